Source: an optimization exercise on an open RTL-to-GDS flow (aim: small area). Production flows keep margins and buffers that such runs may drop. Where RTL was checked, it was by simulation tests only, not by an equivalence proof against the original. Runs are listed by start time; runs that overlapped did not see each other's results, and the first one shown may already differ from the original design. The series may have gaps, and a smaller design here may also do less where the tests do not look. The RTL of runs 7, 8, 12, 15 and 18 was laid out without a check of its function.

### flow/design.v
`timescale 1ns/10ps
module CannyEdge(dAddrRegRow, dAddrRegCol, bWE, bCE, InData, OutData,
	OPMode, bOPEnable, dReadReg, dWriteReg,	clk, rst_b);
input 	[2:0]			dAddrRegRow, dAddrRegCol;
input				bWE, bCE;
input 	[8-1:0] 	InData;
output 	[8-1:0] 	OutData;
reg     [8-1:0] 	OutData;
input 	[2:0]			OPMode;
input 				bOPEnable;
input 	[3:0]			dReadReg, dWriteReg;
input				clk, rst_b;
reg 	[8-1:0]	regX[0:24];	 
reg 	[8-1:0]	regY[0:24];	 
reg 	[8-1:0]	regZ[0:24];	 
wire 	[8-1:0]	gf[0:24];	 
reg signed [31:0] sobel_x [0:8];
reg signed [31:0] sobel_y [0:8];
reg 	[8-1:0]	Out_gf, Out_gradient, Out_direction, Out_bThres;
parameter 			dThresHigh = 15;
parameter			dThresLow = 10;
reg 		[31:0]		tpSum;
reg		[1:0]		IntSignal;
reg signed 	[31:0] 		Gx, Gy, fGx, fGy;
reg signed	[1:0]		dx, dy;
wire signed [31:0] abs_Gx;
wire signed [31:0] abs_Gy;
assign gf[0] =1;  assign gf[1] =3;  assign gf[2]=4;   assign gf[3]=3;   assign gf[4]=1;
assign gf[5] =3;  assign gf[6] =7;  assign gf[7]=10;  assign gf[8]=7;   assign gf[9]=3;
assign gf[10]=4;  assign gf[11]=10; assign gf[12]=16; assign gf[13]=10; assign gf[14]=4;
assign gf[15]=3;  assign gf[16]=7;  assign gf[17]=10; assign gf[18]=7;  assign gf[19]=3;
assign gf[20]=1;  assign gf[21]=3;  assign gf[22]=4;  assign gf[23]=3;  assign gf[24]=1;
assign 	abs_Gx = (Gx < 0) ? -Gx : Gx;
assign	abs_Gy = (Gy < 0) ? -Gy : Gy;
always @(posedge clk or negedge rst_b)
begin
	if(!rst_b) begin
		IntSignal <= 2'b00;
	end
	else if(bCE==1'b0 && bWE==1'b0) 
	begin
		if(dWriteReg == 0)
			regX[dAddrRegRow*5+dAddrRegCol] <= InData;
		else if (dWriteReg == 1)
            regY[dAddrRegRow*5 + dAddrRegCol] <= InData;
        else if (dWriteReg == 2)
            regZ[dAddrRegRow*5 + dAddrRegCol] <= InData;
	end
	else if(bCE==1'b0 && bWE==1'b1)
	begin
		if(dReadReg == 0)
			OutData <= Out_gf;
		else if (dReadReg == 1)
            OutData <= Out_gradient;
        else if (dReadReg == 2)
            OutData <= Out_direction;
        else if (dReadReg == 3)
            OutData <= regX[dAddrRegRow*5 + dAddrRegCol];
        else if (dReadReg == 4)
            OutData <= Out_bThres;
	end
	else
	begin
	if(bOPEnable==1'b0)
	begin
		if(OPMode == 0)
		begin
			if(IntSignal == 2'b00)	begin
				tpSum <= gf[0]*regX[0]+gf[1]*regX[1]+gf[2]*regX[2]+gf[3]*regX[3]+
						 gf[4]*regX[4]+gf[5]*regX[5]+gf[6]*regX[6]+gf[7]*regX[7]+
						 gf[8]*regX[8]+gf[9]*regX[9]+gf[10]*regX[10]+gf[11]*regX[11]+
						 gf[12]*regX[12]+gf[13]*regX[13]+gf[14]*regX[14]+gf[15]*regX[15]+
						 gf[16]*regX[16]+gf[17]*regX[17]+gf[18]*regX[18]+gf[19]*regX[19]+
						 gf[20]*regX[20]+gf[21]*regX[21]+gf[22]*regX[22]+gf[23]*regX[23]+
						 gf[24]*regX[24];
				IntSignal <= 2'b01;
			end
			else if(IntSignal == 2'b01) begin
				Out_gf <= tpSum >> 7;
				tpSum  <= tpSum;
				IntSignal <= IntSignal;
			end
			else begin
				Out_gf <= Out_gf;
				IntSignal <= IntSignal;
				tpSum <= 0;
			end
		end
		else if(OPMode == 1)
		begin
			if(IntSignal == 2'b00)	begin
				Gx <= regX[0]*-1 + regX[1]*0 + regX[2]*1 +
				      regX[5]*-2 + regX[6]*0 + regX[7]*2 +
				      regX[10]*-1 + regX[11]*0 + regX[12]*1;
				Gy <= regX[0]*1 + regX[1]*2 + regX[2]*1 +
				      regX[5]*0 + regX[6]*0 + regX[7]*0 +
				      regX[10]*-1 + regX[11]*-2 + regX[12]*-1;
				IntSignal <= 2'b01;
			end
			else if(IntSignal == 2'b01) begin
				Out_gradient <= (abs_Gx + abs_Gy) >> 3;
				IntSignal <= 2'b10;
			end	
			else if(IntSignal == 2'b10) begin
				if(Gy < 0)
				begin
					fGx <= -Gx;
					fGy <= -Gy;
				end
				else
				begin
					fGx <= Gx;
					fGy <= Gy;
				end
				IntSignal <= 2'b11;
			end
			else if(IntSignal == 2'b11) begin
				if(fGx >=0)
				begin
				Out_direction <= (fGy <= (fGx >> 1)) ? 0 : (fGy > ((5*fGx) >> 1)) ? 90 : 45;
				end
				else  
				begin
				Out_direction <= (fGy <= -(fGx >>> 1)) ? 0 : (fGy > -(5*fGx >>> 1)) ? 90 : 135;
				end
				IntSignal <= IntSignal;
			end
		end
		else if(OPMode == 2)
		begin
			if(IntSignal == 2'b00) begin
				if(regY[6] == 8'd0)begin
					dx <= 1; dy <= 0;
				end
				else if(regY[6] == 8'd45)begin
					dx <= 1; dy <= -1;
				end				
				else if(regY[6] == 8'd90)begin
					dx <= 0; dy <= 1;
				end				
				else if(regY[6] == 8'd135)begin
					dx <= -1; dy <= -1;
				end
				IntSignal <= 2'b01;
			end
			else if(IntSignal == 2'b01) begin
				if((regX[6] >= regX[6+dx+(5*dy)])&&(regX[6] >= regX[6-dx-(5*dy)]))
				begin
					regX[6+dx+(5*dy)] <= 0;
					regX[6-dx-(5*dy)] <= 0;	 
				end
				else
				begin
					regX[6] <= 0;
				end
				IntSignal <= IntSignal;
			end
		end
		else if(OPMode == 3)
		begin
			if(IntSignal == 2'b00) begin
				case (regY[6])
                        0: begin dx <= 1; dy <= 0; end
                        45: begin dx <= 1; dy <= -1; end
                        90: begin dx <= 0; dy <= 1; end
                        135: begin dx <= -1; dy <= -1; end
                endcase
				IntSignal <= 2'b01;
			end	
			else if(IntSignal == 2'b01) begin
				if(regX[6] >= dThresHigh)		 
					Out_bThres <= 1;
				else if(regX[6] <= dThresLow)		 
					Out_bThres <= 0;
				else					 
				begin
					if(regX[6-5*dy-dx] >= dThresHigh || regX[6+5*dy+dx] >= dThresHigh)
						Out_bThres <= 1;
					else if(regZ[6-5*dy-dx] == 1 || regZ[6+5*dy+dx] == 1)
						Out_bThres <= 1;
					else
						Out_bThres <= 0;
				end
				IntSignal <= IntSignal;
			end
		end
	end	
	else
		IntSignal <= 2'b00;
	end  
end
endmodule
### flow/config.mk
export PLATFORM = sky130hd
export DESIGN_NAME = CannyEdge
export DESIGN_NICKNAME = CannyEdge
export VERILOG_FILES = /design/flow/design.v
export SDC_FILE = /design/flow/constraint.sdc
export NUM_CORES = 4
export LEC_CHECK = 0
export CAP_MARGIN = 20
export CORE_MARGIN = 2
export CORE_UTILIZATION = 40
export SLEW_MARGIN = 20
### flow/constraint.sdc
create_clock -name core_clock -period 12.0 [get_ports {clk}]
set_input_delay 2.4000 -clock core_clock [delete_from_list [all_inputs] [get_ports {clk}]]
set_output_delay 2.4000 -clock core_clock [all_outputs]
set_load 0.01 [all_outputs]
### flow/run.sh
#!/bin/bash
# synth_recipe.tcl (not shown) runs the flow's synth.tcl, then flattens the netlist and writes it again
# the make line also repeats each setting of config.mk as NAME=value (left out here)
make -C /OpenROAD-flow-scripts/flow DESIGN_CONFIG=/design/flow/config.mk WORK_HOME=/design/flow/orfs CLKGATE_MAP_FILE= SYNTH_SCRIPT=/design/flow/synth_recipe.tcl finish
==> flow_summary.ini, run 1 <==
[critical_path]
critPathSlowestCell = fa_1
worst-setup-path-type = reg2reg
end_kind = flip-flop
path_delay_family = adder cells
cpMostUsedCell = fa_1
rrSetupSlack_ns = 1.65
worstPathMaxFanout = 8
slowest_delay_ns = 0.72
critPathArrivalTime_ns = 10.78
required_ns = 12.44
cp-start-kind = flip-flop
critical_path_buf_inv_count = 6

[floorplanning]
die_width_um = 387.2
dieArea_sq_mm = 0.1499
coreArea_sq_mm = 0.1457
num_rows = 140
initial_core_util = 0.4030
ioPinCount = 38
die_h_um = 387.2

[synth]
avgSynthCellArea_sq_um = 10.79
syn_inst = 5441
yosys_warnings = 4
synth_edf_count = 579
synth_area_leaders = edfxtp_1 30%, fa_1 25%, ha_1 12%
synth_top_area_cell = edfxtp_1
synth_cell_types = 91
synth-async-reset-ratio = 0.003442
syn-num-nets = 6749
ys_ff_latch = 581
yosysTopAreaCellShare = 0.2960
yosysSeqAreaShare = 0.2969
ys.flop_type = edfxtp_1
synthesis.area_sq_mm = 0.05873

[sta]
maxSlewHeadroom = 0.1016
final-hold-violation-count = 0
rsz0062_at_grt = false
slew_viol_final = 0
period_share = 0.8622
finalClockSkew_ns = 0.04744
fin_crit_ns = 10.35
tightest_slew_ns = 1.334
fin_setup_tns_ns = 0
clock.fmax_ghz = 0.09665
setup_viol = 0

[global_route]
grt_use_met3 = 0.07959
grt_usage = 0.3130
gr-total-overflow = 0
grt_pass1_wl_mm = 333.9
antenna_found_initial = 16
grtUsageMet1 = 0.3997
grt_busiest_layer = met2
grt_start_max_net_pins = 65
grt_use_met2 = 0.4779
grt_pass1_vias = 46080

[run_status]
status = timing/DRC/antenna clean

[finish]
drive_above_1_share = 0.06363
layout_common_cells = 1,048 x inv_1, 721 x fa_1, 579 x edfxtp_1
fillers = 13730
finalNetCount = 6881
syn_to_final_growth_pct = 10.29
final_common_cell = inv_1

[cts]
cts_buffer_depth = 3
path_clk_slew_ns = 0.06
cts_num_sinks = 581
cts_setup_buffers = 0
root_buffer = clkbuf_16
cts_buffers = 68
hold_buffers = 0
cts-resized-gates = 0
cts_tree = built
h-tree-depth = 3
clk-insertion-delay-late_ns = 0.71

[job]
cap_violations = 0

[placed_design]
place_hpwl_mm = 186.6
place_congestion = 1.054
port_buffers = 37

[detailed_routing]
viasPerCell = 5.975
routed_wl_mm = 235.4
wire_per_inst_um = 31.18
dr.pass1.iters = 9
route.detailed.drc = 0
via_count = 45110
drt_iter0_markers = 5350
ant_nets = 0

[worst_hold_path]
min_path_type = reg2reg
==> flip-flops by register name (all words and copies together) (netlist names), 2 cells and up <==
signal         cells
Out_gf             8
dx                 2
regX             200
dy                 2
IntSignal          2
Gx                32
regY               8
fGy               32
Out_gradient       8
fGx               32
regZ             200
OutData            8
Gy                32
tpSum              8
Out_direction      6
==> path summary, 6_finish.rpt <==
kind / start / to / depth (start not counted)
max in group asynchronous: rst_b / IntSignal[0]$_DFFE_PN0P_ / 1
worst min register to register: tpSum[12]$_SDFFCE_PN0P_ / Out_gf[5]$_DFFE_PP_ / 0
worst max-delay path: regX[5][2]$_DFFE_PP_ / Gx[29]$_DFFE_PP_ / 33
worst min-delay path: tpSum[12]$_SDFFCE_PN0P_ / Out_gf[5]$_DFFE_PP_ / 0
worst max register to register: regX[5][2]$_DFFE_PP_ / Gx[29]$_DFFE_PP_ / 33
min in group asynchronous: rst_b / IntSignal[1]$_DFFE_PN0P_ / 1
==> per-stage QoR <==
stage / utilization / hold WS [ns] / instances / setup slack [ns] / area (sq um)
3_5_place_dp: 0.4285 / 0.4144 / 7418 / 1.750 / 62450
3_3_place_gp: 0.4285 / 0.4105 / 7417 / 1.709 / 62450
4_1_cts: 0.4440 / 0.4243 / 7541 / 1.676 / 64710
5_1_grt: 0.4443 / 0.4405 / 7543 / 0.9419 / 64760
2_1_floorplan: - / 0.4003 / 5441 / 2.724 / 58730
6_report: 0.4445 / 0.4221 / 7550 / 1.653 / 64770
==> kinds of logic (layout without fill, tap and decap cells) <==
logic type | after synthesis | after routing | synth area share
muxes | 19 | 19 | 0.003515
DFF | 581 | 581 | 0.2969
xor gates and xnor gates | 273 | 273 | 0.04110
other | 0 | 7 | 0
adders and majority gates | 1278 | 1278 | 0.3646
buffers and inverters | 1173 | 1358 | 0.07544
and+or+nand+nor | 983 | 983 | 0.08520
AOI/OAI and AO/OA | 1134 | 1134 | 0.1333
==> cells in the mapped netlist (94+ instances only) <==
cell type / number
inv_1: 1049
nand2_1: 238
ha_1: 556
nand3_1: 94
clkbuf_1: 95
o21ai_0: 202
nor3_1: 101
fa_1: 722
a22oi_1: 124
a21oi_1: 201
a21o_1: 100
nor2_1: 194
edfxtp_1: 579
xnor2_1: 222
==> layer usage <==
metal | part of all wire | wire [um]
met1 | 0.40 | 93190
met2 | 0.44 | 102400
met3 | 0.095 | 22410
met4 | 0.073 | 17260
met5 | 0.00057 | 134
==> cell type report <==
type | count | area [sq um] | area share
sequential | 581 | 17440 | 0.2692
antenna | 7 | 17.52 | 0.0002704
timing repair buffer | 186 | 1490 | 0.02301
inverter | 1049 | 3938 | 0.06079
clock inverter | 46 | 524.3 | 0.008093
tap | 1917 | 2399 | 0.03703
multi-input combinational | 3687 | 37230 | 0.5748
clock buffer | 77 | 1735 | 0.02679
Power of run 1 is not shown: the default activity estimate is doubtful for this run.
==> run 2, diff against run 1 <==
==> flow/design.v (replaced) <==
module CannyEdge(dAddrRegRow, dAddrRegCol, bWE, bCE, InData, OutData,
	OPMode, bOPEnable, dReadReg, dWriteReg, clk, rst_b);
input  [2:0] dAddrRegRow, dAddrRegCol;
input        bWE, bCE;
input  [7:0] InData;
output [7:0] OutData;
reg    [7:0] OutData;
input  [2:0] OPMode;
input        bOPEnable;
input  [3:0] dReadReg, dWriteReg;
input        clk, rst_b;
reg [7:0] X [0:24];
reg [1:0] y6;             
reg [7:0] zf;             
reg [2:0] cnt;            
reg [14:0] acc;           
reg [10:0] gx, gy;
reg        flag;          
reg        thr;           
wire op   = bCE & ~bOPEnable;
wire act  = op & (cnt < 3'd5);
wire m_g  = (OPMode == 3'd0);
wire m_s  = (OPMode == 3'd1);
wire m_n  = (OPMode == 3'd2);
wire m_h  = (OPMode == 3'd3);
wire wr   = ~bCE & ~bWE;
wire rd   = ~bCE & bWE;
always @(posedge clk or negedge rst_b)
	if (!rst_b) cnt <= 3'd0;
	else if (op) cnt <= (cnt == 3'd5) ? cnt : cnt + 3'd1;
	else cnt <= 3'd0;
wire       d0 = (y6 == 2'd0);
reg  [2:0] rsel, csel;
always @* begin
	if (op & (m_n | m_h)) begin
		if (cnt[0] == 1'b0) begin
			rsel = d0 ? 3'd1 : 3'd0;
			csel = d0 ? 3'd0 : {1'b0, ~y6};
		end else begin
			rsel = d0 ? 3'd1 : 3'd2;
			csel = d0 ? 3'd2 : {1'b0, y6} - 3'd1;
		end
	end else if (op) begin
		rsel = cnt;
		csel = dAddrRegCol;
	end else begin
		rsel = dAddrRegRow;
		csel = dAddrRegCol;
	end
end
reg [7:0] rb0, rb1, rb2, rb3, rb4;
always @* begin
	case (rsel)
	3'd0: begin rb0 = X[0];  rb1 = X[1];  rb2 = X[2];  rb3 = X[3];  rb4 = X[4];  end
	3'd1: begin rb0 = X[5];  rb1 = X[6];  rb2 = X[7];  rb3 = X[8];  rb4 = X[9];  end
	3'd2: begin rb0 = X[10]; rb1 = X[11]; rb2 = X[12]; rb3 = X[13]; rb4 = X[14]; end
	3'd3: begin rb0 = X[15]; rb1 = X[16]; rb2 = X[17]; rb3 = X[18]; rb4 = X[19]; end
	default: begin rb0 = X[20]; rb1 = X[21]; rb2 = X[22]; rb3 = X[23]; rb4 = X[24]; end
	endcase
end
reg [7:0] xr;
always @* begin
	case (csel)
	3'd0: xr = rb0;
	3'd1: xr = rb1;
	3'd2: xr = rb2;
	3'd3: xr = rb3;
	default: xr = rb4;
	endcase
end
wire [11:0] srow = rb0 + rb4 + 3 * (rb1 + rb3) + 4 * rb2;
wire [9:0]  ring = (cnt == 3'd2) ? (rb1 + rb3) : (cnt[0] ? (rb1 + rb2 + rb3) : 10'd0);
wire [14:0] mrow = (cnt == 3'd2) ? {srow, 2'b00} : (cnt[0] ? 3 * srow : srow);
wire [14:0] accn = (cnt == 3'd0 ? 15'd0 : acc) + mrow - {ring, 1'b0};
always @(posedge clk)
	if (act & m_g) acc <= accn;
wire [10:0] dd = {3'b000, rb2} - {3'b000, rb0};
wire [10:0] ss = rb0 + 2 * rb1 + rb2;
always @(posedge clk)
	if (act & m_s & (cnt < 3'd3)) begin
		gx <= (cnt == 3'd0 ? 11'd0 : gx) + (cnt == 3'd1 ? {dd[9:0], 1'b0} : dd);
		if (cnt == 3'd0) gy <= ss;
		else if (cnt == 3'd2) gy <= gy - ss;
	end
wire [10:0] ax = gx[10] ? -gx : gx;
wire [10:0] ay = gy[10] ? -gy : gy;
wire        ng = gx[10] ^ gy[10];
wire [10:0] gsum = ax + ay;
wire [12:0] m5 = ax + 4 * ax;
wire        c0 = ({ay, 1'b0} <= ax + ng);
wire        c90 = ({ay, 1'b0} > m5 + ng);
wire [7:0]  dirv = c0 ? 8'd0 : c90 ? 8'd90 : ng ? 8'd135 : 8'd45;
wire [7:0] x6 = X[6];
wire       ge6 = (x6 >= xr);
reg        za, zb;
always @* begin
	case (y6)
	2'd0: begin za = zf[3]; zb = zf[4]; end
	2'd1: begin za = zf[2]; zb = zf[5]; end
	2'd2: begin za = zf[1]; zb = zf[6]; end
	default: begin za = zf[0]; zb = zf[7]; end
	endcase
end
wire       hi = (xr >= 8'd15);
wire       nmsw = act & m_n & (cnt == 3'd1);
wire       ok = flag & ge6;
always @(posedge clk)
	if (act & (m_n | m_h) & (cnt == 3'd0))
		flag <= m_n ? ge6 : (hi | za);
always @(posedge clk)
	if (act & m_h & (cnt == 3'd1))
		thr <= (x6 >= 8'd15) | ((x6 > 8'd10) & (flag | hi | zb));
wire [7:0] wd = bCE ? 8'd0 : InData;
wire [4:0] ra = dAddrRegRow * 5 + dAddrRegCol;
wire [4:0] na = d0 ? 5'd5 : (y6 == 2'd1) ? 5'd2 : (y6 == 2'd2) ? 5'd1 : 5'd0;
wire [4:0] nb = d0 ? 5'd7 : (y6 == 2'd1) ? 5'd10 : (y6 == 2'd2) ? 5'd11 : 5'd12;
integer i;
always @(posedge clk) begin
	for (i = 0; i < 25; i = i + 1)
		if ((wr & (dWriteReg == 4'd0) & (ra == i)) |
		    (nmsw & (ok ? (na == i || nb == i) : (i == 6))))
			X[i] <= wd;
end
always @(posedge clk)
	if (wr & (dWriteReg == 4'd1) & (ra == 5'd6)) y6 <= InData[1:0];
wire zone = (InData == 8'd1);
always @(posedge clk)
	if (wr & (dWriteReg == 4'd2)) begin
		if (ra == 5'd0)  zf[0] <= zone;
		if (ra == 5'd1)  zf[1] <= zone;
		if (ra == 5'd2)  zf[2] <= zone;
		if (ra == 5'd5)  zf[3] <= zone;
		if (ra == 5'd7)  zf[4] <= zone;
		if (ra == 5'd10) zf[5] <= zone;
		if (ra == 5'd11) zf[6] <= zone;
		if (ra == 5'd12) zf[7] <= zone;
	end
always @(posedge clk)
	if (rd)
		case (dReadReg)
		4'd0: OutData <= acc[14:7];
		4'd1: OutData <= gsum[10:3];
		4'd2: OutData <= dirv;
		4'd3: OutData <= xr;
		4'd4: OutData <= {7'd0, thr};
		default: ;
		endcase
endmodule
==> flow_summary.ini, run 2 <==
[run_status]
status = timing/DRC/antenna clean

[floorplanning]
die_h_um = 215.5
die_width_um = 215.5
dieArea_sq_mm = 0.04642
initial_core_util = 0.4044
num_rows = 77
ioPinCount = 38
coreArea_sq_mm = 0.04422

[cts]
cts_buffers = 27
root_buffer = clkbuf_16
cts_tree = built
clk-insertion-delay-late_ns = 0.56
path_clk_slew_ns = 0.06
cts_num_sinks = 260
hold_buffers = 0
h-tree-depth = 1
cts_buffer_depth = 3

[finish]
layout_common_cells = 257 x edfxtp_1, 172 x ha_1, 156 x inv_1
reg.largest.list = X: 200 flops, acc: 15 flops
syn_to_final_growth_pct = 13.66
finalNetCount = 1974
final_common_cell = edfxtp_1
largest_reg_flops = 200
drive_above_1_share = 0.09373
top_register = X

[detailed_routing]
ant_nets = 0
dr.pass1.iters = 6
via_count = 12960
route.detailed.drc = 0
routed_wl_mm = 47.95
drt_iter0_markers = 1193
viasPerCell = 5.555
wire_per_inst_um = 20.56

[sta]
final-hold-violation-count = 0
period_share = 0.9533
clock.fmax_ghz = 0.08742
fin_setup_tns_ns = 0
setup_viol = 0
tightest_slew_ns = 1.102
maxSlewHeadroom = 0.2629
finalClockSkew_ns = 0.009939
fin_crit_ns = 11.44
slew_viol_final = 0
hold_ws_ns = 0.6149

[synth]
synth-async-reset-ratio = 0.01154
synth_cell_types = 85
ys_ff_latch = 260
yosys-top-cells-count = 257 x edfxtp_1, 172 x ha_1, 156 x inv_1
yosysTopAreaCellShare = 0.4315
syn-num-nets = 1883
synth_top_area_cell = edfxtp_1
ys.flop_type = edfxtp_1
syn_inst = 1628
synthesis.area_sq_mm = 0.01788
synth_edf_count = 257
synth_area_leaders = edfxtp_1 43%, ha_1 12%, fa_1 5.9%
synthMostInstantiatedCell = edfxtp_1
yosysSeqAreaShare = 0.4357
yosys_warnings = 2
avgSynthCellArea_sq_um = 10.99

[critical_path]
slowest_delay_ns = 0.56
worst-setup-path-type = in2reg
critPathSlowestCell = clkdlybuf4s50_1
worstPathMaxFanout = 12
cp-start-kind = input pin
end_kind = flip-flop
required_ns = 12.36
critPathArrivalTime_ns = 11.80

[global_route]
grt_usage = 0.2066
grt_start_max_net_pins = 26
gr-total-overflow = 0
grt_pass1_wl_mm = 74.42
antenna_found_initial = 0
grt_pass1_vias = 13060

[placed_design]
place_congestion = 0.9328
port_buffers = 37
place_hpwl_mm = 36.95

[job]
cap_violations = 0

[worst_hold_path]
min_path_type = reg2reg
run 2: metal layers:
metal / wire [um] / track usage
met1: 21380 / 0.2791
met2: 23040 / 0.3524
met3: 2404 / 0.02537
met4: 1119 / 0.05356
met5: 0 / 0
run 2: timing repair:
item                                    4_1_cts  5_1_grt
buffers inserted                              0        6
resized for setup                             0       17
endpoints found under the setup margin        0        2
run 2: path summary, 6_finish.rpt:
check	startpoint	depth (start not counted)	slack, ns	to
setup reg to reg	cnt[0]$_DFFE_PN0P_	41	1.95	acc[14]$_DFFE_PP_
min in group asynchronous	rst_b	1	2.01	cnt[0]$_DFFE_PN0P_
max in group asynchronous	rst_b	1	9.84	cnt[2]$_DFFE_PN0P_
hold reg to reg	acc[8]$_DFFE_PP_	1	0.61	OutData[1]$_DFFE_PP_
setup / recovery	bOPEnable	41	0.56	acc[14]$_DFFE_PP_
hold / removal	acc[8]$_DFFE_PP_	1	0.61	OutData[1]$_DFFE_PP_
run 2: critical path: cells and delay by family:
| family | cells | cell delay, ns |
|---|---|---|
| xor+xnor | 3 | 0.58 |
| compound gates | 11 | 2.08 |
| mux | 3 | 0.50 |
| buf+inv | 10 | 1.78 |
| simple gates | 5 | 0.92 |
| fa+ha+maj | 9 | 3.51 |
run 2: cell families (layout without fill, tap and decap cells):
family	count (synthesis)	count (layout)	synth area share
and+or+nand+nor	410	410	0.1166
AOI/OAI and AO/OA	399	399	0.1573
DFF	260	260	0.4357
adders and majority gates	227	227	0.1808
buffers and inverters	201	312	0.04477
xor gates and xnor gates	120	120	0.05877
muxes	10	10	0.005807
other	1	2	0.0002097
run 2: per-stage QoR:
step	worst slack, ns	area (sq um)	util	std cells
finish	0.5607	20330	0.4597	2332
global route	-0.05447	20320	0.4596	2331
CTS	0.5078	20220	0.4571	2325
detailed placement	-0.02031	19300	0.4366	2276
global placement	0.1645	19300	0.4364	2276
floorplan	0.7241	17880	-	1628
run 2: layout make-up:
type / count / area [sq um]
Fill cell: 4123 / 23890
Multi-Input combinational cell: 1167 / 9393
Sequential cell: 260 / 7792
Timing Repair Buffer: 107 / 902.1
Tap cell: 592 / 740.7
Clock buffer: 29 / 683.2
Inverter: 156 / 585.6
Clock inverter: 20 / 227.7
Antenna cell: 1 / 2.502
Power of run 2 is not shown: default switching activity piles up to over one toggle a cycle in this logic, so the estimate is an artifact.
==> run 3, diff against run 2 <==
==> flow/design.v (replaced) <==
module CannyEdge(dAddrRegRow, dAddrRegCol, bWE, bCE, InData, OutData,
	OPMode, bOPEnable, dReadReg, dWriteReg, clk, rst_b);
input  [2:0] dAddrRegRow, dAddrRegCol;
input        bWE, bCE;
input  [7:0] InData;
output [7:0] OutData;
reg    [7:0] OutData;
input  [2:0] OPMode;
input        bOPEnable;
input  [3:0] dReadReg, dWriteReg;
input        clk, rst_b;
function [15:0] add;
	input [15:0] a, b;
	input ci;
	integer k;
	reg c;
	begin
		c = ci;
		for (k = 0; k < 16; k = k + 1) begin
			add[k] = a[k] ^ b[k] ^ c;
			c = (a[k] & b[k]) | (c & (a[k] ^ b[k]));
		end
	end
endfunction
function geq;
	input [13:0] a, b;
	integer k;
	reg c;
	begin
		c = 1'b1;
		for (k = 0; k < 14; k = k + 1)
			c = (a[k] & ~b[k]) | (c & (a[k] | ~b[k]));
		geq = c;
	end
endfunction
reg [7:0] X [0:24];
reg [1:0] y6;             
reg [7:0] zf;             
reg [2:0] cnt;            
reg [14:0] acc;           
reg [10:0] gx, gy;        
reg        flag;          
reg        thr;           
wire op   = bCE & ~bOPEnable;
wire act  = op & ~(cnt[2] & cnt[0]);
wire m_g  = (OPMode == 3'd0);
wire m_s  = (OPMode == 3'd1);
wire m_n  = (OPMode == 3'd2);
wire m_h  = (OPMode == 3'd3);
wire wr   = ~bCE & ~bWE;
wire rd   = ~bCE & bWE;
wire c_0  = (cnt == 3'd0);
wire c_1  = (cnt == 3'd1);
wire c_2  = (cnt == 3'd2);
always @(posedge clk or negedge rst_b)
	if (!rst_b) cnt <= 3'd0;
	else if (op) cnt <= (cnt == 3'd5) ? cnt : cnt + 3'd1;
	else cnt <= 3'd0;
wire       d0 = (y6 == 2'd0);
reg  [2:0] rsel, csel;
always @* begin
	if (op & (m_n | m_h)) begin
		if (cnt[0] == 1'b0) begin
			rsel = d0 ? 3'd1 : 3'd0;
			csel = d0 ? 3'd0 : {1'b0, ~y6};
		end else begin
			rsel = d0 ? 3'd1 : 3'd2;
			csel = d0 ? 3'd2 : {1'b0, y6} - 3'd1;
		end
	end else if (op) begin
		rsel = cnt;
		csel = dAddrRegCol;
	end else begin
		rsel = dAddrRegRow;
		csel = dAddrRegCol;
	end
end
reg [7:0] rb0, rb1, rb2, rb3, rb4;
always @* begin
	case (rsel)
	3'd0: begin rb0 = X[0];  rb1 = X[1];  rb2 = X[2];  rb3 = X[3];  rb4 = X[4];  end
	3'd1: begin rb0 = X[5];  rb1 = X[6];  rb2 = X[7];  rb3 = X[8];  rb4 = X[9];  end
	3'd2: begin rb0 = X[10]; rb1 = X[11]; rb2 = X[12]; rb3 = X[13]; rb4 = X[14]; end
	3'd3: begin rb0 = X[15]; rb1 = X[16]; rb2 = X[17]; rb3 = X[18]; rb4 = X[19]; end
	default: begin rb0 = X[20]; rb1 = X[21]; rb2 = X[22]; rb3 = X[23]; rb4 = X[24]; end
	endcase
end
reg [7:0] xr;
always @* begin
	case (csel)
	3'd0: xr = rb0;
	3'd1: xr = rb1;
	3'd2: xr = rb2;
	3'd3: xr = rb3;
	default: xr = rb4;
	endcase
end
wire [8:0]  gP  = add(rb0, rb4, 1'b0);
wire [8:0]  gQ  = add(rb1, rb3, 1'b0);
wire [9:0]  gPQ = add(gP, gQ, 1'b0);
wire [11:0] gS  = add(add(gPQ, {gQ, 1'b0}, 1'b0), {rb2, 2'b00}, 1'b0);
wire [10:0] gE1 = add(gPQ, {rb2, 1'b0}, 1'b0);
wire [14:0] gsh = c_2 ? {gS, 2'b00} : cnt[0] ? {gS, 1'b0} : {3'b000, gS};
wire [14:0] gE  = c_2 ? ~{5'd0, gQ, 1'b0} : cnt[0] ? {4'd0, gE1} : 15'd0;
wire [14:0] accn = add(add(c_0 ? 15'd0 : acc, gsh, 1'b0), gE, c_2);
always @(posedge clk)
	if (act & m_g) acc <= accn;
wire [10:0] dd = add({3'b000, rb2}, ~{3'b000, rb0}, 1'b1);
wire [10:0] ss = add(add(rb0, rb2, 1'b0), {rb1, 1'b0}, 1'b0);
wire [10:0] gxn = add(c_0 ? 11'd0 : gx, c_1 ? {dd[9:0], 1'b0} : dd, 1'b0);
wire [10:0] gyn = add(c_0 ? 11'd0 : gy, c_2 ? ~ss : ss, c_2);
always @(posedge clk)
	if (act & m_s & ~cnt[2] & ~(cnt[1] & cnt[0])) begin
		gx <= gxn;
		if (~cnt[0]) gy <= gyn;
	end
wire        sx = gx[10], sy = gy[10];
wire [10:0] ax = add(gx ^ {11{sx}}, 16'd0, sx);
wire [10:0] ay = add(gy ^ {11{sy}}, 16'd0, sy);
wire        ng = sx ^ sy;
wire [11:0] gsum = add(ax, ay, 1'b0);
wire [13:0] m5 = add(ax, {ax, 2'b00}, ng);
wire [13:0] m1 = add(ax, 16'd0, ng);
wire        c0  = geq(m1, {ay, 1'b0});
wire        c90 = ~geq(m5, {ay, 1'b0});
wire [7:0]  dirv = c0 ? 8'd0 : c90 ? 8'd90 : ng ? 8'd135 : 8'd45;
wire [7:0] x6 = X[6];
wire       ge6 = geq(x6, xr);
reg        za, zb;
always @* begin
	case (y6)
	2'd0: begin za = zf[3]; zb = zf[4]; end
	2'd1: begin za = zf[2]; zb = zf[5]; end
	2'd2: begin za = zf[1]; zb = zf[6]; end
	default: begin za = zf[0]; zb = zf[7]; end
	endcase
end
wire       hi = (xr[7:4] != 4'd0) | (xr[3:0] == 4'hf);
wire       nmsw = act & m_n & c_1;
wire       ok = flag & ge6;
always @(posedge clk)
	if (act & (m_n | m_h) & c_0)
		flag <= m_n ? ge6 : (hi | za);
always @(posedge clk)
	if (act & m_h & c_1)
		thr <= (x6 >= 8'd15) | ((x6 > 8'd10) & (flag | hi | zb));
wire [7:0] wd = bCE ? 8'd0 : InData;
reg  [4:0] rdec, cdec;
always @* begin
	rdec = 5'd0; cdec = 5'd0;
	case (dAddrRegRow)
	3'd0: rdec[0] = 1'b1;
	3'd1: rdec[1] = 1'b1;
	3'd2: rdec[2] = 1'b1;
	3'd3: rdec[3] = 1'b1;
	3'd4: rdec[4] = 1'b1;
	default: ;
	endcase
	case (dAddrRegCol)
	3'd0: cdec[0] = 1'b1;
	3'd1: cdec[1] = 1'b1;
	3'd2: cdec[2] = 1'b1;
	3'd3: cdec[3] = 1'b1;
	3'd4: cdec[4] = 1'b1;
	default: ;
	endcase
end
wire [4:0] na = d0 ? 5'd5 : (y6 == 2'd1) ? 5'd2 : (y6 == 2'd2) ? 5'd1 : 5'd0;
wire [4:0] nb = d0 ? 5'd7 : (y6 == 2'd1) ? 5'd10 : (y6 == 2'd2) ? 5'd11 : 5'd12;
wire       wx = wr & (dWriteReg == 4'd0);
integer i;
always @(posedge clk) begin
	for (i = 0; i < 25; i = i + 1)
		if ((wx & rdec[i / 5] & cdec[i % 5]) |
		    (nmsw & (ok ? (na == i || nb == i) : (i == 6))))
			X[i] <= wd;
end
always @(posedge clk)
	if (wr & (dWriteReg == 4'd1) & rdec[1] & cdec[1]) y6 <= InData[1:0];
wire zone = (InData == 8'd1);
wire wz   = wr & (dWriteReg == 4'd2);
always @(posedge clk) begin
	if (wz & rdec[0] & cdec[0]) zf[0] <= zone;
	if (wz & rdec[0] & cdec[1]) zf[1] <= zone;
	if (wz & rdec[0] & cdec[2]) zf[2] <= zone;
	if (wz & rdec[1] & cdec[0]) zf[3] <= zone;
	if (wz & rdec[1] & cdec[2]) zf[4] <= zone;
	if (wz & rdec[2] & cdec[0]) zf[5] <= zone;
	if (wz & rdec[2] & cdec[1]) zf[6] <= zone;
	if (wz & rdec[2] & cdec[2]) zf[7] <= zone;
end
always @(posedge clk)
	if (rd)
		case (dReadReg)
		4'd0: OutData <= acc[14:7];
		4'd1: OutData <= gsum[10:3];
		4'd2: OutData <= dirv;
		4'd3: OutData <= xr;
		4'd4: OutData <= {7'd0, thr};
		default: ;
		endcase
endmodule
==> flow_summary.ini, run 3 <==
[placed_design]
port_buffers = 37
place_congestion = 0.8826
place_ws_ns = -1.245
place_hpwl_mm = 33.02

[floorplanning]
ioPinCount = 38
coreArea_sq_mm = 0.03955
die_width_um = 203.9
initial_core_util = 0.4043
die_h_um = 203.9
dieArea_sq_mm = 0.04159
num_rows = 73

[finish]
drive_above_1_share = 0.2164
multiInputGateArea_sq_mm = 0.007807
finalNetCount = 1647
largest_reg_flops = 200
diodes = 0
syn_to_final_growth_pct = 20.36
fillers = 3466
seq_area_sq_mm = 0.007792
top_register = X
reg.largest.list = X: 200 flops, acc: 15 flops
layout_common_cells = 257 x edfxtp_1, 153 x buf_4, 113 x nand2_1
final_common_cell = edfxtp_1

[cts]
cts_num_sinks = 260
cts_buffer_depth = 3
hold_buffers = 0
cts_buffers = 28
h-tree-depth = 1
cts_tree = built
clk-insertion-delay-late_ns = 0.59
root_buffer = clkbuf_16
path_clk_slew_ns = 0.06

[detailed_routing]
dr.pass1.iters = 5
viasPerCell = 5.508
ant_nets = 0
route.detailed.drc = 0
wire_per_inst_um = 21.84
drt_iter0_markers = 1332
via_count = 10880
routed_wl_mm = 43.16

[global_route]
gr-total-overflow = 0
grt_start_max_net_pins = 38
antenna_found_initial = 0
grt_pass1_wl_mm = 66.28
grt_usage = 0.2122
grt_pass1_vias = 11020

[worst_hold_path]
min_from = acc[14]$_DFFE_PP_
min_path_type = reg2reg
min_to = OutData[7]$_DFFE_PP_
min_path_cells = 1

[synth]
yosysSeqAreaShare = 0.4874
yosys_warnings = 2
synth_cell_types = 90
yosys-top-cells-count = 257 x edfxtp_1, 127 x fa_1, 115 x nand2_1
synthesis.area_sq_mm = 0.01599
syn-num-nets = 1480
synthMostInstantiatedCell = edfxtp_1
avgSynthCellArea_sq_um = 12.65
syn_inst = 1264
yosysTopAreaCellShare = 0.4827
synth_edf_count = 257
ys.flop_type = edfxtp_1
ys_ff_latch = 260
synth_area_leaders = edfxtp_1 48%, fa_1 16%, ha_1 4.6%
synth-async-reset-ratio = 0.01154
synth_top_area_cell = edfxtp_1

[critical_path]
critPathArrivalTime_ns = 12.39
cpMostUsedCell = fa_2
critPathSlowestCell = fa_2
slowest_delay_ns = 0.60
worstPathMaxFanout = 4
required_ns = 12.31
rrSetupSlack_ns = 1.04
r2r_start = y6[0]$_DFFE_PP_
rr_endpoint = acc[14]$_DFFE_PP_
worst-setup-path-type = in2reg
cp-start-kind = input pin
end_kind = flip-flop
worst_r2r_path_depth = 36

[job]
cap_violations = 0

[sta]
final-hold-violation-count = 0
period_share = 1.006
maxSlewHeadroom = 0.2752
fin_ws_ns = -0.07777
setup_viol = 1
clock.fmax_ghz = 0.08280
slew_viol_final = 0
tightest_slew_ns = 1.087
fin_crit_ns = 12.08
rsz0062_at_grt = true
finalClockSkew_ns = 0.03793
fin_setup_tns_ns = -0.07777

[run_status]
violations = negative setup slack
status = finished with violations
run 3: cell count changes in the layout (fill, tap and decap cells not counted), sizes merged, moves of 22 or more:
cell    before  now
xnor2       90   22
ha         172   59
a21oi       96   41
o21ai       63   24
buf         70  165
inv        159  108
fa          53  127
a21o        34    4
o21bai      23    1
run 3: per-layer routing:
metal / global-route usage / share of wire / vias to the layer above
li1: - / - / 4976
met1: 0.2909 / 0.43 / 5415
met2: 0.3418 / 0.47 / 411
met3: 0.04177 / 0.076 / 81
met4: 0.06439 / 0.032 / 0
met5: 0 / 0 / -
run 3: cell families (layout without fill, tap and decap cells):
group	count (synthesis)	after routing	share of synthesized area
simple gates	334	334	0.1024
flops	260	260	0.4874
compound gates	247	247	0.1220
fa+ha+maj	188	188	0.2064
buf+inv	171	358	0.04414
xor+xnor	43	43	0.02356
mux	21	21	0.01409
run 3: timing repair:
item | in CTS | in global routing
pin swaps | 39 | 27
gates resized for setup | 59 | 14
buffers inserted | 16 | 6
endpoints found under the setup margin | 3 | 2
run 3: area by class of cell:
cell class,instances,share of cell area
clock buffer,33,0.03739
clock inverter,17,0.01073
inverter,109,0.02139
multi-input combinational,833,0.4057
sequential,260,0.4050
tap,525,0.03414
timing repair buffer,199,0.08564
run 3: critical path: cells and delay by family:
family | cells | cell delay, ns
AO/OA/AOI/OAI | 4 | 0.83
AND/OR/NAND/NOR | 4 | 0.73
buffers and inverters | 5 | 0.46
XOR/XNOR | 3 | 0.40
adder cells (fa/ha/maj) | 19 | 7.56
run 3: worst max-delay path by stage:
stage	end	from	depth (start not counted)
finish	acc[14]$_DFFE_PP_	OPMode[1]	35
global route	acc[14]$_DFFE_PP_	OPMode[1]	35
floorplan	acc[14]$_DFFE_PP_	OPMode[1]	34
CTS	acc[14]$_DFFE_PP_	OPMode[1]	35
detailed placement	acc[14]$_DFFE_PP_	OPMode[2]	35
global placement	acc[14]$_DFFE_PP_	OPMode[2]	34
run 3: through the flow:
step	utilization	cells	cell area [sq um]	hold WS (ns)
after floorplan	-	1264	16120	0.5327
after global placement	0.4545	1904	17970	0.5619
after detailed placement	0.4546	1904	17980	0.5650
after CTS	0.4842	1970	19150	0.5865
after global routing	0.4865	1976	19240	0.6104
final	0.4865	1976	19240	0.5857
Power of run 3 is not shown: the default activity estimate is doubtful for this run.
==> run 4, diff against run 3 <==
--- a/flow/design.v
+++ b/flow/design.v
@@ -52,29 +52,18 @@
 wire c_0  = (cnt == 3'd0);
 wire c_1  = (cnt == 3'd1);
 wire c_2  = (cnt == 3'd2);
+wire c_3  = (cnt == 3'd3);
 always @(posedge clk or negedge rst_b)
 	if (!rst_b) cnt <= 3'd0;
 	else if (op) cnt <= (cnt == 3'd5) ? cnt : cnt + 3'd1;
 	else cnt <= 3'd0;
+reg        mnh;
+always @(posedge clk) mnh <= (OPMode[2:1] == 2'b01);
 wire       d0 = (y6 == 2'd0);
-reg  [2:0] rsel, csel;
-always @* begin
-	if (op & (m_n | m_h)) begin
-		if (cnt[0] == 1'b0) begin
-			rsel = d0 ? 3'd1 : 3'd0;
-			csel = d0 ? 3'd0 : {1'b0, ~y6};
-		end else begin
-			rsel = d0 ? 3'd1 : 3'd2;
-			csel = d0 ? 3'd2 : {1'b0, y6} - 3'd1;
-		end
-	end else if (op) begin
-		rsel = cnt;
-		csel = dAddrRegCol;
-	end else begin
-		rsel = dAddrRegRow;
-		csel = dAddrRegCol;
-	end
-end
+wire [2:0] osel = (mnh & c_1 & ~d0) ? 3'd0 : (mnh & c_2 & d0) ? 3'd1 : cnt;
+wire [2:0] ncol = c_1 ? (d0 ? 3'd0 : {1'b0, ~y6}) : (d0 ? 3'd2 : {1'b0, y6} - 3'd1);
+wire [2:0] rsel = bCE ? osel : dAddrRegRow;
+wire [2:0] csel = bCE ? ncol : dAddrRegCol;
 reg [7:0] rb0, rb1, rb2, rb3, rb4;
 always @* begin
 	case (rsel)
@@ -105,19 +94,24 @@
 wire [14:0] accn = add(add(c_0 ? 15'd0 : acc, gsh, 1'b0), gE, c_2);
 always @(posedge clk)
 	if (act & m_g) acc <= accn;
+wire        sx = gx[10], sy = gy[10];
+wire        nx = c_3 & sx, ny = c_3 & sy;
 wire [10:0] dd = add({3'b000, rb2}, ~{3'b000, rb0}, 1'b1);
 wire [10:0] ss = add(add(rb0, rb2, 1'b0), {rb1, 1'b0}, 1'b0);
-wire [10:0] gxn = add(c_0 ? 11'd0 : gx, c_1 ? {dd[9:0], 1'b0} : dd, 1'b0);
-wire [10:0] gyn = add(c_0 ? 11'd0 : gy, c_2 ? ~ss : ss, c_2);
+wire [10:0] gxa = c_0 ? 11'd0 : (gx ^ {11{nx}});
+wire [10:0] gxb = c_3 ? 11'd0 : c_1 ? {dd[9:0], 1'b0} : dd;
+wire [10:0] gya = c_0 ? 11'd0 : (gy ^ {11{ny}});
+wire [10:0] gyb = c_3 ? 11'd0 : c_2 ? ~ss : ss;
+wire [10:0] gxn = add(gxa, gxb, nx);
+wire [10:0] gyn = add(gya, gyb, c_2 | ny);
 always @(posedge clk)
-	if (act & m_s & ~cnt[2] & ~(cnt[1] & cnt[0])) begin
-		gx <= gxn;
-		if (~cnt[0]) gy <= gyn;
+	if (act & m_s & ~cnt[2]) begin
+		gx <= {c_3 ? sx ^ sy : gxn[10], gxn[9:0]};
+		if (~cnt[0] | c_3) gy <= gyn;
 	end
-wire        sx = gx[10], sy = gy[10];
-wire [10:0] ax = add(gx ^ {11{sx}}, 16'd0, sx);
-wire [10:0] ay = add(gy ^ {11{sy}}, 16'd0, sy);
-wire        ng = sx ^ sy;
+wire [9:0]  ax = gx[9:0];
+wire [9:0]  ay = gy[9:0];
+wire        ng = gx[10];
 wire [11:0] gsum = add(ax, ay, 1'b0);
 wire [13:0] m5 = add(ax, {ax, 2'b00}, ng);
 wire [13:0] m1 = add(ax, 16'd0, ng);
@@ -136,13 +130,13 @@
 	endcase
 end
 wire       hi = (xr[7:4] != 4'd0) | (xr[3:0] == 4'hf);
-wire       nmsw = act & m_n & c_1;
+wire       nmsw = act & m_n & c_2;
 wire       ok = flag & ge6;
 always @(posedge clk)
-	if (act & (m_n | m_h) & c_0)
+	if (act & (m_n | m_h) & c_1)
 		flag <= m_n ? ge6 : (hi | za);
 always @(posedge clk)
-	if (act & m_h & c_1)
+	if (act & m_h & c_2)
 		thr <= (x6 >= 8'd15) | ((x6 > 8'd10) & (flag | hi | zb));
 wire [7:0] wd = bCE ? 8'd0 : InData;
 reg  [4:0] rdec, cdec;
==> flow_summary.ini, run 4 <==
[run_status]
status = timing/DRC/antenna clean

[floorplanning]
die_h_um = 203.0
ioPinCount = 38
initial_core_util = 0.4078
num_rows = 72
coreArea_sq_mm = 0.03883
die_width_um = 203.0
dieArea_sq_mm = 0.04119

[cts]
cts_buffers = 28
path_clk_slew_ns = 0.06
cts_buffer_depth = 3
cts_num_sinks = 261
cts_tree = built
clk-insertion-delay-late_ns = 0.60
root_buffer = clkbuf_16
h-tree-depth = 1

[worst_hold_path]
min_path_cells = 1
min_to = OutData[0]$_DFFE_PP_
min_from = acc[7]$_DFFE_PP_
min_path_type = reg2reg

[critical_path]
slowest_delay_ns = 0.60
cpMostUsedCell = fa_2
worstPathMaxFanout = 10
required_ns = 12.31
cp-start-kind = input pin
r2r_start = y6[0]$_DFFE_PP_
rrSetupSlack_ns = 0.73
path_delay_family = adder cells
worst_r2r_path_depth = 35
end_kind = flip-flop
rr_endpoint = acc[14]$_DFFE_PP_
worstSetupPathDepth = 33
cp-startpoint = bCE
worst-setup-path-type = in2reg
critical_path_buf_inv_count = 5
critPathArrivalTime_ns = 12.13
critPathSlowestCell = fa_2

[global_route]
grtUsageMet1 = 0.2859
grt_pass1_vias = 11140
grt_use_met3 = 0.04205
grt_use_met2 = 0.3551
antenna_found_initial = 0
grt_busiest_layer = met2
grt_usage = 0.2145
grt_pass1_wl_mm = 66.87
grt_start_max_net_pins = 39
gr-total-overflow = 0

[sta]
final-hold-violation-count = 0
period_share = 0.9850
tightest_slew_ns = 1.142
rsz0062_at_grt = true
clock.fmax_ghz = 0.08461
slew_viol_final = 0
finalClockSkew_ns = 0.04233
maxSlewHeadroom = 0.2385
fin_crit_ns = 11.82
setup_viol = 0

[synth]
synth_top_area_cell = edfxtp_1
syn-num-nets = 1450
ys.flop_type = edfxtp_1
synthesis.area_sq_mm = 0.01583
synth_edf_count = 257
yosys-top-cells-count = 257 x edfxtp_1, 126 x fa_1, 117 x nand2_1
synthMostInstantiatedCell = edfxtp_1
ys_ff_latch = 261
yosys_warnings = 2
yosysTopAreaCellShare = 0.4874
synth-async-reset-ratio = 0.01149
syn_inst = 1255
yosysSeqAreaShare = 0.4934
synth_area_leaders = edfxtp_1 49%, fa_1 16%, ha_1 3.1%
avgSynthCellArea_sq_um = 12.62
synth_cell_types = 91

[finish]
reg.largest.list = X: 200 flops, acc: 15 flops
top_register = X
finalNetCount = 1612
diodes = 0
largest_reg_flops = 200
drive_above_1_share = 0.2182
fillers = 3428
layout_common_cells = 257 x edfxtp_1, 147 x buf_4, 116 x nand2_1
final_common_cell = edfxtp_1
fin_cells = 1957
seq_area_sq_mm = 0.007812
multiInputGateArea_sq_mm = 0.007662
syn_to_final_growth_pct = 20.59

[detailed_routing]
routed_wl_mm = 43.36
dr.pass1.iters = 7
route.detailed.drc = 0
viasPerCell = 5.585
drt_iter0_markers = 1121
wire_per_inst_um = 22.16
via_count = 10930
ant_nets = 0

[placed_design]
dp_cells = 1885
port_buffers = 37
place_congestion = 0.9532
place_hpwl_mm = 32.91

[job]
cap_violations = 0
==> run 4: cell count changes in the layout (fill, tap and decap cells not counted), moves of 10 or more <==
cell / before / now
and2_1: 18 / 6
nor2b_1: 11 / 29
a31oi_1: 8 / 18
ha_1: 57 / 38
a22oi_1: 25 / 9
nand4_1: 2 / 12
xor2_1: 21 / 2
nand2b_1: 9 / 21
xnor2_1: 21 / 35
==> run 4: metrics by stage <==
stage                     worst slack, ns  hold slack, ns  setup TNS (ns)  area, sq um  utilization
after floorplan                   -0.4840          0.5426         -0.5992        16000            -
after global placement             -1.100          0.6059          -2.296        17770       0.4576
after detailed placement           -1.136          0.6006          -2.440        17780       0.4580
after CTS                        -0.02503          0.6146        -0.02503        18960       0.4884
after global routing              -0.1825          0.6390         -0.1825        19090       0.4918
final                              0.1805          0.6046               0        19090       0.4918
==> run 4: final cells by class <==
cell class,instances,area share
clock buffer,30,0.03709
clock inverter,22,0.01370
inverter,99,0.01959
multi-input combinational,832,0.4013
sequential,261,0.4091
tap,518,0.03394
timing repair buffer,195,0.08525
==> run 4: worst register-to-register path, delay by kind of cell (launching register included) <==
kind | cells | cell delay, ns
multiplexers | 1 | 0.13
AND/OR/NAND/NOR | 3 | 0.64
AO/OA/AOI/OAI | 4 | 0.65
flip-flops | 1 | 0.48
buffers and inverters | 5 | 0.74
XOR/XNOR | 3 | 0.42
adder cells (fa/ha/maj) | 19 | 7.94
==> run 4: cell families (layout without fill, tap and decap cells) <==
group | after synthesis | in the layout | share of synthesized area
and+or+nand+nor | 356 | 356 | 0.1123
DFF | 261 | 261 | 0.4934
AOI/OAI and AO/OA | 249 | 249 | 0.1246
adders and majority gates | 169 | 169 | 0.1927
buffers and inverters | 162 | 346 | 0.04291
xor gates and xnor gates | 38 | 38 | 0.02102
muxes | 20 | 20 | 0.01304
==> run 4: worst max-delay path by stage <==
stage / to
after floorplan: acc[14]$_DFFE_PP_
after global placement: acc[14]$_DFFE_PP_
after detailed placement: acc[14]$_DFFE_PP_
after CTS: acc[14]$_DFFE_PP_
after global routing: acc[14]$_DFFE_PP_
final: acc[14]$_DFFE_PP_
==> run 4: repair_timing <==
action                                  in CTS  in global routing
gates cloned                                 0                  1
buffers inserted                            13                  5
endpoints found under the setup margin       2                  2
gates resized for setup                     48                 18
hold buffers                                 0                  0
pin swaps                                   53                 46
==> run 4: per-layer routing <==
layer / wire length [um] / vias to the layer above
met5: 0 / -
met4: 1490 / 0
met3: 3093 / 99
met2: 20530 / 426
met1: 18250 / 5458
li1: - / 4946
Power of run 4 is not shown: the default activity estimate is doubtful for this run.
==> run 5, diff against run 4 <==
--- a/flow/config.mk
+++ b/flow/config.mk
@@ -7,5 +7,7 @@
 export LEC_CHECK = 0
 export CAP_MARGIN = 20
 export CORE_MARGIN = 2
-export CORE_UTILIZATION = 40
+export CORE_UTILIZATION = 60
+export CTS_BUF_LIST = sky130_fd_sc_hd__clkbuf_8
+export GPL_TIMING_DRIVEN = 0
 export SLEW_MARGIN = 20
==> flow_summary.ini, run 5 <==
[global_route]
grt_start_max_net_pins = 26
gr-total-overflow = 0
antenna_found_initial = 0
grt_pass1_vias = 11230
grt_pass1_wl_mm = 66.56
grt_usage = 0.3213

[sta]
clock.fmax_ghz = 0.08123
finalClockSkew_ns = 0.01917
slew_viol_final = 0
rsz0062_at_grt = true
period_share = 1.026
final-hold-violation-count = 0
setup_viol = 1
fin_ws_ns = -0.3110
maxSlewHeadroom = 0.1840
fin_crit_ns = 12.31
tightest_slew_ns = 1.208

[placed_design]
place_hpwl_mm = 33.15
dpl_cell_area_sq_mm = 0.01706
place_ws_ns = -2.084
dp_cells = 1642
port_buffers = 33
place_congestion = 0.9161

[critical_path]
worst-setup-path-type = in2reg
required_ns = 12.31
worstPathMaxFanout = 8
r2r_start = cnt[0]$_DFFE_PN0P_
slowest_delay_ns = 0.59
critPathArrivalTime_ns = 12.62
end_kind = flip-flop
cp-start-kind = input pin
critPathSlowestCell = fa_2
cp-startpoint = bCE
cpMostUsedCell = fa_2

[finish]
top_register = X
diodes = 0
reg.largest.list = X: 200 flops, acc: 15 flops
largest_reg_flops = 200
drive_above_1_share = 0.1986
utilization = 0.7124
finalNetCount = 1594
final_common_cell = edfxtp_1
fin_area_sq_mm = 0.01851
fin_cells = 1765
syn_to_final_growth_pct = 16.91
layout_common_cells = 257 x edfxtp_1, 115 x nand2_1, 108 x inv_1

[run_status]
status = finished with violations
violations = negative setup slack

[floorplanning]
num_rows = 59
die_h_um = 166.5
coreArea_sq_mm = 0.02598
die_width_um = 166.5
dieArea_sq_mm = 0.02771
initial_core_util = 0.6094
ioPinCount = 38

[synth]
synth_compound_area_frac = 0.1246
yosys_warnings = 2
avgSynthCellArea_sq_um = 12.62
synth_top_area_cell = edfxtp_1
synth-simple-area-share = 0.1123
synthMostInstantiatedCell = edfxtp_1
synth_edf_count = 257
synth_top_family_by_area = adder cells
ys.flop_type = edfxtp_1
yosysSeqAreaShare = 0.4934
syn-num-nets = 1450
ys_ff_latch = 261
synth_xor_xnor_area_share = 0.02102
yosysTopAreaCellShare = 0.4874
synthesis.area_sq_mm = 0.01583
synth-async-reset-ratio = 0.01149
yosys-top-cells-count = 257 x edfxtp_1, 126 x fa_1, 117 x nand2_1
synth.area.mux_share = 0.01304
syn_inst = 1255
synth_cell_types = 91
synth_area_leaders = edfxtp_1 49%, fa_1 16%, ha_1 3.1%
synth_adder_area_share = 0.1927

[detailed_routing]
via_count = 11150
drt_iter0_markers = 1251
wire_per_inst_um = 25.04
ant_nets = 0
viasPerCell = 6.318
route.detailed.drc = 0
routed_wl_mm = 44.19
dr.pass1.iters = 8

[cts]
path_clk_slew_ns = 0.06
cts_num_sinks = 261
cts_tree = built
h-tree-depth = 2
clk-insertion-delay-late_ns = 0.57
root_buffer = clkbuf_8
cts_buffer_depth = 3
cts_buffers = 42

[worst_hold_path]
min_path_type = reg2reg
min_from = acc[13]$_DFFE_PP_

[job]
cap_violations = 0
-- run 5: layout make-up --
class                           count  area (sq um)
Tap cell                          335         419.2
Inverter                           99         379.1
Fill cell                        1835          7473
Timing Repair Buffer              102         914.6
Sequential cell                   261          7812
Clock inverter                     33         192.7
Buffer                             61         446.7
Multi-Input combinational cell    832          7769
Clock buffer                       42         578.1
-- run 5: through the flow --
step	TNS (ns)	hold WS, ns
after CTS	-0.3000	0.6215
after global placement	-6.290	0.6073
after floorplan	-0.5992	0.5426
final	-0.3110	0.6322
after detailed placement	-6.962	0.6218
after global routing	-0.6692	0.6479
-- run 5: final timing paths --
check | endpoint | slack, ns | depth (start not counted)
min in group asynchronous | cnt[0]$_DFFE_PN0P_ | 2.01 | 1
max in group asynchronous | cnt[1]$_DFFE_PN0P_ | 9.85 | 1
worst min-delay path | OutData[6]$_DFFE_PP_ | 0.63 | 2
worst max-delay path | acc[14]$_DFFE_PP_ | -0.31 | 36
worst min register to register | OutData[6]$_DFFE_PP_ | 0.63 | 2
worst max register to register | acc[14]$_DFFE_PP_ | -0.07 | 36
-- run 5: worst max-delay path: cells and delay by family --
family | cells | cell delay (ns)
adder cells (fa/ha/maj) | 19 | 7.72
buffers and inverters | 7 | 0.83
AO/OA/AOI/OAI | 4 | 0.78
XOR/XNOR | 3 | 0.44
AND/OR/NAND/NOR | 2 | 0.30
multiplexers | 1 | 0.14
-- run 5: cell families after synthesis --
group	after synthesis
XOR/XNOR	38
multiplexers	20
adder cells (fa/ha/maj)	169
AO/OA/AOI/OAI	249
flip-flops	261
buffers and inverters	162
AND/OR/NAND/NOR	356
-- run 5: layer usage --
layer	routed length [um]	GRT usage	up-vias
met1	16880	0.4153	5519
met2	21240	0.5287	550
li1	-	-	4933
met3	3523	0.05775	150
met5	0	0	-
met4	2545	0.1612	0
-- run 5: repair_timing --
item	4_1_cts	5_1_grt
endpoints found under the setup margin	5	2
setup buffers	26	23
gates cloned	0	0
gates resized for setup	70	25
hold buffers	0	0
pin swaps	46	57
Power of run 5 is not shown: the default activity estimate is doubtful for this run.
==> run 6, diff against run 5 <==
--- a/flow/config.mk
+++ b/flow/config.mk
@@ -7,7 +7,6 @@
 export LEC_CHECK = 0
 export CAP_MARGIN = 20
 export CORE_MARGIN = 2
-export CORE_UTILIZATION = 60
-export CTS_BUF_LIST = sky130_fd_sc_hd__clkbuf_8
+export CORE_UTILIZATION = 40
 export GPL_TIMING_DRIVEN = 0
 export SLEW_MARGIN = 20
==> flow_summary.ini, run 6 <==
[sta]
period_share = 1.015
fin_crit_ns = 12.18
setup_viol = 1
clock.fmax_ghz = 0.08207
fin_ws_ns = -0.1843
hold_ws_ns = 0.6017
rsz0062_at_grt = true
finalClockSkew_ns = 0.01301
maxSlewHeadroom = 0.2556
tightest_slew_ns = 1.117
final-hold-violation-count = 0
slew_viol_final = 0

[critical_path]
rr_endpoint = acc[14]$_DFFE_PP_
r2r_start = cnt[0]$_DFFE_PN0P_
critPathSlowestCell = fa_2
critPathArrivalTime_ns = 12.50
critPathCapture = acc[14]$_DFFE_PP_
worst_r2r_path_depth = 37
slowest_delay_ns = 0.60
rrSetupSlack_ns = 0.17
cp-startpoint = bCE
cp-start-kind = input pin
required_ns = 12.32
worstPathMaxFanout = 10
worst-setup-path-type = in2reg
cpMostUsedCell = fa_2
end_kind = flip-flop

[synth]
synth_top_area_cell = edfxtp_1
synthesis.area_sq_mm = 0.01583
synth_area_leaders = edfxtp_1 49%, fa_1 16%, ha_1 3.1%
synth_edf_count = 257
synth-async-reset-ratio = 0.01149
yosys_warnings = 2
yosysSeqAreaShare = 0.4934
ys_ff_latch = 261
synth_cell_types = 91
ys.flop_type = edfxtp_1
syn_inst = 1255
yosys-top-cells-count = 257 x edfxtp_1, 126 x fa_1, 117 x nand2_1
avgSynthCellArea_sq_um = 12.62
syn-num-nets = 1450
yosysTopAreaCellShare = 0.4874
synthMostInstantiatedCell = edfxtp_1

[finish]
top_register = X
largest_reg_flops = 200
drive_above_1_share = 0.1838
syn_to_final_growth_pct = 18.07
final_common_cell = edfxtp_1
finalNetCount = 1573
layout_common_cells = 257 x edfxtp_1, 117 x nand2_1, 96 x inv_1
reg.largest.list = X: 200 flops, acc: 15 flops
diodes = 0
fillers = 3432

[cts]
h-tree-depth = 1
cts_buffers = 27
cts_buffer_depth = 3
cts_num_sinks = 261
clk-insertion-delay-late_ns = 0.57
root_buffer = clkbuf_16
path_clk_slew_ns = 0.06
cts_tree = built

[run_status]
status = finished with violations
violations = negative setup slack

[placed_design]
place_hpwl_mm = 33.77
place_congestion = 0.9150
port_buffers = 33

[job]
cap_violations = 0

[detailed_routing]
dr.pass1.iters = 7
route.detailed.drc = 0
via_count = 10840
routed_wl_mm = 44.09
wire_per_inst_um = 23.01
ant_nets = 0
drt_iter0_markers = 896
viasPerCell = 5.655

[global_route]
grt_usage = 0.2186
antenna_found_initial = 2
grt_start_max_net_pins = 26
grt_pass1_wl_mm = 67.32
grt_pass1_vias = 11200
gr-total-overflow = 0

[floorplanning]
die_width_um = 203.0
coreArea_sq_mm = 0.03883
ioPinCount = 38
dieArea_sq_mm = 0.04119
die_h_um = 203.0
initial_core_util = 0.4078
num_rows = 72

[worst_hold_path]
min_path_type = reg2reg
[run 6: cell count changes in the layout (fill, tap and decap cells not counted), moves of 2 or more]
| cell | previous run | this run |
|---|---|---|
| buf_12 | 9 | 2 |
| buf_4 | 63 | 60 |
| buf_6 | 11 | 14 |
| clkbuf_1 | 24 | 27 |
| clkbuf_16 | 0 | 27 |
| clkbuf_8 | 42 | 0 |
| inv_1 | 108 | 96 |
| inv_8 | 2 | 0 |
| nand2_1 | 115 | 117 |
| nand2_2 | 2 | 0 |
| o221ai_2 | 2 | 0 |
| o221ai_4 | 0 | 2 |
[run 6: cell type report]
class	instances	area [sq um]	share of cell area
Inverter	99	374.1	0.02001
Timing Repair Buffer	97	849.6	0.04544
Clock buffer	30	686.9	0.03674
Buffer	60	391.6	0.02095
Sequential cell	261	7812	0.4179
Multi-Input combinational cell	832	7779	0.4161
Tap cell	518	648.1	0.03467
Clock inverter	19	153.9	0.008232
[run 6: cell families (layout without fill, tap and decap cells)]
| kind of cell | Yosys count | count (layout) | synth area share |
|---|---|---|---|
| adders and majority gates | 169 | 169 | 0.1927 |
| buffers and inverters | 162 | 305 | 0.04291 |
| AOI/OAI and AO/OA | 249 | 249 | 0.1246 |
| xor gates and xnor gates | 38 | 38 | 0.02102 |
| muxes | 20 | 20 | 0.01304 |
| DFF | 261 | 261 | 0.4934 |
| and+or+nand+nor | 356 | 356 | 0.1123 |
[run 6: repair_timing]
item,in CTS,in global routing
hold endpoints to repair,0,0
resized for setup,51,22
hold buffers,0,0
setup endpoints to repair,5,2
pin swaps,50,25
setup buffers,38,9
[run 6: per-stage QoR]
step / utilization / worst slack, ns / instances / TNS (ns) / area [sq um]
after CTS: 0.4777 / -0.3001 / 1909 / -0.3001 / 18550
after global routing: 0.4815 / -0.4731 / 1916 / -0.4865 / 18700
after global placement: 0.4374 / -2.148 / 1806 / -7.354 / 16980
final: 0.4815 / -0.1843 / 1916 / -0.1843 / 18700
after detailed placement: 0.4447 / -2.321 / 1823 / -8.367 / 17270
after floorplan: - / -0.4840 / 1255 / -0.5992 / 16000
[run 6: worst min path at each step]
| stage | start | end | slack (ns) | cells past startpoint |
|---|---|---|---|---|
| 2_1_floorplan | acc[8]$_DFFE_PP_ | OutData[1]$_DFFE_PP_ | 0.54 | 1 |
| 3_3_place_gp | acc[7]$_DFFE_PP_ | OutData[0]$_DFFE_PP_ | 0.59 | 1 |
| 3_5_place_dp | acc[7]$_DFFE_PP_ | OutData[0]$_DFFE_PP_ | 0.59 | 1 |
| 4_1_cts | acc[7]$_DFFE_PP_ | OutData[0]$_DFFE_PP_ | 0.60 | 1 |
| 5_1_grt | acc[9]$_DFFE_PP_ | OutData[2]$_DFFE_PP_ | 0.64 | 1 |
| 6_report | acc[7]$_DFFE_PP_ | OutData[0]$_DFFE_PP_ | 0.60 | 1 |
[run 6: layer usage]
layer | global-route usage | vias to the layer above | routed length [um]
met2 | 0.3636 | 429 | 20940
met5 | 0 | - | 13
met4 | 0.07456 | 2 | 1596
met1 | 0.2823 | 5437 | 18140
met3 | 0.05024 | 92 | 3393
li1 | - | 4875 | -
[run 6: worst max-delay path, delay by kind of cell]
kind | cells | cell delay, ns
fa+ha+maj | 19 | 7.58
compound gates | 5 | 1.15
buf+inv | 6 | 0.69
xor+xnor | 3 | 0.47
simple gates | 1 | 0.14
mux | 1 | 0.08
Power of run 6 is not shown: the default activity estimate is doubtful for this run.
==> run 7, diff against run 6 <==
--- a/flow/design.v
+++ b/flow/design.v
@@ -87,13 +87,24 @@
 wire [8:0]  gP  = add(rb0, rb4, 1'b0);
 wire [8:0]  gQ  = add(rb1, rb3, 1'b0);
 wire [9:0]  gPQ = add(gP, gQ, 1'b0);
-wire [11:0] gS  = add(add(gPQ, {gQ, 1'b0}, 1'b0), {rb2, 2'b00}, 1'b0);
+wire [9:0]  gQR = add(gQ, {rb2, 1'b0}, 1'b0);
+wire [11:0] gS  = add(gPQ, {gQR, 1'b0}, 1'b0);
 wire [10:0] gE1 = add(gPQ, {rb2, 1'b0}, 1'b0);
 wire [14:0] gsh = c_2 ? {gS, 2'b00} : cnt[0] ? {gS, 1'b0} : {3'b000, gS};
 wire [14:0] gE  = c_2 ? ~{5'd0, gQ, 1'b0} : cnt[0] ? {4'd0, gE1} : 15'd0;
-wire [14:0] accn = add(add(c_0 ? 15'd0 : acc, gsh, 1'b0), gE, c_2);
-always @(posedge clk)
-	if (act & m_g) acc <= accn;
+reg         k1, k2;
+wire [14:0] acp = c_0 ? 15'd0 : acc;
+wire [7:0]  lo1 = add(acp[6:0], gsh[6:0], 1'b0);
+wire [7:0]  lo2 = add(lo1[6:0], gE[6:0], c_2);
+wire [7:0]  hi1 = add(acp[14:7], gsh[14:7], k1 & ~c_0);
+wire [7:0]  hi2 = add(hi1, gE[14:7], k2 & ~c_0);
+always @(posedge clk)
+	if (act & m_g) begin
+		acc <= {hi2, lo2[6:0]};
+		k1 <= lo1[7];
+		k2 <= lo2[7];
+	end
+wire [7:0]  gres = add(acc[14:7], {7'd0, k2}, k1);
 wire        sx = gx[10], sy = gy[10];
 wire        nx = c_3 & sx, ny = c_3 & sy;
 wire [10:0] dd = add({3'b000, rb2}, ~{3'b000, rb0}, 1'b1);
@@ -186,7 +197,7 @@
 always @(posedge clk)
 	if (rd)
 		case (dReadReg)
-		4'd0: OutData <= acc[14:7];
+		4'd0: OutData <= gres;
 		4'd1: OutData <= gsum[10:3];
 		4'd2: OutData <= dirv;
 		4'd3: OutData <= xr;
--- a/flow/config.mk
+++ b/flow/config.mk
@@ -8,5 +8,4 @@
 export CAP_MARGIN = 20
 export CORE_MARGIN = 2
 export CORE_UTILIZATION = 40
-export GPL_TIMING_DRIVEN = 0
 export SLEW_MARGIN = 20
==> flow_summary.ini, run 7 <==
[floorplanning]
coreArea_sq_mm = 0.03982
num_rows = 73
dieArea_sq_mm = 0.04209
die_h_um = 205.2
initial_core_util = 0.4064
die_width_um = 205.2
ioPinCount = 38

[finish]
multiInputGateArea_sq_mm = 0.007690
drive_above_1_share = 0.1731
reg.largest.list = X: 200 flops, acc: 15 flops
syn_to_final_growth_pct = 18.58
diodes = 0
seq_area_sq_mm = 0.007873
fin_cells = 2021
fillers = 3586
finalNetCount = 1676
layout_common_cells = 259 x edfxtp_1, 146 x buf_4, 125 x inv_1
top_register = X
final_common_cell = edfxtp_1
largest_reg_flops = 200

[detailed_routing]
ant_nets = 0
dr.pass1.iters = 6
via_count = 11260
wire_per_inst_um = 23.35
route.detailed.drc = 0
drt_iter0_markers = 1199
viasPerCell = 5.570
routed_wl_mm = 47.20

[global_route]
grt_start_max_net_pins = 39
gr-total-overflow = 0
antenna_found_initial = 0
grt_pass1_vias = 11460
grt_usage = 0.2286
grt_pass1_wl_mm = 70.50

[critical_path]
critPathSlowestCell = fa_2
cp-start-kind = input pin
cp-startpoint = dAddrRegRow[0]
required_ns = 12.32
slowest_delay_ns = 0.57
cpMostUsedCell = fa_2
worst-setup-path-type = in2reg
critPathArrivalTime_ns = 12.00
end_kind = flip-flop
r2r_start = cnt[1]$_DFFE_PN0P_
worstPathMaxFanout = 7

[cts]
cts_buffer_depth = 3
cts_num_sinks = 263
cts_tree = built
clk-insertion-delay-late_ns = 0.57
hold_buffers = 0
h-tree-depth = 1
root_buffer = clkbuf_16
cts_buffers = 28
path_clk_slew_ns = 0.06

[sta]
rsz0062_at_grt = false
tightest_slew_ns = 1.066
maxSlewHeadroom = 0.2847
fin_setup_tns_ns = 0
setup_viol = 0
final-hold-violation-count = 0
clock.fmax_ghz = 0.08561
fin_crit_ns = 11.68
period_share = 0.9734
slew_viol_final = 0
fin_ws_ns = 0.3190
finalClockSkew_ns = 0.01641

[synth]
synth_area_leaders = edfxtp_1 48%, fa_1 16%, ha_1 3.4%
synth-async-reset-ratio = 0.01141
synth_xor_xnor_area_share = 0.02056
yosysTopAreaCellShare = 0.4805
synth_cell_types = 88
yosys_warnings = 2
synth_adder_area_share = 0.2005
synth-simple-area-share = 0.1079
ys_ff_latch = 263
synth_edf_count = 259
yosysSeqAreaShare = 0.4864
syn-num-nets = 1530
synth_compound_area_frac = 0.1259
synth.area.mux_share = 0.01090
synthMostInstantiatedCell = edfxtp_1
ys.flop_type = edfxtp_1
synth_top_area_cell = edfxtp_1
avgSynthCellArea_sq_um = 12.19
yosys-top-cells-count = 259 x edfxtp_1, 128 x fa_1, 126 x inv_1
syn_inst = 1328
synth_top_family_by_area = adder cells
synthesis.area_sq_mm = 0.01619

[placed_design]
place_hpwl_mm = 36.99
dp_cells = 1965
place_ws_ns = -0.7503
port_buffers = 37
place_congestion = 0.9431

[job]
cap_violations = 0

[run_status]
status = timing/DRC/antenna clean

[worst_hold_path]
min_path_type = reg2reg
min_from = acc[14]$_DFFE_PP_
run 7: cell types whose count changed after synthesis, sizes merged, moves of 11 or more:
cell / change
inv: +28
and3: -11
nand3: +19
a21oi: +14
o21ai: +18
run 7: cell type report:
| cell class | instances | share of cell area |
|---|---|---|
| Sequential cell | 263 | 0.4102 |
| Multi-Input combinational cell | 870 | 0.4007 |
| Timing Repair Buffer | 183 | 0.07627 |
| Clock buffer | 30 | 0.03690 |
| Tap cell | 525 | 0.03422 |
| Inverter | 128 | 0.02503 |
| Clock inverter | 22 | 0.01675 |
run 7: cell families (layout without fill, tap and decap cells):
group	after synthesis	in the layout
adders and majority gates	185	185
DFF	263	263
buffers and inverters	195	363
AOI/OAI and AO/OA	272	272
muxes	17	17
xor gates and xnor gates	38	38
and+or+nand+nor	358	358
run 7: worst paths after layout:
check,slack [ns],depth (start not counted),to
setup / recovery,0.32,31,acc[14]$_DFFE_PP_
hold / removal,0.69,2,acc[14]$_DFFE_PP_
setup reg to reg,1.12,35,acc[14]$_DFFE_PP_
hold reg to reg,0.69,2,acc[14]$_DFFE_PP_
max in group asynchronous,9.84,1,cnt[1]$_DFFE_PN0P_
min in group asynchronous,2.01,1,cnt[2]$_DFFE_PN0P_
run 7: timing repair:
action | CTS | global route
pin swaps | 1 | 13
resized for setup | 5 | 18
setup buffers | 1 | 3
endpoints found under the setup margin | 1 | 1
run 7: layer usage:
layer  track usage  wire [um]  vias up
li1              -          -     5131
met1        0.3066      19980     5604
met2        0.3740      21980      431
met3       0.03500       3229       91
met4       0.08941       2012        0
met5      0.003571          0        -
run 7: worst max-delay path: cells and delay by family:
family,cells,cell delay [ns]
mux,1,0.14
simple gates,4,0.80
compound gates,3,0.56
buf+inv,3,0.68
fa+ha+maj,17,6.99
xor+xnor,3,0.43
run 7: through the flow:
stage,hold WS (ns),util,cell area [sq um]
6_report,0.6898,0.4820,19190
4_1_cts,0.6982,0.4801,19120
5_1_grt,0.7429,0.4820,19190
3_5_place_dp,0.6834,0.4538,18070
2_1_floorplan,0.5669,-,16250
3_3_place_gp,0.6808,0.4538,18070
Power of run 7 is not shown: the default activity estimate is doubtful for this run.
==> run 8, diff against run 7 <==
--- a/flow/design.v
+++ b/flow/design.v
@@ -62,28 +62,48 @@
 wire       d0 = (y6 == 2'd0);
 wire [2:0] osel = (mnh & c_1 & ~d0) ? 3'd0 : (mnh & c_2 & d0) ? 3'd1 : cnt;
 wire [2:0] ncol = c_1 ? (d0 ? 3'd0 : {1'b0, ~y6}) : (d0 ? 3'd2 : {1'b0, y6} - 3'd1);
-wire [2:0] rsel = bCE ? osel : dAddrRegRow;
-wire [2:0] csel = bCE ? ncol : dAddrRegCol;
-reg [7:0] rb0, rb1, rb2, rb3, rb4;
+reg  [4:0] rdec, cdec, odec, ndec;
 always @* begin
-	case (rsel)
-	3'd0: begin rb0 = X[0];  rb1 = X[1];  rb2 = X[2];  rb3 = X[3];  rb4 = X[4];  end
-	3'd1: begin rb0 = X[5];  rb1 = X[6];  rb2 = X[7];  rb3 = X[8];  rb4 = X[9];  end
-	3'd2: begin rb0 = X[10]; rb1 = X[11]; rb2 = X[12]; rb3 = X[13]; rb4 = X[14]; end
-	3'd3: begin rb0 = X[15]; rb1 = X[16]; rb2 = X[17]; rb3 = X[18]; rb4 = X[19]; end
-	default: begin rb0 = X[20]; rb1 = X[21]; rb2 = X[22]; rb3 = X[23]; rb4 = X[24]; end
-	endcase
-end
-reg [7:0] xr;
-always @* begin
-	case (csel)
-	3'd0: xr = rb0;
-	3'd1: xr = rb1;
-	3'd2: xr = rb2;
-	3'd3: xr = rb3;
-	default: xr = rb4;
-	endcase
-end
+	rdec = 5'd0; cdec = 5'd0; odec = 5'd0; ndec = 5'd0;
+	case (dAddrRegRow)
+	3'd0: rdec[0] = 1'b1;
+	3'd1: rdec[1] = 1'b1;
+	3'd2: rdec[2] = 1'b1;
+	3'd3: rdec[3] = 1'b1;
+	3'd4: rdec[4] = 1'b1;
+	default: ;
+	endcase
+	case (dAddrRegCol)
+	3'd0: cdec[0] = 1'b1;
+	3'd1: cdec[1] = 1'b1;
+	3'd2: cdec[2] = 1'b1;
+	3'd3: cdec[3] = 1'b1;
+	3'd4: cdec[4] = 1'b1;
+	default: ;
+	endcase
+	case (osel)
+	3'd0: odec[0] = 1'b1;
+	3'd1: odec[1] = 1'b1;
+	3'd2: odec[2] = 1'b1;
+	3'd3: odec[3] = 1'b1;
+	default: odec[4] = 1'b1;
+	endcase
+	case (ncol)
+	3'd0: ndec[0] = 1'b1;
+	3'd1: ndec[1] = 1'b1;
+	3'd2: ndec[2] = 1'b1;
+	3'd3: ndec[3] = 1'b1;
+	default: ndec[4] = 1'b1;
+	endcase
+end
+wire [4:0] rs = bCE ? odec : rdec;
+wire [4:0] cs = bCE ? ndec : cdec;
+wire [7:0] rb0 = ({8{rs[0]}} & X[0])  | ({8{rs[1]}} & X[5])  | ({8{rs[2]}} & X[10]) | ({8{rs[3]}} & X[15]) | ({8{rs[4]}} & X[20]);
+wire [7:0] rb1 = ({8{rs[0]}} & X[1])  | ({8{rs[1]}} & X[6])  | ({8{rs[2]}} & X[11]) | ({8{rs[3]}} & X[16]) | ({8{rs[4]}} & X[21]);
+wire [7:0] rb2 = ({8{rs[0]}} & X[2])  | ({8{rs[1]}} & X[7])  | ({8{rs[2]}} & X[12]) | ({8{rs[3]}} & X[17]) | ({8{rs[4]}} & X[22]);
+wire [7:0] rb3 = ({8{rs[0]}} & X[3])  | ({8{rs[1]}} & X[8])  | ({8{rs[2]}} & X[13]) | ({8{rs[3]}} & X[18]) | ({8{rs[4]}} & X[23]);
+wire [7:0] rb4 = ({8{rs[0]}} & X[4])  | ({8{rs[1]}} & X[9])  | ({8{rs[2]}} & X[14]) | ({8{rs[3]}} & X[19]) | ({8{rs[4]}} & X[24]);
+wire [7:0] xr  = ({8{cs[0]}} & rb0) | ({8{cs[1]}} & rb1) | ({8{cs[2]}} & rb2) | ({8{cs[3]}} & rb3) | ({8{cs[4]}} & rb4);
 wire [8:0]  gP  = add(rb0, rb4, 1'b0);
 wire [8:0]  gQ  = add(rb1, rb3, 1'b0);
 wire [9:0]  gPQ = add(gP, gQ, 1'b0);
@@ -150,26 +170,6 @@
 	if (act & m_h & c_2)
 		thr <= (x6 >= 8'd15) | ((x6 > 8'd10) & (flag | hi | zb));
 wire [7:0] wd = bCE ? 8'd0 : InData;
-reg  [4:0] rdec, cdec;
-always @* begin
-	rdec = 5'd0; cdec = 5'd0;
-	case (dAddrRegRow)
-	3'd0: rdec[0] = 1'b1;
-	3'd1: rdec[1] = 1'b1;
-	3'd2: rdec[2] = 1'b1;
-	3'd3: rdec[3] = 1'b1;
-	3'd4: rdec[4] = 1'b1;
-	default: ;
-	endcase
-	case (dAddrRegCol)
-	3'd0: cdec[0] = 1'b1;
-	3'd1: cdec[1] = 1'b1;
-	3'd2: cdec[2] = 1'b1;
-	3'd3: cdec[3] = 1'b1;
-	3'd4: cdec[4] = 1'b1;
-	default: ;
-	endcase
-end
 wire [4:0] na = d0 ? 5'd5 : (y6 == 2'd1) ? 5'd2 : (y6 == 2'd2) ? 5'd1 : 5'd0;
 wire [4:0] nb = d0 ? 5'd7 : (y6 == 2'd1) ? 5'd10 : (y6 == 2'd2) ? 5'd11 : 5'd12;
 wire       wx = wr & (dWriteReg == 4'd0);
==> flow_summary.ini, run 8 <==
[worst_hold_path]
min_from = X[6][6]$_DFFE_PP_
min_path_type = reg2reg

[placed_design]
place_ws_ns = -0.6157
place_hpwl_mm = 32.04
port_buffers = 37
place_congestion = 0.9222
dpl_cell_area_sq_mm = 0.01778

[global_route]
antenna_found_initial = 0
grt_pass1_wl_mm = 66.14
grt_pass1_vias = 11370
grt_usage = 0.2083
gr-total-overflow = 0
grt_start_max_net_pins = 44

[floorplanning]
initial_core_util = 0.4050
die_width_um = 204.6
dieArea_sq_mm = 0.04185
num_rows = 73
die_h_um = 204.6
ioPinCount = 38
coreArea_sq_mm = 0.03973

[sta]
finalClockSkew_ns = 0.04370
maxSlewHeadroom = 0.2852
slew_viol_final = 0
final-hold-violation-count = 0
fin_ws_ns = 0.3287
hold_ws_ns = 0.6988
period_share = 0.9726
setup_viol = 0
fin_crit_ns = 11.67
tightest_slew_ns = 1.066
clock.fmax_ghz = 0.08568
rsz0062_at_grt = false

[critical_path]
end_kind = flip-flop
worst-setup-path-type = in2reg
r2r_start = y6[0]$_DFFE_PP_
cpMostUsedCell = fa_2
critPathArrivalTime_ns = 11.97
critical_path_buf_inv_count = 3
cp-start-kind = input pin
path_delay_family = adder cells
worstPathMaxFanout = 5
slowest_delay_ns = 0.56
critPathSlowestCell = fa_2
required_ns = 12.30
cp-startpoint = dAddrRegRow[2]

[synth]
synth_top_area_cell = edfxtp_1
yosysTopAreaCellShare = 0.4833
synth_area_leaders = edfxtp_1 48%, fa_1 16%, ha_1 3.4%
yosys-top-cells-count = 259 x edfxtp_1, 128 x fa_1, 124 x inv_1
syn-num-nets = 1485
yosys_warnings = 2
synth-async-reset-ratio = 0.01141
avgSynthCellArea_sq_um = 12.54
ys.flop_type = edfxtp_1
synthMostInstantiatedCell = edfxtp_1
synthesis.area_sq_mm = 0.01609
synth_cell_types = 79
syn_inst = 1283
synth_edf_count = 259
ys_ff_latch = 263
yosysSeqAreaShare = 0.4892

[cts]
h-tree-depth = 1
cts_setup_buffers = 0
cts_buffers = 28
cts_num_sinks = 263
cts_tree = built
path_clk_slew_ns = 0.06
root_buffer = clkbuf_16
clk-insertion-delay-late_ns = 0.59
hold_buffers = 0
cts_buffer_depth = 3

[detailed_routing]
ant_nets = 0
route.detailed.drc = 0
wire_per_inst_um = 21.61
via_count = 10930
routed_wl_mm = 42.18
drt_iter0_markers = 1038
viasPerCell = 5.600
dr.pass1.iters = 7

[finish]
fin_area_sq_mm = 0.01883
layout_common_cells = 259 x edfxtp_1, 124 x inv_1, 121 x nand2_1
finalNetCount = 1607
largest_reg_flops = 200
diodes = 0
reg.largest.list = X: 200 flops, acc: 15 flops
top_register = X
final_common_cell = edfxtp_1
drive_above_1_share = 0.1661
syn_to_final_growth_pct = 17.00

[run_status]
status = timing/DRC/antenna clean

[job]
cap_violations = 0
[run 8: changes by cell type after synthesis, moves of 11 or more]
cell      before  now
mux2_2         4   15
nand2_1      110  121
a21oi_1       47   32
mux2i_1       12   25
nor2_1        84   69
a22oi_1       18   32
o211ai_1      16    0
[run 8: worst register-to-register path, delay by kind of cell (launching register included)]
| kind | cells | cell delay (ns) |
|---|---|---|
| xor+xnor | 3 | 0.46 |
| compound gates | 4 | 0.74 |
| flops | 1 | 0.50 |
| fa+ha+maj | 19 | 7.68 |
| simple gates | 2 | 0.20 |
| buf+inv | 3 | 0.41 |
| mux | 2 | 0.61 |
[run 8: through the flow]
stage | instances | setup TNS (ns) | utilization
6_report | 1952 | 0 | 0.4738
2_1_floorplan | 1283 | 0 | -
5_1_grt | 1952 | 0 | 0.4738
3_3_place_gp | 1900 | -0.5558 | 0.4473
4_1_cts | 1952 | 0 | 0.4729
3_5_place_dp | 1900 | -0.8384 | 0.4476
[run 8: final cells by class]
class                   instances  area (sq um)
flip-flops and latches        263          7873
fillers                      3603         20910
clock buffers                  30         708.2
repair buffers                156          1261
clock inverters                22         300.3
well taps                     525         656.9
inverters                     125         469.2
multi-input cells             831          7559
[run 8: repair_timing]
action	4_1_cts	5_1_grt
resized for setup	1	10
pin swaps	0	5
endpoints found under the hold margin	0	0
gates cloned	0	0
endpoints found under the setup margin	1	1
[run 8: cell families after synthesis]
kind of cell / share of synthesized area
simple gates: 0.1011
flops: 0.4892
compound gates: 0.1161
buf+inv: 0.04852
fa+ha+maj: 0.1978
mux: 0.02605
xor+xnor: 0.02123
[run 8: path summary, 6_finish.rpt]
path,slack (ns),cells after the start,end
hold reg to reg,0.70,2,thr$_DFFE_PP_
setup reg to reg,1.11,33,acc[14]$_DFFE_PP_
min in group asynchronous,2.02,1,cnt[2]$_DFFE_PN0P_
hold / removal,0.70,2,thr$_DFFE_PP_
max in group asynchronous,9.85,1,cnt[1]$_DFFE_PN0P_
setup / recovery,0.33,31,acc[14]$_DFFE_PP_
[run 8: routing by layer]
layer / global-route usage / wire length, um
met5: 0 / 0
met2: 0.3411 / 19820
met3: 0.03452 / 3011
met4: 0.07867 / 1625
met1: 0.2785 / 17730
Power of run 8 is not shown: the default activity estimate is doubtful for this run.
==> run 9, diff against run 8 <==
--- a/flow/design.v
+++ b/flow/design.v
@@ -112,19 +112,11 @@
 wire [10:0] gE1 = add(gPQ, {rb2, 1'b0}, 1'b0);
 wire [14:0] gsh = c_2 ? {gS, 2'b00} : cnt[0] ? {gS, 1'b0} : {3'b000, gS};
 wire [14:0] gE  = c_2 ? ~{5'd0, gQ, 1'b0} : cnt[0] ? {4'd0, gE1} : 15'd0;
-reg         k1, k2;
 wire [14:0] acp = c_0 ? 15'd0 : acc;
-wire [7:0]  lo1 = add(acp[6:0], gsh[6:0], 1'b0);
-wire [7:0]  lo2 = add(lo1[6:0], gE[6:0], c_2);
-wire [7:0]  hi1 = add(acp[14:7], gsh[14:7], k1 & ~c_0);
-wire [7:0]  hi2 = add(hi1, gE[14:7], k2 & ~c_0);
+wire [14:0] accn = acp + gsh + gE + {14'd0, c_2};
 always @(posedge clk)
-	if (act & m_g) begin
-		acc <= {hi2, lo2[6:0]};
-		k1 <= lo1[7];
-		k2 <= lo2[7];
-	end
-wire [7:0]  gres = add(acc[14:7], {7'd0, k2}, k1);
+	if (act & m_g) acc <= accn;
+wire [7:0]  gres = acc[14:7];
 wire        sx = gx[10], sy = gy[10];
 wire        nx = c_3 & sx, ny = c_3 & sy;
 wire [10:0] dd = add({3'b000, rb2}, ~{3'b000, rb0}, 1'b1);
--- a/flow/config.mk
+++ b/flow/config.mk
@@ -7,5 +7,6 @@
 export LEC_CHECK = 0
 export CAP_MARGIN = 20
 export CORE_MARGIN = 2
-export CORE_UTILIZATION = 40
+export CORE_UTILIZATION = 55
+export GPL_TIMING_DRIVEN = 0
 export SLEW_MARGIN = 20
==> flow_summary.ini, run 9 <==
[finish]
fin_cells = 1877
final_common_cell = edfxtp_1
layout_common_cells = 257 x edfxtp_1, 137 x inv_1, 127 x nand2_1
top_register = X
largest_reg_flops = 200
reg.largest.list = X: 200 flops, acc: 15 flops
fillers = 2327
diodes = 0
multiInputGateArea_sq_mm = 0.007686
seq_area_sq_mm = 0.007812
drive_above_1_share = 0.07234
syn_to_final_growth_pct = 11.73
finalNetCount = 1668

[placed_design]
place_hpwl_mm = 35.33
port_buffers = 33
dp_cells = 1827
place_congestion = 0.9660

[cts]
cts_tree = built
cts_setup_buffers = 0
cts_buffers = 28
cts_num_sinks = 261
path_clk_slew_ns = 0.06
hold_buffers = 0
h-tree-depth = 1
cts-resized-gates = 0
root_buffer = clkbuf_16
cts_buffer_depth = 3
clk-insertion-delay-late_ns = 0.56

[sta]
final-hold-violation-count = 0
clock.fmax_ghz = 0.08692
setup_viol = 0
slew_viol_final = 0
tightest_slew_ns = 1.085
maxSlewHeadroom = 0.2741
rsz0062_at_grt = false
fin_crit_ns = 11.50
period_share = 0.9587
finalClockSkew_ns = 0.01555

[synth]
synth_cell_types = 81
synth.area.mux_share = 0.01120
yosys_warnings = 2
syn-num-nets = 1592
yosysTopAreaCellShare = 0.4763
yosys-top-cells-count = 257 x edfxtp_1, 137 x inv_1, 127 x nand2_1
ys_ff_latch = 261
synth_top_family_by_area = adder cells
synth-simple-area-share = 0.1161
synth_top_area_cell = edfxtp_1
ys.flop_type = edfxtp_1
synth_adder_area_share = 0.1770
synth_xor_xnor_area_share = 0.03027
synth_area_leaders = edfxtp_1 48%, fa_1 12%, ha_1 5.1%
synth_compound_area_frac = 0.1363
avgSynthCellArea_sq_um = 11.60
yosysSeqAreaShare = 0.4821
synth_edf_count = 257
syn_inst = 1397
synthMostInstantiatedCell = edfxtp_1
synthesis.area_sq_mm = 0.01620
synth-async-reset-ratio = 0.01149

[global_route]
grt_pass1_vias = 11250
grt_usage = 0.3061
antenna_found_initial = 0
grt_start_max_net_pins = 26
grt_pass1_wl_mm = 69.50
gr-total-overflow = 0

[floorplanning]
die_h_um = 175.6
dieArea_sq_mm = 0.03085
initial_core_util = 0.5615
coreArea_sq_mm = 0.02886
die_width_um = 175.6
ioPinCount = 38
num_rows = 62

[detailed_routing]
wire_per_inst_um = 24.62
drt_iter0_markers = 1322
viasPerCell = 6.139
via_count = 11520
routed_wl_mm = 46.21
ant_nets = 0
route.detailed.drc = 0
dr.pass1.iters = 6

[critical_path]
path_delay_family = adder cells
cp-start-kind = input pin
critPathSlowestCell = fa_1
critPathArrivalTime_ns = 11.80
worstPathMaxFanout = 10
slowest_delay_ns = 0.74
worst-setup-path-type = in2reg
rrSetupSlack_ns = 0.57
r2r_start = cnt[0]$_DFFE_PN0P_
critical_path_buf_inv_count = 8
required_ns = 12.30
end_kind = flip-flop
cp-startpoint = dAddrRegRow[2]

[worst_hold_path]
min_from = acc[14]$_DFFE_PP_
min_path_type = reg2reg

[job]
cap_violations = 0

[run_status]
status = timing/DRC/antenna clean
run 9: final cells by class:
| class | instances | share of cell area |
|---|---|---|
| plain buffers | 60 | 0.01396 |
| clock buffers | 32 | 0.03953 |
| clock inverters | 18 | 0.01009 |
| inverters | 137 | 0.02840 |
| multi-input cells | 939 | 0.4245 |
| flip-flops and latches | 261 | 0.4315 |
| well taps | 384 | 0.02654 |
| repair buffers | 46 | 0.02543 |
run 9: per-layer routing:
layer,vias to the layer above,GRT usage,part of all wire
met5,-,0,0
met4,0,0.1202,0.044
met3,102,0.04177,0.072
met2,501,0.5162,0.48
met1,5662,0.4049,0.40
li1,5257,-,-
run 9: worst reg2reg max path, delay by kind of cell, from the launching register on:
family / cells / cell delay, ns
adder cells (fa/ha/maj): 15 / 5.29
buffers and inverters: 10 / 2.13
AO/OA/AOI/OAI: 6 / 1.71
AND/OR/NAND/NOR: 5 / 1.01
multiplexers: 2 / 0.43
flip-flops: 1 / 0.41
XOR/XNOR: 1 / 0.17
run 9: metrics by stage:
step	utilization	hold WS, ns	setup WS (ns)	area (sq um)	setup TNS [ns]
2_1_floorplan	-	0.5269	1.360	16200	0
3_3_place_gp	0.5896	0.5679	-0.2113	17020	-0.6218
3_5_place_dp	0.5960	0.5721	-0.2500	17200	-0.8470
4_1_cts	0.6271	0.5895	0.3502	18100	0
5_1_grt	0.6274	0.6118	0.02640	18100	0
6_report	0.6274	0.5898	0.4953	18100	0
run 9: worst paths after layout:
kind / end / cells past startpoint
setup reg to reg: acc[13]$_DFFE_PP_ / 39
max in group asynchronous: cnt[1]$_DFFE_PN0P_ / 1
setup / recovery: acc[13]$_DFFE_PP_ / 39
hold reg to reg: OutData[7]$_DFFE_PP_ / 1
min in group asynchronous: cnt[2]$_DFFE_PN0P_ / 1
hold / removal: OutData[7]$_DFFE_PP_ / 1
run 9: logic make-up (layout without fill, tap and decap cells):
kind of cell,Yosys count,after routing
AOI/OAI and AO/OA,299,299
DFF,261,261
and+or+nand+nor,395,395
buffers and inverters,197,293
muxes,18,18
adders and majority gates,171,171
xor gates and xnor gates,56,56
Power of run 9 is not shown: the default activity estimate is doubtful for this run.
==> run 10, diff against run 9 <==
--- a/flow/config.mk
+++ b/flow/config.mk
@@ -7,6 +7,5 @@
 export LEC_CHECK = 0
 export CAP_MARGIN = 20
 export CORE_MARGIN = 2
-export CORE_UTILIZATION = 55
-export GPL_TIMING_DRIVEN = 0
+export CORE_UTILIZATION = 40
 export SLEW_MARGIN = 20
==> flow_summary.ini, run 10 <==
[run_status]
status = timing/DRC/antenna clean

[detailed_routing]
route.detailed.drc = 0
dr.pass1.iters = 8
wire_per_inst_um = 22.59
viasPerCell = 5.661
routed_wl_mm = 45.01
via_count = 11280
ant_nets = 0
drt_iter0_markers = 1094

[cts]
cts-resized-gates = 0
path_clk_slew_ns = 0.06
hold_buffers = 0
root_buffer = clkbuf_16
cts_buffer_depth = 3
cts_buffers = 29
cts_num_sinks = 261
cts_setup_buffers = 0
clk-insertion-delay-late_ns = 0.60
cts_tree = built
h-tree-depth = 1

[global_route]
gr-total-overflow = 0
grt_start_max_net_pins = 32
antenna_found_initial = 1
grt_pass1_wl_mm = 68.63
grt_pass1_vias = 11300
grt_usage = 0.2184

[sta]
slew_viol_final = 0
fin_crit_ns = 11.22
clock.fmax_ghz = 0.08912
rsz0062_at_grt = false
fin_setup_tns_ns = 0
setup_viol = 0
finalClockSkew_ns = 0.03269
final-hold-violation-count = 0
maxSlewHeadroom = 0.2870
period_share = 0.9351
tightest_slew_ns = 1.065

[critical_path]
r2r_start = cnt[0]$_DFFE_PN0P_
critical_path_buf_inv_count = 7
path_delay_family = adder cells
critPathArrivalTime_ns = 11.55
end_kind = flip-flop
critPathSlowestCell = or4b_2
slowest_delay_ns = 0.78
cpMostUsedCell = fa_1
rrSetupSlack_ns = 1.71
worst_r2r_path_depth = 39
cp-start-kind = input pin
required_ns = 12.33
worst-setup-path-type = in2reg
cp-startpoint = bCE
worstPathMaxFanout = 11
rr_endpoint = acc[13]$_DFFE_PP_

[finish]
layout_common_cells = 257 x edfxtp_1, 137 x inv_1, 127 x nand2_1
fin_area_sq_mm = 0.01831
syn_to_final_growth_pct = 12.98
largest_reg_flops = 200
diodes = 0
utilization = 0.4597
reg.largest.list = X: 200 flops, acc: 15 flops
top_register = X
fillers = 3644
final_common_cell = edfxtp_1
finalNetCount = 1639
drive_above_1_share = 0.07975

[floorplanning]
die_h_um = 205.3
dieArea_sq_mm = 0.04214
initial_core_util = 0.4069
coreArea_sq_mm = 0.03982
ioPinCount = 38
num_rows = 73
die_width_um = 205.3

[synth]
synthMostInstantiatedCell = edfxtp_1
yosys-top-cells-count = 257 x edfxtp_1, 137 x inv_1, 127 x nand2_1
yosysSeqAreaShare = 0.4821
avgSynthCellArea_sq_um = 11.60
syn-num-nets = 1592
synth_edf_count = 257
synth_area_leaders = edfxtp_1 48%, fa_1 12%, ha_1 5.1%
syn_inst = 1397
yosys_warnings = 2
synthesis.area_sq_mm = 0.01620
ys_ff_latch = 261
yosysTopAreaCellShare = 0.4763
ys.flop_type = edfxtp_1
synth-async-reset-ratio = 0.01149
synth_top_area_cell = edfxtp_1
synth_cell_types = 81

[placed_design]
port_buffers = 37
place_hpwl_mm = 33.68
dpl_cell_area_sq_mm = 0.01734
place_congestion = 0.9168

[job]
cap_violations = 0

[worst_hold_path]
min_path_cells = 1
min_path_type = reg2reg
min_from = acc[14]$_DFFE_PP_
min_to = OutData[7]$_DFFE_PP_
==> run 10: through the flow <==
step / cells / hold slack, ns / setup slack, ns
6_report: 1992 / 0.5901 / 0.7787
5_1_grt: 1992 / 0.6107 / 0.2393
4_1_cts: 1992 / 0.5940 / 0.8080
3_5_place_dp: 1938 / 0.5715 / 0.1939
3_3_place_gp: 1938 / 0.5675 / 0.4190
2_1_floorplan: 1397 / 0.5269 / 1.360
==> run 10: worst max-delay path by stage <==
stage | to | slack [ns] | cells past startpoint
2_1_floorplan | acc[13]$_DFFE_PP_ | 1.36 | 36
3_3_place_gp | acc[13]$_DFFE_PP_ | 0.42 | 35
3_5_place_dp | acc[13]$_DFFE_PP_ | 0.19 | 38
4_1_cts | acc[13]$_DFFE_PP_ | 0.81 | 38
5_1_grt | acc[13]$_DFFE_PP_ | 0.24 | 35
6_report | acc[13]$_DFFE_PP_ | 0.78 | 34
==> run 10: cell families after synthesis <==
logic type / synth area share
flops: 0.4821
compound gates: 0.1363
buf+inv: 0.04702
mux: 0.01120
fa+ha+maj: 0.1770
simple gates: 0.1161
xor+xnor: 0.03027
==> run 10: worst reg2reg max path: cells and delay by family, from the launching register on <==
family | cells | cell delay [ns]
xor+xnor | 2 | 0.42
simple gates | 4 | 0.68
flops | 1 | 0.32
compound gates | 9 | 2.45
fa+ha+maj | 15 | 5.03
buf+inv | 9 | 1.12
==> run 10: cell type report <==
cell class	instances	area [sq um]	share of cell area
Sequential cell	261	7812	0.4267
Multi-Input combinational cell	939	7695	0.4203
Clock buffer	34	744.5	0.04066
Timing Repair Buffer	76	675.6	0.03691
Tap cell	525	656.9	0.03588
Inverter	137	514.2	0.02809
Clock inverter	20	209.0	0.01141
==> run 10: routing by layer <==
layer	wire length (um)	share of wire	global-route usage
met4	1604	0.036	0.07066
met5	0	0	0
met2	21060	0.47	0.3576
met3	3245	0.072	0.03674
met1	19100	0.42	0.2964
Power of run 10 is not shown: the default activity estimate is doubtful for this run.
==> run 11, diff against run 10 <==
--- a/flow/config.mk
+++ b/flow/config.mk
@@ -8,4 +8,5 @@
 export CAP_MARGIN = 20
 export CORE_MARGIN = 2
 export CORE_UTILIZATION = 40
+export CTS_BUF_LIST = sky130_fd_sc_hd__clkbuf_4
 export SLEW_MARGIN = 20
==> flow_summary.ini, run 11 <==
[finish]
syn_to_final_growth_pct = 12.55
top_register = X
fin_cells = 2056
fin_area_sq_mm = 0.01824
reg.largest.list = X: 200 flops, acc: 15 flops
final_common_cell = edfxtp_1
layout_common_cells = 257 x edfxtp_1, 137 x inv_1, 127 x nand2_1
largest_reg_flops = 200
finalNetCount = 1680
drive_above_1_share = 0.1170

[run_status]
status = timing/DRC/antenna clean

[global_route]
grt_pass1_wl_mm = 69.21
gr-total-overflow = 0
grt_start_max_net_pins = 32
grt_usage = 0.2213
antenna_found_initial = 2
grt_pass1_vias = 11630

[cts]
path_clk_slew_ns = 0.06
clk-insertion-delay-late_ns = 0.73
h-tree-depth = 3
cts_setup_buffers = 0
cts_num_sinks = 261
hold_buffers = 0
cts_tree = built
cts_buffer_depth = 3
root_buffer = clkbuf_4
cts-resized-gates = 0
cts_buffers = 70

[placed_design]
place_ws_ns = 0.1939
place_hpwl_mm = 33.68
dpl_cell_area_sq_mm = 0.01734
place_congestion = 0.9168
dp_cells = 1938
port_buffers = 37

[synth]
synthMostInstantiatedCell = edfxtp_1
yosysSeqAreaShare = 0.4821
ys_ff_latch = 261
syn_inst = 1397
yosys_warnings = 2
syn-num-nets = 1592
synth_area_leaders = edfxtp_1 48%, fa_1 12%, ha_1 5.1%
ys.flop_type = edfxtp_1
yosys-top-cells-count = 257 x edfxtp_1, 137 x inv_1, 127 x nand2_1
synth-async-reset-ratio = 0.01149
synthesis.area_sq_mm = 0.01620
synth_cell_types = 81
avgSynthCellArea_sq_um = 11.60
synth_top_area_cell = edfxtp_1
synth_edf_count = 257
yosysTopAreaCellShare = 0.4763

[detailed_routing]
viasPerCell = 5.610
routed_wl_mm = 45.42
via_count = 11540
ant_nets = 0
drt_iter0_markers = 1130
dr.pass1.iters = 7
route.detailed.drc = 0
wire_per_inst_um = 22.09

[sta]
tightest_slew_ns = 1.096
clock.fmax_ghz = 0.09009
setup_viol = 0
final-hold-violation-count = 0
fin_setup_tns_ns = 0
period_share = 0.9250
fin_crit_ns = 11.10
finalClockSkew_ns = 0.05462
fin_ws_ns = 0.9000
rsz0062_at_grt = false
slew_viol_final = 0
maxSlewHeadroom = 0.2664

[critical_path]
slowest_delay_ns = 0.66
cp-start-kind = input pin
critPathSlowestCell = clkdlybuf4s50_1
required_ns = 12.45
critPathArrivalTime_ns = 11.55
cpMostUsedCell = fa_1
worst-setup-path-type = in2reg
end_kind = flip-flop
worstPathMaxFanout = 13
worst_r2r_path_depth = 39

[floorplanning]
dieArea_sq_mm = 0.04214
num_rows = 73
die_h_um = 205.3
die_width_um = 205.3
initial_core_util = 0.4069
coreArea_sq_mm = 0.03982
ioPinCount = 38

[worst_hold_path]
min_path_cells = 1
min_path_type = reg2reg

[job]
cap_violations = 0
## run 11: layout make-up
type                    instances  area [sq um]
diodes                          1         2.502
clock buffers                  98         735.7
clock inverters                19         145.1
fillers                      3702         21590
inverters                     137         514.2
multi-input cells             939          7695
flip-flops and latches        261          7812
well taps                     525         656.9
repair buffers                 76         675.6
## run 11: final timing paths
path | from | to | slack, ns
worst max-delay path | bCE | acc[13]$_DFFE_PP_ | 0.90
worst min-delay path | acc[9]$_DFFE_PP_ | OutData[2]$_DFFE_PP_ | 0.58
worst max register to register | cnt[0]$_DFFE_PN0P_ | acc[13]$_DFFE_PP_ | 1.75
worst min register to register | acc[9]$_DFFE_PP_ | OutData[2]$_DFFE_PP_ | 0.58
max in group asynchronous | rst_b | cnt[0]$_DFFE_PN0P_ | 9.96
min in group asynchronous | rst_b | cnt[1]$_DFFE_PN0P_ | 1.90
## run 11: logic make-up after synthesis
group,share of synthesized area
AND/OR/NAND/NOR,0.1161
AO/OA/AOI/OAI,0.1363
flip-flops,0.4821
buffers and inverters,0.04702
adder cells (fa/ha/maj),0.1770
XOR/XNOR,0.03027
multiplexers,0.01120
## run 11: metal layers
layer  global-route usage  up-vias  routed length (um)
li1                     -     5312                   -
met1               0.2912     5690               19230
met2               0.3606      451               21480
met3              0.04783       82                3272
met4              0.08094        0                1436
met5                    0        -                   0
## run 11: metrics by stage
step	hold slack, ns	utilization
CTS	0.5845	0.4576
finish	0.5793	0.4580
global route	0.6067	0.4580
floorplan	0.5269	-
global placement	0.5675	0.4355
detailed placement	0.5715	0.4355
## run 11: critical path, delay by kind of cell
kind                       cells  cell delay (ns)
AOI/OAI and AO/OA              9             2.37
xor gates and xnor gates       2             0.39
adders and majority gates     14             4.66
buffers and inverters          8             1.10
and+or+nand+nor                4             0.63
Power of run 11 is not shown: the default activity estimate is doubtful for this run.
==> run 12, diff against run 11 <==
--- a/flow/design.v
+++ b/flow/design.v
@@ -117,30 +117,32 @@
 always @(posedge clk)
 	if (act & m_g) acc <= accn;
 wire [7:0]  gres = acc[14:7];
+wire        c_4 = (cnt == 3'd4);
 wire        sx = gx[10], sy = gy[10];
 wire        nx = c_3 & sx, ny = c_3 & sy;
 wire [10:0] dd = add({3'b000, rb2}, ~{3'b000, rb0}, 1'b1);
 wire [10:0] ss = add(add(rb0, rb2, 1'b0), {rb1, 1'b0}, 1'b0);
-wire [10:0] gxa = c_0 ? 11'd0 : (gx ^ {11{nx}});
-wire [10:0] gxb = c_3 ? 11'd0 : c_1 ? {dd[9:0], 1'b0} : dd;
+wire [10:0] gxa = c_0 ? 11'd0 : {gx[10] & ~c_4, gx[9:0]} ^ {11{nx}};
+wire [10:0] gxb = c_3 ? 11'd0 : c_1 ? {dd[9:0], 1'b0} : c_4 ? gy : dd;
 wire [10:0] gya = c_0 ? 11'd0 : (gy ^ {11{ny}});
 wire [10:0] gyb = c_3 ? 11'd0 : c_2 ? ~ss : ss;
 wire [10:0] gxn = add(gxa, gxb, nx);
 wire [10:0] gyn = add(gya, gyb, c_2 | ny);
-always @(posedge clk)
-	if (act & m_s & ~cnt[2]) begin
-		gx <= {c_3 ? sx ^ sy : gxn[10], gxn[9:0]};
-		if (~cnt[0] | c_3) gy <= gyn;
-	end
 wire [9:0]  ax = gx[9:0];
 wire [9:0]  ay = gy[9:0];
 wire        ng = gx[10];
-wire [11:0] gsum = add(ax, ay, 1'b0);
 wire [13:0] m5 = add(ax, {ax, 2'b00}, ng);
 wire [13:0] m1 = add(ax, 16'd0, ng);
 wire        c0  = geq(m1, {ay, 1'b0});
 wire        c90 = ~geq(m5, {ay, 1'b0});
-wire [7:0]  dirv = c0 ? 8'd0 : c90 ? 8'd90 : ng ? 8'd135 : 8'd45;
+wire [1:0]  dcode = c0 ? 2'd0 : c90 ? 2'd2 : {ng, 1'b1};
+always @(posedge clk)
+	if (act & m_s) begin
+		gx <= {c_3 ? sx ^ sy : gxn[10], gxn[9:0]};
+		if (~cnt[0] | c_3) gy <= {gyn[10:2], c_4 ? dcode : gyn[1:0]};
+	end
+wire [7:0]  dirv = {gy[1] & gy[0], gy[1] & ~gy[0], ~gy[1] & gy[0], gy[1] & ~gy[0],
+                    gy[1] ^ gy[0], gy[0], gy[1], gy[0]};
 wire [7:0] x6 = X[6];
 wire       ge6 = geq(x6, xr);
 reg        za, zb;
@@ -156,20 +158,21 @@
 wire       nmsw = act & m_n & c_2;
 wire       ok = flag & ge6;
 always @(posedge clk)
-	if (act & (m_n | m_h) & c_1)
-		flag <= m_n ? ge6 : (hi | za);
+	flag <= OPMode[0] ? (hi | za) : ge6;
 always @(posedge clk)
 	if (act & m_h & c_2)
 		thr <= (x6 >= 8'd15) | ((x6 > 8'd10) & (flag | hi | zb));
 wire [7:0] wd = bCE ? 8'd0 : InData;
-wire [4:0] na = d0 ? 5'd5 : (y6 == 2'd1) ? 5'd2 : (y6 == 2'd2) ? 5'd1 : 5'd0;
-wire [4:0] nb = d0 ? 5'd7 : (y6 == 2'd1) ? 5'd10 : (y6 == 2'd2) ? 5'd11 : 5'd12;
+wire       ca = nmsw & ok;
+wire [3:0] dd4 = {y6 == 2'd3, y6 == 2'd2, y6 == 2'd1, d0};
+wire [24:0] clr = {12'd0, ca & dd4[3], ca & dd4[2], ca & dd4[1], 2'd0,
+                   ca & dd4[0], nmsw & ~ok, ca & dd4[0], 2'd0,
+                   ca & dd4[1], ca & dd4[2], ca & dd4[3]};
 wire       wx = wr & (dWriteReg == 4'd0);
 integer i;
 always @(posedge clk) begin
 	for (i = 0; i < 25; i = i + 1)
-		if ((wx & rdec[i / 5] & cdec[i % 5]) |
-		    (nmsw & (ok ? (na == i || nb == i) : (i == 6))))
+		if ((wx & rdec[i / 5] & cdec[i % 5]) | clr[i])
 			X[i] <= wd;
 end
 always @(posedge clk)
@@ -190,7 +193,7 @@
 	if (rd)
 		case (dReadReg)
 		4'd0: OutData <= gres;
-		4'd1: OutData <= gsum[10:3];
+		4'd1: OutData <= gx[10:3];
 		4'd2: OutData <= dirv;
 		4'd3: OutData <= xr;
 		4'd4: OutData <= {7'd0, thr};
--- a/flow/config.mk
+++ b/flow/config.mk
@@ -8,5 +8,4 @@
 export CAP_MARGIN = 20
 export CORE_MARGIN = 2
 export CORE_UTILIZATION = 40
-export CTS_BUF_LIST = sky130_fd_sc_hd__clkbuf_4
 export SLEW_MARGIN = 20
==> flow_summary.ini, run 12 <==
[cts]
clk-insertion-delay-late_ns = 0.59
cts_setup_buffers = 0
cts_buffers = 28
root_buffer = clkbuf_16
cts_buffer_depth = 3
cts-resized-gates = 0
cts_num_sinks = 261
h-tree-depth = 1
path_clk_slew_ns = 0.06
cts_tree = built
hold_buffers = 0

[synth]
synthMostInstantiatedCell = edfxtp_1
syn-num-nets = 1560
yosys_warnings = 2
avgSynthCellArea_sq_um = 11.79
yosysTopAreaCellShare = 0.4761
synth-async-reset-ratio = 0.01149
synth_top_area_cell = edfxtp_1
yosysSeqAreaShare = 0.4832
synthesis.area_sq_mm = 0.01615
synth_area_leaders = edfxtp_1 48%, fa_1 13%, ha_1 4.5%
ys.flop_type = edfxtp_1
synth_edf_count = 256
syn_inst = 1370
ys_ff_latch = 261
synth_cell_types = 81
yosys-top-cells-count = 256 x edfxtp_1, 144 x nand2_1, 131 x inv_1

[run_status]
status = timing/DRC/antenna clean

[finish]
syn_to_final_growth_pct = 14.40
multiInputGateArea_sq_mm = 0.007586
fin_cells = 2005
reg.largest.list = X: 200 flops, acc: 15 flops
drive_above_1_share = 0.1135
top_register = X
finalNetCount = 1648
diodes = 0
fillers = 3665
largest_reg_flops = 200
layout_common_cells = 256 x edfxtp_1, 144 x nand2_1, 131 x inv_1
seq_area_sq_mm = 0.007802
final_common_cell = edfxtp_1

[critical_path]
critPathSlowestCell = fa_1
rr_endpoint = acc[14]$_DFFE_PP_
critPathCapture = acc[14]$_DFFE_PP_
rrSetupSlack_ns = 1.68
worst_r2r_path_depth = 32
end_kind = flip-flop
worstSetupPathDepth = 31
required_ns = 12.30
critPathArrivalTime_ns = 11.76
cpMostUsedCell = fa_1
worstPathMaxFanout = 2
cp-start-kind = input pin
worst-setup-path-type = in2reg
slowest_delay_ns = 0.55
critical_path_buf_inv_count = 4
cp-startpoint = dAddrRegRow[0]
path_delay_family = adder cells
r2r_start = y6[0]$_DFFE_PP_

[floorplanning]
coreArea_sq_mm = 0.03982
initial_core_util = 0.4055
ioPinCount = 38
num_rows = 73
dieArea_sq_mm = 0.04199
die_h_um = 204.9
die_width_um = 204.9

[detailed_routing]
ant_nets = 0
wire_per_inst_um = 22.53
drt_iter0_markers = 1205
route.detailed.drc = 0
viasPerCell = 5.704
via_count = 11440
dr.pass1.iters = 6
routed_wl_mm = 45.18

[worst_hold_path]
min_from = zf[0]$_DFFE_PP_
min_path_type = reg2reg

[global_route]
grt_pass1_wl_mm = 67.82
grt_usage = 0.2170
grt_pass1_vias = 11170
grt_start_max_net_pins = 36
gr-total-overflow = 0
antenna_found_initial = 2

[sta]
tightest_slew_ns = 1.108
setup_viol = 0
period_share = 0.9544
fin_crit_ns = 11.45
final-hold-violation-count = 0
maxSlewHeadroom = 0.2586
clock.fmax_ghz = 0.08732
rsz0062_at_grt = false
finalClockSkew_ns = 0.03337
slew_viol_final = 0

[placed_design]
dp_cells = 1953
port_buffers = 37
place_hpwl_mm = 33.85
place_congestion = 0.9314

[job]
cap_violations = 0
run 12: how the worst min path moves through the flow:
stage                                 to  slack (ns)  depth (start not counted)
floorplan           OutData[6]$_DFFE_PP_        0.53                          1
CTS                         flag$_DFF_P_        0.61                          3
detailed placement          flag$_DFF_P_        0.59                          3
finish                      flag$_DFF_P_        0.61                          3
global placement            flag$_DFF_P_        0.58                          3
global route        OutData[5]$_DFFE_PP_        0.65                          1
run 12: area by class of cell:
| class | instances | share of cell area |
|---|---|---|
| Sequential cell | 261 | 0.4223 |
| Inverter | 133 | 0.02702 |
| Clock buffer | 32 | 0.03874 |
| Tap cell | 525 | 0.03556 |
| Multi-Input combinational cell | 911 | 0.4106 |
| Clock inverter | 20 | 0.01002 |
| Timing Repair Buffer | 123 | 0.05567 |
run 12: per-layer routing:
| layer | routed length (um) | share of wire | vias up | GRT usage |
|---|---|---|---|---|
| met4 | 1196 | 0.026 | 2 | 0.06321 |
| li1 | - | - | 5188 | - |
| met1 | 19050 | 0.42 | 5713 | 0.2923 |
| met3 | 3417 | 0.076 | 72 | 0.03691 |
| met5 | 34 | 0.00075 | - | 0.007143 |
| met2 | 21470 | 0.48 | 461 | 0.3598 |
run 12: logic make-up (layout without fill, tap and decap cells):
| group | count (synthesis) | in the layout | share of synthesized area |
|---|---|---|---|
| DFF | 261 | 261 | 0.4832 |
| adders and majority gates | 174 | 174 | 0.1808 |
| and+or+nand+nor | 382 | 382 | 0.1104 |
| xor gates and xnor gates | 45 | 45 | 0.02441 |
| buffers and inverters | 198 | 308 | 0.04835 |
| AOI/OAI and AO/OA | 297 | 297 | 0.1447 |
| muxes | 13 | 13 | 0.008136 |
run 12: through the flow:
| stage | hold slack, ns | setup slack, ns | cell area [sq um] | util | TNS (ns) |
|---|---|---|---|---|---|
| finish | 0.6093 | 0.5472 | 18470 | 0.4639 | 0 |
| global route | 0.6469 | 0.06777 | 18470 | 0.4639 | 0 |
| CTS | 0.6085 | 0.5283 | 18470 | 0.4639 | 0 |
| detailed placement | 0.5919 | -0.05575 | 17570 | 0.4413 | -0.06782 |
| global placement | 0.5827 | 0.03268 | 17570 | 0.4413 | 0 |
| floorplan | 0.5333 | 0.6961 | 16150 | - | 0 |
run 12: worst min-delay path, stage by stage (launching register included):
cell	delay [ns]
edfxtp_1	0.31
o21ai_0	0.08
nand2_1	0.07
o22a_1	0.12
Power of run 12 is not shown: the default activity estimate is doubtful for this run.
==> run 13, diff against run 12 <==
==> flow/design.v: back to that of run 9 <==
==> flow/flow/run.sh (new file) <==
#!/bin/bash
set -o pipefail
cat standard.sh > standard_copy.log 2>&1
export BUFFER_PORTS_ARGS="-buffer_cell sky130_fd_sc_hd__buf_1"
bash standard.sh > standard.log 2>&1
==> flow/standard.sh (new file) <==
#!/bin/bash
# synth_recipe.tcl (not shown) runs the flow's synth.tcl, then flattens the netlist and writes it again
# the make line also repeats each setting of config.mk as NAME=value (left out here)
make -C /OpenROAD-flow-scripts/flow DESIGN_CONFIG=/design/flow/config.mk WORK_HOME=/design/flow/orfs CLKGATE_MAP_FILE= SYNTH_SCRIPT=/design/flow/synth_recipe.tcl "${@:-finish}"
removed: flow/run.sh
==> flow_summary.ini, run 13 <==
[critical_path]
cp-start-kind = input pin
worstPathMaxFanout = 23
critPathSlowestCell = o21ai_4
end_kind = flip-flop
slowest_delay_ns = 0.67
required_ns = 12.29
critPathArrivalTime_ns = 11.20
worst_r2r_path_depth = 41
cpMostUsedCell = fa_1
worst-setup-path-type = in2reg

[detailed_routing]
viasPerCell = 5.685
met3_length_mm = 3.009
via_count = 11270
drt_iter0_markers = 1028
wl_met2_mm = 21.14
routed_wl_mm = 44.89
highest_layer = met4
m1WireLength_mm = 19.16
dr.pass1.iters = 7
wire_per_inst_um = 22.64
ant_nets = 0
route.detailed.drc = 0

[sta]
tightest_slew_ns = 1.132
fin_setup_tns_ns = 0
fin_crit_ns = 10.90
rsz0062_at_grt = false
maxSlewHeadroom = 0.2422
final-hold-violation-count = 0
setup_viol = 0
fin_ws_ns = 1.096
period_share = 0.9087
slew_viol_final = 0
clock.fmax_ghz = 0.09171
finalClockSkew_ns = 0.04245

[cts]
cts_num_sinks = 261
cts_tree = built
path_clk_slew_ns = 0.06
cts_setup_buffers = 0
cts_buffers = 28
root_buffer = clkbuf_16
h-tree-depth = 1
hold_buffers = 0
cts_buffer_depth = 3
clk-insertion-delay-late_ns = 0.60
cts-resized-gates = 0

[finish]
fin_cells = 1983
layout_common_cells = 257 x edfxtp_1, 137 x inv_1, 127 x nand2_1
final_common_cell = edfxtp_1
syn_to_final_growth_pct = 10.90
top_register = X
multiInputGateArea_sq_mm = 0.007711
finalNetCount = 1634
largest_reg_flops = 200
fillers = 3696
seq_area_sq_mm = 0.007812
diodes = 0
drive_above_1_share = 0.07133
reg.largest.list = X: 200 flops, acc: 15 flops

[synth]
synthMostInstantiatedCell = edfxtp_1
syn_inst = 1397
yosys_warnings = 2
synth_edf_count = 257
syn-num-nets = 1592
ys.flop_type = edfxtp_1
synth-async-reset-ratio = 0.01149
ys_ff_latch = 261
synth_area_leaders = edfxtp_1 48%, fa_1 12%, ha_1 5.1%
synth_cell_types = 81
synth_top_area_cell = edfxtp_1
yosysSeqAreaShare = 0.4821
avgSynthCellArea_sq_um = 11.60
yosysTopAreaCellShare = 0.4763
synthesis.area_sq_mm = 0.01620
yosys-top-cells-count = 257 x edfxtp_1, 137 x inv_1, 127 x nand2_1

[global_route]
grt_start_max_net_pins = 32
antenna_found_initial = 1
grt_pass1_wl_mm = 68.72
gr-total-overflow = 0
grt_usage = 0.2177
grt_pass1_vias = 11360

[run_status]
status = timing/DRC/antenna clean

[floorplanning]
dieArea_sq_mm = 0.04214
num_rows = 73
die_width_um = 205.3
die_h_um = 205.3
initial_core_util = 0.4069
ioPinCount = 38
coreArea_sq_mm = 0.03982

[placed_design]
place_hpwl_mm = 33.22
place_congestion = 0.9226
port_buffers = 37
place_ws_ns = 0.5648
dp_cells = 1934

[worst_hold_path]
min_path_type = reg2reg
min_path_cells = 1

[job]
cap_violations = 0
==> run 13: area by class of cell <==
| cell class | count | share of cell area |
|---|---|---|
| clock inverter | 12 | 0.007102 |
| inverter | 137 | 0.02862 |
| sequential | 261 | 0.4347 |
| timing repair buffer | 72 | 0.02305 |
| tap | 525 | 0.03655 |
| clock buffer | 37 | 0.04087 |
| multi-input combinational | 939 | 0.4291 |
==> run 13: worst max-delay path, delay by kind of cell <==
kind / cells / cell delay (ns)
adder cells (fa/ha/maj): 14 / 5.31
XOR/XNOR: 1 / 0.20
buffers and inverters: 7 / 0.59
AO/OA/AOI/OAI: 9 / 2.01
AND/OR/NAND/NOR: 5 / 0.67
==> run 13: kinds of logic after synthesis <==
kind of cell | after synthesis | share of synthesized area
compound gates | 299 | 0.1363
xor+xnor | 56 | 0.03027
fa+ha+maj | 171 | 0.1770
buf+inv | 197 | 0.04702
flops | 261 | 0.4821
mux | 18 | 0.01120
simple gates | 395 | 0.1161
==> run 13: layer usage <==
layer,global-route usage,vias up
li1,-,5169
met1,0.2902,5642
met2,0.3569,357
met3,0.04260,105
met4,0.07297,0
met5,0,-
==> run 13: path summary, 6_finish.rpt <==
kind	startpoint	end	slack [ns]
setup / recovery	bCE	acc[13]$_DFFE_PP_	1.10
hold / removal	acc[14]$_DFFE_PP_	OutData[7]$_DFFE_PP_	0.62
setup reg to reg	cnt[0]$_DFFE_PN0P_	acc[13]$_DFFE_PP_	1.63
hold reg to reg	acc[14]$_DFFE_PP_	OutData[7]$_DFFE_PP_	0.62
max in group asynchronous	rst_b	cnt[0]$_DFFE_PN0P_	10.21
min in group asynchronous	rst_b	cnt[2]$_DFFE_PN0P_	1.63
==> run 13: per-stage QoR <==
stage          hold WS [ns]  utilization  cell area, sq um
2_1_floorplan        0.5269            -             16200
5_1_grt              0.6110       0.4513             17970
6_report             0.6157       0.4513             17970
4_1_cts              0.6125       0.4509             17960
3_3_place_gp         0.5936       0.4292             17090
3_5_place_dp         0.5944       0.4293             17100
Power of run 13 is not shown: the default activity estimate is doubtful for this run.
==> run 14, diff against run 13 <==
==> flow/run.sh (new file) <==
#!/bin/bash
# synth_recipe.tcl (not shown) runs the flow's synth.tcl, then flattens the netlist and writes it again
# the make line also repeats each setting of config.mk as NAME=value (left out here)
make -C /OpenROAD-flow-scripts/flow DESIGN_CONFIG=/design/flow/config.mk WORK_HOME=/design/flow/orfs CLKGATE_MAP_FILE= SYNTH_SCRIPT=/design/flow/synth_recipe.tcl finish
--- a/flow/config.mk
+++ b/flow/config.mk
@@ -8,4 +8,8 @@
 export CAP_MARGIN = 20
 export CORE_MARGIN = 2
 export CORE_UTILIZATION = 40
+export CTS_BUF_LIST = sky130_fd_sc_hd__clkbuf_16
+export CTS_CLUSTER_DIAMETER = 80
+export CTS_CLUSTER_SIZE = 24
+export GPL_TIMING_DRIVEN = 0
 export SLEW_MARGIN = 20
removed: flow/flow/run.sh
removed: flow/standard.sh
==> flow_summary.ini, run 14 <==
[synth]
synth_cell_types = 81
ys_ff_latch = 261
synthMostInstantiatedCell = edfxtp_1
ys.flop_type = edfxtp_1
synth_top_area_cell = edfxtp_1
synth-simple-area-share = 0.1161
synth.area.mux_share = 0.01120
syn-num-nets = 1592
synth-async-reset-ratio = 0.01149
avgSynthCellArea_sq_um = 11.60
synth_edf_count = 257
synth_area_leaders = edfxtp_1 48%, fa_1 12%, ha_1 5.1%
yosys_warnings = 2
synth_compound_area_frac = 0.1363
yosysSeqAreaShare = 0.4821
synth_xor_xnor_area_share = 0.03027
synth_adder_area_share = 0.1770
syn_inst = 1397
synth_top_family_by_area = adder cells
yosysTopAreaCellShare = 0.4763
yosys-top-cells-count = 257 x edfxtp_1, 137 x inv_1, 127 x nand2_1
synthesis.area_sq_mm = 0.01620

[global_route]
grt_busiest_layer = met2
grt_usage = 0.2220
grt_use_met3 = 0.02740
gr-total-overflow = 0
grt_pass1_wl_mm = 68.96
grt_start_max_net_pins = 26
grt_use_met2 = 0.3834
antenna_found_initial = 0
grt_pass1_vias = 11200
grtUsageMet1 = 0.2947

[cts]
cts_setup_buffers = 0
cts_num_sinks = 261
path_clk_slew_ns = 0.07
cts_buffer_depth = 3
cts_tree = built
root_buffer = clkbuf_16
clk-insertion-delay-late_ns = 0.52
h-tree-depth = 1
cts_buffers = 17

[detailed_routing]
route.detailed.drc = 0
ant_nets = 0
wire_per_inst_um = 23.27
drt_iter0_markers = 1319
dr.pass1.iters = 6
via_count = 11480
routed_wl_mm = 46.37
viasPerCell = 5.758

[floorplanning]
ioPinCount = 38
num_rows = 73
coreArea_sq_mm = 0.03982
die_h_um = 205.3
die_width_um = 205.3
initial_core_util = 0.4069
dieArea_sq_mm = 0.04214

[job]
cap_violations = 0

[finish]
final_common_cell = edfxtp_1
top_register = X
finalNetCount = 1658
syn_to_final_growth_pct = 10.22
layout_common_cells = 257 x edfxtp_1, 137 x inv_1, 127 x nand2_1
diodes = 0
largest_reg_flops = 200
reg.largest.list = X: 200 flops, acc: 15 flops
drive_above_1_share = 0.05995
fin_cells = 1993

[critical_path]
worstPathMaxFanout = 10
worst_r2r_path_depth = 40
end_kind = flip-flop
rrSetupSlack_ns = 0.72
required_ns = 12.24
cpMostUsedCell = fa_1
critPathSlowestCell = fa_1
worst-setup-path-type = in2reg
cp-start-kind = input pin
critPathArrivalTime_ns = 11.75
slowest_delay_ns = 0.71

[worst_hold_path]
min_path_cells = 1
min_path_type = reg2reg

[sta]
fin_setup_tns_ns = 0
rsz0062_at_grt = false
period_share = 0.9584
tightest_slew_ns = 1.037
final-hold-violation-count = 0
maxSlewHeadroom = 0.3064
setup_viol = 0
fin_ws_ns = 0.4992
clock.fmax_ghz = 0.08695
slew_viol_final = 0
fin_crit_ns = 11.50
finalClockSkew_ns = 0.02133

[placed_design]
place_congestion = 0.9220
dp_cells = 1969
place_hpwl_mm = 35.73
place_ws_ns = -0.2020
port_buffers = 33

[run_status]
status = timing/DRC/antenna clean
[run 14: area by class of cell]
| class | instances | area [sq um] |
|---|---|---|
| buffer | 60 | 254.0 |
| clock buffer | 17 | 425.4 |
| clock inverter | 7 | 46.29 |
| fill | 3753 | 21960 |
| inverter | 137 | 514.2 |
| multi-input combinational | 939 | 7684 |
| sequential | 261 | 7812 |
| tap | 525 | 656.9 |
| timing repair buffer | 47 | 466.7 |
[run 14: what timing repair did]
action,CTS,global route
hold buffers,0,0
resized for setup,0,8
setup endpoints to repair,0,3
[run 14: logic make-up (layout without fill, tap and decap cells)]
kind of cell,after synthesis,count (layout)
buf+inv,197,268
mux,18,18
flops,261,261
xor+xnor,56,56
simple gates,395,395
fa+ha+maj,171,171
compound gates,299,299
[run 14: layer usage]
layer	up-vias	share of wire
met4	0	0.030
met3	83	0.061
met2	426	0.48
li1	5213	-
met5	-	0
met1	5753	0.43
[run 14: path summary, 6_finish.rpt]
path,startpoint,endpoint
worst min-delay path,acc[7]$_DFFE_PP_,OutData[0]$_DFFE_PP_
min in group asynchronous,rst_b,cnt[2]$_DFFE_PN0P_
worst max-delay path,dAddrRegRow[2],acc[13]$_DFFE_PP_
max in group asynchronous,rst_b,cnt[1]$_DFFE_PN0P_
worst min register to register,acc[7]$_DFFE_PP_,OutData[0]$_DFFE_PP_
worst max register to register,cnt[0]$_DFFE_PN0P_,acc[13]$_DFFE_PP_
[run 14: worst max-delay path, delay by kind of cell]
family                   cells  cell delay (ns)
XOR/XNOR                     3             0.48
AND/OR/NAND/NOR              4             1.07
buffers and inverters        9             1.65
adder cells (fa/ha/maj)     14             4.60
AO/OA/AOI/OAI               10             1.53
[run 14: metrics by stage]
stage | util | area, sq um | hold WS (ns)
final | 0.4485 | 17860 | 0.5813
after global routing | 0.4485 | 17860 | 0.6077
after CTS | 0.4483 | 17850 | 0.5890
after detailed placement | 0.4365 | 17380 | 0.5616
after global placement | 0.4317 | 17190 | 0.5484
after floorplan | - | 16200 | 0.5269
Power of run 14 is not shown: the default activity estimate is doubtful for this run.
==> run 15, diff against run 14 <==
==> flow/design.v: back to that of run 12 <==
==> flow_summary.ini, run 15 <==
[synth]
ys.flop_type = edfxtp_1
syn_inst = 1370
syn-num-nets = 1560
synth_edf_count = 256
yosysSeqAreaShare = 0.4832
synthesis.area_sq_mm = 0.01615
synth_top_area_cell = edfxtp_1
yosys-top-cells-count = 256 x edfxtp_1, 144 x nand2_1, 131 x inv_1
synthMostInstantiatedCell = edfxtp_1
yosys_warnings = 2
synth-async-reset-ratio = 0.01149
ys_ff_latch = 261
synth_cell_types = 81
yosysTopAreaCellShare = 0.4761
avgSynthCellArea_sq_um = 11.79
synth_area_leaders = edfxtp_1 48%, fa_1 13%, ha_1 4.5%

[finish]
final_common_cell = edfxtp_1
reg.largest.list = X: 200 flops, acc: 15 flops
syn_to_final_growth_pct = 10.54
utilization = 0.4482
layout_common_cells = 256 x edfxtp_1, 144 x nand2_1, 137 x inv_1
finalNetCount = 1619
fillers = 3737
largest_reg_flops = 200
diodes = 0
top_register = X
drive_above_1_share = 0.07922
fin_area_sq_mm = 0.01785

[worst_hold_path]
min_path_cells = 1
min_path_type = reg2reg
min_from = acc[13]$_DFFE_PP_
min_to = OutData[6]$_DFFE_PP_

[cts]
h-tree-depth = 1
cts_tree = built
cts_buffers = 16
path_clk_slew_ns = 0.08
cts_buffer_depth = 3
cts_num_sinks = 261
root_buffer = clkbuf_16
clk-insertion-delay-late_ns = 0.53

[placed_design]
port_buffers = 34
place_hpwl_mm = 34.63
place_congestion = 0.8855
place_ws_ns = -1.172
dpl_cell_area_sq_mm = 0.01725

[critical_path]
end_kind = flip-flop
worst-setup-path-type = in2reg
slowest_delay_ns = 0.55
rrSetupSlack_ns = 1.15
cpMostUsedCell = fa_1
cp-start-kind = input pin
r2r_start = cnt[0]$_DFFE_PN0P_
critPathArrivalTime_ns = 11.73
required_ns = 12.24
critPathSlowestCell = fa_1
worstPathMaxFanout = 10
worst_r2r_path_depth = 33
rr_endpoint = acc[14]$_DFFE_PP_

[global_route]
antenna_found_initial = 1
gr-total-overflow = 0
grt_usage = 0.2237
grt_start_max_net_pins = 26
grt_pass1_vias = 11450
grt_pass1_wl_mm = 69.49

[sta]
rsz0062_at_grt = false
clock.fmax_ghz = 0.08706
slew_viol_final = 0
setup_viol = 0
fin_ws_ns = 0.5131
period_share = 0.9572
tightest_slew_ns = 1.105
maxSlewHeadroom = 0.2563
fin_crit_ns = 11.49
final-hold-violation-count = 0
finalClockSkew_ns = 0.04248

[job]
cap_violations = 0

[detailed_routing]
wire_per_inst_um = 23.50
via_count = 11280
viasPerCell = 5.745
ant_nets = 0
route.detailed.drc = 0
routed_wl_mm = 46.16
dr.pass1.iters = 8
drt_iter0_markers = 1238

[floorplanning]
dieArea_sq_mm = 0.04199
die_width_um = 204.9
initial_core_util = 0.4055
ioPinCount = 38
num_rows = 73
die_h_um = 204.9
coreArea_sq_mm = 0.03982

[run_status]
status = timing/DRC/antenna clean
## run 15: changes by cell type after synthesis, moves of 10 or more
| cell | before | now |
|---|---|---|
| a21oi_1 | 62 | 39 |
| a222oi_1 | 28 | 38 |
| a22o_1 | 2 | 13 |
| maj3_2 | 0 | 10 |
| nand2_1 | 127 | 144 |
| nor3_1 | 27 | 16 |
| o21ai_0 | 35 | 45 |
## run 15: per-stage QoR
| stage | setup TNS (ns) | std cells | hold slack (ns) |
|---|---|---|---|
| finish | 0 | 1964 | 0.6193 |
| global route | 0 | 1964 | 0.6480 |
| CTS | 0 | 1964 | 0.6297 |
| detailed placement | -5.181 | 1935 | 0.6006 |
| global placement | -4.516 | 1929 | 0.5992 |
| floorplan | 0 | 1370 | 0.5333 |
## run 15: per-layer routing
layer,global-route usage,share of wire
met3,0.03866,0.073
met5,0,0
met4,0.07760,0.037
met2,0.3723,0.47
met1,0.2954,0.42
## run 15: final cells by class
| class | instances | area (sq um) | share of cell area |
|---|---|---|---|
| Sequential cell | 261 | 7802 | 0.4371 |
| Buffer | 64 | 296.5 | 0.01661 |
| Inverter | 133 | 499.2 | 0.02797 |
| Timing Repair Buffer | 42 | 416.7 | 0.02334 |
| Tap cell | 525 | 656.9 | 0.03680 |
| Clock inverter | 12 | 122.6 | 0.006870 |
| Multi-Input combinational cell | 911 | 7655 | 0.4289 |
| Clock buffer | 16 | 400.4 | 0.02243 |
## run 15: how the worst max path moves through the flow
stage | from | to
after floorplan | dAddrRegRow[2] | acc[14]$_DFFE_PP_
after global placement | bCE | acc[14]$_DFFE_PP_
after detailed placement | bCE | acc[14]$_DFFE_PP_
after CTS | dAddrRegRow[0] | acc[14]$_DFFE_PP_
after global routing | dAddrRegRow[2] | acc[14]$_DFFE_PP_
final | bCE | acc[14]$_DFFE_PP_
## run 15: logic make-up (layout without fill, tap and decap cells)
logic type	Yosys count	after routing	synth area share
AOI/OAI and AO/OA	297	297	0.1447
adders and majority gates	174	174	0.1808
buffers and inverters	198	267	0.04835
DFF	261	261	0.4832
xor gates and xnor gates	45	45	0.02441
muxes	13	13	0.008136
and+or+nand+nor	382	382	0.1104
## run 15: critical path: cells and delay by family
family	cells	cell delay [ns]
buffers and inverters	6	0.87
adders and majority gates	14	6.29
AOI/OAI and AO/OA	8	1.31
and+or+nand+nor	5	0.84
## run 15: timing repair
| item | 4_1_cts | 5_1_grt |
|---|---|---|
| endpoints found under the setup margin | 5 | 5 |
| resized for setup | 17 | 14 |
| pin swaps | 2 | 2 |
| buffers inserted | 1 | 1 |
| hold buffers | 0 | 0 |
Power of run 15 is not shown: the default activity estimate is doubtful for this run.
==> run 16, diff against run 15 <==
==> flow/design.v: back to that of run 9 <==
--- a/flow/config.mk
+++ b/flow/config.mk
@@ -11,5 +11,4 @@
 export CTS_BUF_LIST = sky130_fd_sc_hd__clkbuf_16
 export CTS_CLUSTER_DIAMETER = 80
 export CTS_CLUSTER_SIZE = 24
-export GPL_TIMING_DRIVEN = 0
 export SLEW_MARGIN = 20
==> flow_summary.ini, run 16 <==
[worst_hold_path]
min_from = acc[14]$_DFFE_PP_
min_to = OutData[7]$_DFFE_PP_
min_path_type = reg2reg
min_path_cells = 1

[cts]
clk-insertion-delay-late_ns = 0.53
cts_setup_buffers = 0
hold_buffers = 0
root_buffer = clkbuf_16
cts_buffer_depth = 3
cts-resized-gates = 0
path_clk_slew_ns = 0.09
cts_tree = built
h-tree-depth = 1
cts_num_sinks = 261
cts_buffers = 17

[critical_path]
cp-start-kind = input pin
path_delay_family = adder cells
worst-setup-path-type = in2reg
critPathArrivalTime_ns = 11.57
critical_path_buf_inv_count = 8
critPathSlowestCell = clkdlybuf4s50_1
end_kind = flip-flop
worstPathMaxFanout = 13
worst_r2r_path_depth = 40
slowest_delay_ns = 0.65
rrSetupSlack_ns = 1.72
required_ns = 12.26
r2r_start = cnt[0]$_DFFE_PN0P_
cpMostUsedCell = fa_1
worstSetupPathDepth = 37
rr_endpoint = acc[13]$_DFFE_PP_

[job]
cap_violations = 0

[synth]
synth_cell_types = 81
synth_top_area_cell = edfxtp_1
yosysSeqAreaShare = 0.4821
syn_inst = 1397
synth-async-reset-ratio = 0.01149
synthesis.area_sq_mm = 0.01620
ys.flop_type = edfxtp_1
synth_area_leaders = edfxtp_1 48%, fa_1 12%, ha_1 5.1%
syn-num-nets = 1592
avgSynthCellArea_sq_um = 11.60
ys_ff_latch = 261
synthMostInstantiatedCell = edfxtp_1
yosys_warnings = 2
synth_edf_count = 257
yosys-top-cells-count = 257 x edfxtp_1, 137 x inv_1, 127 x nand2_1
yosysTopAreaCellShare = 0.4763

[floorplanning]
ioPinCount = 38
die_h_um = 205.3
coreArea_sq_mm = 0.03982
initial_core_util = 0.4069
die_width_um = 205.3
dieArea_sq_mm = 0.04214
num_rows = 73

[finish]
drive_above_1_share = 0.06815
utilization = 0.4493
top_register = X
diodes = 0
seq_area_sq_mm = 0.007812
layout_common_cells = 257 x edfxtp_1, 137 x inv_1, 127 x nand2_1
finalNetCount = 1627
final_common_cell = edfxtp_1
multiInputGateArea_sq_mm = 0.007695
largest_reg_flops = 200
fillers = 3676
reg.largest.list = X: 200 flops, acc: 15 flops
syn_to_final_growth_pct = 10.42

[sta]
tightest_slew_ns = 1.043
final-hold-violation-count = 0
fin_crit_ns = 11.31
setup_viol = 0
maxSlewHeadroom = 0.3020
fin_setup_tns_ns = 0
rsz0062_at_grt = false
clock.fmax_ghz = 0.08844
finalClockSkew_ns = 0.01910
period_share = 0.9422
slew_viol_final = 0

[global_route]
grt_usage = 0.2155
antenna_found_initial = 1
grt_pass1_wl_mm = 67.96
gr-total-overflow = 0
grt_start_max_net_pins = 32
grt_pass1_vias = 11160

[placed_design]
place_hpwl_mm = 33.68
port_buffers = 37
place_congestion = 0.9168

[run_status]
status = timing/DRC/antenna clean

[detailed_routing]
route.detailed.drc = 0
ant_nets = 0
viasPerCell = 5.709
wire_per_inst_um = 22.72
drt_iter0_markers = 1099
via_count = 11210
routed_wl_mm = 44.61
dr.pass1.iters = 7
[run 16: cell types whose count changed after synthesis, sizes merged, moves of 9 or more]
cell    change
a21oi      +23
nor3       +10
a221oi      -9
nand2      -18
a222oi     -10
o21ai      -11
a22o       -11
and3        +9
[run 16: cell families after synthesis]
logic type | count (synthesis) | share of synthesized area
simple gates | 395 | 0.1161
xor+xnor | 56 | 0.03027
buf+inv | 197 | 0.04702
compound gates | 299 | 0.1363
flops | 261 | 0.4821
fa+ha+maj | 171 | 0.1770
mux | 18 | 0.01120
[run 16: area by class of cell]
| class | count | share of cell area |
|---|---|---|
| timing repair buffer | 76 | 0.03776 |
| tap | 525 | 0.03671 |
| clock buffer | 17 | 0.02378 |
| inverter | 137 | 0.02874 |
| sequential | 261 | 0.4366 |
| multi-input combinational | 939 | 0.4301 |
| clock inverter | 8 | 0.006294 |
[run 16: per-stage QoR]
stage / cells / hold slack (ns) / area [sq um] / setup slack (ns)
floorplan: 1397 / 0.5269 / 16200 / 1.360
global placement: 1938 / 0.5675 / 17340 / 0.4190
detailed placement: 1938 / 0.5715 / 17340 / 0.1939
CTS: 1963 / 0.5958 / 17880 / 0.7309
global route: 1963 / 0.6110 / 17890 / 0.1674
finish: 1963 / 0.5875 / 17890 / 0.6931
[run 16: worst max path at each step]
| stage | startpoint | end | slack [ns] |
|---|---|---|---|
| after floorplan | bCE | acc[13]$_DFFE_PP_ | 1.36 |
| after global placement | bCE | acc[13]$_DFFE_PP_ | 0.42 |
| after detailed placement | bCE | acc[13]$_DFFE_PP_ | 0.19 |
| after CTS | bCE | acc[13]$_DFFE_PP_ | 0.73 |
| after global routing | bCE | acc[13]$_DFFE_PP_ | 0.17 |
| final | bCE | acc[13]$_DFFE_PP_ | 0.69 |
[run 16: routing by layer]
layer / part of all wire / up-vias / global-route usage
li1: - / 5139 / -
met3: 0.062 / 75 / 0.03136
met4: 0.034 / 0 / 0.06475
met2: 0.47 / 371 / 0.3568
met1: 0.43 / 5622 / 0.2943
met5: 0 / - / 0
Power of run 16 is not shown: the default activity estimate is doubtful for this run.
==> run 17, diff against run 16 <==
==> flow/flow/run.sh (new file) <==
#!/bin/bash
set -o pipefail
cat standard.sh > standard_copy.log 2>&1
export BUFFER_PORTS_ARGS="-buffer_cell sky130_fd_sc_hd__buf_1"
bash standard.sh > standard.log 2>&1
==> flow/standard.sh (new file) <==
#!/bin/bash
# synth_recipe.tcl (not shown) runs the flow's synth.tcl, then flattens the netlist and writes it again
# the make line also repeats each setting of config.mk as NAME=value (left out here)
make -C /OpenROAD-flow-scripts/flow DESIGN_CONFIG=/design/flow/config.mk WORK_HOME=/design/flow/orfs CLKGATE_MAP_FILE= SYNTH_SCRIPT=/design/flow/synth_recipe.tcl "${@:-finish}"
removed: flow/run.sh
==> flow_summary.ini, run 17 <==
[critical_path]
r2r_start = cnt[0]$_DFFE_PN0P_
critPathCapture = acc[13]$_DFFE_PP_
required_ns = 12.25
worst-setup-path-type = in2reg
rr_endpoint = acc[13]$_DFFE_PP_
worstPathMaxFanout = 23
cp-startpoint = bCE
slowest_delay_ns = 0.68
critPathSlowestCell = o21ai_4
critPathArrivalTime_ns = 11.23
end_kind = flip-flop
worst_r2r_path_depth = 41
cpMostUsedCell = fa_1
cp-start-kind = input pin
rrSetupSlack_ns = 1.62

[detailed_routing]
via_count = 11200
viasPerCell = 5.719
routed_wl_mm = 44.37
dr.pass1.iters = 7
route.detailed.drc = 0
drt_iter0_markers = 1035
wire_per_inst_um = 22.66
ant_nets = 0

[finish]
top_register = X
finalNetCount = 1622
final_common_cell = edfxtp_1
drive_above_1_share = 0.06494
largest_reg_flops = 200
syn_to_final_growth_pct = 8.687
reg.largest.list = X: 200 flops, acc: 15 flops
layout_common_cells = 257 x edfxtp_1, 137 x inv_1, 127 x nand2_1

[run_status]
status = timing/DRC/antenna clean

[synth]
syn-num-nets = 1592
synth_area_leaders = edfxtp_1 48%, fa_1 12%, ha_1 5.1%
synth_edf_count = 257
synthMostInstantiatedCell = edfxtp_1
synth-async-reset-ratio = 0.01149
yosys-top-cells-count = 257 x edfxtp_1, 137 x inv_1, 127 x nand2_1
synth_cell_types = 81
synth_top_area_cell = edfxtp_1
yosysTopAreaCellShare = 0.4763
syn_inst = 1397
ys_ff_latch = 261
yosysSeqAreaShare = 0.4821
yosys_warnings = 2
ys.flop_type = edfxtp_1
synthesis.area_sq_mm = 0.01620
avgSynthCellArea_sq_um = 11.60

[sta]
finalClockSkew_ns = 0.02283
setup_viol = 0
slew_viol_final = 0
tightest_slew_ns = 1.121
clock.fmax_ghz = 0.09113
fin_crit_ns = 10.97
rsz0062_at_grt = false
fin_setup_tns_ns = 0
final-hold-violation-count = 0
period_share = 0.9145
maxSlewHeadroom = 0.2493

[cts]
hold_buffers = 0
root_buffer = clkbuf_16
h-tree-depth = 1
cts_setup_buffers = 0
clk-insertion-delay-late_ns = 0.53
cts_buffer_depth = 3
cts_tree = built
cts_buffers = 16
cts-resized-gates = 0
cts_num_sinks = 261
path_clk_slew_ns = 0.09

[placed_design]
port_buffers = 37
place_congestion = 0.9226
place_hpwl_mm = 33.22

[floorplanning]
coreArea_sq_mm = 0.03982
die_h_um = 205.3
dieArea_sq_mm = 0.04214
initial_core_util = 0.4069
num_rows = 73
ioPinCount = 38
die_width_um = 205.3

[global_route]
grt_usage = 0.2154
antenna_found_initial = 1
grt_pass1_wl_mm = 68.08
grt_start_max_net_pins = 32
gr-total-overflow = 0
grt_pass1_vias = 11210

[job]
cap_violations = 0

[worst_hold_path]
min_path_type = reg2reg
-- run 17: cell count changes in the layout (fill, tap and decap cells not counted), moves of 2 or more --
cell,change
buf_1,+37
buf_4,-4
clkdlybuf4s50_1,-37
nor2b_1,-2
nor2b_2,+2
-- run 17: metal layers --
| metal | track usage | up-vias | part of all wire |
|---|---|---|---|
| met5 | 0 | - | 0 |
| met1 | 0.2905 | 5586 | 0.42 |
| li1 | - | 5135 | - |
| met2 | 0.3534 | 392 | 0.47 |
| met3 | 0.03896 | 85 | 0.071 |
| met4 | 0.06835 | 0 | 0.032 |
-- run 17: worst max-delay path: cells and delay by family --
| kind | cells | cell delay [ns] |
|---|---|---|
| compound gates | 9 | 2.02 |
| fa+ha+maj | 14 | 5.30 |
| xor+xnor | 1 | 0.20 |
| simple gates | 5 | 0.68 |
| buf+inv | 7 | 0.59 |
-- run 17: logic make-up after synthesis --
kind of cell               share of synthesized area
DFF                                           0.4821
muxes                                        0.01120
AOI/OAI and AO/OA                             0.1363
adders and majority gates                     0.1770
xor gates and xnor gates                     0.03027
buffers and inverters                        0.04702
and+or+nand+nor                               0.1161
-- run 17: worst min-delay path by stage --
| stage | startpoint | to | slack (ns) | cells after the start |
|---|---|---|---|---|
| final | acc[14]$_DFFE_PP_ | OutData[7]$_DFFE_PP_ | 0.62 | 1 |
| after global routing | acc[14]$_DFFE_PP_ | OutData[7]$_DFFE_PP_ | 0.62 | 1 |
| after floorplan | acc[7]$_DFFE_PP_ | OutData[0]$_DFFE_PP_ | 0.53 | 1 |
| after CTS | acc[14]$_DFFE_PP_ | OutData[7]$_DFFE_PP_ | 0.62 | 1 |
| after global placement | acc[9]$_DFFE_PP_ | OutData[2]$_DFFE_PP_ | 0.59 | 1 |
| after detailed placement | acc[14]$_DFFE_PP_ | OutData[7]$_DFFE_PP_ | 0.59 | 1 |
-- run 17: layout make-up --
type	count	area (sq um)
antenna	1	2.502
clock buffer	16	400.4
clock inverter	7	100.1
fill	3716	22210
inverter	137	514.2
multi-input combinational	939	7711
sequential	261	7812
tap	525	656.9
timing repair buffer	72	414.1
-- run 17: stage by stage --
| step | worst slack [ns] | hold WS (ns) | instances | util | area, sq um |
|---|---|---|---|---|---|
| after global routing | 0.6348 | 0.6189 | 1957 | 0.4422 | 17610 |
| after CTS | 1.095 | 0.6196 | 1957 | 0.4418 | 17600 |
| after global placement | 0.7537 | 0.5936 | 1934 | 0.4292 | 17090 |
| after floorplan | 1.360 | 0.5269 | 1397 | - | 16200 |
| after detailed placement | 0.5648 | 0.5944 | 1934 | 0.4293 | 17100 |
| final | 1.026 | 0.6198 | 1958 | 0.4423 | 17610 |
Power of run 17 is not shown: the default activity estimate is doubtful for this run.
==> run 18, diff against run 17 <==
--- a/flow/design.v
+++ b/flow/design.v
@@ -38,7 +38,9 @@
 reg [7:0] zf;             
 reg [2:0] cnt;            
 reg [14:0] acc;           
-reg [10:0] gx, gy;        
+reg [14:0] sb;            
+wire [10:0] gx = sb[10:0];
+wire [10:0] gy = {sb[14:11], acc[6:0]};
 reg        flag;          
 reg        thr;           
 wire op   = bCE & ~bOPEnable;
@@ -116,31 +118,37 @@
 wire [14:0] accn = acp + gsh + gE + {14'd0, c_2};
 always @(posedge clk)
 	if (act & m_g) acc <= accn;
+	else if (wgy) acc[6:0] <= gyw[6:0];
 wire [7:0]  gres = acc[14:7];
+wire        c_4 = (cnt == 3'd4);
 wire        sx = gx[10], sy = gy[10];
 wire        nx = c_3 & sx, ny = c_3 & sy;
 wire [10:0] dd = add({3'b000, rb2}, ~{3'b000, rb0}, 1'b1);
 wire [10:0] ss = add(add(rb0, rb2, 1'b0), {rb1, 1'b0}, 1'b0);
-wire [10:0] gxa = c_0 ? 11'd0 : (gx ^ {11{nx}});
-wire [10:0] gxb = c_3 ? 11'd0 : c_1 ? {dd[9:0], 1'b0} : dd;
+wire [10:0] gxa = c_0 ? 11'd0 : {gx[10] & ~c_4, gx[9:0]} ^ {11{nx}};
+wire [10:0] gxb = c_3 ? 11'd0 : c_1 ? {dd[9:0], 1'b0} : c_4 ? gy : dd;
 wire [10:0] gya = c_0 ? 11'd0 : (gy ^ {11{ny}});
 wire [10:0] gyb = c_3 ? 11'd0 : c_2 ? ~ss : ss;
 wire [10:0] gxn = add(gxa, gxb, nx);
 wire [10:0] gyn = add(gya, gyb, c_2 | ny);
-always @(posedge clk)
-	if (act & m_s & ~cnt[2]) begin
-		gx <= {c_3 ? sx ^ sy : gxn[10], gxn[9:0]};
-		if (~cnt[0] | c_3) gy <= gyn;
-	end
 wire [9:0]  ax = gx[9:0];
 wire [9:0]  ay = gy[9:0];
 wire        ng = gx[10];
-wire [11:0] gsum = add(ax, ay, 1'b0);
 wire [13:0] m5 = add(ax, {ax, 2'b00}, ng);
 wire [13:0] m1 = add(ax, 16'd0, ng);
 wire        c0  = geq(m1, {ay, 1'b0});
 wire        c90 = ~geq(m5, {ay, 1'b0});
-wire [7:0]  dirv = c0 ? 8'd0 : c90 ? 8'd90 : ng ? 8'd135 : 8'd45;
+wire [1:0]  dcode = c0 ? 2'd0 : c90 ? 2'd2 : {ng, 1'b1};
+wire        wgy = act & m_s & (~cnt[0] | c_3);
+wire [10:0] gyw = {gyn[10:9], c_4 ? dcode : gyn[8:7], gyn[6:0]};
+always @(posedge clk)
+	if (act & m_s) begin
+		sb[10:0] <= {c_3 ? sx ^ sy : gxn[10], gxn[9:0]};
+		if (wgy) sb[14:11] <= gyw[10:7];
+	end
+wire [1:0]  dc = gy[8:7];
+wire [7:0]  dirv = {dc[1] & dc[0], dc[1] & ~dc[0], ~dc[1] & dc[0], dc[1] & ~dc[0],
+                    dc[1] ^ dc[0], dc[0], dc[1], dc[0]};
 wire [7:0] x6 = X[6];
 wire       ge6 = geq(x6, xr);
 reg        za, zb;
@@ -156,20 +164,21 @@
 wire       nmsw = act & m_n & c_2;
 wire       ok = flag & ge6;
 always @(posedge clk)
-	if (act & (m_n | m_h) & c_1)
-		flag <= m_n ? ge6 : (hi | za);
+	flag <= OPMode[0] ? (hi | za) : ge6;
 always @(posedge clk)
 	if (act & m_h & c_2)
 		thr <= (x6 >= 8'd15) | ((x6 > 8'd10) & (flag | hi | zb));
 wire [7:0] wd = bCE ? 8'd0 : InData;
-wire [4:0] na = d0 ? 5'd5 : (y6 == 2'd1) ? 5'd2 : (y6 == 2'd2) ? 5'd1 : 5'd0;
-wire [4:0] nb = d0 ? 5'd7 : (y6 == 2'd1) ? 5'd10 : (y6 == 2'd2) ? 5'd11 : 5'd12;
+wire       ca = nmsw & ok;
+wire [3:0] dd4 = {y6 == 2'd3, y6 == 2'd2, y6 == 2'd1, d0};
+wire [24:0] clr = {12'd0, ca & dd4[3], ca & dd4[2], ca & dd4[1], 2'd0,
+                   ca & dd4[0], nmsw & ~ok, ca & dd4[0], 2'd0,
+                   ca & dd4[1], ca & dd4[2], ca & dd4[3]};
 wire       wx = wr & (dWriteReg == 4'd0);
 integer i;
 always @(posedge clk) begin
 	for (i = 0; i < 25; i = i + 1)
-		if ((wx & rdec[i / 5] & cdec[i % 5]) |
-		    (nmsw & (ok ? (na == i || nb == i) : (i == 6))))
+		if ((wx & rdec[i / 5] & cdec[i % 5]) | clr[i])
 			X[i] <= wd;
 end
 always @(posedge clk)
@@ -190,7 +199,7 @@
 	if (rd)
 		case (dReadReg)
 		4'd0: OutData <= gres;
-		4'd1: OutData <= gsum[10:3];
+		4'd1: OutData <= gx[10:3];
 		4'd2: OutData <= dirv;
 		4'd3: OutData <= xr;
 		4'd4: OutData <= {7'd0, thr};
==> flow/run.sh (new file) <==
#!/bin/bash
# synth_recipe.tcl (not shown) runs the flow's synth.tcl, then flattens the netlist and writes it again
# the make line also repeats each setting of config.mk as NAME=value (left out here)
make -C /OpenROAD-flow-scripts/flow DESIGN_CONFIG=/design/flow/config.mk WORK_HOME=/design/flow/orfs CLKGATE_MAP_FILE= SYNTH_SCRIPT=/design/flow/synth_recipe.tcl finish
removed: flow/flow/run.sh
removed: flow/standard.sh
==> flow_summary.ini, run 18 <==
[worst_hold_path]
min_path_type = reg2reg
min_path_cells = 1
min_from = acc[11]$_DFFE_PP_
min_to = OutData[4]$_DFFE_PP_

[placed_design]
place_congestion = 0.9615
place_hpwl_mm = 35.84
dp_cells = 1973
port_buffers = 37
dpl_cell_area_sq_mm = 0.01751

[finish]
top_register = X
seq_area_sq_mm = 0.007592
fin_cells = 1998
largest_reg_flops = 200
fin_area_sq_mm = 0.01806
syn_to_final_growth_pct = 11.81
drive_above_1_share = 0.09640
diodes = 0
fillers = 3668
final_common_cell = edfxtp_1
finalNetCount = 1657
layout_common_cells = 249 x edfxtp_1, 133 x nand2_1, 127 x inv_1
reg.largest.list = X: 200 flops, acc: 15 flops, sb: 15 flops
multiInputGateArea_sq_mm = 0.007812

[cts]
cts_tree = built
clk-insertion-delay-late_ns = 0.53
hold_buffers = 0
cts_setup_buffers = 0
cts_num_sinks = 254
path_clk_slew_ns = 0.09
cts_buffer_depth = 3
cts-resized-gates = 0
cts_buffers = 17
h-tree-depth = 1
root_buffer = clkbuf_16

[critical_path]
rr_endpoint = acc[14]$_DFFE_PP_
worst-setup-path-type = in2reg
end_kind = flip-flop
worst_r2r_path_depth = 32
cpMostUsedCell = fa_1
required_ns = 12.26
r2r_start = cnt[0]$_DFFE_PN0P_
critical_path_buf_inv_count = 6
cp-start-kind = input pin
critPathArrivalTime_ns = 11.74
worstPathMaxFanout = 12
cp-startpoint = bCE
rrSetupSlack_ns = 1.48
slowest_delay_ns = 0.59
critPathSlowestCell = fa_1
path_delay_family = adder cells

[sta]
slew_viol_final = 0
setup_viol = 0
fin_crit_ns = 11.48
clock.fmax_ghz = 0.08710
maxSlewHeadroom = 0.2013
period_share = 0.9568
final-hold-violation-count = 0
rsz0062_at_grt = false
tightest_slew_ns = 1.198
finalClockSkew_ns = 0.01708

[synth]
synth_area_leaders = edfxtp_1 46%, fa_1 13%, ha_1 4.3%
ys_ff_latch = 254
avgSynthCellArea_sq_um = 11.58
yosysSeqAreaShare = 0.4701
ys.flop_type = edfxtp_1
yosys_warnings = 2
synth_top_area_cell = edfxtp_1
synthesis.area_sq_mm = 0.01615
synth_cell_types = 89
yosys-top-cells-count = 249 x edfxtp_1, 133 x nand2_1, 127 x inv_1
synth-async-reset-ratio = 0.01181
yosysTopAreaCellShare = 0.4630
syn-num-nets = 1585
synthMostInstantiatedCell = edfxtp_1
synth_edf_count = 249
syn_inst = 1395

[detailed_routing]
viasPerCell = 5.689
ant_nets = 0
drt_iter0_markers = 1167
wire_per_inst_um = 23.72
via_count = 11370
dr.pass1.iters = 6
routed_wl_mm = 47.39
route.detailed.drc = 0

[run_status]
status = timing/DRC/antenna clean

[floorplanning]
die_h_um = 204.9
initial_core_util = 0.4055
num_rows = 73
dieArea_sq_mm = 0.04200
coreArea_sq_mm = 0.03982
ioPinCount = 38
die_width_um = 204.9

[global_route]
grt_pass1_wl_mm = 71.71
gr-total-overflow = 0
grt_start_max_net_pins = 39
antenna_found_initial = 0
grt_usage = 0.2300
grt_pass1_vias = 11550

[job]
cap_violations = 0
==> run 18: metrics by stage <==
| stage | setup TNS, ns | setup WS (ns) | utilization | hold WS (ns) |
|---|---|---|---|---|
| after global placement | 0 | 0.1065 | 0.4394 | 0.5775 |
| after CTS | 0 | 0.5005 | 0.4531 | 0.5963 |
| final | 0 | 0.5183 | 0.4534 | 0.5772 |
| after floorplan | 0 | 0.9288 | - | 0.5333 |
| after global routing | 0 | 0.06589 | 0.4534 | 0.6249 |
| after detailed placement | -0.03399 | -0.01773 | 0.4396 | 0.5778 |
==> run 18: how the worst max path moves through the flow <==
stage | to | cells past startpoint
after floorplan | acc[14]$_DFFE_PP_ | 29
after global routing | acc[13]$_DFFE_PP_ | 31
after global placement | acc[14]$_DFFE_PP_ | 31
after detailed placement | acc[14]$_DFFE_PP_ | 31
final | acc[14]$_DFFE_PP_ | 31
after CTS | acc[14]$_DFFE_PP_ | 31
==> run 18: cell families after synthesis <==
family | count (synthesis) | share of synthesized area
and+or+nand+nor | 409 | 0.1233
xor gates and xnor gates | 44 | 0.02386
DFF | 254 | 0.4701
adders and majority gates | 171 | 0.1791
AOI/OAI and AO/OA | 290 | 0.1325
buffers and inverters | 192 | 0.04811
muxes | 35 | 0.02301
==> run 18: metal layers <==
metal  vias up  track usage  part of all wire
li1       5202            -                 -
met1      5667       0.3123              0.43
met2       409       0.3717              0.46
met3        89      0.04709             0.079
met4         0      0.07040             0.032
met5         -            0                 0
==> run 18: final cells by class <==
cell class | instances | share of cell area
repair buffers | 116 | 0.05405
multi-input cells | 949 | 0.4327
clock inverters | 8 | 0.006029
well taps | 525 | 0.03638
flip-flops and latches | 254 | 0.4205
inverters | 129 | 0.02682
clock buffers | 17 | 0.02356
Power of run 18 is not shown: the default activity estimate is doubtful for this run.
==> run 19, diff against run 18 <==
--- a/flow/design.v
+++ b/flow/design.v
@@ -41,6 +41,8 @@
 reg [14:0] sb;            
 wire [10:0] gx = sb[10:0];
 wire [10:0] gy = {sb[14:11], acc[6:0]};
+wire        wgy;          
+wire [10:0] gyw;          
 reg        flag;          
 reg        thr;           
 wire op   = bCE & ~bOPEnable;
@@ -139,8 +141,8 @@
 wire        c0  = geq(m1, {ay, 1'b0});
 wire        c90 = ~geq(m5, {ay, 1'b0});
 wire [1:0]  dcode = c0 ? 2'd0 : c90 ? 2'd2 : {ng, 1'b1};
-wire        wgy = act & m_s & (~cnt[0] | c_3);
-wire [10:0] gyw = {gyn[10:9], c_4 ? dcode : gyn[8:7], gyn[6:0]};
+assign      wgy = act & m_s & (~cnt[0] | c_3);
+assign      gyw = {gyn[10:9], c_4 ? dcode : gyn[8:7], gyn[6:0]};
 always @(posedge clk)
 	if (act & m_s) begin
 		sb[10:0] <= {c_3 ? sx ^ sy : gxn[10], gxn[9:0]};
==> flow/flow/run.sh (new file) <==
#!/bin/bash
set -o pipefail
cat standard.sh > standard_copy.log 2>&1
export BUFFER_PORTS_ARGS="-buffer_cell sky130_fd_sc_hd__buf_1"
bash standard.sh > standard.log 2>&1
==> flow/standard.sh (new file) <==
#!/bin/bash
# synth_recipe.tcl (not shown) runs the flow's synth.tcl, then flattens the netlist and writes it again
# the make line also repeats each setting of config.mk as NAME=value (left out here)
make -C /OpenROAD-flow-scripts/flow DESIGN_CONFIG=/design/flow/config.mk WORK_HOME=/design/flow/orfs CLKGATE_MAP_FILE= SYNTH_SCRIPT=/design/flow/synth_recipe.tcl "${@:-finish}"
--- a/flow/config.mk
+++ b/flow/config.mk
@@ -11,4 +11,5 @@
 export CTS_BUF_LIST = sky130_fd_sc_hd__clkbuf_16
 export CTS_CLUSTER_DIAMETER = 80
 export CTS_CLUSTER_SIZE = 24
+export GPL_TIMING_DRIVEN = 0
 export SLEW_MARGIN = 20
removed: flow/run.sh
==> flow_summary.ini, run 19 <==
[critical_path]
end_kind = flip-flop
cpMostUsedCell = fa_1
worst-setup-path-type = in2reg
worstPathMaxFanout = 10
rrSetupSlack_ns = 1.12
r2r_start = cnt[0]$_DFFE_PN0P_
worst_r2r_path_depth = 30
critPathSlowestCell = fa_1
critPathArrivalTime_ns = 11.92
path_delay_family = adder cells
critical_path_buf_inv_count = 6
rr_endpoint = acc[14]$_DFFE_PP_
required_ns = 12.24
cp-start-kind = input pin
slowest_delay_ns = 0.60

[global_route]
grt_start_max_net_pins = 25
grt_usage = 0.2288
grt_pass1_vias = 11240
grt_pass1_wl_mm = 71.08
antenna_found_initial = 0
gr-total-overflow = 0

[cts]
path_clk_slew_ns = 0.08
cts_buffers = 17
cts_num_sinks = 254
root_buffer = clkbuf_16
hold_buffers = 0
h-tree-depth = 1
clk-insertion-delay-late_ns = 0.53
cts_buffer_depth = 3
cts_tree = built

[worst_hold_path]
min_path_type = reg2reg
min_to = OutData[4]$_DFFE_PP_
min_from = acc[11]$_DFFE_PP_
min_path_cells = 1

[detailed_routing]
m1WireLength_mm = 20.03
routed_wl_mm = 47.83
drt_iter0_markers = 1132
wl_met2_mm = 22.67
dr.pass1.iters = 6
viasPerCell = 5.787
via_count = 11540
wire_per_inst_um = 23.98
route.detailed.drc = 0
highest_layer = met4
ant_nets = 0
met3_length_mm = 3.333

[synth]
synthMostInstantiatedCell = edfxtp_1
yosys_warnings = 2
synthesis.area_sq_mm = 0.01615
synth-async-reset-ratio = 0.01181
synth_edf_count = 249
synth_cell_types = 89
avgSynthCellArea_sq_um = 11.58
yosysSeqAreaShare = 0.4701
ys.flop_type = edfxtp_1
yosys-top-cells-count = 249 x edfxtp_1, 133 x nand2_1, 127 x inv_1
ys_ff_latch = 254
syn_inst = 1395
synth_area_leaders = edfxtp_1 46%, fa_1 13%, ha_1 4.3%
yosysTopAreaCellShare = 0.4630
syn-num-nets = 1585
synth_top_area_cell = edfxtp_1

[floorplanning]
dieArea_sq_mm = 0.04200
initial_core_util = 0.4055
num_rows = 73
die_h_um = 204.9
coreArea_sq_mm = 0.03982
die_width_um = 204.9
ioPinCount = 38

[run_status]
status = timing/DRC/antenna clean

[finish]
final_common_cell = edfxtp_1
syn_to_final_growth_pct = 9.948
diodes = 0
top_register = X
layout_common_cells = 249 x edfxtp_1, 132 x nand2_1, 127 x inv_1
fin_area_sq_mm = 0.01776
drive_above_1_share = 0.08101
finalNetCount = 1653
reg.largest.list = X: 200 flops, acc: 15 flops, sb: 15 flops
largest_reg_flops = 200

[sta]
period_share = 0.9731
clock.fmax_ghz = 0.08564
fin_crit_ns = 11.68
maxSlewHeadroom = 0.2371
finalClockSkew_ns = 0.03791
tightest_slew_ns = 1.134
final-hold-violation-count = 0
setup_viol = 0
slew_viol_final = 0

[placed_design]
dpl_cell_area_sq_mm = 0.01714
place_congestion = 0.9088
place_hpwl_mm = 36.87
port_buffers = 35

[job]
cap_violations = 0
## run 19: cell types whose count changed in the layout (fill, tap and decap cells not counted), moves of 4 or more
cell,change
o22ai_1,-6
buf_6,+11
buf_2,+13
clkdlybuf4s50_1,-37
buf_8,+4
buf_1,+41
clkbuf_4,+4
clkbuf_1,+31
o22ai_2,+5
nor2b_2,+7
nor2b_1,-5
buf_4,-73
## run 19: repair_timing
action / 4_1_cts / 5_1_grt
setup endpoints to repair: 5 / 5
pin swaps: 1 / 2
buffers inserted: 1 / 2
resized for setup: 2 / 14
## run 19: worst max-delay path by stage
stage	endpoint	slack (ns)	start	cells past startpoint
2_1_floorplan	acc[14]$_DFFE_PP_	0.93	dAddrRegRow[0]	29
3_3_place_gp	acc[14]$_DFFE_PP_	-0.76	bCE	29
3_5_place_dp	acc[14]$_DFFE_PP_	-0.86	bCE	29
4_1_cts	acc[14]$_DFFE_PP_	0.05	bCE	29
5_1_grt	acc[14]$_DFFE_PP_	-0.02	dAddrRegRow[1]	31
6_report	acc[14]$_DFFE_PP_	0.32	dAddrRegRow[1]	31
## run 19: metal layers
metal	track usage	vias up
met5	0	-
met1	0.3082	5761
li1	-	5201
met4	0.07657	0
met2	0.3801	486
met3	0.03277	92
## run 19: per-stage QoR
| step | hold WS [ns] | utilization | instances | setup TNS, ns | setup slack [ns] |
|---|---|---|---|---|---|
| after floorplan | 0.5333 | - | 1395 | 0 | 0.9288 |
| after global placement | 0.5694 | 0.4253 | 1955 | -3.552 | -0.7598 |
| after detailed placement | 0.5751 | 0.4305 | 1968 | -3.978 | -0.8551 |
| after CTS | 0.6053 | 0.4438 | 1993 | 0 | 0.04840 |
| after global routing | 0.6265 | 0.4459 | 1994 | -0.01833 | -0.01833 |
| final | 0.6036 | 0.4459 | 1994 | 0 | 0.3229 |
## run 19: logic make-up after synthesis
| group | Yosys count | share of synthesized area |
|---|---|---|
| buffers and inverters | 192 | 0.04811 |
| muxes | 35 | 0.02301 |
| AOI/OAI and AO/OA | 290 | 0.1325 |
| xor gates and xnor gates | 44 | 0.02386 |
| and+or+nand+nor | 409 | 0.1233 |
| adders and majority gates | 171 | 0.1791 |
| DFF | 254 | 0.4701 |
## run 19: final cells by class
| type | count | area [sq um] |
|---|---|---|
| timing repair buffer | 51 | 305.3 |
| multi-input combinational | 949 | 7903 |
| sequential | 254 | 7592 |
| tap | 525 | 656.9 |
| fill | 3692 | 22070 |
| clock buffer | 17 | 425.4 |
| buffer | 61 | 296.5 |
| clock inverter | 8 | 92.59 |
| inverter | 129 | 484.2 |
Power of run 19 is not shown: the default activity estimate is doubtful for this run.
==> run 20, diff against run 19 <==
--- a/flow/config.mk
+++ b/flow/config.mk
@@ -7,7 +7,7 @@
 export LEC_CHECK = 0
 export CAP_MARGIN = 20
 export CORE_MARGIN = 2
-export CORE_UTILIZATION = 40
+export CORE_UTILIZATION = 55
 export CTS_BUF_LIST = sky130_fd_sc_hd__clkbuf_16
 export CTS_CLUSTER_DIAMETER = 80
 export CTS_CLUSTER_SIZE = 24
==> flow_summary.ini, run 20 <==
[run_status]
status = timing/DRC/antenna clean

[critical_path]
required_ns = 12.23
critPathSlowestCell = fa_1
end_kind = flip-flop
r2r_start = cnt[0]$_DFFE_PN0P_
cp-start-kind = input pin
worstPathMaxFanout = 10
rrSetupSlack_ns = 1.12
path_delay_family = adder cells
critPathArrivalTime_ns = 11.89
worstSetupPathDepth = 30
rr_endpoint = acc[14]$_DFFE_PP_
cpMostUsedCell = fa_1
critical_path_buf_inv_count = 5
worst_r2r_path_depth = 34
slowest_delay_ns = 0.59
worst-setup-path-type = in2reg

[detailed_routing]
wire_per_inst_um = 25.59
routed_wl_mm = 47.34
route.detailed.drc = 0
dr.pass1.iters = 6
via_count = 11530
drt_iter0_markers = 1136
ant_nets = 0
viasPerCell = 6.232

[finish]
top_register = X
fin_area_sq_mm = 0.01755
fin_cells = 1850
drive_above_1_share = 0.07776
reg.largest.list = X: 200 flops, acc: 15 flops, sb: 15 flops
syn_to_final_growth_pct = 8.647
finalNetCount = 1651
diodes = 0
utilization = 0.6096
largest_reg_flops = 200
layout_common_cells = 249 x edfxtp_1, 132 x nand2_1, 127 x inv_1
final_common_cell = edfxtp_1

[sta]
tightest_slew_ns = 1.192
maxSlewHeadroom = 0.1978
slew_viol_final = 0
fin_crit_ns = 11.66
clock.fmax_ghz = 0.08574
finalClockSkew_ns = 0.02264
period_share = 0.9720
final-hold-violation-count = 0
setup_viol = 0

[synth]
synth_cell_types = 89
synthesis.area_sq_mm = 0.01615
yosysTopAreaCellShare = 0.4630
syn-num-nets = 1585
yosysSeqAreaShare = 0.4701
yosys-top-cells-count = 249 x edfxtp_1, 133 x nand2_1, 127 x inv_1
avgSynthCellArea_sq_um = 11.58
synth-async-reset-ratio = 0.01181
ys_ff_latch = 254
synthMostInstantiatedCell = edfxtp_1
synth_top_area_cell = edfxtp_1
synth_area_leaders = edfxtp_1 46%, fa_1 13%, ha_1 4.3%
syn_inst = 1395
synth_edf_count = 249
ys.flop_type = edfxtp_1
yosys_warnings = 2

[floorplanning]
initial_core_util = 0.5611
die_h_um = 175.4
die_width_um = 175.4
coreArea_sq_mm = 0.02878
ioPinCount = 38
dieArea_sq_mm = 0.03075
num_rows = 62

[cts]
cts_num_sinks = 254
h-tree-depth = 1
path_clk_slew_ns = 0.08
cts_tree = built
clk-insertion-delay-late_ns = 0.52
root_buffer = clkbuf_16
cts_buffers = 16
cts_buffer_depth = 3

[placed_design]
dpl_cell_area_sq_mm = 0.01692
place_congestion = 0.9191
port_buffers = 35
dp_cells = 1823
place_hpwl_mm = 36.54

[global_route]
gr-total-overflow = 0
grt_pass1_wl_mm = 71.11
antenna_found_initial = 0
grt_start_max_net_pins = 26
grt_usage = 0.3142
grt_pass1_vias = 11670

[worst_hold_path]
min_path_type = reg2reg
min_from = acc[14]$_DFFE_PP_
min_path_cells = 1
min_to = OutData[7]$_DFFE_PP_

[job]
cap_violations = 0
==> run 20: repair_timing <==
action / CTS / global route
gates cloned: 0 / 0
buffers inserted: 0 / 6
resized for setup: 2 / 16
endpoints found under the hold margin: 0 / 0
pin swaps: 0 / 3
hold buffers: 0 / 0
endpoints found under the setup margin: 4 / 5
==> run 20: routing by layer <==
metal / vias to the layer above / global-route usage / part of all wire
met3: 111 / 0.04913 / 0.074
li1: 5187 / - / -
met2: 460 / 0.5363 / 0.48
met4: 0 / 0.1167 / 0.042
met5: - / 0 / 0
met1: 5771 / 0.4074 / 0.40
==> run 20: worst reg2reg max path: cells and delay by family (launching register included) <==
family	cells	cell delay (ns)
adder cells (fa/ha/maj)	15	6.30
AO/OA/AOI/OAI	7	1.68
buffers and inverters	7	1.54
AND/OR/NAND/NOR	5	0.65
flip-flops	1	0.43
==> run 20: worst max-delay path by stage <==
stage,startpoint,endpoint,slack [ns]
after detailed placement,bCE,acc[13]$_DFFE_PP_,-0.80
after CTS,bCE,acc[13]$_DFFE_PP_,0.06
after global placement,bCE,acc[14]$_DFFE_PP_,-0.70
after floorplan,dAddrRegRow[0],acc[14]$_DFFE_PP_,0.93
after global routing,dAddrRegRow[1],acc[14]$_DFFE_PP_,-0.02
final,dAddrRegRow[1],acc[14]$_DFFE_PP_,0.34
==> run 20: cell type report <==
type	instances	area [sq um]
inverters	129	484.2
multi-input cells	949	7901
plain buffers	61	297.8
clock buffers	16	400.4
fillers	2415	11230
clock inverters	7	110.1
well taps	384	480.5
flip-flops and latches	254	7592
repair buffers	50	279.0
==> run 20: kinds of logic (layout without fill, tap and decap cells) <==
logic type	after synthesis	in the layout	synth area share
AND/OR/NAND/NOR	409	409	0.1233
multiplexers	35	35	0.02301
buffers and inverters	192	263	0.04811
adder cells (fa/ha/maj)	171	171	0.1791
flip-flops	254	254	0.4701
AO/OA/AOI/OAI	290	290	0.1325
XOR/XNOR	44	44	0.02386
==> run 20: per-stage QoR <==
| step | hold WS (ns) | setup slack [ns] | TNS, ns |
|---|---|---|---|
| finish | 0.6423 | 0.3364 | 0 |
| global route | 0.6775 | -0.02106 | -0.02106 |
| CTS | 0.6544 | 0.05589 | 0 |
| detailed placement | 0.6107 | -0.7965 | -3.622 |
| global placement | 0.6367 | -0.6990 | -3.117 |
| floorplan | 0.5333 | 0.9288 | 0 |
Power of run 20 is not shown: the default activity estimate is doubtful for this run.
==> run 21, diff against run 20 <==
==> flow/config.mk (replaced) <==
export PLATFORM = sky130hd
export DESIGN_NAME = CannyEdge
export DESIGN_NICKNAME = CannyEdge
export VERILOG_FILES = /design/flow/design.v
export SDC_FILE = /design/flow/constraint.sdc
export NUM_CORES = 4
export LEC_CHECK = 0
export CAP_MARGIN = 5
export CORE_MARGIN = 2
export CORE_UTILIZATION = 40
export CTS_BUF_LIST = sky130_fd_sc_hd__clkbuf_16
export CTS_CLUSTER_DIAMETER = 80
export CTS_CLUSTER_SIZE = 24
export SLEW_MARGIN = 5
==> flow_summary.ini, run 21 <==
[run_status]
status = timing/DRC/antenna clean

[finish]
reg.largest.list = X: 200 flops, acc: 15 flops, sb: 15 flops
seq_area_sq_mm = 0.007592
multiInputGateArea_sq_mm = 0.007796
syn_to_final_growth_pct = 8.561
finalNetCount = 1626
top_register = X
fillers = 3784
diodes = 0
layout_common_cells = 249 x edfxtp_1, 133 x nand2_1, 128 x inv_1
drive_above_1_share = 0.07564
fin_area_sq_mm = 0.01753
final_common_cell = edfxtp_1
largest_reg_flops = 200

[cts]
h-tree-depth = 1
root_buffer = clkbuf_16
cts_buffers = 16
cts_num_sinks = 254
hold_buffers = 0
cts_tree = built
cts-resized-gates = 0
clk-insertion-delay-late_ns = 0.52
cts_setup_buffers = 0
path_clk_slew_ns = 0.09
cts_buffer_depth = 3

[critical_path]
worst-setup-path-type = in2reg
critPathSlowestCell = fa_1
cp-start-kind = input pin
worstPathMaxFanout = 14
end_kind = flip-flop
required_ns = 12.31
slowest_delay_ns = 0.57
cpMostUsedCell = fa_1
critPathArrivalTime_ns = 11.67

[floorplanning]
die_width_um = 204.9
coreArea_sq_mm = 0.03982
ioPinCount = 38
die_h_um = 204.9
dieArea_sq_mm = 0.04200
num_rows = 73
initial_core_util = 0.4055

[synth]
ys_ff_latch = 254
yosys_warnings = 2
synth_top_area_cell = edfxtp_1
yosysTopAreaCellShare = 0.4630
yosys-top-cells-count = 249 x edfxtp_1, 133 x nand2_1, 127 x inv_1
syn_inst = 1395
synth_edf_count = 249
synth_area_leaders = edfxtp_1 46%, fa_1 13%, ha_1 4.3%
synthMostInstantiatedCell = edfxtp_1
syn-num-nets = 1585
avgSynthCellArea_sq_um = 11.58
synth_cell_types = 89
synth-async-reset-ratio = 0.01181
ys.flop_type = edfxtp_1
yosysSeqAreaShare = 0.4701
synthesis.area_sq_mm = 0.01615

[global_route]
gr-total-overflow = 0
antenna_found_initial = 1
grt_usage = 0.2254
grt_start_max_net_pins = 39
grt_pass1_vias = 11510
grt_pass1_wl_mm = 70.73

[worst_hold_path]
min_path_type = reg2reg

[detailed_routing]
drt_iter0_markers = 1177
viasPerCell = 5.799
via_count = 11400
route.detailed.drc = 0
routed_wl_mm = 46.91
dr.pass1.iters = 6
wire_per_inst_um = 23.86
ant_nets = 0

[sta]
fin_crit_ns = 11.36
final-hold-violation-count = 0
finalClockSkew_ns = 0.01744
hold_ws_ns = 0.6195
setup_viol = 0
fin_setup_tns_ns = 0
tightest_slew_ns = 1.227
slew_viol_final = 0
rsz0062_at_grt = false
maxSlewHeadroom = 0.1821
clock.fmax_ghz = 0.08800
period_share = 0.9470

[placed_design]
place_hpwl_mm = 35.45
dpl_cell_area_sq_mm = 0.01704
port_buffers = 37
place_congestion = 0.9284

[job]
cap_violations = 0
[run 21: cell types whose count changed in the layout (fill, tap and decap cells not counted), sizes merged]
cell	change
inv	+1
buf	+13
clkinv	-2
clkinvlp	+1
clkbuf	-38
[run 21: cells by family after synthesis]
| group | count (synthesis) | synth area share |
|---|---|---|
| compound gates | 290 | 0.1325 |
| simple gates | 409 | 0.1233 |
| xor+xnor | 44 | 0.02386 |
| buf+inv | 192 | 0.04811 |
| flops | 254 | 0.4701 |
| mux | 35 | 0.02301 |
| fa+ha+maj | 171 | 0.1791 |
[run 21: layout make-up]
cell class / instances / share of cell area
clock inverters: 7 / 0.005353
well taps: 525 / 0.03747
repair buffers: 86 / 0.02898
multi-input cells: 949 / 0.4447
inverters: 129 / 0.02762
flip-flops and latches: 254 / 0.4331
clock buffers: 16 / 0.02284
[run 21: path summary, 6_finish.rpt]
check                                   start                    to  slack [ns]  cells past startpoint
max                            dAddrRegRow[2]     acc[13]$_DFFE_PP_        0.64                     30
min                         acc[12]$_DFFE_PP_  OutData[5]$_DFFE_PP_        0.62                      1
max reg2reg                cnt[1]$_DFFE_PN0P_     acc[13]$_DFFE_PP_        1.33                     31
min reg2reg                 acc[12]$_DFFE_PP_  OutData[5]$_DFFE_PP_        0.62                      1
max in group asynchronous               rst_b    cnt[0]$_DFFE_PN0P_       10.17                      1
min in group asynchronous               rst_b    cnt[2]$_DFFE_PN0P_        1.68                      1
[run 21: metal layers]
| metal | track usage | wire length, um | up-vias |
|---|---|---|---|
| met5 | 0 | 0 | - |
| met4 | 0.08479 | 1811 | 0 |
| met3 | 0.04375 | 3756 | 107 |
| met2 | 0.3651 | 21690 | 476 |
| met1 | 0.3004 | 19650 | 5687 |
| li1 | - | - | 5131 |
[run 21: metrics by stage]
step / worst slack (ns) / cells / utilization
finish: 0.6365 / 1966 / 0.4402
global route: 0.1711 / 1966 / 0.4402
CTS: 0.6422 / 1966 / 0.4402
detailed placement: 0.1527 / 1943 / 0.4278
global placement: 0.3255 / 1943 / 0.4278
floorplan: 0.9288 / 1395 / -
[run 21: worst max-delay path, delay by kind of cell]
kind            cells  cell delay (ns)
buf+inv             5             0.76
fa+ha+maj          14             6.09
simple gates        5             0.73
compound gates      6             1.65
Power of run 21 is not shown: the default activity estimate is doubtful for this run.
==> run 22, diff against run 21 <==
--- a/flow/config.mk
+++ b/flow/config.mk
@@ -11,4 +11,5 @@
 export CTS_BUF_LIST = sky130_fd_sc_hd__clkbuf_16
 export CTS_CLUSTER_DIAMETER = 80
 export CTS_CLUSTER_SIZE = 24
+export PLACE_DENSITY = 0.75
 export SLEW_MARGIN = 5
==> flow_summary.ini, run 22 <==
[critical_path]
end_kind = flip-flop
critPathArrivalTime_ns = 11.71
critPathSlowestCell = fa_1
slowest_delay_ns = 0.60
cpMostUsedCell = fa_1
cp-start-kind = input pin
worst_r2r_path_depth = 32
required_ns = 12.31
worst-setup-path-type = in2reg
r2r_start = cnt[0]$_DFFE_PN0P_
cp-startpoint = dAddrRegRow[0]
worstPathMaxFanout = 9

[synth]
yosysSeqAreaShare = 0.4701
syn-num-nets = 1585
synth_top_area_cell = edfxtp_1
yosysTopAreaCellShare = 0.4630
ys.flop_type = edfxtp_1
syn_inst = 1395
synth-async-reset-ratio = 0.01181
synth_edf_count = 249
avgSynthCellArea_sq_um = 11.58
synthMostInstantiatedCell = edfxtp_1
ys_ff_latch = 254
synth_area_leaders = edfxtp_1 46%, fa_1 13%, ha_1 4.3%
synthesis.area_sq_mm = 0.01615
yosys-top-cells-count = 249 x edfxtp_1, 133 x nand2_1, 127 x inv_1
synth_cell_types = 89
yosys_warnings = 2

[finish]
final_common_cell = edfxtp_1
fillers = 3675
reg.largest.list = X: 200 flops, acc: 15 flops, sb: 15 flops
syn_to_final_growth_pct = 8.406
finalNetCount = 1628
fin_cells = 1966
diodes = 0
largest_reg_flops = 200
layout_common_cells = 249 x edfxtp_1, 133 x nand2_1, 127 x inv_1
drive_above_1_share = 0.07356
top_register = X

[cts]
cts_setup_buffers = 0
cts_buffer_depth = 3
cts_buffers = 15
cts_num_sinks = 254
cts_tree = built
hold_buffers = 0
cts-resized-gates = 0
h-tree-depth = 1
root_buffer = clkbuf_16
clk-insertion-delay-late_ns = 0.52
path_clk_slew_ns = 0.09

[detailed_routing]
route.detailed.drc = 0
drt_iter0_markers = 1262
ant_nets = 0
via_count = 11610
viasPerCell = 5.904
wire_per_inst_um = 22.65
routed_wl_mm = 44.54
dr.pass1.iters = 6

[global_route]
gr-total-overflow = 0
grt_pass1_vias = 11500
antenna_found_initial = 1
grt_start_max_net_pins = 38
grt_usage = 0.2128
grt_pass1_wl_mm = 67.45

[floorplanning]
initial_core_util = 0.4055
coreArea_sq_mm = 0.03982
die_h_um = 204.9
dieArea_sq_mm = 0.04200
num_rows = 73
die_width_um = 204.9
ioPinCount = 38

[placed_design]
port_buffers = 37
dp_cells = 1945
place_ws_ns = 0.1565
place_congestion = 0.9917
place_hpwl_mm = 33.61

[sta]
fin_ws_ns = 0.5980
setup_viol = 0
tightest_slew_ns = 1.368
fin_setup_tns_ns = 0
maxSlewHeadroom = 0.08792
finalClockSkew_ns = 0.01580
slew_viol_final = 0
final-hold-violation-count = 0
clock.fmax_ghz = 0.08770
period_share = 0.9502
fin_crit_ns = 11.40
rsz0062_at_grt = false

[worst_hold_path]
min_from = acc[7]$_DFFE_PP_
min_path_cells = 1
min_path_type = reg2reg

[run_status]
status = timing/DRC/antenna clean

[job]
cap_violations = 0
## run 22: cell counts after synthesis
Identical to the previous run, type by type.
## run 22: layout make-up
type / count / area [sq um] / area share
inverter: 129 / 484.2 / 0.02766
clock inverter: 5 / 72.57 / 0.004145
tap: 525 / 656.9 / 0.03752
clock buffer: 15 / 375.4 / 0.02144
sequential: 254 / 7592 / 0.4337
multi-input combinational: 949 / 7782 / 0.4445
timing repair buffer: 89 / 543.0 / 0.03102
## run 22: kinds of logic (layout without fill, tap and decap cells)
logic type,count (synthesis),count (layout),synth area share
multiplexers,35,35,0.02301
AO/OA/AOI/OAI,290,290,0.1325
buffers and inverters,192,238,0.04811
AND/OR/NAND/NOR,409,409,0.1233
flip-flops,254,254,0.4701
XOR/XNOR,44,44,0.02386
adder cells (fa/ha/maj),171,171,0.1791
## run 22: per-layer routing
metal / vias to the layer above / GRT usage / part of all wire
met5: - / 0 / 0
met4: 0 / 0.08196 / 0.041
met3: 117 / 0.03707 / 0.092
met2: 601 / 0.3413 / 0.46
met1: 5744 / 0.2885 / 0.41
li1: 5145 / - / -
## run 22: through the flow
| stage | hold WS [ns] | cell area [sq um] | utilization |
|---|---|---|---|
| floorplan | 0.5333 | 16150 | - |
| global placement | 0.5848 | 17050 | 0.4282 |
| detailed placement | 0.5719 | 17050 | 0.4282 |
| CTS | 0.6028 | 17500 | 0.4394 |
| global route | 0.6357 | 17510 | 0.4396 |
| finish | 0.6055 | 17510 | 0.4396 |
## run 22: final timing paths
kind	endpoint	slack, ns
max in group asynchronous	cnt[1]$_DFFE_PN0P_	10.17
setup reg to reg	acc[13]$_DFFE_PP_	1.14
min in group asynchronous	cnt[2]$_DFFE_PN0P_	1.68
hold reg to reg	OutData[0]$_DFFE_PP_	0.61
hold / removal	OutData[0]$_DFFE_PP_	0.61
setup / recovery	acc[13]$_DFFE_PP_	0.60
## run 22: worst max-delay path: cells and delay by family
family	cells	cell delay, ns
buf+inv	5	0.74
simple gates	4	0.50
fa+ha+maj	15	6.62
compound gates	6	1.45
Power of run 22 is not shown: the default activity estimate is doubtful for this run.
==> run 23, diff against run 22 <==
--- a/flow/config.mk
+++ b/flow/config.mk
@@ -7,9 +7,8 @@
 export LEC_CHECK = 0
 export CAP_MARGIN = 5
 export CORE_MARGIN = 2
-export CORE_UTILIZATION = 40
+export CORE_UTILIZATION = 50
 export CTS_BUF_LIST = sky130_fd_sc_hd__clkbuf_16
-export CTS_CLUSTER_DIAMETER = 80
-export CTS_CLUSTER_SIZE = 24
-export PLACE_DENSITY = 0.75
+export CTS_CLUSTER_DIAMETER = 85
+export CTS_CLUSTER_SIZE = 26
 export SLEW_MARGIN = 5
==> flow_summary.ini, run 23 <==
[cts]
root_buffer = clkbuf_16
clk-insertion-delay-late_ns = 0.53
hold_buffers = 0
cts_num_sinks = 254
cts-resized-gates = 0
cts_buffer_depth = 3
path_clk_slew_ns = 0.08
cts_setup_buffers = 0
cts_tree = built
cts_buffers = 16
h-tree-depth = 1

[critical_path]
cpMostUsedCell = fa_1
worst_r2r_path_depth = 32
worst-setup-path-type = in2reg
r2r_start = cnt[0]$_DFFE_PN0P_
required_ns = 12.31
rrSetupSlack_ns = 1.36
critPathCapture = acc[13]$_DFFE_PP_
critPathSlowestCell = fa_1
cp-start-kind = input pin
end_kind = flip-flop
critPathArrivalTime_ns = 11.65
cp-startpoint = dAddrRegRow[2]
worstPathMaxFanout = 22
rr_endpoint = acc[13]$_DFFE_PP_
slowest_delay_ns = 0.57

[sta]
tightest_slew_ns = 1.232
finalClockSkew_ns = 0.03944
maxSlewHeadroom = 0.1788
final-hold-violation-count = 0
fin_setup_tns_ns = 0
slew_viol_final = 0
setup_viol = 0
rsz0062_at_grt = false
fin_crit_ns = 11.34
period_share = 0.9448
fin_ws_ns = 0.6622
clock.fmax_ghz = 0.08820

[placed_design]
port_buffers = 37
place_hpwl_mm = 34.61
place_ws_ns = 0.1777
place_congestion = 0.9514

[synth]
yosysSeqAreaShare = 0.4701
syn_inst = 1395
ys.flop_type = edfxtp_1
avgSynthCellArea_sq_um = 11.58
synth_area_leaders = edfxtp_1 46%, fa_1 13%, ha_1 4.3%
yosys-top-cells-count = 249 x edfxtp_1, 133 x nand2_1, 127 x inv_1
yosysTopAreaCellShare = 0.4630
synth_cell_types = 89
synth_top_area_cell = edfxtp_1
synth-async-reset-ratio = 0.01181
syn-num-nets = 1585
ys_ff_latch = 254
synthesis.area_sq_mm = 0.01615
yosys_warnings = 2
synthMostInstantiatedCell = edfxtp_1
synth_edf_count = 249

[detailed_routing]
drt_iter0_markers = 1192
ant_nets = 0
via_count = 11250
routed_wl_mm = 45.62
wire_per_inst_um = 24.74
viasPerCell = 6.101
dr.pass1.iters = 7
route.detailed.drc = 0

[floorplanning]
die_h_um = 183.7
coreArea_sq_mm = 0.03172
die_width_um = 183.7
ioPinCount = 38
num_rows = 65
initial_core_util = 0.5092
dieArea_sq_mm = 0.03375

[finish]
multiInputGateArea_sq_mm = 0.007799
syn_to_final_growth_pct = 7.763
top_register = X
layout_common_cells = 249 x edfxtp_1, 133 x nand2_1, 129 x inv_1
seq_area_sq_mm = 0.007592
finalNetCount = 1627
largest_reg_flops = 200
reg.largest.list = X: 200 flops, acc: 15 flops, sb: 15 flops
final_common_cell = edfxtp_1
fillers = 2736
diodes = 0
drive_above_1_share = 0.07628

[global_route]
gr-total-overflow = 0
grt_pass1_vias = 11170
grt_pass1_wl_mm = 69.93
grt_usage = 0.2800
antenna_found_initial = 1
grt_start_max_net_pins = 39

[worst_hold_path]
min_path_type = reg2reg

[job]
cap_violations = 0

[run_status]
status = timing/DRC/antenna clean
-- run 23: cell counts after synthesis --
Identical to the previous run, type by type.
-- run 23: worst max-delay path: cells and delay by family --
kind	cells	cell delay [ns]
adder cells (fa/ha/maj)	14	6.30
AO/OA/AOI/OAI	5	1.31
buffers and inverters	5	0.82
AND/OR/NAND/NOR	5	0.79
-- run 23: final cells by class --
class,count,share of cell area
multi-input combinational,949,0.4481
tap,402,0.02890
sequential,254,0.4363
inverter,129,0.02782
timing repair buffer,87,0.02962
clock inverter,7,0.006255
clock buffer,16,0.02301
-- run 23: layer usage --
layer  vias up  part of all wire  global-route usage
met5         -           0.00031                   0
met4         2             0.032             0.08448
met3        89             0.070             0.05131
met2       394              0.48              0.4670
met1      5612              0.42              0.3748
li1       5153                 -                   -
-- run 23: logic make-up (layout without fill, tap and decap cells) --
| group | count (synthesis) | count (layout) | synth area share |
|---|---|---|---|
| xor+xnor | 44 | 44 | 0.02386 |
| buf+inv | 192 | 239 | 0.04811 |
| mux | 35 | 35 | 0.02301 |
| simple gates | 409 | 409 | 0.1233 |
| fa+ha+maj | 171 | 171 | 0.1791 |
| compound gates | 290 | 290 | 0.1325 |
| flops | 254 | 254 | 0.4701 |
-- run 23: metrics by stage --
stage          hold slack [ns]  std cells  cell area [sq um]  utilization
2_1_floorplan           0.5333       1395              16150            -
3_3_place_gp            0.6104       1821              16890       0.5326
3_5_place_dp            0.6307       1821              16890       0.5326
4_1_cts                 0.6515       1844              17400       0.5487
5_1_grt                 0.6712       1844              17400       0.5487
6_report                0.6365       1844              17400       0.5487
-- run 23: worst min path at each step --
| stage | start | to | slack, ns | cells after the start |
|---|---|---|---|---|
| 5_1_grt | acc[9]$_DFFE_PP_ | OutData[2]$_DFFE_PP_ | 0.67 | 1 |
| 2_1_floorplan | acc[13]$_DFFE_PP_ | OutData[6]$_DFFE_PP_ | 0.53 | 1 |
| 6_report | acc[12]$_DFFE_PP_ | OutData[5]$_DFFE_PP_ | 0.64 | 1 |
| 3_5_place_dp | acc[9]$_DFFE_PP_ | OutData[2]$_DFFE_PP_ | 0.63 | 1 |
| 4_1_cts | acc[9]$_DFFE_PP_ | OutData[2]$_DFFE_PP_ | 0.65 | 1 |
| 3_3_place_gp | acc[11]$_DFFE_PP_ | OutData[4]$_DFFE_PP_ | 0.61 | 1 |
Power of run 23 is not shown: the default activity estimate is doubtful for this run.
==> run 24, diff against run 23 <==
--- a/flow/config.mk
+++ b/flow/config.mk
@@ -7,8 +7,9 @@
 export LEC_CHECK = 0
 export CAP_MARGIN = 5
 export CORE_MARGIN = 2
-export CORE_UTILIZATION = 50
+export CORE_UTILIZATION = 40
 export CTS_BUF_LIST = sky130_fd_sc_hd__clkbuf_16
-export CTS_CLUSTER_DIAMETER = 85
-export CTS_CLUSTER_SIZE = 26
+export CTS_CLUSTER_DIAMETER = 90
+export CTS_CLUSTER_SIZE = 28
+export PLACE_DENSITY = 0.75
 export SLEW_MARGIN = 5
==> flow_summary.ini, run 24 <==
[critical_path]
end_kind = flip-flop
cp-startpoint = dAddrRegRow[0]
cp-start-kind = input pin
critPathArrivalTime_ns = 11.65
slowest_delay_ns = 0.57
worst-setup-path-type = in2reg
worstPathMaxFanout = 9
cpMostUsedCell = fa_1
required_ns = 12.30
r2r_start = cnt[0]$_DFFE_PN0P_
critPathSlowestCell = fa_1

[detailed_routing]
routed_wl_mm = 44.23
dr.pass1.iters = 7
wire_per_inst_um = 22.53
via_count = 11460
drt_iter0_markers = 1320
viasPerCell = 5.838
ant_nets = 0
route.detailed.drc = 0

[sta]
rsz0062_at_grt = false
final-hold-violation-count = 0
fin_setup_tns_ns = 0
setup_viol = 0
tightest_slew_ns = 1.320
maxSlewHeadroom = 0.1197
fin_crit_ns = 11.35
clock.fmax_ghz = 0.08812
period_share = 0.9457
slew_viol_final = 0
finalClockSkew_ns = 0.02180

[synth]
ys.flop_type = edfxtp_1
avgSynthCellArea_sq_um = 11.58
synth_edf_count = 249
synth-async-reset-ratio = 0.01181
synth_area_leaders = edfxtp_1 46%, fa_1 13%, ha_1 4.3%
synth_top_area_cell = edfxtp_1
yosys_warnings = 2
yosys-top-cells-count = 249 x edfxtp_1, 133 x nand2_1, 127 x inv_1
syn_inst = 1395
yosysTopAreaCellShare = 0.4630
synth_cell_types = 89
synthMostInstantiatedCell = edfxtp_1
syn-num-nets = 1585
ys_ff_latch = 254
yosysSeqAreaShare = 0.4701
synthesis.area_sq_mm = 0.01615

[finish]
reg.largest.list = X: 200 flops, acc: 15 flops, sb: 15 flops
fillers = 3691
seq_area_sq_mm = 0.007592
syn_to_final_growth_pct = 7.918
final_common_cell = edfxtp_1
diodes = 0
fin_cells = 1963
drive_above_1_share = 0.07163
largest_reg_flops = 200
finalNetCount = 1626
multiInputGateArea_sq_mm = 0.007782
layout_common_cells = 249 x edfxtp_1, 133 x nand2_1, 127 x inv_1
top_register = X

[cts]
hold_buffers = 0
cts-resized-gates = 0
clk-insertion-delay-late_ns = 0.52
cts_num_sinks = 254
cts_buffer_depth = 3
cts_buffers = 13
path_clk_slew_ns = 0.10
root_buffer = clkbuf_16
cts_setup_buffers = 0
cts_tree = built
h-tree-depth = 1

[floorplanning]
coreArea_sq_mm = 0.03982
dieArea_sq_mm = 0.04200
die_width_um = 204.9
num_rows = 73
ioPinCount = 38
initial_core_util = 0.4055
die_h_um = 204.9

[worst_hold_path]
min_from = acc[7]$_DFFE_PP_
min_path_type = reg2reg

[global_route]
grt_pass1_vias = 11430
grt_pass1_wl_mm = 67.20
gr-total-overflow = 0
grt_start_max_net_pins = 38
grt_usage = 0.2120
antenna_found_initial = 1

[placed_design]
port_buffers = 37
place_congestion = 0.9917
dp_cells = 1945
place_hpwl_mm = 33.61

[run_status]
status = timing/DRC/antenna clean

[job]
cap_violations = 0
==> run 24: cell count changes in the layout (fill, tap and decap cells not counted), sizes merged <==
| cell | before | now |
|---|---|---|
| bufinv | 1 | 0 |
| clkbuf | 17 | 14 |
| inv | 131 | 130 |
| buf | 86 | 88 |
| clkinvlp | 0 | 1 |
| clkinv | 4 | 2 |
==> run 24: through the flow <==
stage	hold slack [ns]	area, sq um	setup slack [ns]	util
floorplan	0.5333	16150	0.9288	-
global placement	0.5848	17050	0.3164	0.4282
detailed placement	0.5719	17050	0.1565	0.4282
CTS	0.6054	17420	0.6539	0.4374
global route	0.6390	17430	0.1577	0.4376
finish	0.6064	17430	0.6514	0.4376
==> run 24: area by class of cell <==
class                           count  area share
Multi-Input combinational cell    949      0.4465
Sequential cell                   254      0.4356
Tap cell                          525     0.03769
Timing Repair Buffer               89     0.03116
Inverter                          129     0.02778
Clock buffer                       13     0.01867
Clock inverter                      4    0.002513
==> run 24: metal layers <==
| metal | GRT usage | wire, um | share of wire |
|---|---|---|---|
| met1 | 0.2839 | 17940 | 0.41 |
| met2 | 0.3431 | 20370 | 0.46 |
| met3 | 0.04407 | 4263 | 0.096 |
| met4 | 0.07220 | 1654 | 0.037 |
| met5 | 0 | 0 | 0 |
==> run 24: cell families after synthesis <==
family	count (synthesis)	synth area share
flops	254	0.4701
simple gates	409	0.1233
xor+xnor	44	0.02386
compound gates	290	0.1325
buf+inv	192	0.04811
mux	35	0.02301
fa+ha+maj	171	0.1791
==> run 24: worst paths after layout <==
check                                  endpoint  slack, ns  cells past startpoint
min reg2reg                OutData[0]$_DFFE_PP_       0.61                      1
max reg2reg                   acc[13]$_DFFE_PP_       1.17                     32
max in group asynchronous    cnt[1]$_DFFE_PN0P_      10.17                      1
min in group asynchronous    cnt[2]$_DFFE_PN0P_       1.67                      1
min                        OutData[0]$_DFFE_PP_       0.61                      1
max                           acc[13]$_DFFE_PP_       0.65                     31
==> run 24: critical path: cells and delay by family <==
family          cells  cell delay (ns)
compound gates      6             1.46
fa+ha+maj          15             6.35
buf+inv             5             0.71
simple gates        5             0.71
Power of run 24 is not shown: the default activity estimate is doubtful for this run.
==> run 25, diff against run 24 <==
--- a/flow/config.mk
+++ b/flow/config.mk
@@ -11,5 +11,4 @@
 export CTS_BUF_LIST = sky130_fd_sc_hd__clkbuf_16
 export CTS_CLUSTER_DIAMETER = 90
 export CTS_CLUSTER_SIZE = 28
-export PLACE_DENSITY = 0.75
 export SLEW_MARGIN = 5
==> flow_summary.ini, run 25 <==
[run_status]
status = timing/DRC/antenna clean

[global_route]
grtUsageMet1 = 0.3017
grt_usage = 0.2248
grt_start_max_net_pins = 39
grt_use_met3 = 0.04200
grt_pass1_wl_mm = 70.59
grt_pass1_vias = 11440
gr-total-overflow = 0
antenna_found_initial = 1
grt_use_met2 = 0.3679
grt_busiest_layer = met2

[critical_path]
worst-setup-path-type = in2reg
cp-start-kind = input pin
worstPathMaxFanout = 14
rr_endpoint = acc[13]$_DFFE_PP_
critPathSlowestCell = a221oi_1
critical_path_buf_inv_count = 5
rrSetupSlack_ns = 1.28
cpMostUsedCell = fa_1
critPathArrivalTime_ns = 11.76
worst_r2r_path_depth = 31
path_delay_family = adder cells
required_ns = 12.29
end_kind = flip-flop
r2r_start = cnt[1]$_DFFE_PN0P_
slowest_delay_ns = 0.61

[sta]
clock.fmax_ghz = 0.08723
rsz0062_at_grt = false
setup_viol = 0
finalClockSkew_ns = 0.03711
tightest_slew_ns = 1.213
slew_viol_final = 0
fin_setup_tns_ns = 0
period_share = 0.9554
fin_crit_ns = 11.46
maxSlewHeadroom = 0.1916
final-hold-violation-count = 0

[finish]
diodes = 0
top_register = X
final_common_cell = edfxtp_1
utilization = 0.4380
largest_reg_flops = 200
drive_above_1_share = 0.07302
layout_common_cells = 249 x edfxtp_1, 133 x nand2_1, 128 x inv_1
reg.largest.list = X: 200 flops, acc: 15 flops, sb: 15 flops
syn_to_final_growth_pct = 8.011
finalNetCount = 1624

[floorplanning]
ioPinCount = 38
dieArea_sq_mm = 0.04200
coreArea_sq_mm = 0.03982
die_width_um = 204.9
num_rows = 73
initial_core_util = 0.4055
die_h_um = 204.9

[cts]
cts-resized-gates = 0
clk-insertion-delay-late_ns = 0.53
cts_tree = built
path_clk_slew_ns = 0.09
hold_buffers = 0
h-tree-depth = 1
cts_setup_buffers = 0
cts_num_sinks = 254
cts_buffer_depth = 3
root_buffer = clkbuf_16
cts_buffers = 14

[detailed_routing]
wire_per_inst_um = 23.91
dr.pass1.iters = 6
via_count = 11430
drt_iter0_markers = 1325
route.detailed.drc = 0
routed_wl_mm = 46.93
viasPerCell = 5.820
ant_nets = 0

[worst_hold_path]
min_path_cells = 1
min_from = acc[12]$_DFFE_PP_
min_path_type = reg2reg
min_to = OutData[5]$_DFFE_PP_

[synth]
syn-num-nets = 1585
yosys-top-cells-count = 249 x edfxtp_1, 133 x nand2_1, 127 x inv_1
synth_top_area_cell = edfxtp_1
yosys_warnings = 2
ys_ff_latch = 254
synthesis.area_sq_mm = 0.01615
yosysTopAreaCellShare = 0.4630
ys.flop_type = edfxtp_1
synth_edf_count = 249
synth_area_leaders = edfxtp_1 46%, fa_1 13%, ha_1 4.3%
synth_cell_types = 89
synth-async-reset-ratio = 0.01181
syn_inst = 1395
synthMostInstantiatedCell = edfxtp_1
yosysSeqAreaShare = 0.4701
avgSynthCellArea_sq_um = 11.58

[job]
cap_violations = 0

[placed_design]
port_buffers = 37
place_congestion = 0.9284
place_hpwl_mm = 35.45
-- run 25: cell counts after synthesis --
No cell type changed its count.
-- run 25: worst max-delay path by stage --
| stage | startpoint | depth (start not counted) | to | slack (ns) |
|---|---|---|---|---|
| 2_1_floorplan | dAddrRegRow[0] | 29 | acc[14]$_DFFE_PP_ | 0.93 |
| 3_3_place_gp | dAddrRegRow[2] | 30 | acc[13]$_DFFE_PP_ | 0.33 |
| 3_5_place_dp | dAddrRegRow[2] | 30 | acc[13]$_DFFE_PP_ | 0.15 |
| 4_1_cts | dAddrRegRow[2] | 30 | acc[13]$_DFFE_PP_ | 0.64 |
| 5_1_grt | dAddrRegRow[2] | 30 | acc[13]$_DFFE_PP_ | 0.16 |
| 6_report | dAddrRegRow[2] | 30 | acc[13]$_DFFE_PP_ | 0.54 |
-- run 25: cell families (layout without fill, tap and decap cells) --
kind of cell | count (synthesis) | after routing | share of synthesized area
fa+ha+maj | 171 | 171 | 0.1791
buf+inv | 192 | 235 | 0.04811
mux | 35 | 35 | 0.02301
xor+xnor | 44 | 44 | 0.02386
simple gates | 409 | 409 | 0.1233
flops | 254 | 254 | 0.4701
compound gates | 290 | 290 | 0.1325
-- run 25: metrics by stage --
| step | instance area [sq um] | hold slack (ns) | setup WS (ns) | cells |
|---|---|---|---|---|
| 2_1_floorplan | 16150 | 0.5333 | 0.9288 | 1395 |
| 3_3_place_gp | 17040 | 0.5752 | 0.3255 | 1943 |
| 3_5_place_dp | 17040 | 0.5885 | 0.1527 | 1943 |
| 4_1_cts | 17440 | 0.6057 | 0.6419 | 1963 |
| 5_1_grt | 17440 | 0.6324 | 0.1614 | 1963 |
| 6_report | 17440 | 0.5970 | 0.5355 | 1963 |
-- run 25: cell type report --
class / instances / area [sq um]
clock inverter: 6 / 55.05
fill: 3798 / 22380
inverter: 129 / 484.2
clock buffer: 14 / 350.3
tap: 525 / 656.9
timing repair buffer: 86 / 508.0
sequential: 254 / 7592
multi-input combinational: 949 / 7796
-- run 25: worst register-to-register path, delay by kind of cell, from the launching register on --
kind,cells,cell delay [ns]
DFF,1,0.58
AOI/OAI and AO/OA,6,1.94
and+or+nand+nor,5,0.85
adders and majority gates,16,6.70
buffers and inverters,4,0.42
-- run 25: routing by layer --
layer,vias to the layer above,share of wire
met5,-,0.00028
met3,102,0.082
met2,485,0.47
li1,5132,-
met4,2,0.034
met1,5704,0.42
Power of run 25 is not shown: the default activity estimate is doubtful for this run.
==> run 26, diff against run 25 <==
--- a/flow/config.mk
+++ b/flow/config.mk
@@ -8,7 +8,7 @@
 export CAP_MARGIN = 5
 export CORE_MARGIN = 2
 export CORE_UTILIZATION = 40
-export CTS_BUF_LIST = sky130_fd_sc_hd__clkbuf_16
-export CTS_CLUSTER_DIAMETER = 90
-export CTS_CLUSTER_SIZE = 28
+export CTS_BUF_LIST = sky130_fd_sc_hd__clkbuf_8 sky130_fd_sc_hd__clkbuf_16
+export CTS_CLUSTER_DIAMETER = 80
+export CTS_CLUSTER_SIZE = 24
 export SLEW_MARGIN = 5
==> flow_summary.ini, run 26 <==
[critical_path]
path_delay_family = adder cells
critPathSlowestCell = fa_1
worst_r2r_path_depth = 31
rr_endpoint = acc[13]$_DFFE_PP_
worst-setup-path-type = in2reg
r2r_start = cnt[1]$_DFFE_PN0P_
end_kind = flip-flop
rrSetupSlack_ns = 1.33
critical_path_buf_inv_count = 5
required_ns = 12.31
critPathArrivalTime_ns = 11.67
cp-start-kind = input pin
slowest_delay_ns = 0.57
worstPathMaxFanout = 14
cpMostUsedCell = fa_1

[cts]
hold_buffers = 0
cts_buffers = 16
cts_setup_buffers = 0
root_buffer = clkbuf_16
clk-insertion-delay-late_ns = 0.52
h-tree-depth = 1
cts_buffer_depth = 3
cts_tree = built
cts_num_sinks = 254
path_clk_slew_ns = 0.09
cts-resized-gates = 0

[worst_hold_path]
min_from = acc[12]$_DFFE_PP_
min_path_cells = 1
min_to = OutData[5]$_DFFE_PP_
min_path_type = reg2reg

[global_route]
grt_use_met3 = 0.04375
grt_busiest_layer = met2
grt_pass1_vias = 11510
grt_usage = 0.2254
grt_start_max_net_pins = 39
grt_use_met2 = 0.3651
grt_pass1_wl_mm = 70.73
grtUsageMet1 = 0.3004
antenna_found_initial = 1
gr-total-overflow = 0

[sta]
maxSlewHeadroom = 0.1821
fin_crit_ns = 11.36
final-hold-violation-count = 0
rsz0062_at_grt = false
slew_viol_final = 0
tightest_slew_ns = 1.227
setup_viol = 0
clock.fmax_ghz = 0.08800
period_share = 0.9470
finalClockSkew_ns = 0.01744
fin_setup_tns_ns = 0

[floorplanning]
coreArea_sq_mm = 0.03982
die_width_um = 204.9
num_rows = 73
initial_core_util = 0.4055
ioPinCount = 38
die_h_um = 204.9
dieArea_sq_mm = 0.04200

[placed_design]
place_congestion = 0.9284
dp_cells = 1943
place_hpwl_mm = 35.45
port_buffers = 37

[synth]
yosysSeqAreaShare = 0.4701
yosys-top-cells-count = 249 x edfxtp_1, 133 x nand2_1, 127 x inv_1
avgSynthCellArea_sq_um = 11.58
syn-num-nets = 1585
ys.flop_type = edfxtp_1
synthMostInstantiatedCell = edfxtp_1
synthesis.area_sq_mm = 0.01615
yosysTopAreaCellShare = 0.4630
synth_edf_count = 249
synth-async-reset-ratio = 0.01181
ys_ff_latch = 254
yosys_warnings = 2
synth_area_leaders = edfxtp_1 46%, fa_1 13%, ha_1 4.3%
synth_top_area_cell = edfxtp_1
synth_cell_types = 89
syn_inst = 1395

[finish]
diodes = 0
syn_to_final_growth_pct = 8.561
finalNetCount = 1626
final_common_cell = edfxtp_1
fillers = 3784
multiInputGateArea_sq_mm = 0.007796
fin_cells = 1966
largest_reg_flops = 200
utilization = 0.4402
reg.largest.list = X: 200 flops, acc: 15 flops, sb: 15 flops
top_register = X
seq_area_sq_mm = 0.007592
drive_above_1_share = 0.07564
layout_common_cells = 249 x edfxtp_1, 133 x nand2_1, 128 x inv_1

[detailed_routing]
viasPerCell = 5.799
routed_wl_mm = 46.91
dr.pass1.iters = 6
drt_iter0_markers = 1177
wire_per_inst_um = 23.86
via_count = 11400
ant_nets = 0
route.detailed.drc = 0

[run_status]
status = timing/DRC/antenna clean

[job]
cap_violations = 0
==> run 26: worst max-delay path by stage <==
stage                        endpoint           start  cells after the start
floorplan           acc[14]$_DFFE_PP_  dAddrRegRow[0]                     29
global placement    acc[13]$_DFFE_PP_  dAddrRegRow[2]                     30
detailed placement  acc[13]$_DFFE_PP_  dAddrRegRow[2]                     30
CTS                 acc[13]$_DFFE_PP_  dAddrRegRow[2]                     30
global route        acc[13]$_DFFE_PP_  dAddrRegRow[2]                     30
finish              acc[13]$_DFFE_PP_  dAddrRegRow[2]                     30
==> run 26: layout make-up <==
| type | instances | area share |
|---|---|---|
| multi-input cells | 949 | 0.4447 |
| flip-flops and latches | 254 | 0.4331 |
| well taps | 525 | 0.03747 |
| repair buffers | 86 | 0.02898 |
| inverters | 129 | 0.02762 |
| clock buffers | 16 | 0.02284 |
| clock inverters | 7 | 0.005353 |
==> run 26: metal layers <==
layer	wire length, um	vias up
met3	3756	107
met2	21690	476
met5	0	-
li1	-	5131
met1	19650	5687
met4	1811	0
==> run 26: cell families after synthesis <==
logic type	share of synthesized area
AOI/OAI and AO/OA	0.1325
xor gates and xnor gates	0.02386
adders and majority gates	0.1791
buffers and inverters	0.04811
DFF	0.4701
muxes	0.02301
and+or+nand+nor	0.1233
==> run 26: per-stage QoR <==
stage               instance area [sq um]  setup slack [ns]  hold slack (ns)
finish                              17530            0.6365           0.6195
global route                        17530            0.1711           0.6384
CTS                                 17530            0.6422           0.6176
detailed placement                  17040            0.1527           0.5885
global placement                    17040            0.3255           0.5752
floorplan                           16150            0.9288           0.5333
Power of run 26 is not shown: the default activity estimate is doubtful for this run.
==> run 27, diff against run 26 <==
--- a/flow/config.mk
+++ b/flow/config.mk
@@ -8,7 +8,9 @@
 export CAP_MARGIN = 5
 export CORE_MARGIN = 2
 export CORE_UTILIZATION = 40
-export CTS_BUF_LIST = sky130_fd_sc_hd__clkbuf_8 sky130_fd_sc_hd__clkbuf_16
-export CTS_CLUSTER_DIAMETER = 80
-export CTS_CLUSTER_SIZE = 24
+export CTS_BUF_LIST = sky130_fd_sc_hd__clkbuf_16
+export CTS_CLUSTER_DIAMETER = 90
+export CTS_CLUSTER_SIZE = 28
+export GPL_ROUTABILITY_DRIVEN = 0
+export PLACE_DENSITY = 0.75
 export SLEW_MARGIN = 5
==> flow_summary.ini, run 27 <==
[synth]
ys.flop_type = edfxtp_1
avgSynthCellArea_sq_um = 11.58
yosysSeqAreaShare = 0.4701
syn-num-nets = 1585
synthesis.area_sq_mm = 0.01615
synthMostInstantiatedCell = edfxtp_1
synth_cell_types = 89
synth_edf_count = 249
yosys_warnings = 2
syn_inst = 1395
yosysTopAreaCellShare = 0.4630
ys_ff_latch = 254
synth_area_leaders = edfxtp_1 46%, fa_1 13%, ha_1 4.3%
synth_top_area_cell = edfxtp_1
yosys-top-cells-count = 249 x edfxtp_1, 133 x nand2_1, 127 x inv_1
synth-async-reset-ratio = 0.01181

[cts]
cts-resized-gates = 0
cts_buffers = 13
cts_num_sinks = 254
hold_buffers = 0
clk-insertion-delay-late_ns = 0.51
cts_buffer_depth = 3
root_buffer = clkbuf_16
cts_tree = built
h-tree-depth = 1
cts_setup_buffers = 0
path_clk_slew_ns = 0.10

[placed_design]
place_hpwl_mm = 33.21
port_buffers = 37

[critical_path]
critPathSlowestCell = a221oi_1
required_ns = 12.28
critPathArrivalTime_ns = 11.84
slowest_delay_ns = 0.58
cpMostUsedCell = fa_1
cp-start-kind = input pin
worstPathMaxFanout = 14
worst-setup-path-type = in2reg
end_kind = flip-flop
worst_r2r_path_depth = 31

[floorplanning]
die_width_um = 204.9
dieArea_sq_mm = 0.04200
initial_core_util = 0.4055
coreArea_sq_mm = 0.03982
num_rows = 73
die_h_um = 204.9
ioPinCount = 38

[finish]
final_common_cell = edfxtp_1
reg.largest.list = X: 200 flops, acc: 15 flops, sb: 15 flops
syn_to_final_growth_pct = 7.670
seq_area_sq_mm = 0.007592
diodes = 0
finalNetCount = 1622
layout_common_cells = 249 x edfxtp_1, 133 x nand2_1, 129 x inv_1
fillers = 3658
drive_above_1_share = 0.06894
top_register = X
largest_reg_flops = 200
multiInputGateArea_sq_mm = 0.007782

[detailed_routing]
highest_layer = met4
route.detailed.drc = 0
via_count = 11670
met3_length_mm = 4.382
wl_met2_mm = 19.63
routed_wl_mm = 43.53
drt_iter0_markers = 1576
viasPerCell = 5.951
dr.pass1.iters = 8
m1WireLength_mm = 17.48
ant_nets = 0
wire_per_inst_um = 22.20

[sta]
tightest_slew_ns = 1.339
setup_viol = 0
rsz0062_at_grt = false
final-hold-violation-count = 0
fin_setup_tns_ns = 0
clock.fmax_ghz = 0.08650
period_share = 0.9634
fin_crit_ns = 11.56
slew_viol_final = 0
maxSlewHeadroom = 0.1071
finalClockSkew_ns = 0.01993

[job]
cap_violations = 0

[global_route]
gr-total-overflow = 0
grt_pass1_vias = 11490
grt_usage = 0.2082
grt_start_max_net_pins = 38
grt_pass1_wl_mm = 66.56
antenna_found_initial = 0

[worst_hold_path]
min_path_cells = 1
min_path_type = reg2reg

[run_status]
status = timing/DRC/antenna clean
[run 27: path summary, 6_finish.rpt]
kind | endpoint | slack [ns] | from
worst max-delay path | acc[13]$_DFFE_PP_ | 0.44 | bCE
worst min-delay path | OutData[5]$_DFFE_PP_ | 0.60 | acc[12]$_DFFE_PP_
min in group asynchronous | cnt[0]$_DFFE_PN0P_ | 1.67 | rst_b
worst min register to register | OutData[5]$_DFFE_PP_ | 0.60 | acc[12]$_DFFE_PP_
worst max register to register | acc[13]$_DFFE_PP_ | 1.21 | cnt[1]$_DFFE_PN0P_
max in group asynchronous | cnt[1]$_DFFE_PN0P_ | 10.15 | rst_b
[run 27: through the flow]
step	instance area, sq um	hold WS (ns)	std cells	util	worst slack, ns
after global placement	17020	0.5825	1942	0.4273	0.3243
after floorplan	16150	0.5333	1395	-	0.9288
after global routing	17390	0.6295	1961	0.4366	0.1197
after CTS	17390	0.6086	1961	0.4366	0.5166
after detailed placement	17020	0.5758	1942	0.4273	0.02560
final	17390	0.6046	1961	0.4366	0.4391
[run 27: cells by family (layout without fill, tap and decap cells)]
logic type,after synthesis,in the layout,share of synthesized area
muxes,35,35,0.02301
and+or+nand+nor,409,409,0.1233
buffers and inverters,192,233,0.04811
DFF,254,254,0.4701
xor gates and xnor gates,44,44,0.02386
AOI/OAI and AO/OA,290,290,0.1325
adders and majority gates,171,171,0.1791
[run 27: metal layers]
| metal | global-route usage | vias up |
|---|---|---|
| met3 | 0.03468 | 146 |
| met4 | 0.09018 | 0 |
| met2 | 0.3346 | 666 |
| met1 | 0.2788 | 5730 |
| met5 | 0 | - |
| li1 | - | 5127 |
[run 27: final cells by class]
type | instances | area share
tap | 525 | 0.03778
sequential | 254 | 0.4366
inverter | 129 | 0.02785
multi-input combinational | 949 | 0.4476
timing repair buffer | 85 | 0.02878
clock buffer | 13 | 0.01871
clock inverter | 6 | 0.002662
[run 27: worst max-delay path, delay by kind of cell]
kind / cells / cell delay, ns
compound gates: 6 / 1.64
buf+inv: 5 / 0.71
fa+ha+maj: 15 / 6.35
simple gates: 5 / 0.73
Power of run 27 is not shown: the default activity estimate is doubtful for this run.

-- port drivers added, routing unchanged --
How much do the figures lean on ideal ports? The routed layouts below were timed once more, with nothing changed but the port constraints.
Step 1 (the two cells are an assumption about what drives the block):
set clk [get_ports {clk}]
set_driving_cell -lib_cell sky130_fd_sc_hd__clkbuf_16 $clk
set_driving_cell -lib_cell sky130_fd_sc_hd__buf_2 [delete_from_list [all_inputs] $clk]
Step 2 also shifts input and output timing later by t, the mid clock arrival at the registers, as if the neighbouring blocks saw the same clock.
a / b / c = ideal / step 1 / step 2; a / b = the first two.
run	shift t [ns]	setup slack, ns	worst data-port slew with drivers (ns)
run 1	0.764	1.653 / 1.653 / 1.653	0.09
run 2	0.613	0.561 / 0.584 / -0.029	0.04
run 3	0.617	-0.078 / -0.066 / -0.683	0.06
run 4	0.626	0.180 / 0.156 / -0.470	0.07
run 5	0.611	-0.311 / -0.313 / -0.924	0.06
run 6	0.621	-0.184 / -0.175 / -0.796	0.04
run 7	0.617	0.319 / 0.349 / -0.268	0.05
run 8	0.625	0.329 / 0.356 / -0.269	0.03
run 9	0.608	0.495 / 0.522 / -0.086	0.04
run 10	0.633	0.779 / 0.810 / 0.177	0.05
run 11	0.742	0.900 / 0.925 / 0.182	0.04
run 12	0.627	0.547 / 0.574 / -0.053	0.04
run 13	0.633	1.096 / 1.127 / 0.494	0.03
run 14	0.561	0.499 / 0.514 / -0.047	0.04
run 15	0.562	0.513 / 0.541 / -0.021	0.03
run 16	0.575	0.693 / 0.727 / 0.153	0.04
run 17	0.570	1.026 / 1.056 / 0.487	0.03
run 18	0.573	0.518 / 0.549 / -0.023	0.04
run 19	0.561	0.323 / 0.342 / -0.219	0.04
run 20	0.558	0.336 / 0.366 / -0.192	0.03
run 21	0.572	0.636 / 0.661 / 0.089	0.04
run 22	0.559	0.598 / 0.626 / 0.067	0.05
run 23	0.567	0.662 / 0.693 / 0.127	0.07
run 24	0.559	0.651 / 0.683 / 0.124	0.06
run 25	0.563	0.535 / 0.560 / -0.003	0.04
run 26	0.572	0.636 / 0.661 / 0.089	0.04
run 27	0.557	0.439 / 0.474 / -0.083	0.07
With both steps, setup timing fails in 13 of these runs, where it was met with ideal ports. The setup slack of run 11, which loses most, moves by +0.025 ns with the drivers and by -0.718 ns with both steps.
